This design comes from an exercise in tuning for small area on the open sky130 flow, not from production work. RTL that was checked went through simulation tests only; none was proved equivalent to the original. Runs are listed by start time; runs that overlapped did not see each other's results, and the first one shown may already differ from the original design. Some runs may be left out. An edit can pass the tests and still lose a function that they never use. The RTL of runs 1 to 6 was laid out without a check of its function. No activity file was given, so power comes from the tool's default toggle rates.

$ cat flow/design.v
package riscv_pkg;
    localparam XLEN = 64;
endpackage
package riscv_privileged_pkg;
    localparam MXLEN            = 64;
    localparam BOOT_ADDRESS     = 63'h100;
    typedef enum logic [1:0]
    {
        XLEN_32     = 2'd1,
        XLEN_64     = 2'd2,
        XLEN_128    = 2'd3
    } mxl_t;
    typedef enum logic [25:0]
    {
        A  = 26'h1,
        B  = 26'h2,
        C  = 26'h4,
        D  = 26'h8,
        E  = 26'h10,
        F  = 26'h20,
        G  = 26'h40,           
        H  = 26'h80,
        I  = 26'h100,          
        J  = 26'h200,          
        K  = 26'h400,          
        L  = 26'h800,          
        M  = 26'h1000,
        N  = 26'h2000,
        O  = 26'h4000,         
        P  = 26'h8000,
        Q  = 26'h10000,
        R  = 26'h20000,        
        S  = 26'h40000,
        T  = 26'h80000,        
        U  = 26'h100000,
        V  = 26'h200000,
        W  = 26'h400000,       
        X  = 26'h800000,
        Y  = 26'h1000000,      
        Z  = 26'h2000000       
    } extensions_t;
    typedef struct packed
    {
        logic           sd;
        logic [24:0]    wpri_4;
        logic           mbe;
        logic           sbe;
        logic [1:0]     sxl;
        logic [1:0]     uxl;
        logic [8:0]     wpri_3;
        logic           tsr;
        logic           tw;
        logic           tvm;
        logic           mxr;
        logic           sum;
        logic           mprv;
        logic [1:0]     xs;
        logic [1:0]     fs;
        logic [1:0]     mpp;
        logic [1:0]     vs;
        logic           spp;
        logic           mpie;
        logic           ube;
        logic           spie;
        logic           wpri_2;
        logic           mie;
        logic           wpri_1;
        logic           sie;
        logic           wpri_0;
    } mstatus_t;
    typedef struct packed
    {
        logic [1:0]     mxl;
        logic [35:0]    zero;
        logic [25:0]    extensions;
    } misa_t;
    typedef logic [63:0]        medeleg_t;
    typedef logic [MXLEN - 1:0] mideleg_t;
    typedef struct packed {
        logic [47:0]    non_standard;
        logic [1:0]     zero_7;
        logic           lcofie;
        logic           zero_6;
        logic           meie;
        logic           zero_5;
        logic           seie;
        logic           zero_4;
        logic           mtie;
        logic           zero_3;
        logic           stie;
        logic           zero_2;
        logic           msie;
        logic           zero_1;
        logic           ssie;
        logic           zero_0;
    } mie_t;
    typedef struct packed
    {
        logic [61:0]    base;
        logic [1:0]     mode;
    } mtvec_t;
    typedef enum logic [1:0]
    {
        DIRECT      = 2'd0,
        VECTORED    = 2'd1
    } mtvec_mode_t;
    typedef struct packed
    {
        logic hpm31;
        logic hpm30;
        logic hpm29;
        logic hpm28;
        logic hpm27;
        logic hpm26;
        logic hpm25;
        logic hpm24;
        logic hpm23;
        logic hpm22;
        logic hpm21;
        logic hpm20;
        logic hpm19;
        logic hpm18;
        logic hpm17;
        logic hpm16;
        logic hpm15;
        logic hpm14;
        logic hpm13;
        logic hpm12;
        logic hpm11;
        logic hpm10;
        logic hpm9;
        logic hpm8;
        logic hpm7;
        logic hpm6;
        logic hpm5;
        logic hpm4;
        logic hpm3;
        logic ir;
        logic tm;
        logic cy;
    } mcounteren_t;
    typedef struct packed {
        logic [25:0]    wpri_1;
        logic           mbe;
        logic           sbe;
        logic [3:0]     wpri_0;
    } mstatush_t;
    typedef logic [MXLEN - 1:0] medelegh_t;  
    typedef logic [MXLEN - 1:0] mscratch_t;
    typedef logic [MXLEN - 1:0] mepc_t;
    typedef struct packed {
        logic           interrupt;
        logic [62:0]    exception_code;
    } mcause_t;
    typedef logic [MXLEN - 1:0] mtval_t;
    typedef struct packed {
        logic [47:0]    non_standard;
        logic [1:0]     zero_7;
        logic           lcofip;
        logic           zero_6;
        logic           meip;
        logic           zero_5;
        logic           seip;
        logic           zero_4;
        logic           mtip;
        logic           zero_3;
        logic           stip;
        logic           zero_2;
        logic           msip;
        logic           zero_1;
        logic           ssip;
        logic           zero_0;
    } mip_t;
    typedef logic [MXLEN - 1:0] mtinst_t;
    typedef logic [MXLEN - 1:0] mtval2_t;
    typedef logic [MXLEN - 1:0] mcycle_t;
    typedef logic [MXLEN - 1:0] minstret_t;
    typedef logic [MXLEN - 1:0] mhpmcounter_t;
    typedef enum logic [MXLEN - 2:0]
    {
        SUPERVISOR_SOFTWARE_INTERRUPT   = 63'd1,
        MACHINE_SOFTWARE_INTERRUPT      = 63'd3,
        SUPERVISOR_TIMER_INTERRUPT      = 63'd5,
        MACHINE_TIMER_INTERRUPT         = 63'd7,
        SUPERVISOR_EXTERNAL_INTERRUPT   = 63'd9,
        MACHINE_EXTERNAL_INTERRUPT      = 63'd11,
        COUNTER_OVERFLOW_INTERRUPT      = 63'd13
    } asynchronous_exception_code_t;
    typedef enum logic [MXLEN - 2:0]
    {   
        INSTRUCTION_ADDRESS_MISALIGNED  = 63'd0,
        INSTRUCTION_ACCESS_FAULT        = 63'd1,
        ILLEGAL_INSTRUCTION             = 63'd2,
        BREAKPOINT                      = 63'd3,
        LOAD_ADDRESS_MISALIGNED         = 63'd4,
        LOAD_ACCESS_FAULT               = 63'd5,
        STORE_AMO_ADDRESS_MISALIGNED    = 63'd6,
        STORE_AMO_ACCESS_FAULT          = 63'd7,
        ENVIRONMENT_CALL_FROM_U_MODE    = 63'd8,
        ENVIRONMENT_CALL_FROM_S_MODE    = 63'd9,
        ENVIRONMENT_CALL_FROM_M_MODE    = 63'd11,
        INSTRUCTION_PAGE_FAULT          = 63'd12,
        LOAD_PAGE_FAULT                 = 63'd13,
        STORE_AMO_PAGE_FAULT            = 63'd15,
        SOFTWARE_CHECK                  = 63'd18,
        HARDWARE_ERROR                  = 63'd19
    } synchronous_exception_code_t;
    typedef logic [MXLEN - 1:0] exception_code_t;
    typedef struct packed
    {
        logic               interrupt;
        exception_code_t    exception_code;
    } csr_exception_cause_t;
    typedef enum logic [1:0]
    {
        USER        = 2'b00,
        SUPERVISOR  = 2'b01,
        RESERVED    = 2'b10,
        MACHINE     = 2'b11
    } privilege_level_t;
    typedef enum logic [1:0]
    {
        OFF     = 2'b00,
        INITIAL = 2'b01,
        CLEAN   = 2'b10,
        DIRTY   = 2'b11
    } extension_status_t;
    typedef enum logic [11:0]
    {
        CSR_MSTATUS         = 12'h300,
        CSR_MISA            = 12'h301,
        CSR_MEDELEG         = 12'h302,
        CSR_MIDELEG         = 12'h303,
        CSR_MIE             = 12'h304,
        CSR_MTVEC           = 12'h305,
        CSR_MCOUNTEREN      = 12'h306,
        CSR_MSCRATCH        = 12'h340,
        CSR_MEPC            = 12'h341,
        CSR_MCAUSE          = 12'h342,
        CSR_MTVAL           = 12'h343,
        CSR_MIP             = 12'h344,
        CSR_MTINST          = 12'h34A,
        CSR_MTVAL2          = 12'h34B,
        CSR_MCYCLE           = 12'hB00,
        CSR_MINSTRET         = 12'hB02,
        CSR_MHPMCOUNTER_3    = 12'hB03,
        CSR_MHPMCOUNTER_4    = 12'hB04,
        CSR_MHPMCOUNTER_5    = 12'hB05,
        CSR_MHPMCOUNTER_6    = 12'hB06,
        CSR_MHPMCOUNTER_7    = 12'hB07,
        CSR_MHPMCOUNTER_8    = 12'hB08,
        CSR_MHPMCOUNTER_9    = 12'hB09,
        CSR_MHPMCOUNTER_10   = 12'hB0A,
        CSR_MHPMCOUNTER_11   = 12'hB0B,
        CSR_MHPMCOUNTER_12   = 12'hB0C,
        CSR_MHPMCOUNTER_13   = 12'hB0D,
        CSR_MHPMCOUNTER_14   = 12'hB0E,
        CSR_MHPMCOUNTER_15   = 12'hB0F,
        CSR_MHPMCOUNTER_16   = 12'hB10,
        CSR_MHPMCOUNTER_17   = 12'hB11,
        CSR_MHPMCOUNTER_18   = 12'hB12,
        CSR_MHPMCOUNTER_19   = 12'hB13,
        CSR_MHPMCOUNTER_20   = 12'hB14,
        CSR_MHPMCOUNTER_21   = 12'hB15,
        CSR_MHPMCOUNTER_22   = 12'hB16,
        CSR_MHPMCOUNTER_23   = 12'hB17,
        CSR_MHPMCOUNTER_24   = 12'hB18,
        CSR_MHPMCOUNTER_25   = 12'hB19,
        CSR_MHPMCOUNTER_26   = 12'hB1A,
        CSR_MHPMCOUNTER_27   = 12'hB1B,
        CSR_MHPMCOUNTER_28   = 12'hB1C,
        CSR_MHPMCOUNTER_29   = 12'hB1D,
        CSR_MHPMCOUNTER_30   = 12'hB1E,
        CSR_MHPMCOUNTER_31   = 12'hB1F
    } csr_allocation_t;
    typedef enum logic [3:0]
    {
        WRITE_AND_READ  = 4'b0001,
        SET_AND_READ    = 4'b0010,
        CLEAR_AND_READ  = 4'b0011,
        READ_ONLY       = 4'b0101,
        WRITE_ONLY      = 4'b1000
    } csr_command_t;
    typedef struct packed
    {
        logic [1:0]         read_write_access;
        privilege_level_t   minimum_privilege_level;
        logic [7:0]         physical_address;
    } csr_address_t;
endpackage
module exception_handler
(
    input logic                             clock_i,
    input logic                             reset_ni,
    input logic [riscv_pkg::XLEN - 1:0]                pc_i,
    input riscv_privileged_pkg::csr_address_t                     csr_address_i,
    input riscv_privileged_pkg::csr_command_t                     csr_command_i,
    input logic [riscv_privileged_pkg::MXLEN - 1:0]               csr_write_data_i,
    input logic                             csr_exception_i,
    input riscv_privileged_pkg::csr_exception_cause_t             csr_exception_cause_i,
    input logic [riscv_pkg::XLEN - 1:0]                csr_exception_pc_i,
    input logic                             timer_interrupt_i,
    input logic                             instruction_retired_i,
    input logic                             mret_i,
    output logic [riscv_privileged_pkg::MXLEN - 1:0]              csr_read_data_o,
    output logic                            csr_read_data_valid_o,
    output logic [riscv_pkg::XLEN - 1:0]               trap_pc_o,
    output logic                            flush_pipeline_o
);
    riscv_privileged_pkg::mstatus_t       mstatus_r,          mstatus_w,          mstatus_reset_w;
    riscv_privileged_pkg::misa_t          misa_r,             misa_w,             misa_reset_w;
    riscv_privileged_pkg::mie_t           mie_r,              mie_w,              mie_reset_w;
    riscv_privileged_pkg::mtvec_t         mtvec_r,            mtvec_w,            mtvec_reset_w;
    riscv_privileged_pkg::mcounteren_t    mcounteren_r,       mcounteren_w,       mcounteren_reset_w;
    riscv_privileged_pkg::mscratch_t      mscratch_r,         mscratch_w,         mscratch_reset_w;
    riscv_privileged_pkg::mepc_t          mepc_r,             mepc_w,             mepc_reset_w;
    riscv_privileged_pkg::mcause_t        mcause_r,           mcause_w,           mcause_reset_w;
    riscv_privileged_pkg::mtval_t         mtval_r,            mtval_w,            mtval_reset_w;
    riscv_privileged_pkg::mip_t           mip_r,              mip_w,              mip_reset_w;
    riscv_privileged_pkg::mtinst_t        mtinst_r,           mtinst_w,           mtinst_reset_w;
    riscv_privileged_pkg::mtval2_t        mtval2_r,           mtval2_w,           mtval2_reset_w;
    riscv_privileged_pkg::privilege_level_t   privilege_level_r, privilege_level_w;
    logic               trap_taken_w;
    logic csr_address_exists_w;
    logic csr_privilege_violation_w;
    logic csr_read_enable_w;
    logic csr_write_enable_w;
    riscv_privileged_pkg::mstatus_t       mstatus_write_data;
    assign mstatus_write_data      = riscv_privileged_pkg::mstatus_t'(csr_write_data_i);
    riscv_privileged_pkg::mie_t           mie_write_data_w;
    assign mie_write_data_w        = riscv_privileged_pkg::mie_t'(csr_write_data_i);
    riscv_privileged_pkg::mtvec_t         mtvec_write_data_w;
    assign mtvec_write_data_w      = riscv_privileged_pkg::mtvec_t'(csr_write_data_i);
    riscv_privileged_pkg::mcounteren_t    mcounteren_write_data;
    assign mcounteren_write_data   = riscv_privileged_pkg::mcounteren_t'(csr_write_data_i[31:0]);
    riscv_privileged_pkg::mscratch_t      mscratch_write_data;
    assign mscratch_write_data     = riscv_privileged_pkg::mscratch_t'(csr_write_data_i);
    riscv_privileged_pkg::mepc_t          mepc_write_data;
    assign mepc_write_data         = riscv_privileged_pkg::mepc_t'(csr_exception_pc_i);
    riscv_privileged_pkg::mcause_t        mcause_write_data;
    assign mcause_write_data       = riscv_privileged_pkg::mcause_t'(csr_exception_cause_i);
    riscv_privileged_pkg::mtval_t         mtval_write_data;
    assign mtval_write_data        = riscv_privileged_pkg::mtval_t'(csr_write_data_i);
    riscv_privileged_pkg::mip_t           mip_write_data;
    assign mip_write_data          = riscv_privileged_pkg::mip_t'(csr_write_data_i);
    riscv_privileged_pkg::mtinst_t        mtinst_write_data;
    assign mtinst_write_data       = riscv_privileged_pkg::mtinst_t'(csr_write_data_i);
    riscv_privileged_pkg::mtval2_t        mtval2_write_data;
    assign mtval2_write_data       = riscv_privileged_pkg::mtval2_t'(csr_write_data_i);
    assign mstatus_reset_w          = '0;
    assign misa_reset_w             = misa_w;
    assign mie_reset_w              = '0;
    assign mtvec_reset_w.base       = {2'b0, riscv_privileged_pkg::BOOT_ADDRESS};
    assign mtvec_reset_w.mode       = riscv_privileged_pkg::DIRECT;
    assign mcounteren_reset_w       = '0;
    assign mscratch_reset_w         = '0;
    assign mepc_reset_w             = '0;
    assign mcause_reset_w           = '0;
    assign mtval_reset_w            = '0;
    assign mip_reset_w              = '0;
    assign mtinst_reset_w           = '0;
    assign mtval2_reset_w           = '0;
    assign privilege_level_w = riscv_privileged_pkg::MACHINE;
    always_comb
        case(csr_address_i)
            riscv_privileged_pkg::CSR_MSTATUS,
            riscv_privileged_pkg::CSR_MISA,
            riscv_privileged_pkg::CSR_MEDELEG,
            riscv_privileged_pkg::CSR_MIDELEG,
            riscv_privileged_pkg::CSR_MIE,
            riscv_privileged_pkg::CSR_MTVEC,
            riscv_privileged_pkg::CSR_MCOUNTEREN,
            riscv_privileged_pkg::CSR_MSCRATCH,
            riscv_privileged_pkg::CSR_MEPC,
            riscv_privileged_pkg::CSR_MCAUSE,
            riscv_privileged_pkg::CSR_MTVAL,
            riscv_privileged_pkg::CSR_MIP,
            riscv_privileged_pkg::CSR_MTINST,
            riscv_privileged_pkg::CSR_MTVAL2:             csr_address_exists_w = 1'b1;
            default:                csr_address_exists_w = 1'b0;
        endcase
    assign csr_privilege_violation_w    = (csr_address_i.minimum_privilege_level < privilege_level_r) ? 1'b1 : 1'b0;
    assign csr_read_enable_w            = (csr_command_i == riscv_privileged_pkg::READ_ONLY || csr_command_i == riscv_privileged_pkg::WRITE_AND_READ)    && csr_address_exists_w && !csr_privilege_violation_w ? 1'b1 : 1'b0;
    assign csr_write_enable_w           = (csr_command_i == riscv_privileged_pkg::WRITE_ONLY || csr_command_i == riscv_privileged_pkg::WRITE_AND_READ)   && csr_address_exists_w && !csr_privilege_violation_w ? 1'b1 : 1'b0;
    assign csr_read_data_valid_o        = csr_address_exists_w && !csr_privilege_violation_w ? 1'b1 : 1'b0;
    always_ff @ (posedge clock_i, negedge reset_ni)
        if (!reset_ni)
            privilege_level_r <= riscv_privileged_pkg::MACHINE;
        else
            privilege_level_r <= privilege_level_w;
    always_comb
        if (csr_read_enable_w)
            case(csr_address_i)
                riscv_privileged_pkg::CSR_MSTATUS:            csr_read_data_o = mstatus_r;
                riscv_privileged_pkg::CSR_MISA:               csr_read_data_o = misa_r;
                riscv_privileged_pkg::CSR_MIE:                csr_read_data_o = mie_r;
                riscv_privileged_pkg::CSR_MTVEC:              csr_read_data_o = mtvec_r;
                riscv_privileged_pkg::CSR_MCOUNTEREN:         csr_read_data_o = mcounteren_r;
                riscv_privileged_pkg::CSR_MSCRATCH:           csr_read_data_o = mscratch_r;
                riscv_privileged_pkg::CSR_MEPC:               csr_read_data_o = mepc_r;
                riscv_privileged_pkg::CSR_MCAUSE:             csr_read_data_o = mcause_r;
                riscv_privileged_pkg::CSR_MTVAL:              csr_read_data_o = mtval_r;
                riscv_privileged_pkg::CSR_MIP:                csr_read_data_o = mip_r;
                riscv_privileged_pkg::CSR_MTINST:             csr_read_data_o = mtinst_r;
                riscv_privileged_pkg::CSR_MTVAL2:             csr_read_data_o = mtval2_r;
                default:            csr_read_data_o = '0;
            endcase
        else
            csr_read_data_o = '0;
    always_ff @ (posedge clock_i, negedge reset_ni)
        if (!reset_ni)
            begin
                mstatus_r       <= mstatus_reset_w;
                misa_r          <= misa_reset_w;
                mie_r           <= mie_reset_w;
                mtvec_r         <= mtvec_reset_w;
                mcounteren_r    <= mcounteren_reset_w;
                mscratch_r      <= mscratch_reset_w;
                mepc_r          <= mepc_reset_w;
                mcause_r        <= mcause_reset_w;
                mtval_r         <= mtval_reset_w;
                mip_r           <= mip_reset_w;
                mtinst_r        <= mtinst_reset_w;
                mtval2_r        <= mtval2_reset_w;
            end
        else
            begin
                mstatus_r       <= mstatus_w;
                misa_r          <= misa_w;
                mie_r           <= mie_w;
                mtvec_r         <= mtvec_w;
                mcounteren_r    <= mcounteren_w;
                mscratch_r      <= mscratch_w;
                mepc_r          <= mepc_w;
                mcause_r        <= mcause_w;
                mtval_r         <= mtval_w;
                mip_r           <= mip_w;
                mtinst_r        <= mtinst_w;
                mtval2_r        <= mtval2_w;
            end
    always_comb
        begin   : mstatus_update
            mstatus_w.sd        = '0;
            mstatus_w.xs        = '0;
            mstatus_w.fs        = '0;
            mstatus_w.vs        = '0;
            mstatus_w.wpri_4    = '0;
            mstatus_w.wpri_3    = '0;
            mstatus_w.wpri_2    = '0;
            mstatus_w.wpri_1    = '0;
            mstatus_w.wpri_0    = '0;
            mstatus_w.mbe       = '0;
            mstatus_w.sbe       = '0;
            mstatus_w.ube       = '0;
            mstatus_w.uxl       = '0;
            mstatus_w.sxl       = '0;
            mstatus_w.tsr       = '0;
            mstatus_w.tw        = '0;
            mstatus_w.tvm       = '0;
            mstatus_w.mxr       = '0;
            mstatus_w.sum       = '0;
            mstatus_w.mprv      = '0;
            mstatus_w.spp       = '0;
            mstatus_w.spie      = '0;
            mstatus_w.sie       = '0;
            if (csr_write_enable_w && !csr_privilege_violation_w && csr_address_i == riscv_privileged_pkg::CSR_MSTATUS)
                mstatus_w.mie = mstatus_write_data.mie;
            else
                mstatus_w.mie = mstatus_r.mie;
            if (trap_taken_w)
                begin
                    mstatus_w.mpp   = privilege_level_r;
                    mstatus_w.mpie  = mstatus_r.mie;
                    mstatus_w.mie   = 1'b0;
                end
            else if (mret_i)
                begin
                    mstatus_w.mpp   = riscv_privileged_pkg::MACHINE;
                    mstatus_w.mpie  = 1'b0;
                    mstatus_w.mie   = mstatus_r.mpie;
                end
            else
                begin
                    mstatus_w.mpp   = mstatus_r.mpp;
                    mstatus_w.mpie  = mstatus_r.mpie;
                end
        end     : mstatus_update
    always_comb
        begin   : misa_update
            misa_w.mxl          = riscv_privileged_pkg::XLEN_64;
            misa_w.zero         = '0;
            misa_w.extensions   = riscv_privileged_pkg::I;
        end     : misa_update
    always_comb
        begin   : mie_update
            mie_w.non_standard  = '0;
            mie_w.lcofie        = '0;
            mie_w.seie          = '0;
            mie_w.stie          = '0;
            mie_w.ssie          = '0;
            mie_w.zero_7        = '0;
            mie_w.zero_6        = '0;
            mie_w.zero_5        = '0;
            mie_w.zero_4        = '0;
            mie_w.zero_3        = '0;
            mie_w.zero_2        = '0;
            mie_w.zero_1        = '0;
            mie_w.zero_0        = '0;
            if (csr_write_enable_w && csr_address_i == riscv_privileged_pkg::CSR_MIE)
                begin
                    mie_w.meie = mie_write_data_w.meie;
                    mie_w.mtie = mie_write_data_w.mtie;
                    mie_w.msie = mie_write_data_w.msie;
                end
            else
                begin
                    mie_w.meie = mie_r.meie;
                    mie_w.mtie = mie_r.mtie;
                    mie_w.msie = mie_r.msie;
                end
        end     : mie_update
    always_comb
        begin   : mtvec_update
            if (csr_write_enable_w && csr_address_i == riscv_privileged_pkg::CSR_MTVEC)
                begin
                    mtvec_w.base = mtvec_write_data_w.base;
                    mtvec_w.mode = mtvec_write_data_w.mode;
                end
            else
                begin
                    mtvec_w.base = mtvec_r.base;
                    mtvec_w.mode = mtvec_r.mode;
                end
        end     : mtvec_update
    always_comb
        begin   : mcounteren_update
            if (csr_write_enable_w && csr_address_i == riscv_privileged_pkg::CSR_MCOUNTEREN)
                mcounteren_w = mcounteren_write_data;
            else
                mcounteren_w = mcounteren_r;
        end     : mcounteren_update
    always_comb
        begin   : mscratch_update
            if (csr_write_enable_w && csr_address_i == riscv_privileged_pkg::CSR_MSCRATCH)
                mscratch_w = mscratch_write_data;
            else
                mscratch_w = mscratch_r;
        end     : mscratch_update
    always_comb
        begin   : mepc_update
            mepc_w = mepc_r;
            if (csr_exception_i && csr_write_enable_w && csr_address_i == riscv_privileged_pkg::CSR_MEPC)
                mepc_w = {mepc_write_data[63:1], 1'b0};
            else
                mepc_w = mepc_r;
            if (trap_taken_w)
                mepc_w = pc_i;
            else
                mepc_w = mepc_r;
        end     : mepc_update
    always_comb
        begin   : mcause_update
            if (timer_interrupt_i)
                begin
                    mcause_w.interrupt      = 1'b1;
                    mcause_w.exception_code = riscv_privileged_pkg::MACHINE_TIMER_INTERRUPT;
                end
            else
                mcause_w = mcause_r;
        end     : mcause_update
    always_comb
        begin   : mtval_update
            if (csr_exception_i && csr_write_enable_w)
                case (csr_exception_cause_i)
                    riscv_privileged_pkg::LOAD_ADDRESS_MISALIGNED,
                    riscv_privileged_pkg::LOAD_ACCESS_FAULT, 
                    riscv_privileged_pkg::STORE_AMO_ADDRESS_MISALIGNED,
                    riscv_privileged_pkg::STORE_AMO_ACCESS_FAULT,
                    riscv_privileged_pkg::LOAD_ACCESS_FAULT,
                    riscv_privileged_pkg::STORE_AMO_PAGE_FAULT,
                    riscv_privileged_pkg::INSTRUCTION_PAGE_FAULT,
                    riscv_privileged_pkg::INSTRUCTION_ADDRESS_MISALIGNED  : mtval_w = csr_write_data_i;
                    riscv_privileged_pkg::ILLEGAL_INSTRUCTION             : mtval_w = '0;
                    riscv_privileged_pkg::BREAKPOINT                      : mtval_w = csr_exception_pc_i;
                    default                         : mtval_w = '0; 
                endcase
            else
                mtval_w = mtval_r;
        end     : mtval_update
    always_comb
        begin   : mip_update
            mip_w.non_standard  = '0;
            mip_w.lcofip        = '0;
            mip_w.seip          = '0;
            mip_w.stip          = '0;
            mip_w.ssip          = '0;
            mip_w.zero_7        = '0;
            mip_w.zero_6        = '0;
            mip_w.zero_5        = '0;
            mip_w.zero_4        = '0;
            mip_w.zero_3        = '0;
            mip_w.zero_2        = '0;
            mip_w.zero_1        = '0;
            mip_w.zero_0        = '0;
            mip_w.meip          = '0;
            mip_w.mtip          = '0;
            mip_w.msip          = '0;
            if (timer_interrupt_i)
                mip_w.mtip = '1;
            if (csr_exception_i && csr_write_enable_w && csr_address_i == riscv_privileged_pkg::CSR_MIP)
                begin
                    mip_w.meip = mip_write_data.meip;
                    mip_w.mtip = mip_write_data.mtip;
                    mip_w.msip = mip_write_data.msip;
                end
            else
                mip_w = mip_r;
        end     : mip_update
    always_comb
        begin   : mtinst_update
            if (csr_exception_i && csr_write_enable_w && csr_address_i == riscv_privileged_pkg::CSR_MTINST)
                mtinst_w = mtinst_write_data;
            else
                mtinst_w = mtinst_r;
        end     : mtinst_update
    always_comb
        begin   : mtval2_update
            if (csr_exception_i && csr_write_enable_w && csr_address_i == riscv_privileged_pkg::CSR_MTVAL2)
                mtval2_w = mtval2_write_data;
            else
                mtval2_w = mtval2_r;
        end     : mtval2_update
    always_comb
        begin   : interrupt_handler
            trap_taken_w        = 1'b0;
            if (mstatus_r.mie)
                if (mip_r.mtip && mie_r.mtie)
                    trap_taken_w = 1'b1;
                else if (mret_i)
                    trap_taken_w = 1'b0;
                else
                    trap_taken_w = 1'b0;
        end     : interrupt_handler
    always_comb
        begin   : pipeline_update
            flush_pipeline_o = 1'b0;
            if (trap_taken_w && instruction_retired_i)
                flush_pipeline_o = 1'b1;
            else
                flush_pipeline_o = 1'b0;
        end     : pipeline_update
    always_comb
        if (trap_taken_w)
            case(mtvec_r.mode)
                riscv_privileged_pkg::DIRECT:     trap_pc_o = riscv_privileged_pkg::BOOT_ADDRESS;
                riscv_privileged_pkg::VECTORED:   trap_pc_o = {1'b0, riscv_privileged_pkg::BOOT_ADDRESS} + (64'd4 * {1'b0, mcause_w.exception_code});
                default:    trap_pc_o = riscv_privileged_pkg::BOOT_ADDRESS;
            endcase
        else
            trap_pc_o = pc_i + 'd4;
endmodule
$ cat flow/run.sh
#!/bin/bash
# synth_recipe.tcl (not shown) runs the flow's synth.tcl, then flattens the netlist and writes it again
# the make line also repeats each setting of config.mk as NAME=value (left out here)
make -C /OpenROAD-flow-scripts/flow DESIGN_CONFIG=/design/flow/config.mk WORK_HOME=/design/flow/orfs CLKGATE_MAP_FILE= SYNTH_SCRIPT=/design/flow/synth_recipe.tcl finish
$ cat flow/config.mk
export PLATFORM = sky130hd
export DESIGN_NAME = exception_handler
export DESIGN_NICKNAME = exception_handler
export VERILOG_FILES = /design/flow/design.v
export SDC_FILE = /design/flow/constraint.sdc
export NUM_CORES = 4
export LEC_CHECK = 0
export CAP_MARGIN = 20
export CORE_MARGIN = 2
export CORE_UTILIZATION = 40
export SLEW_MARGIN = 20
$ cat flow/constraint.sdc
create_clock -name core_clock -period 8.0 [get_ports {clock_i}]
set_input_delay 1.6000 -clock core_clock [delete_from_list [all_inputs] [get_ports {clock_i}]]
set_output_delay 1.6000 -clock core_clock [all_outputs]
set_load 0.01 [all_outputs]
==> results.json, run 1 <==
{
  "synth_largest_type_area_fraction": 0.4992,
  "unrepaired_setup_endpoints_after_global_routing": "no",
  "dominant_combinational_cell_family_by_area_after_synthesis": "compound AO/OA/AOI/OAI gates",
  "die_boundary_width_um": 251.1,
  "synth_edf_count": 0,
  "vdd_ir_drop_max_mv": 0.1799,
  "global_route.usage.total": 0.2955,
  "detailedPlacementHpwl_um": 63830,
  "placementRows": 90,
  "report.final.setup_viol": 0,
  "synth.distinct_cells": 65,
  "place.gp.congestion": 0.9079,
  "critical_path.slowest_cell": "sky130_fd_sc_hd__clkdlybuf4s50_1",
  "cts.hold.buffers_added": 0,
  "worst_r2r_path_depth": 4,
  "final.setup_skew_ps": 12.52,
  "synth.ff_latch_count": 488,
  "wl_um": 94640,
  "syn2layout_area_growth_pct": 28.50,
  "worst-path-max-fanout": 5,
  "routedWlPerCell_um": 27.06,
  "clkSinkCount": 488,
  "grt.overflow.total": 0,
  "async_flop_share": 1.000,
  "drt_first_iter_violations": 1939,
  "crit_required_ps": 6400,
  "yosys.area_share.xor_xnor": 0.04125,
  "final_hold_viol_count": 0,
  "synth_seq_area_share": 0.5002,
  "timing.critical_path.arrival_ps": 5470,
  "critPathMaxStageDelay_ps": 720,
  "die_height_um": 251.1,
  "cp_common_cell": "sky130_fd_sc_hd__clkdlybuf4s50_1",
  "layout_worst_path_cycle_share": 0.8832,
  "antenna_found_initial": 6,
  "prevailing_post_synth_register_cell": "sky130_fd_sc_hd__dfrtp_1",
  "yosys.area.top_type": "sky130_fd_sc_hd__dfrtp_1",
  "yosys_warnings": 1,
  "outcome": "complete, no violations",
  "syn_inst": 2309,
  "layout.nets": 2952,
  "cts_inserted_buffers": 54,
  "final_period_minus_worst_setup_slack_ps": 7066,
  "synth.cell_area_sq_mm": 0.02441,
  "root_buffer": "sky130_fd_sc_hd__clkbuf_16",
  "timing.max_cap.violations": 0,
  "drt_pass1_iterations": 7,
  "final_common_cell": "sky130_fd_sc_hd__dfrtp_1",
  "timing.hold.worst.start": "mcause_r[63]$_DFFE_PN0P_",
  "grt_start_max_net_pins": 178,
  "initial_core_util": 0.4045,
  "fillCellCount": 5370,
  "maxSlewHeadroom": 0.2192,
  "tritoncts": "yes",
  "port-buffer-count": 408,
  "die-area_sq_mm": 0.06303,
  "synthSimpleGateAreaFrac": 0.1449,
  "cts.clk_slew.worst_paths_ps": 60,
  "launch_instance_of_the_worst_register_to_register_path": "mip_r[7]$_DFFE_PN0P_",
  "synth_adder_area_share": 0.001025,
  "whs_path_depth": 1,
  "post_cts.repair.setup_buffers": 0,
  "p_leak_nw": 12.95,
  "power.density_mw_per_mm2": 176.3,
  "critical_path.startpoint_type": "input port",
  "share_of_layout_cells_above_drive_strength_1": 0.1745,
  "dr_total_vias": 21270,
  "ant_nets": 0,
  "drv_slew": 0,
  "worstMarginPinSlew_ps": 1171,
  "clock_path_buffers": 3,
  "global_route_wire_length_before_repair_um": 140600,
  "clock.fmax_ghz": 0.1415,
  "final.hold.worst_slack_ps": 467.0,
  "drt_drc_violations_left": 0,
  "kind_of_critical_path": "input port to output port",
  "core_sq_mm": 0.06036,
  "fin_total_pwr_mw": 5.532,
  "compound_gate_fraction_of_synth_area": 0.1455,
  "worst_hold_path_type": "flop to flop",
  "end_kind": "output port",
  "crit_chain": "clkdlybuf4s50_1 -> nand4_1 -> nor4b_2 -> nand2_1 -> or4_1 -> xor2_1 -> o22ai_1 -> clkdlybuf4s50_1",
  "cts_repair_resize_count": 0,
  "crit_path_start": "pc_i[6]",
  "vias_per_cell": 6.081,
  "most_area_consuming_cells_after_synthesis": "sky130_fd_sc_hd__dfrtp_1, sky130_fd_sc_hd__mux2_2, sky130_fd_sc_hd__a22oi_1",
  "avgSynthCellArea_sq_um": 10.57,
  "muxShareOfSynthArea": 0.1368,
  "pin_count": 409,
  "final.setup.tns_ps": 0,
  "grt_pass1_vias": 21810,
  "worst_skew_pair.late_latency_ps": 620,
  "mostFrequentLayoutCells": "sky130_fd_sc_hd__dfrtp_1, sky130_fd_sc_hd__clkdlybuf4s50_1, sky130_fd_sc_hd__nand2_1, sky130_fd_sc_hd__mux2_2, sky130_fd_sc_hd__a22oi_1",
  "htree_num_levels": 2
}
-- path summary, 6_finish.rpt --
check,end,slack [ps]
worst max-delay path,trap_pc_o[36],930
worst min-delay path,mcause_r[63]$_DFFE_PN0P_,470
worst max register to register,mepc_r[50]$_DFFE_PN0P_,5570
worst min register to register,mcause_r[63]$_DFFE_PN0P_,470
max in group asynchronous,mtval_r[38]$_DFFE_PN0P_,5400
min in group asynchronous,mtval_r[17]$_DFFE_PN0P_,1020
-- state kept, by name, indices dropped and copies added (netlist names) --
register      count
mepc_r           64
mscratch_r       64
mtinst_r         64
mtval2_r         64
mtval_r          64
mtvec_r          64
mcause_r         63
mcounteren_r     32
mie_r             3
mip_r             3
mstatus_r         3
-- routing by layer --
layer  track usage  part of all wire  vias up
li1              -                 -     9260
met1        0.3985              0.42    10790
met2        0.4771              0.47      989
met3       0.04587             0.074      225
met4        0.1211             0.041        2
met5             0           0.00013        -
-- cell usage after synthesis (36+ instances only) --
cell and number:
sky130_fd_sc_hd__nand3_1 67, sky130_fd_sc_hd__a221oi_1 52, sky130_fd_sc_hd__clkbuf_1 121, sky130_fd_sc_hd__nor2_1 92
sky130_fd_sc_hd__dfrtp_1 487, sky130_fd_sc_hd__xor2_1 44, sky130_fd_sc_hd__o22ai_1 58, sky130_fd_sc_hd__xnor2_1 71
sky130_fd_sc_hd__nor3_1 36, sky130_fd_sc_hd__a222oi_1 36, sky130_fd_sc_hd__nor2b_1 57, sky130_fd_sc_hd__o21ai_1 61
sky130_fd_sc_hd__a22oi_1 175, sky130_fd_sc_hd__a21oi_1 39, sky130_fd_sc_hd__nand2_1 315, sky130_fd_sc_hd__mux2_2 289
-- final cells by class --
| type | count | area, sq um | share of cell area |
|---|---|---|---|
| Multi-Input combinational cell | 1639 | 11590 | 0.3695 |
| Clock buffer | 76 | 1565 | 0.04989 |
| Sequential cell | 488 | 12210 | 0.3893 |
| Antenna cell | 4 | 10.01 | 0.0003190 |
| Clock inverter | 20 | 301.5 | 0.009611 |
| Timing Repair Buffer | 467 | 4634 | 0.1477 |
| Tap cell | 782 | 978.4 | 0.03119 |
| Inverter | 21 | 78.83 | 0.002512 |
-- per-stage QoR --
stage                     instances  setup WS (ps)  area [sq um]  utilization
after detailed placement       3396          988.9         29470       0.4882
after global placement         3396           1012         29470       0.4882
after CTS                      3492          960.0         31340       0.5192
final                          3497          934.2         31370       0.5198
after global routing           3497          708.7         31370       0.5198
after floorplan                2309           1949         24410            -
-- logic make-up after synthesis --
kind of cell | after synthesis
mux | 297
fa+ha+maj | 2
compound gates | 503
simple gates | 722
buf+inv | 182
flops | 488
xor+xnor | 115
-- critical path, delay by kind of cell --
family	cells	cell delay [ps]
buf+inv	2	1350
simple gates	4	2020
xor+xnor	1	160
compound gates	1	330
-- report_power, final --
group / switching [mW] / leakage (nW) / internal (mW) / total, mW
Combinational: 0.234 / 5.58 / 0.199 / 0.433
Sequential: 0.00129 / 6.45 / 2.47 / 2.47
Clock: 1.04 / 0.914 / 1.58 / 2.63
==> run 2, diff against run 1 <==
==> flow/design.v (replaced) <==
package riscv_pkg;
    localparam XLEN = 64;
endpackage
package riscv_privileged_pkg;
    localparam MXLEN            = 64;
    localparam BOOT_ADDRESS     = 63'h100;
    typedef enum logic [1:0]
    {
        XLEN_32     = 2'd1,
        XLEN_64     = 2'd2,
        XLEN_128    = 2'd3
    } mxl_t;
    typedef enum logic [25:0]
    {
        A  = 26'h1,
        B  = 26'h2,
        C  = 26'h4,
        D  = 26'h8,
        E  = 26'h10,
        F  = 26'h20,
        G  = 26'h40,           
        H  = 26'h80,
        I  = 26'h100,          
        J  = 26'h200,          
        K  = 26'h400,          
        L  = 26'h800,          
        M  = 26'h1000,
        N  = 26'h2000,
        O  = 26'h4000,         
        P  = 26'h8000,
        Q  = 26'h10000,
        R  = 26'h20000,        
        S  = 26'h40000,
        T  = 26'h80000,        
        U  = 26'h100000,
        V  = 26'h200000,
        W  = 26'h400000,       
        X  = 26'h800000,
        Y  = 26'h1000000,      
        Z  = 26'h2000000       
    } extensions_t;
    typedef struct packed
    {
        logic           sd;
        logic [24:0]    wpri_4;
        logic           mbe;
        logic           sbe;
        logic [1:0]     sxl;
        logic [1:0]     uxl;
        logic [8:0]     wpri_3;
        logic           tsr;
        logic           tw;
        logic           tvm;
        logic           mxr;
        logic           sum;
        logic           mprv;
        logic [1:0]     xs;
        logic [1:0]     fs;
        logic [1:0]     mpp;
        logic [1:0]     vs;
        logic           spp;
        logic           mpie;
        logic           ube;
        logic           spie;
        logic           wpri_2;
        logic           mie;
        logic           wpri_1;
        logic           sie;
        logic           wpri_0;
    } mstatus_t;
    typedef struct packed
    {
        logic [1:0]     mxl;
        logic [35:0]    zero;
        logic [25:0]    extensions;
    } misa_t;
    typedef logic [63:0]        medeleg_t;
    typedef logic [MXLEN - 1:0] mideleg_t;
    typedef struct packed {
        logic [47:0]    non_standard;
        logic [1:0]     zero_7;
        logic           lcofie;
        logic           zero_6;
        logic           meie;
        logic           zero_5;
        logic           seie;
        logic           zero_4;
        logic           mtie;
        logic           zero_3;
        logic           stie;
        logic           zero_2;
        logic           msie;
        logic           zero_1;
        logic           ssie;
        logic           zero_0;
    } mie_t;
    typedef struct packed
    {
        logic [61:0]    base;
        logic [1:0]     mode;
    } mtvec_t;
    typedef enum logic [1:0]
    {
        DIRECT      = 2'd0,
        VECTORED    = 2'd1
    } mtvec_mode_t;
    typedef struct packed
    {
        logic hpm31;
        logic hpm30;
        logic hpm29;
        logic hpm28;
        logic hpm27;
        logic hpm26;
        logic hpm25;
        logic hpm24;
        logic hpm23;
        logic hpm22;
        logic hpm21;
        logic hpm20;
        logic hpm19;
        logic hpm18;
        logic hpm17;
        logic hpm16;
        logic hpm15;
        logic hpm14;
        logic hpm13;
        logic hpm12;
        logic hpm11;
        logic hpm10;
        logic hpm9;
        logic hpm8;
        logic hpm7;
        logic hpm6;
        logic hpm5;
        logic hpm4;
        logic hpm3;
        logic ir;
        logic tm;
        logic cy;
    } mcounteren_t;
    typedef struct packed {
        logic [25:0]    wpri_1;
        logic           mbe;
        logic           sbe;
        logic [3:0]     wpri_0;
    } mstatush_t;
    typedef logic [MXLEN - 1:0] medelegh_t;  
    typedef logic [MXLEN - 1:0] mscratch_t;
    typedef logic [MXLEN - 1:0] mepc_t;
    typedef struct packed {
        logic           interrupt;
        logic [62:0]    exception_code;
    } mcause_t;
    typedef logic [MXLEN - 1:0] mtval_t;
    typedef struct packed {
        logic [47:0]    non_standard;
        logic [1:0]     zero_7;
        logic           lcofip;
        logic           zero_6;
        logic           meip;
        logic           zero_5;
        logic           seip;
        logic           zero_4;
        logic           mtip;
        logic           zero_3;
        logic           stip;
        logic           zero_2;
        logic           msip;
        logic           zero_1;
        logic           ssip;
        logic           zero_0;
    } mip_t;
    typedef logic [MXLEN - 1:0] mtinst_t;
    typedef logic [MXLEN - 1:0] mtval2_t;
    typedef logic [MXLEN - 1:0] mcycle_t;
    typedef logic [MXLEN - 1:0] minstret_t;
    typedef logic [MXLEN - 1:0] mhpmcounter_t;
    typedef enum logic [MXLEN - 2:0]
    {
        SUPERVISOR_SOFTWARE_INTERRUPT   = 63'd1,
        MACHINE_SOFTWARE_INTERRUPT      = 63'd3,
        SUPERVISOR_TIMER_INTERRUPT      = 63'd5,
        MACHINE_TIMER_INTERRUPT         = 63'd7,
        SUPERVISOR_EXTERNAL_INTERRUPT   = 63'd9,
        MACHINE_EXTERNAL_INTERRUPT      = 63'd11,
        COUNTER_OVERFLOW_INTERRUPT      = 63'd13
    } asynchronous_exception_code_t;
    typedef enum logic [MXLEN - 2:0]
    {   
        INSTRUCTION_ADDRESS_MISALIGNED  = 63'd0,
        INSTRUCTION_ACCESS_FAULT        = 63'd1,
        ILLEGAL_INSTRUCTION             = 63'd2,
        BREAKPOINT                      = 63'd3,
        LOAD_ADDRESS_MISALIGNED         = 63'd4,
        LOAD_ACCESS_FAULT               = 63'd5,
        STORE_AMO_ADDRESS_MISALIGNED    = 63'd6,
        STORE_AMO_ACCESS_FAULT          = 63'd7,
        ENVIRONMENT_CALL_FROM_U_MODE    = 63'd8,
        ENVIRONMENT_CALL_FROM_S_MODE    = 63'd9,
        ENVIRONMENT_CALL_FROM_M_MODE    = 63'd11,
        INSTRUCTION_PAGE_FAULT          = 63'd12,
        LOAD_PAGE_FAULT                 = 63'd13,
        STORE_AMO_PAGE_FAULT            = 63'd15,
        SOFTWARE_CHECK                  = 63'd18,
        HARDWARE_ERROR                  = 63'd19
    } synchronous_exception_code_t;
    typedef logic [MXLEN - 1:0] exception_code_t;
    typedef struct packed
    {
        logic               interrupt;
        exception_code_t    exception_code;
    } csr_exception_cause_t;
    typedef enum logic [1:0]
    {
        USER        = 2'b00,
        SUPERVISOR  = 2'b01,
        RESERVED    = 2'b10,
        MACHINE     = 2'b11
    } privilege_level_t;
    typedef enum logic [1:0]
    {
        OFF     = 2'b00,
        INITIAL = 2'b01,
        CLEAN   = 2'b10,
        DIRTY   = 2'b11
    } extension_status_t;
    typedef enum logic [11:0]
    {
        CSR_MSTATUS         = 12'h300,
        CSR_MISA            = 12'h301,
        CSR_MEDELEG         = 12'h302,
        CSR_MIDELEG         = 12'h303,
        CSR_MIE             = 12'h304,
        CSR_MTVEC           = 12'h305,
        CSR_MCOUNTEREN      = 12'h306,
        CSR_MSCRATCH        = 12'h340,
        CSR_MEPC            = 12'h341,
        CSR_MCAUSE          = 12'h342,
        CSR_MTVAL           = 12'h343,
        CSR_MIP             = 12'h344,
        CSR_MTINST          = 12'h34A,
        CSR_MTVAL2          = 12'h34B,
        CSR_MCYCLE           = 12'hB00,
        CSR_MINSTRET         = 12'hB02,
        CSR_MHPMCOUNTER_3    = 12'hB03,
        CSR_MHPMCOUNTER_4    = 12'hB04,
        CSR_MHPMCOUNTER_5    = 12'hB05,
        CSR_MHPMCOUNTER_6    = 12'hB06,
        CSR_MHPMCOUNTER_7    = 12'hB07,
        CSR_MHPMCOUNTER_8    = 12'hB08,
        CSR_MHPMCOUNTER_9    = 12'hB09,
        CSR_MHPMCOUNTER_10   = 12'hB0A,
        CSR_MHPMCOUNTER_11   = 12'hB0B,
        CSR_MHPMCOUNTER_12   = 12'hB0C,
        CSR_MHPMCOUNTER_13   = 12'hB0D,
        CSR_MHPMCOUNTER_14   = 12'hB0E,
        CSR_MHPMCOUNTER_15   = 12'hB0F,
        CSR_MHPMCOUNTER_16   = 12'hB10,
        CSR_MHPMCOUNTER_17   = 12'hB11,
        CSR_MHPMCOUNTER_18   = 12'hB12,
        CSR_MHPMCOUNTER_19   = 12'hB13,
        CSR_MHPMCOUNTER_20   = 12'hB14,
        CSR_MHPMCOUNTER_21   = 12'hB15,
        CSR_MHPMCOUNTER_22   = 12'hB16,
        CSR_MHPMCOUNTER_23   = 12'hB17,
        CSR_MHPMCOUNTER_24   = 12'hB18,
        CSR_MHPMCOUNTER_25   = 12'hB19,
        CSR_MHPMCOUNTER_26   = 12'hB1A,
        CSR_MHPMCOUNTER_27   = 12'hB1B,
        CSR_MHPMCOUNTER_28   = 12'hB1C,
        CSR_MHPMCOUNTER_29   = 12'hB1D,
        CSR_MHPMCOUNTER_30   = 12'hB1E,
        CSR_MHPMCOUNTER_31   = 12'hB1F
    } csr_allocation_t;
    typedef enum logic [3:0]
    {
        WRITE_AND_READ  = 4'b0001,
        SET_AND_READ    = 4'b0010,
        CLEAR_AND_READ  = 4'b0011,
        READ_ONLY       = 4'b0101,
        WRITE_ONLY      = 4'b1000
    } csr_command_t;
    typedef struct packed
    {
        logic [1:0]         read_write_access;
        privilege_level_t   minimum_privilege_level;
        logic [7:0]         physical_address;
    } csr_address_t;
endpackage
module exception_handler
(
    input logic                             clock_i,
    input logic                             reset_ni,
    input logic [riscv_pkg::XLEN - 1:0]                pc_i,
    input riscv_privileged_pkg::csr_address_t                     csr_address_i,
    input riscv_privileged_pkg::csr_command_t                     csr_command_i,
    input logic [riscv_privileged_pkg::MXLEN - 1:0]               csr_write_data_i,
    input logic                             csr_exception_i,
    input riscv_privileged_pkg::csr_exception_cause_t             csr_exception_cause_i,
    input logic [riscv_pkg::XLEN - 1:0]                csr_exception_pc_i,
    input logic                             timer_interrupt_i,
    input logic                             instruction_retired_i,
    input logic                             mret_i,
    output logic [riscv_privileged_pkg::MXLEN - 1:0]              csr_read_data_o,
    output logic                            csr_read_data_valid_o,
    output logic [riscv_pkg::XLEN - 1:0]               trap_pc_o,
    output logic                            flush_pipeline_o
);
    logic [11:0] a;
    assign a = csr_address_i;
    logic hi30, hi34;
    assign hi30 = (a[11:4] == 8'h30);
    assign hi34 = (a[11:4] == 8'h34);
    logic a300, a301, a304, a305, a306, a340, a341, a342, a343, a344, a34a, a34b;
    assign a300 = hi30 & (a[3:0] == 4'h0);
    assign a301 = hi30 & (a[3:0] == 4'h1);
    assign a304 = hi30 & (a[3:0] == 4'h4);
    assign a305 = hi30 & (a[3:0] == 4'h5);
    assign a306 = hi30 & (a[3:0] == 4'h6);
    assign a340 = hi34 & (a[3:0] == 4'h0);
    assign a341 = hi34 & (a[3:0] == 4'h1);
    assign a342 = hi34 & (a[3:0] == 4'h2);
    assign a343 = hi34 & (a[3:0] == 4'h3);
    assign a344 = hi34 & (a[3:0] == 4'h4);
    assign a34a = hi34 & (a[3:0] == 4'hA);
    assign a34b = hi34 & (a[3:0] == 4'hB);
    logic exists;
    assign exists = (hi30 & (a[3:0] <= 4'h6)) | (hi34 & ((a[3:0] <= 4'h4) | (a[3:1] == 3'b101)));
    logic rd_cmd, wr_cmd, rd_en, wr_en, xwr;
    assign rd_cmd = (csr_command_i == 4'b0001) | (csr_command_i == 4'b0101);
    assign wr_cmd = (csr_command_i == 4'b0001) | (csr_command_i == 4'b1000);
    assign rd_en  = rd_cmd & exists;
    assign wr_en  = wr_cmd & exists;
    assign xwr    = csr_exception_i & wr_en;
    logic mie_b, mpie_b, mpp_b;           
    logic [2:0] mie_r;                    
    logic [2:0] mip_r;                    
    logic mcause_b;                       
    logic v_mtvec, v_mcounteren, v_mscratch, v_mepc, v_mtval, v_mtinst, v_mtval2;
    logic [63:0] mtvec_q, mscratch_q, mepc_q, mtval_q, mtinst_q, mtval2_q;
    logic [31:0] mcounteren_q;
    logic trap;
    assign trap = mie_b & mip_r[1] & mie_r[1];
    logic we_mtvec, we_mcounteren, we_mscratch, we_mie, we_mip, we_mtinst, we_mtval2;
    assign we_mtvec      = wr_en & a305;
    assign we_mcounteren = wr_en & a306;
    assign we_mscratch   = wr_en & a340;
    assign we_mie        = wr_en & a304;
    assign we_mip        = xwr & a344;
    assign we_mtinst     = xwr & a34a;
    assign we_mtval2     = xwr & a34b;
    logic [64:0] cause;
    assign cause = csr_exception_cause_i;
    logic cause_small, c_wdata, c_epc;
    assign cause_small = (cause[64:4] == 61'd0);
    assign c_wdata = cause_small & (cause[3:0] == 4'd0 || cause[3:0] == 4'd4 || cause[3:0] == 4'd5 ||
                                    cause[3:0] == 4'd6 || cause[3:0] == 4'd7 || cause[3:0] == 4'd12 ||
                                    cause[3:0] == 4'd15);
    assign c_epc = cause_small & (cause[3:0] == 4'd3);
    logic [63:0] mtval_new;
    assign mtval_new = ({64{c_wdata}} & csr_write_data_i) | ({64{c_epc}} & csr_exception_pc_i);
    always_ff @(posedge clock_i, negedge reset_ni)
        if (!reset_ni) begin
            mie_b <= 1'b0; mpie_b <= 1'b0; mpp_b <= 1'b0;
            mie_r <= 3'b0; mip_r <= 3'b0; mcause_b <= 1'b0;
            v_mtvec <= 1'b0; v_mcounteren <= 1'b0; v_mscratch <= 1'b0; v_mepc <= 1'b0;
            v_mtval <= 1'b0; v_mtinst <= 1'b0; v_mtval2 <= 1'b0;
        end else begin
            if (trap) begin
                mpp_b <= 1'b1; mpie_b <= mie_b; mie_b <= 1'b0;
            end else if (mret_i) begin
                mpp_b <= 1'b1; mpie_b <= 1'b0; mie_b <= mpie_b;
            end else if (wr_en & a300)
                mie_b <= csr_write_data_i[3];
            if (we_mie) mie_r <= {csr_write_data_i[11], csr_write_data_i[7], csr_write_data_i[3]};
            if (we_mip) mip_r <= {csr_write_data_i[11], csr_write_data_i[7], csr_write_data_i[3]};
            if (timer_interrupt_i) mcause_b <= 1'b1;
            if (we_mtvec)      v_mtvec <= 1'b1;
            if (we_mcounteren) v_mcounteren <= 1'b1;
            if (we_mscratch)   v_mscratch <= 1'b1;
            if (trap)          v_mepc <= 1'b1;
            if (xwr)           v_mtval <= 1'b1;
            if (we_mtinst)     v_mtinst <= 1'b1;
            if (we_mtval2)     v_mtval2 <= 1'b1;
        end
    always_ff @(posedge clock_i) begin
        if (we_mtvec)      mtvec_q <= csr_write_data_i;
        if (we_mcounteren) mcounteren_q <= csr_write_data_i[31:0];
        if (we_mscratch)   mscratch_q <= csr_write_data_i;
        if (trap)          mepc_q <= pc_i;
        if (xwr)           mtval_q <= mtval_new;
        if (we_mtinst)     mtinst_q <= csr_write_data_i;
        if (we_mtval2)     mtval2_q <= csr_write_data_i;
    end
    logic s_mstatus, s_misa, s_mie, s_mtvec, s_mtvec0, s_mcounteren, s_mscratch, s_mepc,
          s_mcause, s_mtval, s_mip, s_mtinst, s_mtval2;
    assign s_mstatus    = rd_en & a300;
    assign s_misa       = rd_en & a301;
    assign s_mie        = rd_en & a304;
    assign s_mtvec      = rd_en & a305 & v_mtvec;
    assign s_mtvec0     = rd_en & a305 & ~v_mtvec;
    assign s_mcounteren = rd_en & a306 & v_mcounteren;
    assign s_mscratch   = rd_en & a340 & v_mscratch;
    assign s_mepc       = rd_en & a341 & v_mepc;
    assign s_mcause     = rd_en & a342 & mcause_b;
    assign s_mtval      = rd_en & a343 & v_mtval;
    assign s_mip        = rd_en & a344;
    assign s_mtinst     = rd_en & a34a & v_mtinst;
    assign s_mtval2     = rd_en & a34b & v_mtval2;
    logic [63:0] rd_small;
    always_comb begin
        rd_small = 64'd0;
        rd_small[3]  = (s_mstatus & mie_b) | (s_mie & mie_r[0]) | (s_mip & mip_r[0]);
        rd_small[7]  = (s_mstatus & mpie_b) | (s_mie & mie_r[1]) | (s_mip & mip_r[1]);
        rd_small[11] = (s_mstatus & mpp_b) | (s_mie & mie_r[2]) | (s_mip & mip_r[2]);
        rd_small[12] = s_mstatus & mpp_b;
        rd_small[63] = s_misa | s_mcause;
        rd_small[8]  = s_misa;
        rd_small[2:0] = {3{s_mcause}};
        rd_small[10] = s_mtvec0;
    end
    assign csr_read_data_o = rd_small
                           | ({64{s_mtvec}}      & mtvec_q)
                           | ({64{s_mcounteren}} & {32'd0, mcounteren_q})
                           | ({64{s_mscratch}}   & mscratch_q)
                           | ({64{s_mepc}}       & mepc_q)
                           | ({64{s_mtval}}      & mtval_q)
                           | ({64{s_mtinst}}     & mtinst_q)
                           | ({64{s_mtval2}}     & mtval2_q);
    assign csr_read_data_valid_o = exists;
    assign flush_pipeline_o = trap & instruction_retired_i;
    logic vec, code7;
    assign vec   = v_mtvec & (mtvec_q[1:0] == 2'b01);
    assign code7 = vec & (timer_interrupt_i | mcause_b);
    assign trap_pc_o = trap ? {55'd0, 1'b1, 3'b000, {3{code7}}, 2'b00}
                            : pc_i + 64'd4;
endmodule
==> run 2 against run 1 <==
Sequential power about the same. Via count fell by 34%. First-iteration DRC count is 36% lower. Critical path type unchanged. Global-route usage shrank 3.9 points. Clock skew increased by 14 ps. Synthesized cell count decreased by 44%. Clock-buffer cell count is 15 lower. Flip-flop and latch count fell by 55. Synthesized area down 24%. Cell count shrank 33%. Wire length down 34%.
==> results.json, run 2 <==
{
  "synth.cell_area_sq_mm": 0.01862,
  "critical_path.startpoint_type": "input port",
  "global_route.usage.total": 0.2563,
  "clock.fmax_ghz": 0.1392,
  "final_common_cell": "sky130_fd_sc_hd__edfxtp_1",
  "cts_repair_resize_count": 0,
  "most_area_consuming_cells_after_synthesis": "sky130_fd_sc_hd__edfxtp_1, sky130_fd_sc_hd__a22oi_1, sky130_fd_sc_hd__a22o_1",
  "initial_core_util": 0.4025,
  "share_clk_of_total_power": 0.428,
  "tritoncts": "yes",
  "report.final.setup_viol": 0,
  "placementRows": 79,
  "end_kind": "output port",
  "globalRoute.busiestLayer": "met2",
  "synth.ff_latch_count": 433,
  "worst_hold_path_type": "flop to flop",
  "prevailing_post_synth_register_cell": "sky130_fd_sc_hd__edfxtp_1",
  "outcome": "complete, no violations",
  "syn_inst": 1282,
  "comb_power_share": 0.062,
  "crit_required_ps": 6400,
  "grt_start_max_net_pins": 114,
  "yosys.area.top_type": "sky130_fd_sc_hd__edfxtp_1",
  "internal_power_mw": 3.864,
  "kind_of_critical_path": "input port to output port",
  "layout_worst_path_cycle_share": 0.8977,
  "place.gp.congestion": 0.8846,
  "layout.nets": 1968,
  "detailedPlacementHpwl_um": 40560,
  "worstMarginPinSlew_ps": 1122,
  "dr_total_vias": 13980,
  "yosys_warnings": 1,
  "unrepaired_setup_endpoints_after_global_routing": "no",
  "cts_inserted_buffers": 46,
  "use_met1": 0.3317,
  "power.density_mw_per_mm2": 195.2,
  "drt_pass1_iterations": 6,
  "ant_nets": 0,
  "drt_drc_violations_left": 0,
  "core_sq_mm": 0.04626,
  "hold_end": "v_mscratch$_DFFE_PN0P_",
  "seq_power_share": 0.510,
  "post_cts.repair.setup_buffers": 0,
  "synth_edf_count": 416,
  "sw_frac_of_total": 0.2047,
  "final.setup.tns_ps": 0,
  "vias_per_cell": 5.993,
  "syn2layout_area_growth_pct": 33.68,
  "final_period_minus_worst_setup_slack_ps": 7182,
  "timing.critical_path.arrival_ps": 5580,
  "die_height_um": 219.8,
  "port-buffer-count": 408,
  "ff2ff_setup_slack_ps": 6010,
  "commonest_cells_in_the_netlist": "sky130_fd_sc_hd__edfxtp_1, sky130_fd_sc_hd__a22oi_1, sky130_fd_sc_hd__a22o_1, sky130_fd_sc_hd__nor2_1, sky130_fd_sc_hd__nand3_1",
  "worst_r2r_path_depth": 4,
  "clkSinkCount": 433,
  "timing.max_cap.violations": 0,
  "die-area_sq_mm": 0.04830,
  "maxSlewHeadroom": 0.2518,
  "wl_um": 62800,
  "root_buffer": "sky130_fd_sc_hd__clkbuf_16",
  "final.setup_skew_ps": 27.02,
  "grt.overflow.total": 0,
  "net-switching-power_mw": 0.9945,
  "synth_largest_type_area_fraction": 0.6708,
  "share_of_layout_cells_above_drive_strength_1": 0.08125,
  "grtUsageMet3": 0.03920,
  "avgSynthCellArea_sq_um": 14.53,
  "synth.distinct_cells": 67,
  "cts.clk_slew.worst_paths_ps": 60,
  "worst_skew_pair.late_latency_ps": 580,
  "launch_instance_of_the_worst_register_to_register_path": "mie_b$_DFFE_PN0P_",
  "timing.hold.worst.start": "v_mscratch$_DFFE_PN0P_",
  "yosysMostFrequentCell": "sky130_fd_sc_hd__edfxtp_1",
  "p_leak_nw": 7.730,
  "synth_seq_area_share": 0.6937,
  "antenna_found_initial": 4,
  "clock_path_buffers": 3,
  "worst-path-max-fanout": 26,
  "drt_first_iter_violations": 1243,
  "mostFrequentLayoutCells": "sky130_fd_sc_hd__edfxtp_1, sky130_fd_sc_hd__clkdlybuf4s50_1, sky130_fd_sc_hd__a22oi_1, sky130_fd_sc_hd__a22o_1, sky130_fd_sc_hd__clkbuf_16",
  "fin_total_pwr_mw": 4.859,
  "async_flop_share": 0.03926,
  "routedWlPerCell_um": 26.93,
  "groute.layer.met2.usage": 0.4409,
  "cts.hold.buffers_added": 0,
  "die_boundary_width_um": 219.8,
  "worst_r2r_endpoint": "mepc_q[20]$_DFFE_PP_",
  "pin_count": 409,
  "drv_slew": 0,
  "global_route_wire_length_before_repair_um": 90560,
  "htree_num_levels": 2,
  "grt_pass1_vias": 14160,
  "final_hold_viol_count": 0,
  "whs_path_depth": 1,
  "vdd_ir_drop_max_mv": 0.1631
}
-- run 2: changes by cell type in the layout (fill, tap and decap cells not counted), moves of 37 or more --
cell,delta
sky130_fd_sc_hd__nor2b_1,-52
sky130_fd_sc_hd__o21ai_1,-54
sky130_fd_sc_hd__o22ai_1,-57
sky130_fd_sc_hd__nand2_1,-277
sky130_fd_sc_hd__a22o_1,+74
sky130_fd_sc_hd__xnor2_1,-54
sky130_fd_sc_hd__nor2_1,-47
sky130_fd_sc_hd__edfxtp_1,+416
sky130_fd_sc_hd__mux2_2,-283
sky130_fd_sc_hd__o211ai_1,+37
sky130_fd_sc_hd__dfrtp_1,-470
sky130_fd_sc_hd__a221oi_1,-52
-- run 2: cell families after synthesis --
family,after synthesis,synth area share
muxes,6,0.003628
and+or+nand+nor,311,0.09857
AOI/OAI and AO/OA,397,0.1625
buffers and inverters,102,0.02593
xor gates and xnor gates,32,0.01505
adders and majority gates,1,0.0006718
DFF,433,0.6937
-- run 2: metal layers --
layer	vias up	share of wire
met2	640	0.50
met4	2	0.028
met1	7113	0.40
met5	-	0.00021
met3	103	0.075
li1	6118	-
-- run 2: area by class of cell --
type	count	area (sq um)
Fill cell	3890	21370
Sequential cell	433	12920
Multi-Input combinational cell	747	5293
Timing Repair Buffer	447	4402
Clock buffer	61	1271
Tap cell	607	759.5
Clock inverter	22	193.9
Inverter	13	51.30
Antenna cell	2	5.005
-- run 2: per-stage QoR --
step	utilization	std cells	instance area, sq um	hold WS, ps	worst slack [ps]
global placement	0.5063	2247	23420	440.5	857.2
global route	0.5381	2332	24890	478.5	768.8
floorplan	-	1282	18630	424.4	229.9
CTS	0.5380	2330	24890	459.9	808.3
detailed placement	0.5063	2247	23420	444.9	829.6
finish	0.5381	2332	24890	459.0	818.2
-- run 2: power groups by stage --
stage	Sequential (mW)	Combinational (mW)	Clock, mW
floorplan	2.53	0.0591	0
global placement	2.53	0.295	0
detailed placement	2.53	0.298	0
CTS	2.48	0.300	2.12
global route	2.48	0.318	2.20
finish	2.48	0.299	2.08
-- run 2: worst max path at each step --
stage                                       to        startpoint  cells past startpoint  slack [ps]
after floorplan           mtvec_q[0]$_DFFE_PP_  csr_address_i[2]                      6         230
final                      csr_read_data_o[38]  csr_address_i[1]                      7         820
after detailed placement   csr_read_data_o[27]  csr_address_i[1]                      7         830
after CTS                  csr_read_data_o[27]  csr_address_i[1]                      7         810
after global routing       csr_read_data_o[38]  csr_address_i[1]                      7         770
after global placement     csr_read_data_o[27]  csr_address_i[1]                      7         860
-- run 2: critical path, cell delays in order --
cell and delay (ps):
sky130_fd_sc_hd__clkdlybuf4s50_1 700, sky130_fd_sc_hd__or2_1 410, sky130_fd_sc_hd__a311o_1 560, sky130_fd_sc_hd__or3_2 890, sky130_fd_sc_hd__buf_4 420, sky130_fd_sc_hd__o211ai_1 370, sky130_fd_sc_hd__clkdlybuf4s50_1 610
==> run 3, diff against run 2 <==
==> flow/flow/run.sh (new file) <==
#!/bin/bash
# Standard layout (standard.sh: standard synthesis and ORFS flow), with
# plain buf_1 cells as port buffers and small clock-tree buffers without dummy loads.
set -euo pipefail
export BUFFER_PORTS_ARGS="-buffer_cell sky130_fd_sc_hd__buf_1"
export CTS_ARGS="-sink_clustering_enable -repair_clock_nets -buf_list sky130_fd_sc_hd__clkbuf_4 -dont_use_dummy_load"
bash standard.sh > standard_flow.log 2>&1
==> flow/standard.sh (new file) <==
#!/bin/bash
# synth_recipe.tcl (not shown) runs the flow's synth.tcl, then flattens the netlist and writes it again
# the make line also repeats each setting of config.mk as NAME=value (left out here)
make -C /OpenROAD-flow-scripts/flow DESIGN_CONFIG=/design/flow/config.mk WORK_HOME=/design/flow/orfs CLKGATE_MAP_FILE= SYNTH_SCRIPT=/design/flow/synth_recipe.tcl "${@:-finish}"
removed: flow/run.sh
==> run 3 against run 2 <==
Still clean on timing, DRC and antenna. Critical path type unchanged. Synthesized area unchanged. Critical path depth increased by 2. Non-clock buffer count decreased by 11. Utilization decreased by 7.1 points. Register-to-register slack got worse by 80 ps. Wire length decreased by 2.9%. Synthesized cell count unchanged. Maximum frequency increased by 10%. Clock power decreased by 34%. Clock skew increased by 45 ps.
==> results.json, run 3 <==
{
  "outcome": "complete, no violations",
  "layout.nets": 2021,
  "synth.ff_latch_count": 433,
  "layout_worst_path_cycle_share": 0.8132,
  "cts.hold.buffers_added": 0,
  "post_dp_cell_area_sq_mm": 0.02077,
  "syn2layout_area_growth_pct": 16.03,
  "root_buffer": "sky130_fd_sc_hd__clkbuf_4",
  "commonest_cells_in_the_netlist": "sky130_fd_sc_hd__edfxtp_1, sky130_fd_sc_hd__a22oi_1, sky130_fd_sc_hd__a22o_1, sky130_fd_sc_hd__nor2_1, sky130_fd_sc_hd__nand3_1",
  "syn_inst": 1282,
  "dr_total_vias": 14020,
  "yosysMostFrequentCell": "sky130_fd_sc_hd__edfxtp_1",
  "drt_pass1_iterations": 8,
  "die-area_sq_mm": 0.04830,
  "worst_hold_path_type": "flop to flop",
  "final.setup.tns_ps": 0,
  "end_kind": "output port",
  "vdd_ir_drop_max_mv": 0.07878,
  "htree_num_levels": 3,
  "grt_start_max_net_pins": 65,
  "global_route_wire_length_before_repair_um": 87340,
  "die_height_um": 219.8,
  "layout.cell_area.non_filler_sq_mm": 0.02161,
  "worst-path-max-fanout": 36,
  "async_flop_share": 0.03926,
  "timing.critical_path.arrival_ps": 4910,
  "port-buffer-count": 408,
  "critical_path.startpoint_type": "input port",
  "cts.clk_slew.worst_paths_ps": 60,
  "synth_seq_area_share": 0.6937,
  "initial_core_util": 0.4025,
  "p_leak_nw": 6.393,
  "ant_nets": 0,
  "most_area_consuming_cells_after_synthesis": "sky130_fd_sc_hd__edfxtp_1, sky130_fd_sc_hd__a22oi_1, sky130_fd_sc_hd__a22o_1",
  "final_common_cell": "sky130_fd_sc_hd__edfxtp_1",
  "vias_per_cell": 5.971,
  "clock_path_buffers": 3,
  "die_boundary_width_um": 219.8,
  "grt.overflow.total": 0,
  "final.setup_skew_ps": 72.44,
  "synth_largest_type_area_fraction": 0.6708,
  "clkSinkCount": 433,
  "drt_drc_violations_left": 0,
  "kind_of_critical_path": "input port to output port",
  "final_hold_viol_count": 0,
  "timing.max_cap.violations": 0,
  "pin_count": 409,
  "routedWlPerCell_um": 25.97,
  "post_cts.repair.setup_buffers": 0,
  "worstMarginPinSlew_ps": 1102,
  "antenna_found_initial": 5,
  "share_of_layout_cells_above_drive_strength_1": 0.1024,
  "cts_inserted_buffers": 110,
  "core_sq_mm": 0.04626,
  "power.density_mw_per_mm2": 187.1,
  "avgSynthCellArea_sq_um": 14.53,
  "wl_um": 60990,
  "drt_first_iter_violations": 1099,
  "cts_repair_resize_count": 0,
  "yosys.area.top_type": "sky130_fd_sc_hd__edfxtp_1",
  "synth.cell_area_sq_mm": 0.01862,
  "global_route.usage.total": 0.2495,
  "drv_slew": 0,
  "placementRows": 79,
  "maxSlewHeadroom": 0.2650,
  "worst_skew_pair.late_latency_ps": 790,
  "report.final.setup_viol": 0,
  "clock.fmax_ghz": 0.1537,
  "crit_required_ps": 6400,
  "unrepaired_setup_endpoints_after_global_routing": "no",
  "grt_pass1_vias": 13950,
  "place.gp.congestion": 0.8543,
  "prevailing_post_synth_register_cell": "sky130_fd_sc_hd__edfxtp_1",
  "tritoncts": "yes",
  "mostFrequentLayoutCells": "sky130_fd_sc_hd__edfxtp_1, sky130_fd_sc_hd__buf_1, sky130_fd_sc_hd__a22oi_1, sky130_fd_sc_hd__clkbuf_4, sky130_fd_sc_hd__a22o_1",
  "detailedPlacementHpwl_um": 39860,
  "final_period_minus_worst_setup_slack_ps": 6505,
  "yosys_warnings": 1,
  "synth_edf_count": 416,
  "synth.distinct_cells": 67
}
-- run 3: worst paths after layout --
check                                       end                start  cells past startpoint  slack (ps)
max                         csr_read_data_o[53]     csr_address_i[6]                      9        1490
min                         v_mtval$_DFFE_PN0P_  v_mtval$_DFFE_PN0P_                      1         460
max reg2reg                mepc_q[41]$_DFFE_PP_    mie_b$_DFFE_PN0P_                      4        5930
min reg2reg                 v_mtval$_DFFE_PN0P_  v_mtval$_DFFE_PN0P_                      1         460
max in group asynchronous    v_mepc$_DFFE_PN0P_             reset_ni                      1        6870
min in group asynchronous    mpie_b$_DFFE_PN0P_             reset_ni                      1         760
-- run 3: power breakdown --
group          internal, mW  switching, mW  total, mW
Clock                 0.618          0.757       1.37
Combinational        0.0598          0.129      0.189
Sequential             2.48       0.000415       2.48
-- run 3: kinds of logic (layout without fill, tap and decap cells) --
logic type	count (synthesis)	count (layout)	synth area share
fa+ha+maj	1	1	0.0006718
xor+xnor	32	32	0.01505
compound gates	397	397	0.1625
mux	6	6	0.003628
flops	433	433	0.6937
simple gates	311	311	0.09857
other cells	0	2	0
buf+inv	102	559	0.02593
-- run 3: metrics by stage --
| stage | util | instances | setup WS [ps] | power, mW | hold WS, ps |
|---|---|---|---|---|---|
| after floorplan | - | 1282 | 229.9 | 2.586 | 424.4 |
| after global placement | 0.4491 | 2236 | 1544 | 2.709 | 443.3 |
| after CTS | 0.4669 | 2346 | 1511 | 4.093 | 463.5 |
| final | 0.4671 | 2348 | 1495 | 4.043 | 462.7 |
| after detailed placement | 0.4491 | 2236 | 1514 | 2.713 | 445.7 |
| after global routing | 0.4671 | 2348 | 1287 | 4.207 | 472.8 |
-- run 3: routing by layer --
layer | track usage | up-vias | routed length, um
met5 | 0 | - | 13
met4 | 0.09374 | 2 | 1554
met3 | 0.05190 | 94 | 4381
met2 | 0.4285 | 651 | 30800
met1 | 0.3099 | 7067 | 24240
li1 | - | 6207 | -
-- run 3: layout make-up --
class	count	area, sq um
diodes	2	5.005
clock buffers	110	825.8
fillers	4263	24650
inverters	13	51.30
multi-input cells	747	5293
flip-flops and latches	433	12920
well taps	607	759.5
repair buffers	436	1755
-- run 3: critical path, stage by stage --
cell and delay, ps:
sky130_fd_sc_hd__buf_1 510, sky130_fd_sc_hd__or3b_2 570, sky130_fd_sc_hd__nor4_4 150, sky130_fd_sc_hd__buf_4 280, sky130_fd_sc_hd__and2_2 930, sky130_fd_sc_hd__buf_4 400, sky130_fd_sc_hd__a22oi_1 100, sky130_fd_sc_hd__o211ai_1 150
sky130_fd_sc_hd__buf_1 180
==> run 4, diff against run 3 <==
==> flow/run.sh (new file) <==
#!/bin/bash
# synth_recipe.tcl (not shown) runs the flow's synth.tcl, then flattens the netlist and writes it again
# the make line also repeats each setting of config.mk as NAME=value (left out here)
make -C /OpenROAD-flow-scripts/flow DESIGN_CONFIG=/design/flow/config.mk WORK_HOME=/design/flow/orfs CLKGATE_MAP_FILE= SYNTH_SCRIPT=/design/flow/synth_recipe.tcl finish
--- a/flow/config.mk
+++ b/flow/config.mk
@@ -9,3 +9,4 @@
 export CORE_MARGIN = 2
 export CORE_UTILIZATION = 40
+export CTS_BUF_LIST = sky130_fd_sc_hd__clkbuf_4
 export SLEW_MARGIN = 20
removed: flow/flow/run.sh
removed: flow/standard.sh
==> run 4 against run 3 <==
Maximum frequency fell by 9.3%. Utilization up 7.0 points. Flip-flop and latch count did not move. Wire length grew 3.8%. Combinational power rose by 58%. Sequential share of layout area is 7.8 points lower. Die area unchanged. First-iteration DRC count is 25% higher.
==> results.json, run 4 <==
{
  "outcome": "complete, no violations",
  "die_boundary_width_um": 219.8,
  "antenna_found_initial": 6,
  "commonest_cells_in_the_netlist": "sky130_fd_sc_hd__edfxtp_1, sky130_fd_sc_hd__a22oi_1, sky130_fd_sc_hd__a22o_1, sky130_fd_sc_hd__nor2_1, sky130_fd_sc_hd__nand3_1",
  "worst-path-max-fanout": 26,
  "vias_per_cell": 5.834,
  "worst_hold_path_type": "flop to flop",
  "cts.clk_slew.worst_paths_ps": 70,
  "drv_slew": 0,
  "avgSynthCellArea_sq_um": 14.53,
  "grt.overflow.total": 0,
  "syn2layout_area_growth_pct": 33.41,
  "cts_repair_resize_count": 0,
  "synth_seq_area_share": 0.6937,
  "global_route.usage.total": 0.2595,
  "final.hold.worst_slack_ps": 464.7,
  "post_dp_cell_area_sq_mm": 0.02342,
  "synth.cell_area_sq_mm": 0.01862,
  "post_cts.repair.setup_buffers": 0,
  "async_flop_share": 0.03926,
  "drt_first_iter_violations": 1375,
  "initial_core_util": 0.4025,
  "clock.fmax_ghz": 0.1395,
  "p_leak_nw": 7.854,
  "die-area_sq_mm": 0.04830,
  "grt_pass1_vias": 14650,
  "muxShareOfSynthArea": 0.003628,
  "yosys_warnings": 1,
  "wl_um": 63290,
  "timing.critical_path.arrival_ps": 5570,
  "crit_required_ps": 6400,
  "drt_drc_violations_left": 0,
  "final_period_minus_worst_setup_slack_ps": 7169,
  "cts.hold.buffers_added": 0,
  "synthSimpleGateAreaFrac": 0.09857,
  "share_of_layout_cells_above_drive_strength_1": 0.1386,
  "place.gp.congestion": 0.8846,
  "worst_skew_pair.late_latency_ps": 860,
  "layout_worst_path_cycle_share": 0.8961,
  "layout.cell_area.non_filler_sq_mm": 0.02484,
  "area.sequential_sq_mm": 0.01292,
  "crit_path_start": "csr_address_i[1]",
  "fin_total_pwr_mw": 4.647,
  "tritoncts": "yes",
  "drt_pass1_iterations": 8,
  "clkSinkCount": 433,
  "die_height_um": 219.8,
  "timing.max_cap.violations": 0,
  "yosys.area.top_type": "sky130_fd_sc_hd__edfxtp_1",
  "detailedPlacementHpwl_um": 40560,
  "worstMarginPinSlew_ps": 1123,
  "dp.cells": 2247,
  "yosysMostFrequentCell": "sky130_fd_sc_hd__edfxtp_1",
  "htree_num_levels": 3,
  "launch_instance_of_the_worst_register_to_register_path": "mie_b$_DFFE_PN0P_",
  "end_kind": "output port",
  "unrepaired_setup_endpoints_after_global_routing": "no",
  "final_cell_count_no_fill": 2447,
  "final_common_cell": "sky130_fd_sc_hd__edfxtp_1",
  "final.setup.tns_ps": 0,
  "syn_inst": 1282,
  "vdd_ir_drop_max_mv": 0.08426,
  "port-buffer-count": 408,
  "clock_path_buffers": 3,
  "synth.distinct_cells": 67,
  "most_area_consuming_cells_after_synthesis": "sky130_fd_sc_hd__edfxtp_1, sky130_fd_sc_hd__a22oi_1, sky130_fd_sc_hd__a22o_1",
  "multiInputGateArea_sq_mm": 0.005293,
  "final.setup_skew_ps": 56.17,
  "prevailing_post_synth_register_cell": "sky130_fd_sc_hd__edfxtp_1",
  "kind_of_critical_path": "input port to output port",
  "dominant_combinational_cell_family_by_area_after_synthesis": "compound AO/OA/AOI/OAI gates",
  "fillCellCount": 3963,
  "layout.nets": 2033,
  "synth.ff_latch_count": 433,
  "placementRows": 79,
  "routedWlPerCell_um": 25.86,
  "mostFrequentLayoutCells": "sky130_fd_sc_hd__edfxtp_1, sky130_fd_sc_hd__clkdlybuf4s50_1, sky130_fd_sc_hd__clkbuf_4, sky130_fd_sc_hd__a22oi_1, sky130_fd_sc_hd__a22o_1",
  "compound_gate_fraction_of_synth_area": 0.1625,
  "synth_largest_type_area_fraction": 0.6708,
  "synth_edf_count": 416,
  "ant_nets": 0,
  "dr_total_vias": 14280,
  "yosys.area_share.xor_xnor": 0.01505,
  "power.density_mw_per_mm2": 187.0,
  "grt_start_max_net_pins": 114,
  "maxSlewHeadroom": 0.2514,
  "synth_adder_area_share": 0.0006719,
  "report.final.setup_viol": 0,
  "final_hold_viol_count": 0,
  "global_route_wire_length_before_repair_um": 91310,
  "critical_path.startpoint_type": "input port",
  "pin_count": 409,
  "cts_inserted_buffers": 111,
  "root_buffer": "sky130_fd_sc_hd__clkbuf_4",
  "core_sq_mm": 0.04626,
  "timing.hold.worst.start": "v_mcounteren$_DFFE_PN0P_"
}
==> run 4: cell counts after synthesis <==
Identical to the previous run, type by type.
==> run 4: worst max-delay path, stage by stage <==
cell and delay (ps):
sky130_fd_sc_hd__clkdlybuf4s50_1 690, sky130_fd_sc_hd__or2_1 410, sky130_fd_sc_hd__a311o_1 550, sky130_fd_sc_hd__or3_2 890, sky130_fd_sc_hd__buf_4 420, sky130_fd_sc_hd__o211ai_1 360, sky130_fd_sc_hd__clkdlybuf4s50_1 620
==> run 4: routing by layer <==
metal | track usage | routed length (um)
met2 | 0.4340 | 31230
met5 | 0 | 13
met4 | 0.1029 | 2008
met3 | 0.05535 | 4732
met1 | 0.3293 | 25300
==> run 4: logic make-up (layout without fill, tap and decap cells) <==
family,after synthesis,after routing
buf+inv,102,653
simple gates,311,311
xor+xnor,32,32
compound gates,397,397
mux,6,6
other cells,0,7
flops,433,433
fa+ha+maj,1,1
==> run 4: cell type report <==
| cell class | count | area share |
|---|---|---|
| multi-input combinational | 747 | 0.2130 |
| sequential | 433 | 0.5200 |
| tap | 607 | 0.03057 |
| clock inverter | 25 | 0.005691 |
| timing repair buffer | 447 | 0.1772 |
| inverter | 13 | 0.002065 |
| clock buffer | 168 | 0.05077 |
| antenna | 7 | 0.0007051 |
==> run 4: per-stage QoR <==
step,setup WS (ps),utilization
final,831.2,0.5370
after global routing,770.5,0.5370
after CTS,801.3,0.5366
after detailed placement,829.6,0.5063
after global placement,857.2,0.5063
after floorplan,229.9,-
==> run 4: worst paths after layout <==
| kind | to | slack, ps | cells after the start |
|---|---|---|---|
| max reg2reg | mepc_q[26]$_DFFE_PP_ | 6020 | 4 |
| max | csr_read_data_o[22] | 830 | 7 |
| min | v_mcounteren$_DFFE_PN0P_ | 460 | 1 |
| max in group asynchronous | mip_r[0]$_DFFE_PN0P_ | 6200 | 1 |
| min in group asynchronous | v_mcounteren$_DFFE_PN0P_ | 1240 | 1 |
| min reg2reg | v_mcounteren$_DFFE_PN0P_ | 460 | 1 |
==> run 4: report_power, final <==
part	switching, mW	internal (mW)	total (mW)
Sequential	0.000414	2.48	2.48
Combinational	0.127	0.172	0.299
Clock	0.887	0.983	1.87
Total	1.01	3.63	4.65
==> run 5, diff against run 4 <==
==> flow/flow/run.sh (new file) <==
#!/bin/bash
# The standard layout (standard.sh: the standard synthesis and ORFS flow) with two changes:
# the port buffers are plain buf_1 cells, and the clock tree uses clkbuf_8 cells in larger
# clusters, without dummy loads. All output goes to standard_flow.log here (ORFS keeps each
# step's own log under orfs/logs/).
set -euo pipefail
export BUFFER_PORTS_ARGS="-buffer_cell sky130_fd_sc_hd__buf_1"
export CTS_ARGS="-sink_clustering_enable -repair_clock_nets -buf_list sky130_fd_sc_hd__clkbuf_8 -dont_use_dummy_load -sink_clustering_size 20 -sink_clustering_max_diameter 80"
bash standard.sh > standard_flow.log 2>&1
==> flow/standard.sh (new file) <==
#!/bin/bash
# synth_recipe.tcl (not shown) runs the flow's synth.tcl, then flattens the netlist and writes it again
# the make line also repeats each setting of config.mk as NAME=value (left out here)
make -C /OpenROAD-flow-scripts/flow DESIGN_CONFIG=/design/flow/config.mk WORK_HOME=/design/flow/orfs CLKGATE_MAP_FILE= SYNTH_SCRIPT=/design/flow/synth_recipe.tcl "${@:-finish}"
--- a/flow/config.mk
+++ b/flow/config.mk
@@ -9,4 +9,3 @@
 export CORE_MARGIN = 2
 export CORE_UTILIZATION = 40
-export CTS_BUF_LIST = sky130_fd_sc_hd__clkbuf_4
 export SLEW_MARGIN = 20
removed: flow/run.sh
==> run 5 against run 4 <==
Sequential power is essentially flat. First-iteration DRC count shrank 13%. Critical endpoint is now csr_read_data_o[49]. Flip-flop and latch count is the same. Maximum frequency grew 10%. Clock skew shrank 14 ps. Global-route usage shrank 1.7 points. Wire length shrank 4.7%.
==> results.json, run 5 <==
{
  "outcome": "complete, no violations",
  "cts_repair_resize_count": 0,
  "report.final.setup_viol": 0,
  "die_boundary_width_um": 219.8,
  "clock_path_buffers": 3,
  "synth_edf_count": 416,
  "crit_required_ps": 6400,
  "dr_wl_met3_um": 4127,
  "p_leak_nw": 6.081,
  "syn_inst": 1282,
  "cts.hold.buffers_added": 0,
  "maxSlewHeadroom": 0.2770,
  "placementRows": 79,
  "detailedPlacementHpwl_um": 39860,
  "final_period_minus_worst_setup_slack_ps": 6506,
  "synth.ff_latch_count": 433,
  "global_route_wire_length_before_repair_um": 85980,
  "routedWlPerCell_um": 26.62,
  "htree_num_levels": 1,
  "tritoncts": "yes",
  "final_cell_count_no_fill": 2265,
  "drt-met1-wl_um": 24220,
  "place.gp.congestion": 0.8543,
  "ant_nets": 0,
  "unrepaired_setup_endpoints_after_global_routing": "no",
  "layout_worst_path_cycle_share": 0.8133,
  "layout.cell_area.non_filler_sq_mm": 0.02115,
  "avgSynthCellArea_sq_um": 14.53,
  "commonest_cells_in_the_netlist": "sky130_fd_sc_hd__edfxtp_1, sky130_fd_sc_hd__a22oi_1, sky130_fd_sc_hd__a22o_1, sky130_fd_sc_hd__nor2_1, sky130_fd_sc_hd__nand3_1",
  "wl_um": 60300,
  "critical_path.startpoint_type": "input port",
  "timing.critical_path.arrival_ps": 4910,
  "yosys.area.top_type": "sky130_fd_sc_hd__edfxtp_1",
  "post_dp_cell_area_sq_mm": 0.02077,
  "critPathMaxStageDelay_ps": 920,
  "async_flop_share": 0.03926,
  "mostFrequentLayoutCells": "sky130_fd_sc_hd__edfxtp_1, sky130_fd_sc_hd__buf_1, sky130_fd_sc_hd__a22oi_1, sky130_fd_sc_hd__a22o_1, sky130_fd_sc_hd__nand3_1",
  "yosys_warnings": 1,
  "end_kind": "output port",
  "die-area_sq_mm": 0.04830,
  "vdd_ir_drop_max_mv": 0.09997,
  "finalCoreUtilization": 0.4573,
  "drt_drc_violations_left": 0,
  "root_buffer": "sky130_fd_sc_hd__clkbuf_8",
  "most_area_consuming_cells_after_synthesis": "sky130_fd_sc_hd__edfxtp_1, sky130_fd_sc_hd__a22oi_1, sky130_fd_sc_hd__a22o_1",
  "highest-signal-layer": "met5",
  "met2RoutedLength_um": 30650,
  "dr_total_vias": 13600,
  "post_cts.repair.setup_buffers": 0,
  "timing.final.ws_setup_ps": 1494,
  "share_of_layout_cells_above_drive_strength_1": 0.05737,
  "critical_path.slowest_cell": "sky130_fd_sc_hd__and2_2",
  "fin_total_pwr_mw": 3.625,
  "synth.distinct_cells": 67,
  "power.density_mw_per_mm2": 171.4,
  "final.hold.worst_slack_ps": 476.6,
  "initial_core_util": 0.4025,
  "die_height_um": 219.8,
  "antenna_found_initial": 3,
  "timing.max_cap.violations": 0,
  "synth_seq_area_share": 0.6937,
  "layout.nets": 1938,
  "drv_slew": 0,
  "grt_pass1_vias": 13150,
  "syn2layout_area_growth_pct": 13.59,
  "crit_chain": "buf_1 -> or3b_2 -> nor4_4 -> buf_4 -> and2_2 -> buf_4 -> a22oi_1 -> o211ai_1 -> buf_1",
  "vias_per_cell": 6.004,
  "pin_count": 409,
  "kind_of_critical_path": "input port to output port",
  "final.setup_skew_ps": 42.01,
  "worst_hold_path_type": "flop to flop",
  "grt.overflow.total": 0,
  "dp.cells": 2236,
  "detailedPlace.worstSlack_ps": 1514,
  "synth_largest_type_area_fraction": 0.6708,
  "cts.clk_slew.worst_paths_ps": 120,
  "cts_inserted_buffers": 27,
  "worst-path-max-fanout": 36,
  "port-buffer-count": 408,
  "drt_pass1_iterations": 8,
  "global_route.usage.total": 0.2429,
  "grt_start_max_net_pins": 65,
  "drt_first_iter_violations": 1190,
  "worstMarginPinSlew_ps": 1084,
  "prevailing_post_synth_register_cell": "sky130_fd_sc_hd__edfxtp_1",
  "core_sq_mm": 0.04626,
  "yosysMostFrequentCell": "sky130_fd_sc_hd__edfxtp_1",
  "final_hold_viol_count": 0,
  "final_common_cell": "sky130_fd_sc_hd__edfxtp_1",
  "final.setup.tns_ps": 0,
  "worst_skew_pair.late_latency_ps": 630,
  "clock.fmax_ghz": 0.1537,
  "synth.cell_area_sq_mm": 0.01862,
  "clkSinkCount": 433
}
## run 5: final cells by class
class | count | area, sq um
Antenna cell | 2 | 5.005
Clock buffer | 27 | 371.6
Fill cell | 4239 | 25110
Inverter | 13 | 51.30
Multi-Input combinational cell | 747 | 5293
Sequential cell | 433 | 12920
Tap cell | 607 | 759.5
Timing Repair Buffer | 436 | 1755
## run 5: layer usage
layer  up-vias  global-route usage
met3        76             0.03492
met5         -                   0
met4         2             0.06107
li1       6007                   -
met1      6922              0.3151
met2       593              0.4278
## run 5: critical path: cells and delay by family
family                 cells  cell delay, ps
AO/OA/AOI/OAI              2             240
buffers and inverters      4            1390
AND/OR/NAND/NOR            3            1630
## run 5: cell families after synthesis
group,after synthesis,synth area share
and+or+nand+nor,311,0.09857
DFF,433,0.6937
xor gates and xnor gates,32,0.01505
adders and majority gates,1,0.0006718
muxes,6,0.003628
buffers and inverters,102,0.02593
AOI/OAI and AO/OA,397,0.1625
## run 5: worst paths after layout
kind,startpoint,endpoint,slack (ps),depth (start not counted)
worst max-delay path,csr_address_i[6],csr_read_data_o[49],1490,9
worst min-delay path,v_mcounteren$_DFFE_PN0P_,v_mcounteren$_DFFE_PN0P_,480,1
worst max register to register,mie_b$_DFFE_PN0P_,mepc_q[24]$_DFFE_PP_,5930,4
worst min register to register,v_mcounteren$_DFFE_PN0P_,v_mcounteren$_DFFE_PN0P_,480,1
max in group asynchronous,reset_ni,v_mepc$_DFFE_PN0P_,6740,1
min in group asynchronous,reset_ni,mie_b$_DFFE_PN0P_,900,1
## run 5: report_power, final
group / internal, mW / leakage [nW] / total (mW) / switching (mW)
Sequential: 2.47 / 3.83 / 2.47 / 0.000412
Clock: 0.303 / 0.194 / 0.962 / 0.659
Combinational: 0.0598 / 2.06 / 0.188 / 0.129
Total: 2.84 / 6.08 / 3.63 / 0.788
==> run 6, diff against run 5 <==
--- a/flow/design.v
+++ b/flow/design.v
@@ -339,6 +339,8 @@
     logic mcause_b;                       
     logic v_mtvec, v_mcounteren, v_mscratch, v_mepc, v_mtval, v_mtinst, v_mtval2;
-    logic [63:0] mtvec_q, mscratch_q, mepc_q, mtval_q, mtinst_q, mtval2_q;
-    logic [31:0] mcounteren_q;
+    logic [63:0] mtvec_n, mscratch_n, mepc_n, mtval_n, mtinst_n, mtval2_n;
+    logic [31:0] mcounteren_n;
+    logic [63:0] mtvec_d, mscratch_d, mepc_d, mtval_d, mtinst_d, mtval2_d;
+    logic [31:0] mcounteren_d;
     logic trap;
     assign trap = mie_b & mip_r[1] & mie_r[1];
@@ -359,6 +361,19 @@
                                     cause[3:0] == 4'd15);
     assign c_epc = cause_small & (cause[3:0] == 4'd3);
-    logic [63:0] mtval_new;
-    assign mtval_new = ({64{c_wdata}} & csr_write_data_i) | ({64{c_epc}} & csr_exception_pc_i);
+    logic en_w, en_e;
+    assign en_w = xwr & c_wdata;
+    assign en_e = xwr & c_epc;
+    for (genvar i = 0; i < 64; i++) begin : g_next
+        eh_hold_n u_mtvec    (.we(we_mtvec), .we_h(we_mtvec),    .d(csr_write_data_i[i]), .qn(mtvec_n[i]),    .dn(mtvec_d[i]));
+        eh_hold_n u_mscratch (.we(we_mscratch), .we_h(we_mscratch), .d(csr_write_data_i[i]), .qn(mscratch_n[i]), .dn(mscratch_d[i]));
+        eh_hold_n u_mepc     (.we(trap), .we_h(trap),        .d(pc_i[i]),             .qn(mepc_n[i]),     .dn(mepc_d[i]));
+        eh_hold_n u_mtinst   (.we(we_mtinst), .we_h(we_mtinst),   .d(csr_write_data_i[i]), .qn(mtinst_n[i]),   .dn(mtinst_d[i]));
+        eh_hold_n u_mtval2   (.we(we_mtval2), .we_h(we_mtval2),   .d(csr_write_data_i[i]), .qn(mtval2_n[i]),   .dn(mtval2_d[i]));
+        eh_mtval_n u_mtval   (.ew(en_w), .wd(csr_write_data_i[i]), .ee(en_e), .ed(csr_exception_pc_i[i]),
+                              .we(xwr), .qn(mtval_n[i]), .dn(mtval_d[i]));
+    end
+    for (genvar i = 0; i < 32; i++) begin : g_next_cnt
+        eh_hold_n u_mcounteren (.we(we_mcounteren), .we_h(we_mcounteren), .d(csr_write_data_i[i]), .qn(mcounteren_n[i]), .dn(mcounteren_d[i]));
+    end
     always_ff @(posedge clock_i, negedge reset_ni)
         if (!reset_ni) begin
@@ -386,27 +401,27 @@
         end
     always_ff @(posedge clock_i) begin
-        if (we_mtvec)      mtvec_q <= csr_write_data_i;
-        if (we_mcounteren) mcounteren_q <= csr_write_data_i[31:0];
-        if (we_mscratch)   mscratch_q <= csr_write_data_i;
-        if (trap)          mepc_q <= pc_i;
-        if (xwr)           mtval_q <= mtval_new;
-        if (we_mtinst)     mtinst_q <= csr_write_data_i;
-        if (we_mtval2)     mtval2_q <= csr_write_data_i;
+        mtvec_n      <= mtvec_d;
+        mcounteren_n <= mcounteren_d;
+        mscratch_n   <= mscratch_d;
+        mepc_n       <= mepc_d;
+        mtval_n      <= mtval_d;
+        mtinst_n     <= mtinst_d;
+        mtval2_n     <= mtval2_d;
     end
-    logic s_mstatus, s_misa, s_mie, s_mtvec, s_mtvec0, s_mcounteren, s_mscratch, s_mepc,
-          s_mcause, s_mtval, s_mip, s_mtinst, s_mtval2;
+    logic s_mstatus, s_misa, s_mie, s_mtvec0, s_mcause, s_mip;
     assign s_mstatus    = rd_en & a300;
     assign s_misa       = rd_en & a301;
     assign s_mie        = rd_en & a304;
-    assign s_mtvec      = rd_en & a305 & v_mtvec;
     assign s_mtvec0     = rd_en & a305 & ~v_mtvec;
-    assign s_mcounteren = rd_en & a306 & v_mcounteren;
-    assign s_mscratch   = rd_en & a340 & v_mscratch;
-    assign s_mepc       = rd_en & a341 & v_mepc;
     assign s_mcause     = rd_en & a342 & mcause_b;
-    assign s_mtval      = rd_en & a343 & v_mtval;
     assign s_mip        = rd_en & a344;
-    assign s_mtinst     = rd_en & a34a & v_mtinst;
-    assign s_mtval2     = rd_en & a34b & v_mtval2;
+    logic sn_mtvec, sn_mcounteren, sn_mscratch, sn_mepc, sn_mtval, sn_mtinst, sn_mtval2;
+    assign sn_mtvec      = ~(rd_en & a305 & v_mtvec);
+    assign sn_mcounteren = ~(rd_en & a306 & v_mcounteren);
+    assign sn_mscratch   = ~(rd_en & a340 & v_mscratch);
+    assign sn_mepc       = ~(rd_en & a341 & v_mepc);
+    assign sn_mtval      = ~(rd_en & a343 & v_mtval);
+    assign sn_mtinst     = ~(rd_en & a34a & v_mtinst);
+    assign sn_mtval2     = ~(rd_en & a34b & v_mtval2);
     logic [63:0] rd_small;
     always_comb begin
@@ -421,18 +436,77 @@
         rd_small[10] = s_mtvec0;
     end
-    assign csr_read_data_o = rd_small
-                           | ({64{s_mtvec}}      & mtvec_q)
-                           | ({64{s_mcounteren}} & {32'd0, mcounteren_q})
-                           | ({64{s_mscratch}}   & mscratch_q)
-                           | ({64{s_mepc}}       & mepc_q)
-                           | ({64{s_mtval}}      & mtval_q)
-                           | ({64{s_mtinst}}     & mtinst_q)
-                           | ({64{s_mtval2}}     & mtval2_q);
+    logic [63:0] rd_wide;
+    for (genvar i = 0; i < 32; i++) begin : g_rd_lo
+        eh_rd7n u_rd (
+            .sn({sn_mtvec, sn_mscratch, sn_mepc, sn_mtval, sn_mtinst, sn_mtval2, sn_mcounteren}),
+            .qn({mtvec_n[i], mscratch_n[i], mepc_n[i], mtval_n[i], mtinst_n[i], mtval2_n[i], mcounteren_n[i]}),
+            .y(rd_wide[i]));
+    end
+    for (genvar i = 32; i < 64; i++) begin : g_rd_hi
+        eh_rd6n u_rd (
+            .sn({sn_mtvec, sn_mscratch, sn_mepc, sn_mtval, sn_mtinst, sn_mtval2}),
+            .qn({mtvec_n[i], mscratch_n[i], mepc_n[i], mtval_n[i], mtinst_n[i], mtval2_n[i]}),
+            .y(rd_wide[i]));
+    end
+    assign csr_read_data_o = rd_small | rd_wide;
     assign csr_read_data_valid_o = exists;
     assign flush_pipeline_o = trap & instruction_retired_i;
     logic vec, code7;
-    assign vec   = v_mtvec & (mtvec_q[1:0] == 2'b01);
+    assign vec   = v_mtvec & (mtvec_n[1:0] == 2'b10);    
     assign code7 = vec & (timer_interrupt_i | mcause_b);
-    assign trap_pc_o = trap ? {55'd0, 1'b1, 3'b000, {3{code7}}, 2'b00}
-                            : pc_i + 64'd4;
+    logic tn;
+    assign tn = ~trap;
+    logic [63:0] inc_g;
+    logic [15:0] blk_c;    
+    logic [14:0] blk_p;    
+    assign blk_c[0] = 1'b1;
+    for (genvar k = 0; k < 15; k++) begin : g_inc
+        eh_inc4 u_inc (.p(pc_i[4*k+2 +: 4]), .c(blk_c[k]), .tn(tn), .o(inc_g[4*k+2 +: 4]), .g(blk_p[k]));
+        assign blk_c[k+1] = blk_c[k] & blk_p[k];
+    end
+    assign inc_g[62] = tn & (pc_i[62] ^ blk_c[15]);
+    assign inc_g[63] = tn & (pc_i[63] ^ (blk_c[15] & pc_i[62]));
+    assign inc_g[1:0] = {2{tn}} & pc_i[1:0];
+    assign trap_pc_o = inc_g | {55'd0, trap, 3'b000, {3{trap & code7}}, 2'b00};
+endmodule
+module eh_hold_n (input logic we, input logic we_h, input logic d, input logic qn, output logic dn);
+    assign dn = ~((we & d) | (~we_h & ~qn));
+endmodule
+module eh_mtval_n (input logic ew, input logic wd, input logic ee, input logic ed,
+                   input logic we, input logic qn, output logic dn);
+    logic h;
+    eh_nor2 u_h (.a(we), .b(qn), .y(h));
+    eh_aoi221 u_d (.a1(ew), .a2(wd), .b1(ee), .b2(ed), .c(h), .y(dn));
+endmodule
+module eh_nor2 (input logic a, b, output logic y);
+    assign y = ~(a | b);
+endmodule
+module eh_aoi221 (input logic a1, a2, b1, b2, c, output logic y);
+    assign y = ~((a1 & a2) | (b1 & b2) | c);
+endmodule
+module eh_rd7n (input logic [6:0] sn, input logic [6:0] qn, output logic y);
+    logic n0, n1, n2;
+    eh_oai22 u0 (.a1(sn[0]), .a2(qn[0]), .b1(sn[1]), .b2(qn[1]), .y(n0));
+    eh_oai22 u1 (.a1(sn[2]), .a2(qn[2]), .b1(sn[3]), .b2(qn[3]), .y(n1));
+    eh_oai22 u2 (.a1(sn[4]), .a2(qn[4]), .b1(sn[5]), .b2(qn[5]), .y(n2));
+    assign y = n0 | n1 | n2 | ~(sn[6] | qn[6]);
+endmodule
+module eh_rd6n (input logic [5:0] sn, input logic [5:0] qn, output logic y);
+    logic n0, n1, n2;
+    eh_oai22 u0 (.a1(sn[0]), .a2(qn[0]), .b1(sn[1]), .b2(qn[1]), .y(n0));
+    eh_oai22 u1 (.a1(sn[2]), .a2(qn[2]), .b1(sn[3]), .b2(qn[3]), .y(n1));
+    eh_oai22 u2 (.a1(sn[4]), .a2(qn[4]), .b1(sn[5]), .b2(qn[5]), .y(n2));
+    assign y = n0 | n1 | n2;
+endmodule
+module eh_oai22 (input logic a1, a2, b1, b2, output logic y);
+    assign y = ~((a1 | a2) & (b1 | b2));
+endmodule
+module eh_inc4 (input logic [3:0] p, input logic c, input logic tn, output logic [3:0] o, output logic g);
+    logic [3:0] cc;
+    assign cc[0] = c;
+    assign cc[1] = c & p[0];
+    assign cc[2] = c & p[0] & p[1];
+    assign cc[3] = c & p[0] & p[1] & p[2];
+    assign o = {4{tn}} & (p ^ cc);
+    assign g = &p;
 endmodule
==> flow/flow/run.sh (replaced) <==
#!/bin/bash
# The standard layout (standard.sh: the standard synthesis and ORFS flow) with three
# changes: combinational cells are set to their smallest size before floorplan
# (flow/downsize.tcl; repair sizes up what timing needs), the port buffers are plain buf_1
# cells, and the clock tree uses clkbuf_8 cells in larger clusters, without dummy loads.
# All output goes to standard_flow.log here (ORFS keeps each step's own log under orfs/logs/).
set -euo pipefail
export PRE_FLOORPLAN_TCL="$PWD/flow/downsize.tcl"
export BUFFER_PORTS_ARGS="-buffer_cell sky130_fd_sc_hd__buf_1"
export CTS_ARGS="-sink_clustering_enable -repair_clock_nets -buf_list sky130_fd_sc_hd__clkbuf_8 -dont_use_dummy_load -sink_clustering_size 20 -sink_clustering_max_diameter 80"
bash standard.sh > standard_flow.log 2>&1
==> flow/flow/downsize.tcl (new file) <==
# Sourced by ORFS at the start of floorplan (PRE_FLOORPLAN_TCL), after the synthesized
# netlist is loaded: every combinational cell that synthesis gave a stronger drive than it
# needs is put back to the smallest cell of its family (same function). Timing repair later
# in the flow sizes up whatever the timing or slew needs. Flip-flops, buffers and inverters
# are left alone.
set db [ord::get_db]
set block [ord::get_db_block]
array set best {}
foreach m [concat {*}[lmap l [$db getLibs] {$l getMasters}]] {
  set n [$m getName]
  if {![regexp {^(sky130_fd_sc_hd__[a-z0-9]+)_([0-9]+)$} $n -> fam drv]} { continue }
  set a [expr {[$m getWidth] * [$m getHeight]}]
  if {[info exists ::env(DONT_USE_CELLS)] && [lsearch -exact $::env(DONT_USE_CELLS) $n] >= 0} { continue }
  if {![info exists best($fam)] || $a < [lindex $best($fam) 1] || ($a == [lindex $best($fam) 1] && $drv > [lindex $best($fam) 2])} {
    set best($fam) [list $n $a $drv]
  }
}
set count 0
foreach inst [$block getInsts] {
  set m [$inst getMaster]
  set n [$m getName]
  if {![regexp {^(sky130_fd_sc_hd__[a-z0-9]+)_([0-9]+)$} $n -> fam drv]} { continue }
  if {[regexp {buf|inv|df|dl|sdf|edf|conb|tap|fill|decap} $fam]} { continue }
  if {![info exists best($fam)]} { continue }
  set a [expr {[$m getWidth] * [$m getHeight]}]
  if {[lindex $best($fam) 1] < $a} {
    replace_cell [$inst getName] [lindex $best($fam) 0]
    incr count
  }
}
puts "downsize.tcl: $count cells set to the smallest size of their family"
--- a/flow/config.mk
+++ b/flow/config.mk
@@ -10,2 +10,4 @@
 export CORE_UTILIZATION = 40
 export SLEW_MARGIN = 20
+export SYNTH_HIERARCHICAL = 1
+export SYNTH_MINIMUM_KEEP_SIZE = 0
==> run 6 against run 5 <==
Register-to-register slack got worse by 200 ps. Utilization increased by 0.51 points. First-iteration DRC count decreased by 38%. Still clean. Maximum frequency increased by 2.4%. Combinational power decreased by 9%. Wire length decreased by 8.9%.
==> results.json, run 6 <==
{
  "global_route_wire_length_before_repair_um": 84260,
  "crit_path_start": "pc_i[5]",
  "pin_count": 409,
  "die-area_sq_mm": 0.04435,
  "cts.hold.buffers_added": 0,
  "p_leak_nw": 7.507,
  "worst_hold_path_type": "flop to flop",
  "critical_path.startpoint_type": "input port",
  "crit_required_ps": 6400,
  "layout.nets": 2285,
  "fillCellCount": 4079,
  "root_buffer": "sky130_fd_sc_hd__clkbuf_8",
  "routedWlPerCell_um": 22.00,
  "post_cts.repair.setup_buffers": 0,
  "share_clk_of_total_power": 0.287,
  "antenna_found_initial": 6,
  "launch_instance_of_the_worst_register_to_register_path": "mie_r[1]$_DFFE_PN0P_",
  "vdd_ir_drop_max_mv": 0.09147,
  "place.gp.congestion": 0.8741,
  "internal_power_mw": 2.521,
  "worst_r2r_endpoint": "mepc_n[11]$_DFF_P_",
  "worstMarginPinSlew_ps": 1065,
  "clock.fmax_ghz": 0.1574,
  "final_cell_count_no_fill": 2498,
  "syn_inst": 1565,
  "clkSinkCount": 433,
  "grt.overflow.total": 0,
  "clock_path_buffers": 3,
  "hold_end": "v_mscratch$_DFFE_PN0P_",
  "timing.hold.worst.start": "v_mscratch$_DFFE_PN0P_",
  "worst_skew_pair.late_latency_ps": 630,
  "seq_power_share": 0.660,
  "kind_of_critical_path": "input port to output port",
  "ff2ff_setup_slack_ps": 5730,
  "final_hold_viol_count": 0,
  "drt_drc_violations_left": 0,
  "worst_r2r_path_depth": 4,
  "maxSlewHeadroom": 0.2898,
  "detailedPlacementHpwl_um": 35600,
  "drv_slew": 0,
  "port-buffer-count": 408,
  "cts_repair_resize_count": 0,
  "grt_pass1_vias": 14530,
  "mostFrequentLayoutCells": "sky130_fd_sc_hd__dfxtp_1, sky130_fd_sc_hd__buf_1, sky130_fd_sc_hd__a2bb2oi_1, sky130_fd_sc_hd__o22ai_1, sky130_fd_sc_hd__nor2_1",
  "outcome": "complete, no violations",
  "share_of_layout_cells_above_drive_strength_1": 0.04494,
  "placementRows": 75,
  "dp.cells": 2471,
  "net-switching-power_mw": 0.7619,
  "vias_per_cell": 5.888,
  "drt_first_iter_violations": 743,
  "cts.clk_slew.worst_paths_ps": 130,
  "tritoncts": "yes",
  "yosys_warnings": 7,
  "timing.critical_path.arrival_ps": 4750,
  "global_route.usage.total": 0.2412,
  "core_sq_mm": 0.04204,
  "final_period_minus_worst_setup_slack_ps": 6352,
  "initial_core_util": 0.4061,
  "whs_path_depth": 1,
  "final_common_cell": "sky130_fd_sc_hd__dfxtp_1",
  "cts_inserted_buffers": 26,
  "ant_nets": 0,
  "worst-path-max-fanout": 4,
  "comb_power_share": 0.052,
  "timing.max_cap.violations": 0,
  "dr_total_vias": 14710,
  "power.density_mw_per_mm2": 168.9,
  "final.setup_skew_ps": 43.09,
  "die_boundary_width_um": 210.6,
  "report.final.setup_viol": 0,
  "final.setup.tns_ps": 0,
  "htree_num_levels": 1,
  "grt_start_max_net_pins": 92,
  "layout_worst_path_cycle_share": 0.7941,
  "end_kind": "output port",
  "drt_pass1_iterations": 6,
  "die_height_um": 210.6,
  "sw_frac_of_total": 0.2321,
  "wl_um": 54960,
  "unrepaired_setup_endpoints_after_global_routing": "no"
}
-- run 6: layer usage --
metal,share of wire,GRT usage,vias to the layer above
met5,0.0012,0,-
met4,0.021,0.05270,10
met3,0.061,0.04127,80
met2,0.47,0.4078,514
met1,0.45,0.3233,7017
li1,-,-,7088
-- run 6: metrics by stage --
stage	instance area (sq um)	hold slack (ps)	setup slack, ps	util	total power, mW
2_1_floorplan	17090	427.4	1390	-	2.269
3_3_place_gp	19080	458.3	1658	0.4538	2.382
3_5_place_dp	19080	462.5	1601	0.4538	2.386
4_1_cts	19440	491.2	1593	0.4624	3.320
5_1_grt	19440	503.0	1489	0.4624	3.412
6_report	19440	490.0	1648	0.4624	3.282
-- run 6: cell type report --
class	instances	area, sq um	area share
diodes	1	2.502	0.0001287
clock buffers	26	357.8	0.01841
inverters	8	32.53	0.001673
multi-input cells	1062	7930	0.4079
flip-flops and latches	433	8753	0.4503
well taps	539	674.4	0.03469
repair buffers	429	1689	0.08689
-- run 6: power groups by stage --
stage	registers, mW	clock network (mW)	logic, mW
detailed placement	2.22	0	0.170
global route	2.17	1.05	0.189
global placement	2.22	0	0.166
finish	2.17	0.943	0.171
floorplan	2.21	0	0.0540
CTS	2.17	0.981	0.171
-- run 6: worst max-delay path by stage --
stage,endpoint,cells past startpoint
detailed placement,trap_pc_o[61],14
global route,trap_pc_o[61],14
global placement,trap_pc_o[61],14
floorplan,v_mtvec$_DFFE_PN0P_,5
finish,trap_pc_o[61],14
CTS,trap_pc_o[61],14
-- run 6: critical path: stages --
cell,delay (ps)
sky130_fd_sc_hd__buf_1,160
sky130_fd_sc_hd__and4_1,410
sky130_fd_sc_hd__nand3_1,200
sky130_fd_sc_hd__nor2_1,400
sky130_fd_sc_hd__nand2_1,310
sky130_fd_sc_hd__inv_1,210
sky130_fd_sc_hd__and3_1,230
sky130_fd_sc_hd__and2_1,260
sky130_fd_sc_hd__ha_1,190
sky130_fd_sc_hd__ha_1,140
sky130_fd_sc_hd__ha_1,190
sky130_fd_sc_hd__xor2_1,140
sky130_fd_sc_hd__and2_1,130
sky130_fd_sc_hd__buf_1,160
==> run 7, diff against run 6 <==
--- a/flow/design.v
+++ b/flow/design.v
@@ -462,5 +462,5 @@
     assign blk_c[0] = 1'b1;
     for (genvar k = 0; k < 15; k++) begin : g_inc
-        eh_inc4 u_inc (.p(pc_i[4*k+2 +: 4]), .c(blk_c[k]), .tn(tn), .o(inc_g[4*k+2 +: 4]), .g(blk_p[k]));
+        eh_inc4 u_inc (.p(pc_i[4*k+2 +: 4]), .c(blk_c[k]), .t(trap), .o(inc_g[4*k+2 +: 4]), .g(blk_p[k]));
         assign blk_c[k+1] = blk_c[k] & blk_p[k];
     end
@@ -502,11 +502,32 @@
     assign y = ~((a1 | a2) & (b1 | b2));
 endmodule
-module eh_inc4 (input logic [3:0] p, input logic c, input logic tn, output logic [3:0] o, output logic g);
-    logic [3:0] cc;
-    assign cc[0] = c;
-    assign cc[1] = c & p[0];
-    assign cc[2] = c & p[0] & p[1];
-    assign cc[3] = c & p[0] & p[1] & p[2];
-    assign o = {4{tn}} & (p ^ cc);
+module eh_inc4 (input logic [3:0] p, input logic c, input logic t, output logic [3:0] o, output logic g);
+    logic n1, n2, n3, x0, x1, x2, x3;
+    eh_nand2 u_n1 (.a(c), .b(p[0]), .y(n1));                         
+    eh_nand3 u_n2 (.a(c), .b(p[0]), .c(p[1]), .y(n2));               
+    eh_nand4 u_n3 (.a(c), .b(p[0]), .c(p[1]), .d(p[2]), .y(n3));     
+    eh_xnor2 u_x0 (.a(p[0]), .b(c),  .y(x0));                        
+    eh_xor2  u_x1 (.a(p[1]), .b(n1), .y(x1));                        
+    eh_xor2  u_x2 (.a(p[2]), .b(n2), .y(x2));
+    eh_xor2  u_x3 (.a(p[3]), .b(n3), .y(x3));
+    eh_nor2  u_o0 (.a(t), .b(x0), .y(o[0]));
+    eh_nor2  u_o1 (.a(t), .b(x1), .y(o[1]));
+    eh_nor2  u_o2 (.a(t), .b(x2), .y(o[2]));
+    eh_nor2  u_o3 (.a(t), .b(x3), .y(o[3]));
     assign g = &p;
 endmodule
+module eh_nand2 (input logic a, b, output logic y);
+    assign y = ~(a & b);
+endmodule
+module eh_nand3 (input logic a, b, c, output logic y);
+    assign y = ~(a & b & c);
+endmodule
+module eh_nand4 (input logic a, b, c, d, output logic y);
+    assign y = ~(a & b & c & d);
+endmodule
+module eh_xor2 (input logic a, b, output logic y);
+    assign y = a ^ b;
+endmodule
+module eh_xnor2 (input logic a, b, output logic y);
+    assign y = ~(a ^ b);
+endmodule
==> flow/flow/run.sh (replaced) <==
#!/bin/bash
# The standard layout (standard.sh: the standard synthesis and ORFS flow) with three
# changes: combinational cells are set to their smallest size before floorplan
# (flow/downsize.tcl; repair sizes up what timing needs), the port buffers are plain buf_1
# cells, and the clock tree uses clkbuf_8 cells in larger within 50 um, without dummy loads.
# All output goes to standard_flow.log here (ORFS keeps each step's own log under orfs/logs/).
set -euo pipefail
export PRE_FLOORPLAN_TCL="$PWD/flow/downsize.tcl"
export BUFFER_PORTS_ARGS="-buffer_cell sky130_fd_sc_hd__buf_1"
export CTS_ARGS="-sink_clustering_enable -repair_clock_nets -buf_list sky130_fd_sc_hd__clkbuf_8 -dont_use_dummy_load -sink_clustering_size 12 -sink_clustering_max_diameter 50"
bash standard.sh > standard_flow.log 2>&1
==> run 7 against run 6 <==
Clock-buffer cell count grew 20. Clock skew shrank 21 ps. Sequential share of layout area shrank 0.50 points. Via count grew 1.7%. Clock power grew 29%. Utilization grew 0.72 points.
==> results.json, run 7 <==
{
  "kind_of_critical_path": "input port to output port",
  "syn_inst": 1601,
  "grt.overflow.total": 0,
  "worst_hold_path_type": "flop to flop",
  "unrepaired_setup_endpoints_after_global_routing": "no",
  "layout.nets": 2300,
  "area.sequential_sq_mm": 0.008753,
  "htree_num_levels": 2,
  "maxSlewHeadroom": 0.3100,
  "cts_inserted_buffers": 46,
  "initial_core_util": 0.4045,
  "fillCellCount": 3988,
  "grt_pass1_vias": 14580,
  "fin_total_pwr_mw": 3.566,
  "mostFrequentLayoutCells": "sky130_fd_sc_hd__dfxtp_1, sky130_fd_sc_hd__buf_1, sky130_fd_sc_hd__a2bb2oi_1, sky130_fd_sc_hd__o22ai_1, sky130_fd_sc_hd__nor2_1",
  "detailedPlacementHpwl_um": 35380,
  "final.setup_skew_ps": 22.18,
  "crit_required_ps": 6400,
  "final_cell_count_no_fill": 2557,
  "global_route_wire_length_before_repair_um": 84230,
  "worstMarginPinSlew_ps": 1035,
  "grtUsageMet3": 0.03905,
  "tritoncts": "yes",
  "port-buffer-count": 408,
  "die_height_um": 209.7,
  "cts_repair_resize_count": 0,
  "clkSinkCount": 433,
  "final_common_cell": "sky130_fd_sc_hd__dfxtp_1",
  "worst_r2r_endpoint": "mepc_n[40]$_DFF_P_",
  "final_hold_viol_count": 0,
  "critical_path.slowest_cell": "sky130_fd_sc_hd__nor3_1",
  "place.gp.congestion": 0.8712,
  "whs_path_depth": 1,
  "grt_start_max_net_pins": 159,
  "ant_nets": 0,
  "timing.hold.worst.start": "mtinst_n[0]$_DFF_P_",
  "worst_skew_pair.late_latency_ps": 610,
  "crit_chain": "buf_1 -> nor3_1 -> nand3_1 -> nor3_1 -> nand3_4 -> buf_4 -> o22ai_1 -> nor3_1 -> o21ai_1 -> buf_1",
  "drt_first_iter_violations": 891,
  "drt_drc_violations_left": 0,
  "worst-path-max-fanout": 46,
  "p_leak_nw": 7.229,
  "hold_end": "mtinst_n[0]$_DFF_P_",
  "report.final.setup_viol": 0,
  "end_kind": "output port",
  "clock_path_buffers": 3,
  "dp.cells": 2511,
  "dr_total_vias": 14950,
  "die-area_sq_mm": 0.04398,
  "launch_instance_of_the_worst_register_to_register_path": "mie_r[1]$_DFFE_PN0P_",
  "layout_worst_path_cycle_share": 0.8227,
  "timing.max_cap.violations": 0,
  "use_met1": 0.3376,
  "placementRows": 75,
  "root_buffer": "sky130_fd_sc_hd__clkbuf_8",
  "critical_path.startpoint_type": "input port",
  "vdd_ir_drop_max_mv": 0.07907,
  "pin_count": 409,
  "cts.clk_slew.worst_paths_ps": 50,
  "final_period_minus_worst_setup_slack_ps": 6582,
  "clock.fmax_ghz": 0.1519,
  "yosys_warnings": 7,
  "globalRoute.busiestLayer": "met2",
  "post_cts.repair.setup_buffers": 0,
  "die_boundary_width_um": 209.7,
  "cp_common_cell": "sky130_fd_sc_hd__nor3_1",
  "ff2ff_setup_slack_ps": 5730,
  "antenna_found_initial": 2,
  "final.setup.tns_ps": 0,
  "worst_r2r_path_depth": 4,
  "crit_path_start": "csr_address_i[5]",
  "global_route.usage.total": 0.2423,
  "vias_per_cell": 5.848,
  "timing.critical_path.arrival_ps": 4980,
  "multiInputGateArea_sq_mm": 0.007802,
  "share_of_layout_cells_above_drive_strength_1": 0.04906,
  "routedWlPerCell_um": 21.55,
  "core_sq_mm": 0.04185,
  "drv_slew": 0,
  "critPathMaxStageDelay_ps": 740,
  "outcome": "complete, no violations",
  "wl_um": 55110,
  "drt_pass1_iterations": 5,
  "cts.hold.buffers_added": 0,
  "groute.layer.met2.usage": 0.3904,
  "power.density_mw_per_mm2": 181.4,
  "ant_cells": 0
}
==> run 7: through the flow <==
step,setup WS (ps),util,cell area [sq um],hold slack (ps)
after global routing,1160,0.4697,19660,495.5
after floorplan,766.2,-,16960,434.3
after global placement,1557,0.4541,19000,465.5
after CTS,1430,0.4697,19660,487.2
after detailed placement,1447,0.4545,19020,465.7
final,1418,0.4697,19660,487.5
==> run 7: where the power goes <==
group	internal, mW	total [mW]	leakage [nW]	switching, mW
Sequential	2.16	2.17	3.57	0.00366
Combinational	0.0616	0.177	3.33	0.115
Clock	0.511	1.22	0.331	0.713
Total	2.73	3.57	7.23	0.832
==> run 7: critical path: cells and delay by family <==
| family | cells | cell delay, ps |
|---|---|---|
| AO/OA/AOI/OAI | 2 | 310 |
| buffers and inverters | 3 | 760 |
| AND/OR/NAND/NOR | 5 | 2290 |
==> run 7: routing by layer <==
| metal | share of wire | vias to the layer above |
|---|---|---|
| met2 | 0.46 | 492 |
| li1 | - | 7243 |
| met4 | 0.017 | 4 |
| met3 | 0.059 | 78 |
| met5 | 0.00049 | - |
| met1 | 0.47 | 7137 |
==> run 7: worst max-delay path by stage <==
| stage | endpoint | slack, ps | cells after the start |
|---|---|---|---|
| detailed placement | csr_read_data_o[16] | 1450 | 10 |
| CTS | csr_read_data_o[16] | 1430 | 10 |
| finish | csr_read_data_o[24] | 1420 | 10 |
| global route | csr_read_data_o[6] | 1160 | 10 |
| global placement | csr_read_data_o[16] | 1560 | 10 |
| floorplan | mtval2_n[0]$_DFF_P_ | 770 | 7 |
==> run 7: final cells by class <==
| type | instances | share of cell area |
|---|---|---|
| Clock buffer | 46 | 0.03221 |
| Inverter | 9 | 0.001973 |
| Multi-Input combinational cell | 1099 | 0.3969 |
| Sequential cell | 433 | 0.4453 |
| Tap cell | 539 | 0.03431 |
| Timing Repair Buffer | 431 | 0.08924 |
==> run 8, diff against run 7 <==
--- a/flow/config.mk
+++ b/flow/config.mk
@@ -8,5 +8,5 @@
 export CAP_MARGIN = 20
 export CORE_MARGIN = 2
-export CORE_UTILIZATION = 40
+export CORE_UTILIZATION = 60
 export SLEW_MARGIN = 20
 export SYNTH_HIERARCHICAL = 1
==> run 8 against run 7 <==
Still clean on timing, DRC and antenna. Clock power hardly changed. Register-to-register slack worse by 130 ps. Cell count down 5.9%. Maximum frequency rose by 0.10%.
==> results.json, run 8 <==
{
  "kind_of_critical_path": "input port to output port",
  "detailedPlace.worstSlack_ps": 1555,
  "timing.final.ws_setup_ps": 1425,
  "grt_pass1_vias": 14010,
  "crit_chain": "buf_1 -> nor3_1 -> nand3_1 -> nor3_1 -> nand3_4 -> buf_4 -> o22ai_1 -> nor3_1 -> o21ai_1 -> or2_2 -> buf_1",
  "layout_worst_path_cycle_share": 0.8219,
  "share_of_layout_cells_above_drive_strength_1": 0.05138,
  "drt_first_iter_violations": 1130,
  "htree_num_levels": 2,
  "grt_start_max_net_pins": 107,
  "placementRows": 61,
  "end_kind": "output port",
  "ant_nets": 0,
  "final_period_minus_worst_setup_slack_ps": 6575,
  "post_dp_cell_area_sq_mm": 0.01882,
  "worst-path-max-fanout": 35,
  "routedWlPerCell_um": 21.29,
  "syn_inst": 1601,
  "pin_count": 409,
  "wl_um": 51250,
  "port-buffer-count": 408,
  "maxSlewHeadroom": 0.3504,
  "power.density_mw_per_mm2": 182.2,
  "drv_slew": 0,
  "clock.fmax_ghz": 0.1521,
  "place.gp.congestion": 0.9331,
  "worst_hold_path_type": "flop to flop",
  "vdd_ir_drop_max_mv": 0.1606,
  "final.setup.tns_ps": 0,
  "die_height_um": 172.0,
  "outcome": "complete, no violations",
  "grt.overflow.total": 0,
  "final_hold_viol_count": 0,
  "layout.nets": 2306,
  "vias_per_cell": 6.407,
  "critical_path.startpoint_type": "input port",
  "worst_skew_pair.late_latency_ps": 570,
  "worstMarginPinSlew_ps": 974.4,
  "cp_common_cell": "sky130_fd_sc_hd__nor3_1",
  "clock_path_buffers": 3,
  "cts.clk_slew.worst_paths_ps": 60,
  "critPathMaxStageDelay_ps": 760,
  "antenna_found_initial": 4,
  "timing.critical_path.arrival_ps": 4980,
  "critical_path.slowest_cell": "sky130_fd_sc_hd__nor3_1",
  "dr_total_vias": 15420,
  "global_route.usage.total": 0.3341,
  "p_leak_nw": 7.259,
  "post_cts.repair.setup_buffers": 0,
  "cts.hold.buffers_added": 0,
  "mostFrequentLayoutCells": "sky130_fd_sc_hd__dfxtp_1, sky130_fd_sc_hd__buf_1, sky130_fd_sc_hd__a2bb2oi_1, sky130_fd_sc_hd__o22ai_1, sky130_fd_sc_hd__nor2_1",
  "crit_required_ps": 6400,
  "tritoncts": "yes",
  "dp.cells": 2355,
  "timing.max_cap.violations": 0,
  "cts_inserted_buffers": 46,
  "cts_repair_resize_count": 0,
  "detailedPlacementHpwl_um": 33030,
  "drt_drc_violations_left": 0,
  "final_common_cell": "sky130_fd_sc_hd__dfxtp_1",
  "die-area_sq_mm": 0.02957,
  "unrepaired_setup_endpoints_after_global_routing": "no",
  "final.setup_skew_ps": 44.71,
  "yosys_warnings": 7,
  "final_cell_count_no_fill": 2407,
  "report.final.setup_viol": 0,
  "core_sq_mm": 0.02778,
  "initial_core_util": 0.6093,
  "fin_total_pwr_mw": 3.549,
  "root_buffer": "sky130_fd_sc_hd__clkbuf_8",
  "global_route_wire_length_before_repair_um": 77630,
  "die_boundary_width_um": 172.0,
  "clkSinkCount": 433,
  "layout.cell_area.non_filler_sq_mm": 0.01948,
  "drt_pass1_iterations": 7
}
## run 8: critical path: cells and delay by family
kind                   cells  cell delay (ps)
AND/OR/NAND/NOR            6             2320
AO/OA/AOI/OAI              2              300
buffers and inverters      3              700
## run 8: layout make-up
type / count / area (sq um)
inverter: 9 / 38.79
clock buffer: 46 / 633.1
antenna: 5 / 12.51
timing repair buffer: 437 / 1774
tap: 378 / 473.0
multi-input combinational: 1099 / 7796
sequential: 433 / 8753
fill: 2224 / 8300
## run 8: power breakdown
part / switching (mW) / internal, mW
sequential: 0.00380 / 2.16
combinational: 0.113 / 0.0616
clock: 0.697 / 0.512
## run 8: path summary, 6_finish.rpt
check                                    startpoint                  endpoint  slack [ps]  depth (start not counted)
max                                csr_address_i[5]        csr_read_data_o[0]        1420                         11
min                        v_mcounteren$_DFFE_PN0P_  v_mcounteren$_DFFE_PN0P_         470                          1
max reg2reg                    mie_r[1]$_DFFE_PN0P_        mepc_n[33]$_DFF_P_        5600                          4
min reg2reg                v_mcounteren$_DFFE_PN0P_  v_mcounteren$_DFFE_PN0P_         470                          1
max in group asynchronous                  reset_ni      mie_r[0]$_DFFE_PN0P_        6220                          1
min in group asynchronous                  reset_ni      mip_r[1]$_DFFE_PN0P_        1170                          1
## run 8: layer usage
layer / vias to the layer above / part of all wire / track usage
met5: - / 0 / 0
li1: 7298 / - / -
met4: 0 / 0.031 / 0.1418
met1: 7280 / 0.44 / 0.4616
met2: 742 / 0.45 / 0.5207
met3: 101 / 0.082 / 0.05539
## run 8: per-stage QoR
| step | hold slack [ps] | utilization |
|---|---|---|
| final | 474.0 | 0.7012 |
| after global routing | 494.1 | 0.7011 |
| after CTS | 478.9 | 0.7001 |
| after detailed placement | 462.2 | 0.6773 |
| after global placement | 457.7 | 0.6773 |
| after floorplan | 434.3 | - |
==> run 9, diff against run 8 <==
--- a/flow/flow/run.sh
+++ b/flow/flow/run.sh
@@ -8,4 +8,4 @@
 export PRE_FLOORPLAN_TCL="$PWD/flow/downsize.tcl"
 export BUFFER_PORTS_ARGS="-buffer_cell sky130_fd_sc_hd__buf_1"
-export CTS_ARGS="-sink_clustering_enable -repair_clock_nets -buf_list sky130_fd_sc_hd__clkbuf_8 -dont_use_dummy_load -sink_clustering_size 12 -sink_clustering_max_diameter 50"
+export CTS_ARGS="-sink_clustering_enable -repair_clock_nets -buf_list sky130_fd_sc_hd__clkbuf_8 -dont_use_dummy_load -sink_clustering_size 20 -sink_clustering_max_diameter 70"
 bash standard.sh > standard_flow.log 2>&1
--- a/flow/config.mk
+++ b/flow/config.mk
@@ -8,5 +8,5 @@
 export CAP_MARGIN = 20
 export CORE_MARGIN = 2
-export CORE_UTILIZATION = 60
+export CORE_UTILIZATION = 40
 export SLEW_MARGIN = 20
 export SYNTH_HIERARCHICAL = 1
==> run 9 against run 8 <==
Still clean on timing, DRC and antenna. Critical path depth fell by 1. Combinational power about the same. Utilization fell by 24 points. Setup slack got worse by 7.5 ps. Wire length up 6.5%. Global-route usage shrank 9.6 points. Register-to-register slack improved by 130 ps. Clock skew barely moved.
==> results.json, run 9 <==
{
  "syn_inst": 1601,
  "unrepaired_setup_endpoints_after_global_routing": "no",
  "maxSlewHeadroom": 0.3131,
  "seq_power_share": 0.656,
  "final_period_minus_worst_setup_slack_ps": 6583,
  "die-area_sq_mm": 0.04398,
  "sw_frac_of_total": 0.2346,
  "placementRows": 75,
  "cts_inserted_buffers": 27,
  "port-buffer-count": 408,
  "routedWlPerCell_um": 21.51,
  "comb_power_share": 0.054,
  "worstMarginPinSlew_ps": 1030,
  "drt_first_iter_violations": 941,
  "mostFrequentLayoutCells": "sky130_fd_sc_hd__dfxtp_1, sky130_fd_sc_hd__buf_1, sky130_fd_sc_hd__a2bb2oi_1, sky130_fd_sc_hd__o22ai_1, sky130_fd_sc_hd__nor2_1",
  "htree_num_levels": 1,
  "wl_um": 54590,
  "initial_core_util": 0.4045,
  "cts.hold.buffers_added": 0,
  "grt.overflow.total": 0,
  "final_common_cell": "sky130_fd_sc_hd__dfxtp_1",
  "dr_total_vias": 14920,
  "worst_hold_path_type": "flop to flop",
  "place.gp.congestion": 0.8712,
  "root_buffer": "sky130_fd_sc_hd__clkbuf_8",
  "drt_pass1_iterations": 5,
  "end_kind": "output port",
  "core_sq_mm": 0.04185,
  "power.density_mw_per_mm2": 170.3,
  "drt_drc_violations_left": 0,
  "p_leak_nw": 7.092,
  "kind_of_critical_path": "input port to output port",
  "timing.critical_path.arrival_ps": 4980,
  "final.setup_skew_ps": 44.71,
  "fillCellCount": 4004,
  "die_height_um": 209.7,
  "cts_repair_resize_count": 0,
  "outcome": "complete, no violations",
  "detailedPlacementHpwl_um": 35380,
  "post_cts.repair.setup_buffers": 0,
  "vdd_ir_drop_max_mv": 0.09028,
  "report.final.setup_viol": 0,
  "pin_count": 409,
  "grt_start_max_net_pins": 159,
  "antenna_found_initial": 1,
  "final_cell_count_no_fill": 2538,
  "clock.fmax_ghz": 0.1519,
  "ant_nets": 0,
  "net-switching-power_mw": 0.7747,
  "timing.max_cap.violations": 0,
  "final.setup.tns_ps": 0,
  "share_of_layout_cells_above_drive_strength_1": 0.04002,
  "cts.clk_slew.worst_paths_ps": 80,
  "layout.cell_area.non_filler_sq_mm": 0.01939,
  "share_clk_of_total_power": 0.290,
  "yosys_warnings": 7,
  "layout.nets": 2281,
  "worst-path-max-fanout": 46,
  "clkSinkCount": 433,
  "timing.final.ws_setup_ps": 1417,
  "grt_pass1_vias": 14370,
  "critical_path.startpoint_type": "input port",
  "worst_skew_pair.late_latency_ps": 630,
  "vias_per_cell": 5.879,
  "die_boundary_width_um": 209.7,
  "drv_slew": 0,
  "layout_worst_path_cycle_share": 0.8228,
  "global_route_wire_length_before_repair_um": 83460,
  "ant_cells": 0,
  "clock_path_buffers": 3,
  "crit_required_ps": 6400,
  "detailedPlace.worstSlack_ps": 1447,
  "tritoncts": "yes",
  "post_dp_cell_area_sq_mm": 0.01902,
  "dp.cells": 2511,
  "fin_total_pwr_mw": 3.302,
  "internal_power_mw": 2.528,
  "global_route.usage.total": 0.2384,
  "final_hold_viol_count": 0
}
## run 9: per-layer routing
metal / global-route usage / part of all wire
met1: 0.3375 / 0.47
met2: 0.3885 / 0.46
met3: 0.03172 / 0.056
met4: 0.05234 / 0.016
met5: 0 / 0.00024
## run 9: critical path, stage by stage
cell and delay (ps):
sky130_fd_sc_hd__buf_1 70, sky130_fd_sc_hd__nor3_1 570, sky130_fd_sc_hd__nand3_1 190, sky130_fd_sc_hd__nor3_1 740, sky130_fd_sc_hd__nand3_4 730, sky130_fd_sc_hd__buf_4 500, sky130_fd_sc_hd__o22ai_1 180, sky130_fd_sc_hd__nor3_1 60
sky130_fd_sc_hd__o21ai_1 130, sky130_fd_sc_hd__buf_1 190
## run 9: area by class of cell
| class | instances | area [sq um] | share of cell area |
|---|---|---|---|
| Clock buffer | 27 | 371.6 | 0.01916 |
| Inverter | 9 | 38.79 | 0.002000 |
| Sequential cell | 433 | 8753 | 0.4513 |
| Tap cell | 539 | 674.4 | 0.03477 |
| Timing Repair Buffer | 431 | 1754 | 0.09045 |
| Multi-Input combinational cell | 1099 | 7802 | 0.4023 |
## run 9: path summary, 6_finish.rpt
path	from	to	slack, ps	cells after the start
max in group asynchronous	reset_ni	mip_r[2]$_DFFE_PN0P_	6260	1
hold / removal	mtinst_n[0]$_DFF_P_	mtinst_n[0]$_DFF_P_	490	1
hold reg to reg	mtinst_n[0]$_DFF_P_	mtinst_n[0]$_DFF_P_	490	1
min in group asynchronous	reset_ni	v_mcounteren$_DFFE_PN0P_	1130	1
setup reg to reg	mie_b$_DFFE_PN0P_	mepc_n[40]$_DFF_P_	5730	4
setup / recovery	csr_address_i[5]	csr_read_data_o[24]	1420	10
## run 9: power by group through the flow
stage,clock network (mW),registers [mW],logic (mW)
after floorplan,0,2.21,0.0538
after global placement,0,2.21,0.173
after detailed placement,0,2.21,0.176
after CTS,0.989,2.17,0.177
after global routing,1.07,2.17,0.194
final,0.959,2.17,0.177
## run 9: through the flow
stage	util	hold slack, ps
final	0.4634	492.2
after floorplan	-	434.3
after detailed placement	0.4545	465.7
after CTS	0.4634	491.1
after global placement	0.4541	465.5
after global routing	0.4634	501.0
==> run 10, diff against run 9 <==
--- a/flow/flow/run.sh
+++ b/flow/flow/run.sh
@@ -8,4 +8,4 @@
 export PRE_FLOORPLAN_TCL="$PWD/flow/downsize.tcl"
 export BUFFER_PORTS_ARGS="-buffer_cell sky130_fd_sc_hd__buf_1"
-export CTS_ARGS="-sink_clustering_enable -repair_clock_nets -buf_list sky130_fd_sc_hd__clkbuf_8 -dont_use_dummy_load -sink_clustering_size 20 -sink_clustering_max_diameter 70"
+export CTS_ARGS="-sink_clustering_enable -repair_clock_nets -buf_list sky130_fd_sc_hd__clkbuf_8 -dont_use_dummy_load -sink_clustering_size 15 -sink_clustering_max_diameter 60"
 bash standard.sh > standard_flow.log 2>&1
--- a/flow/config.mk
+++ b/flow/config.mk
@@ -6,8 +6,8 @@
 export NUM_CORES = 4
 export LEC_CHECK = 0
-export CAP_MARGIN = 20
+export CAP_MARGIN = 0
 export CORE_MARGIN = 2
 export CORE_UTILIZATION = 40
-export SLEW_MARGIN = 20
+export SLEW_MARGIN = 0
 export SYNTH_HIERARCHICAL = 1
 export SYNTH_MINIMUM_KEEP_SIZE = 0
==> run 10 against run 9 <==
Still clean. Combinational power is essentially flat. Critical path depth is the same. Via count grew 0.84%. Non-clock buffer count shrank 1. Maximum frequency shrank 0.53%. Synthesized cell count is the same. Die area is the same. Sequential share of layout area shrank 0.27 points. Cell count grew 0.35%. Critical endpoint unchanged. Global-route usage grew 0.21 points.
==> results.json, run 10 <==
{
  "outcome": "complete, no violations",
  "cts_inserted_buffers": 37,
  "critPathMaxStageDelay_ps": 740,
  "worstMarginPinSlew_ps": 1178,
  "die-area_sq_mm": 0.04398,
  "share_of_layout_cells_above_drive_strength_1": 0.04432,
  "fillCellCount": 4028,
  "routedWlPerCell_um": 21.45,
  "final_hold_viol_count": 0,
  "critical_path.startpoint_type": "input port",
  "sw_frac_of_total": 0.2332,
  "finalCoreUtilization": 0.4662,
  "tritoncts": "yes",
  "global_route.usage.total": 0.2406,
  "die_boundary_width_um": 209.7,
  "report.final.setup_viol": 0,
  "grt.overflow.total": 0,
  "vdd_ir_drop_max_mv": 0.08630,
  "critical_path.slowest_cell": "sky130_fd_sc_hd__nor3_1",
  "drv_slew": 0,
  "drt-met1-wl_um": 25100,
  "ant_nets": 0,
  "drt_first_iter_violations": 971,
  "place.gp.congestion": 0.8712,
  "final_period_minus_worst_setup_slack_ps": 6617,
  "grt_pass1_vias": 14500,
  "detailedPlacementHpwl_um": 35180,
  "root_buffer": "sky130_fd_sc_hd__clkbuf_8",
  "worst-path-max-fanout": 46,
  "highest-signal-layer": "met5",
  "unrepaired_setup_endpoints_after_global_routing": "no",
  "dr_total_vias": 15050,
  "layout.nets": 2290,
  "detailedPlace.worstSlack_ps": 1451,
  "kind_of_critical_path": "input port to output port",
  "initial_core_util": 0.4045,
  "met2RoutedLength_um": 24840,
  "worst_skew_pair.late_latency_ps": 580,
  "drt_pass1_iterations": 7,
  "net-switching-power_mw": 0.8025,
  "internal_power_mw": 2.639,
  "crit_family": "simple AND/OR/NAND/NOR gates",
  "comb_power_share": 0.051,
  "share_clk_of_total_power": 0.320,
  "worst_hold_path_type": "flop to flop",
  "power.density_mw_per_mm2": 176.4,
  "placementRows": 75,
  "antenna_found_initial": 1,
  "end_kind": "output port",
  "clock.fmax_ghz": 0.1511,
  "die_height_um": 209.7,
  "maxSlewHeadroom": 0.2128,
  "launch_instance_of_the_worst_register_to_register_path": "mie_r[1]$_DFFE_PN0P_",
  "critical_path_buf_inv_count": 3,
  "htree_num_levels": 2,
  "timing.critical_path.arrival_ps": 5020,
  "drt_drc_violations_left": 0,
  "post_cts.repair.setup_buffers": 0,
  "port-buffer-count": 408,
  "timing.max_cap.violations": 0,
  "clkSinkCount": 433,
  "pin_count": 409,
  "vias_per_cell": 5.908,
  "cts_repair_resize_count": 0,
  "core_sq_mm": 0.04185,
  "cts.clk_slew.worst_paths_ps": 80,
  "seq_power_share": 0.629,
  "dr_wl_met3_um": 3593,
  "layout_worst_path_cycle_share": 0.8272,
  "syn_inst": 1601,
  "global_route_wire_length_before_repair_um": 83950,
  "cts.hold.buffers_added": 0,
  "timing.final.ws_setup_ps": 1383,
  "grt_start_max_net_pins": 159,
  "final.setup_skew_ps": 31.58,
  "crit_chain": "buf_1 -> nor2b_1 -> nand3_1 -> nor3_1 -> nand3_4 -> buf_4 -> o22ai_1 -> nor3_1 -> o21ai_1 -> buf_1",
  "ant_cells": 0,
  "mostFrequentLayoutCells": "sky130_fd_sc_hd__dfxtp_1, sky130_fd_sc_hd__buf_1, sky130_fd_sc_hd__a2bb2oi_1, sky130_fd_sc_hd__o22ai_1, sky130_fd_sc_hd__nor2_1",
  "crit_path_start": "csr_address_i[6]",
  "p_leak_nw": 7.156,
  "wl_um": 54630,
  "timing.hold.worst.start": "v_mtinst$_DFFE_PN0P_",
  "yosys_warnings": 7,
  "crit_required_ps": 6400,
  "final.setup.tns_ps": 0,
  "final_common_cell": "sky130_fd_sc_hd__dfxtp_1",
  "clock_path_buffers": 3,
  "ff2ff_setup_slack_ps": 5710
}
## run 10: path summary, 6_finish.rpt
| kind | cells after the start | to |
|---|---|---|
| max | 10 | csr_read_data_o[24] |
| min reg2reg | 1 | v_mtinst$_DFFE_PN0P_ |
| min | 1 | v_mtinst$_DFFE_PN0P_ |
| max reg2reg | 4 | mepc_n[33]$_DFF_P_ |
| max in group asynchronous | 1 | mpp_b$_DFFE_PN0P_ |
| min in group asynchronous | 1 | v_mcounteren$_DFFE_PN0P_ |
## run 10: power groups by stage
| stage | Sequential (mW) | Combinational [mW] | Clock [mW] |
|---|---|---|---|
| floorplan | 2.21 | 0.0538 | 0 |
| global placement | 2.21 | 0.173 | 0 |
| detailed placement | 2.22 | 0.175 | 0 |
| CTS | 2.16 | 0.176 | 1.14 |
| global route | 2.17 | 0.194 | 1.22 |
| finish | 2.16 | 0.176 | 1.10 |
## run 10: final cells by class
type / instances / area [sq um] / share of cell area
flip-flops and latches: 433 / 8753 / 0.4486
clock buffers: 37 / 509.2 / 0.02610
repair buffers: 430 / 1734 / 0.08887
multi-input cells: 1099 / 7802 / 0.3999
well taps: 539 / 674.4 / 0.03456
inverters: 9 / 38.79 / 0.001988
## run 10: worst register-to-register path: stages (launching register included)
cell and delay, ps:
sky130_fd_sc_hd__dfrtp_1 380, sky130_fd_sc_hd__nand3_1 470, sky130_fd_sc_hd__inv_6 460, sky130_fd_sc_hd__buf_12 520, sky130_fd_sc_hd__a2bb2oi_1 310
## run 10: stage by stage
stage          total power, mW  cell area, sq um  hold slack, ps  std cells
2_1_floorplan            2.268             16960           434.3       1604
3_3_place_gp             2.388             19000           465.5       2510
3_5_place_dp             2.390             19000           465.7       2510
4_1_cts                  3.480             19510           488.1       2547
5_1_grt                  3.577             19510           498.3       2547
6_report                 3.442             19510           487.7       2547
## run 10: per-layer routing
layer	up-vias	track usage
li1	7212	-
met1	7189	0.3389
met2	571	0.3847
met3	73	0.04070
met4	2	0.05845
met5	-	0
==> run 11, diff against run 10 <==
--- a/flow/config.mk
+++ b/flow/config.mk
@@ -6,8 +6,9 @@
 export NUM_CORES = 4
 export LEC_CHECK = 0
-export CAP_MARGIN = 0
+export CAP_MARGIN = 20
 export CORE_MARGIN = 2
 export CORE_UTILIZATION = 40
-export SLEW_MARGIN = 0
+export PLACE_DENSITY = 0.85
+export SLEW_MARGIN = 20
 export SYNTH_HIERARCHICAL = 1
 export SYNTH_MINIMUM_KEEP_SIZE = 0
==> run 11 against run 10 <==
Still clean. Flip-flop and latch count did not move. Register-to-register slack worse by 50 ps. Hold slack got worse by 1.3 ps. Non-clock buffer count up 1. Wire length increased by 3.2%. Setup slack got worse by 39 ps. Global-route usage is 0.71 points higher. Critical path depth stayed put. Die area did not move. Via count up 2.7%. Critical path type unchanged. Critical endpoint is now csr_read_data_o[20]. Highest routed layer unchanged.
==> results.json, run 11 <==
{
  "final.setup_skew_ps": 31.30,
  "mostFrequentLayoutCells": "sky130_fd_sc_hd__dfxtp_1, sky130_fd_sc_hd__buf_1, sky130_fd_sc_hd__a2bb2oi_1, sky130_fd_sc_hd__o22ai_1, sky130_fd_sc_hd__nor2_1",
  "yosys_warnings": 7,
  "layout_worst_path_cycle_share": 0.8320,
  "use_met1": 0.3197,
  "port-buffer-count": 408,
  "drv_slew": 0,
  "antenna_found_initial": 8,
  "worst_hold_path_type": "flop to flop",
  "end_kind": "output port",
  "fin_total_pwr_mw": 3.469,
  "launch_instance_of_the_worst_register_to_register_path": "mie_b$_DFFE_PN0P_",
  "crit_path_start": "csr_address_i[5]",
  "layout.nets": 2292,
  "ff2ff_setup_slack_ps": 5660,
  "tritoncts": "yes",
  "cts.hold.buffers_added": 0,
  "critical_path.startpoint_type": "input port",
  "syn_inst": 1601,
  "unrepaired_setup_endpoints_after_global_routing": "no",
  "final_hold_viol_count": 0,
  "final_period_minus_worst_setup_slack_ps": 6656,
  "die_boundary_width_um": 209.7,
  "report.final.setup_viol": 0,
  "hold_end": "mtval2_n[18]$_DFF_P_",
  "cts_repair_resize_count": 0,
  "globalRoute.busiestLayer": "met2",
  "cts_inserted_buffers": 38,
  "groute.layer.met2.usage": 0.4084,
  "timing.hold.worst.start": "mtval2_n[18]$_DFF_P_",
  "share_of_layout_cells_above_drive_strength_1": 0.04527,
  "die-area_sq_mm": 0.04398,
  "grt.overflow.total": 0,
  "clock_path_buffers": 3,
  "outcome": "complete, no violations",
  "crit_required_ps": 6400,
  "grt_start_max_net_pins": 107,
  "timing.max_cap.violations": 0,
  "final.hold.worst_slack_ps": 486.4,
  "clock.fmax_ghz": 0.1502,
  "global_route.usage.total": 0.2477,
  "dr_total_vias": 15450,
  "ant_nets": 0,
  "worst_r2r_path_depth": 4,
  "cts.clk_slew.worst_paths_ps": 50,
  "detailedPlacementHpwl_um": 36350,
  "worstMarginPinSlew_ps": 1063,
  "power.density_mw_per_mm2": 177.7,
  "whs_path_depth": 1,
  "core_sq_mm": 0.04185,
  "clkSinkCount": 433,
  "final.setup.tns_ps": 0,
  "final_cell_count_no_fill": 2557,
  "final_common_cell": "sky130_fd_sc_hd__dfxtp_1",
  "worst-path-max-fanout": 37,
  "initial_core_util": 0.4045,
  "root_buffer": "sky130_fd_sc_hd__clkbuf_8",
  "wl_um": 56360,
  "global_route_wire_length_before_repair_um": 85460,
  "post_cts.repair.setup_buffers": 0,
  "die_height_um": 209.7,
  "htree_num_levels": 2,
  "kind_of_critical_path": "input port to output port",
  "vias_per_cell": 6.042,
  "timing.critical_path.arrival_ps": 5060,
  "placementRows": 75,
  "p_leak_nw": 7.165,
  "drt_drc_violations_left": 0,
  "maxSlewHeadroom": 0.2917,
  "vdd_ir_drop_max_mv": 0.1137,
  "grt_pass1_vias": 14870,
  "pin_count": 409,
  "grtUsageMet3": 0.04968,
  "worst_skew_pair.late_latency_ps": 610,
  "routedWlPerCell_um": 22.04,
  "worst_r2r_endpoint": "mepc_n[9]$_DFF_P_",
  "place.gp.congestion": 0.8776,
  "drt_pass1_iterations": 5,
  "drt_first_iter_violations": 1259,
  "dp.cells": 2511
}
-- run 11: worst max-delay path, stage by stage --
cell,delay (ps)
sky130_fd_sc_hd__buf_1,70
sky130_fd_sc_hd__nor3_1,630
sky130_fd_sc_hd__nand3_1,200
sky130_fd_sc_hd__nor3_1,750
sky130_fd_sc_hd__nand3_4,640
sky130_fd_sc_hd__buf_4,490
sky130_fd_sc_hd__o22ai_1,220
sky130_fd_sc_hd__nor3_1,70
sky130_fd_sc_hd__o21ai_1,140
sky130_fd_sc_hd__buf_1,190
-- run 11: report_power, final --
part	switching, mW	internal, mW
Clock	0.697	0.427
Sequential	0.00401	2.16
Combinational	0.119	0.0617
Total	0.820	2.65
-- run 11: cell type report --
class                      count  area, sq um
antenna                        8        20.02
clock buffer                  38        523.0
fill                        3819        22320
inverter                       9        38.79
multi-input combinational   1099         7802
sequential                   433         8753
tap                          539        674.4
timing repair buffer         431         1717
-- run 11: worst max-delay path by stage --
stage	cells past startpoint	slack (ps)	to
after floorplan	7	770	mtval2_n[0]$_DFF_P_
after global placement	10	1540	csr_read_data_o[20]
after detailed placement	10	1480	csr_read_data_o[20]
after CTS	10	1460	csr_read_data_o[20]
after global routing	10	1210	csr_read_data_o[20]
final	10	1340	csr_read_data_o[20]
-- run 11: per-stage QoR --
stage | setup WS, ps | utilization | cell area [sq um]
3_5_place_dp | 1479 | 0.4536 | 18990
5_1_grt | 1208 | 0.4665 | 19520
3_3_place_gp | 1535 | 0.4536 | 18990
6_report | 1344 | 0.4666 | 19530
2_1_floorplan | 766.2 | - | 16960
4_1_cts | 1459 | 0.4661 | 19510
-- run 11: layer usage --
metal | part of all wire | routed length [um]
met1 | 0.42 | 23840
met5 | 0.00023 | 13
met2 | 0.47 | 26310
met4 | 0.032 | 1816
met3 | 0.078 | 4369
==> run 12, diff against run 11 <==
--- a/flow/config.mk
+++ b/flow/config.mk
@@ -9,5 +9,4 @@
 export CORE_MARGIN = 2
 export CORE_UTILIZATION = 40
-export PLACE_DENSITY = 0.85
 export SLEW_MARGIN = 20
 export SYNTH_HIERARCHICAL = 1
==> run 12 against run 11 <==
Die area unchanged. Sequential share of layout area about the same. Cell count down 0.31%. Maximum frequency up 1.1%. Clock power about the same. Sequential power about the same. Non-clock buffer count unchanged. Flip-flop and latch count unchanged.
==> results.json, run 12 <==
{
  "port-buffer-count": 408,
  "global_route.usage.total": 0.2398,
  "dp.cells": 2511,
  "drt_pass1_iterations": 5,
  "tritoncts": "yes",
  "drt_drc_violations_left": 0,
  "final_common_cell": "sky130_fd_sc_hd__dfxtp_1",
  "cp_common_cell": "sky130_fd_sc_hd__nor3_1",
  "p_leak_nw": 7.171,
  "critical_path.slowest_cell": "sky130_fd_sc_hd__nor3_1",
  "layout_worst_path_cycle_share": 0.8230,
  "cts_repair_resize_count": 0,
  "ant_nets": 0,
  "initial_core_util": 0.4045,
  "final.hold.worst_slack_ps": 489.7,
  "launch_instance_of_the_worst_register_to_register_path": "mie_r[1]$_DFFE_PN0P_",
  "worst_skew_pair.late_latency_ps": 580,
  "critPathMaxStageDelay_ps": 740,
  "report.final.setup_viol": 0,
  "share_of_layout_cells_above_drive_strength_1": 0.04527,
  "die_height_um": 209.7,
  "place.gp.congestion": 0.8712,
  "timing.max_cap.violations": 0,
  "yosys_warnings": 7,
  "die-area_sq_mm": 0.04398,
  "dr_wl_met3_um": 3604,
  "sw_frac_of_total": 0.2335,
  "root_buffer": "sky130_fd_sc_hd__clkbuf_8",
  "end_kind": "output port",
  "drt-met1-wl_um": 25180,
  "internal_power_mw": 2.650,
  "worst_hold_path_type": "flop to flop",
  "mostFrequentLayoutCells": "sky130_fd_sc_hd__dfxtp_1, sky130_fd_sc_hd__buf_1, sky130_fd_sc_hd__a2bb2oi_1, sky130_fd_sc_hd__o22ai_1, sky130_fd_sc_hd__nor2_1",
  "highest-signal-layer": "met5",
  "ant_cells": 0,
  "detailedPlacementHpwl_um": 35380,
  "kind_of_critical_path": "input port to output port",
  "post_dp_cell_area_sq_mm": 0.01902,
  "drt_first_iter_violations": 988,
  "crit_required_ps": 6400,
  "critical_path.startpoint_type": "input port",
  "final.setup.tns_ps": 0,
  "vias_per_cell": 5.899,
  "crit_path_start": "csr_address_i[5]",
  "maxSlewHeadroom": 0.3090,
  "cts.clk_slew.worst_paths_ps": 60,
  "cts_inserted_buffers": 38,
  "final.setup_skew_ps": 41.72,
  "outcome": "complete, no violations",
  "clock_path_buffers": 3,
  "core_sq_mm": 0.04185,
  "timing.final.ws_setup_ps": 1416,
  "crit_chain": "buf_1 -> nor3_1 -> nand3_1 -> nor3_1 -> nand3_4 -> buf_4 -> o22ai_1 -> nor3_1 -> o21ai_1 -> buf_1",
  "syn_inst": 1601,
  "grt.overflow.total": 0,
  "routedWlPerCell_um": 21.52,
  "net-switching-power_mw": 0.8074,
  "seq_power_share": 0.626,
  "final_cell_count_no_fill": 2549,
  "final_hold_viol_count": 0,
  "clock.fmax_ghz": 0.1519,
  "drv_slew": 0,
  "crit_family": "simple AND/OR/NAND/NOR gates",
  "worst-path-max-fanout": 46,
  "detailedPlace.worstSlack_ps": 1447,
  "share_clk_of_total_power": 0.323,
  "cts.hold.buffers_added": 0,
  "pin_count": 409,
  "dr_total_vias": 15040,
  "timing.hold.worst.start": "mtvec_n[55]$_DFF_P_",
  "global_route_wire_length_before_repair_um": 83590,
  "grt_pass1_vias": 14450,
  "post_cts.repair.setup_buffers": 0,
  "unrepaired_setup_endpoints_after_global_routing": "no",
  "layout.nets": 2292,
  "critical_path_buf_inv_count": 3,
  "antenna_found_initial": 1,
  "worstMarginPinSlew_ps": 1037,
  "vdd_ir_drop_max_mv": 0.1108,
  "timing.critical_path.arrival_ps": 4980,
  "clkSinkCount": 433,
  "power.density_mw_per_mm2": 176.9,
  "met2RoutedLength_um": 25090,
  "placementRows": 75,
  "grt_start_max_net_pins": 159,
  "wl_um": 54860,
  "final_period_minus_worst_setup_slack_ps": 6584,
  "layout.cell_area.non_filler_sq_mm": 0.01955,
  "htree_num_levels": 2,
  "die_boundary_width_um": 209.7,
  "comb_power_share": 0.051
}
run 12: path summary, 6_finish.rpt:
path	to	slack (ps)	depth (start not counted)
setup / recovery	csr_read_data_o[16]	1420	10
hold / removal	mtvec_n[55]$_DFF_P_	490	1
setup reg to reg	mepc_n[40]$_DFF_P_	5720	4
hold reg to reg	mtvec_n[55]$_DFF_P_	490	1
max in group asynchronous	mpp_b$_DFFE_PN0P_	6220	1
min in group asynchronous	mcause_b$_DFFE_PN0P_	1170	1
run 12: metal layers:
| metal | vias up | global-route usage |
|---|---|---|
| met5 | - | 0 |
| met4 | 2 | 0.05356 |
| met3 | 74 | 0.03965 |
| met2 | 556 | 0.3898 |
| met1 | 7181 | 0.3351 |
| li1 | 7224 | - |
run 12: through the flow:
step	total power [mW]	util
finish	3.457	0.4670
detailed placement	2.391	0.4545
floorplan	2.268	-
global placement	2.388	0.4541
CTS	3.490	0.4670
global route	3.579	0.4670
run 12: power by group through the flow:
stage / logic (mW) / registers [mW] / clock network [mW]
5_1_grt: 0.194 / 2.17 / 1.22
3_3_place_gp: 0.173 / 2.21 / 0
6_report: 0.177 / 2.17 / 1.12
2_1_floorplan: 0.0538 / 2.21 / 0
4_1_cts: 0.177 / 2.17 / 1.15
3_5_place_dp: 0.176 / 2.21 / 0
run 12: cell type report:
| class | instances | area [sq um] |
|---|---|---|
| multi-input cells | 1099 | 7802 |
| flip-flops and latches | 433 | 8753 |
| clock buffers | 38 | 523.0 |
| repair buffers | 431 | 1754 |
| fillers | 4000 | 22310 |
| well taps | 539 | 674.4 |
| inverters | 9 | 38.79 |
run 12: worst reg2reg max path: stages, from the launching register on:
cell	delay [ps]
sky130_fd_sc_hd__dfrtp_1	390
sky130_fd_sc_hd__nand3_1	460
sky130_fd_sc_hd__inv_6	450
sky130_fd_sc_hd__buf_12	540
sky130_fd_sc_hd__a2bb2oi_1	310
==> run 13, diff against run 12 <==
--- a/flow/design.v
+++ b/flow/design.v
@@ -461,5 +461,7 @@
     logic [14:0] blk_p;    
     assign blk_c[0] = 1'b1;
-    for (genvar k = 0; k < 15; k++) begin : g_inc
+    eh_inc4_first u_inc0 (.p(pc_i[5:2]), .t(trap), .o(inc_g[5:2]), .g(blk_p[0]));
+    assign blk_c[1] = blk_p[0];
+    for (genvar k = 1; k < 15; k++) begin : g_inc
         eh_inc4 u_inc (.p(pc_i[4*k+2 +: 4]), .c(blk_c[k]), .t(trap), .o(inc_g[4*k+2 +: 4]), .g(blk_p[k]));
         assign blk_c[k+1] = blk_c[k] & blk_p[k];
@@ -514,4 +516,17 @@
     eh_nor2  u_o1 (.a(t), .b(x1), .y(o[1]));
     eh_nor2  u_o2 (.a(t), .b(x2), .y(o[2]));
+    eh_nor2  u_o3 (.a(t), .b(x3), .y(o[3]));
+    assign g = &p;
+endmodule
+module eh_inc4_first (input logic [3:0] p, input logic t, output logic [3:0] o, output logic g);
+    logic n2, n3, x1, x2, x3;
+    eh_nand2 u_n2 (.a(p[0]), .b(p[1]), .y(n2));                      
+    eh_nand3 u_n3 (.a(p[0]), .b(p[1]), .c(p[2]), .y(n3));            
+    eh_xnor2 u_x1 (.a(p[1]), .b(p[0]), .y(x1));                      
+    eh_xor2  u_x2 (.a(p[2]), .b(n2), .y(x2));
+    eh_xor2  u_x3 (.a(p[3]), .b(n3), .y(x3));
+    eh_nor2  u_o0 (.a(t), .b(p[0]), .y(o[0]));
+    eh_nor2  u_o1 (.a(t), .b(x1), .y(o[1]));
+    eh_nor2  u_o2 (.a(t), .b(x2), .y(o[2]));
     eh_nor2  u_o3 (.a(t), .b(x3), .y(o[3]));
     assign g = &p;
--- a/flow/flow/run.sh
+++ b/flow/flow/run.sh
@@ -3,5 +3,5 @@
 # changes: combinational cells are set to their smallest size before floorplan
 # (flow/downsize.tcl; repair sizes up what timing needs), the port buffers are plain buf_1
-# cells, and the clock tree uses clkbuf_8 cells in larger within 50 um, without dummy loads.
+# cells, and the clock tree uses clkbuf_8 cells in clusters of at most 15 sinks within 60 um, without dummy loads.
 # All output goes to standard_flow.log here (ORFS keeps each step's own log under orfs/logs/).
 set -euo pipefail
==> run 13 against run 12 <==
Clock skew increased by 7.0 ps. Cell area about the same. Sequential power about the same. Via count decreased by 0.54%. Critical path type unchanged. Largest cell class unchanged.
==> results.json, run 13 <==
{
  "outcome": "complete, no violations",
  "yosys_warnings": 7,
  "fin_total_pwr_mw": 3.465,
  "final_period_minus_worst_setup_slack_ps": 6655,
  "clock_path_buffers": 3,
  "net-switching-power_mw": 0.8154,
  "grt_pass1_vias": 14620,
  "antenna_found_initial": 3,
  "seq_power_share": 0.625,
  "cts.hold.buffers_added": 0,
  "worstMarginPinSlew_ps": 1108,
  "final_common_cell": "sky130_fd_sc_hd__dfxtp_1",
  "routedWlPerCell_um": 21.73,
  "cts_repair_resize_count": 0,
  "initial_core_util": 0.4041,
  "worst_skew_pair.late_latency_ps": 570,
  "worst_hold_path_type": "flop to flop",
  "report.final.setup_viol": 0,
  "maxSlewHeadroom": 0.2614,
  "end_kind": "output port",
  "final.setup_skew_ps": 48.69,
  "tritoncts": "yes",
  "kind_of_critical_path": "input port to output port",
  "timing.max_cap.violations": 0,
  "critical_path.startpoint_type": "input port",
  "crit_required_ps": 6400,
  "die-area_sq_mm": 0.04394,
  "cts.clk_slew.worst_paths_ps": 60,
  "drv_slew": 0,
  "sw_frac_of_total": 0.2353,
  "vdd_ir_drop_max_mv": 0.1050,
  "share_of_layout_cells_above_drive_strength_1": 0.04826,
  "drt_first_iter_violations": 993,
  "port-buffer-count": 408,
  "crit_path_start": "csr_address_i[5]",
  "ant_nets": 0,
  "layout_worst_path_cycle_share": 0.8318,
  "share_clk_of_total_power": 0.325,
  "launch_instance_of_the_worst_register_to_register_path": "mie_r[1]$_DFFE_PN0P_",
  "wl_um": 55420,
  "dr_total_vias": 14960,
  "timing.hold.worst.start": "mcounteren_n[8]$_DFF_P_",
  "syn_inst": 1598,
  "comb_power_share": 0.050,
  "core_sq_mm": 0.04185,
  "global_route_wire_length_before_repair_um": 85320,
  "die_boundary_width_um": 209.6,
  "htree_num_levels": 2,
  "final_hold_viol_count": 0,
  "post_cts.repair.setup_buffers": 0,
  "mostFrequentLayoutCells": "sky130_fd_sc_hd__dfxtp_1, sky130_fd_sc_hd__buf_1, sky130_fd_sc_hd__a2bb2oi_1, sky130_fd_sc_hd__o22ai_1, sky130_fd_sc_hd__nor2_1",
  "cts_inserted_buffers": 38,
  "drt_drc_violations_left": 0,
  "dp.cells": 2511,
  "fillCellCount": 4064,
  "die_height_um": 209.6,
  "final_cell_count_no_fill": 2550,
  "detailedPlacementHpwl_um": 35070,
  "global_route.usage.total": 0.2452,
  "pin_count": 409,
  "internal_power_mw": 2.650,
  "clkSinkCount": 433,
  "vias_per_cell": 5.865,
  "drt_pass1_iterations": 5,
  "grt.overflow.total": 0,
  "root_buffer": "sky130_fd_sc_hd__clkbuf_8",
  "clock.fmax_ghz": 0.1503,
  "worst-path-max-fanout": 15,
  "final.setup.tns_ps": 0,
  "grt_start_max_net_pins": 85,
  "place.gp.congestion": 0.8229,
  "timing.critical_path.arrival_ps": 5050,
  "unrepaired_setup_endpoints_after_global_routing": "no",
  "p_leak_nw": 7.197,
  "layout.nets": 2292,
  "placementRows": 75,
  "power.density_mw_per_mm2": 177.3
}
[run 13: cell type report]
type | instances | area, sq um | area share
diodes | 1 | 2.502 | 0.0001281
well taps | 539 | 674.4 | 0.03451
repair buffers | 437 | 1774 | 0.09079
flip-flops and latches | 433 | 8753 | 0.4479
inverters | 8 | 35.03 | 0.001793
clock buffers | 38 | 523.0 | 0.02676
multi-input cells | 1094 | 7779 | 0.3981
[run 13: power by group through the flow]
stage / Clock, mW / Sequential, mW / Combinational (mW)
finish: 1.13 / 2.16 / 0.173
global route: 1.23 / 2.17 / 0.192
CTS: 1.16 / 2.16 / 0.173
detailed placement: 0 / 2.21 / 0.172
global placement: 0 / 2.21 / 0.170
floorplan: 0 / 2.21 / 0.0531
[run 13: path summary, 6_finish.rpt]
check / to / slack (ps) / depth (start not counted)
min in group asynchronous: mie_r[1]$_DFFE_PN0P_ / 1150 / 1
max in group asynchronous: mie_b$_DFFE_PN0P_ / 6230 / 1
worst max-delay path: csr_read_data_o[20] / 1350 / 11
worst min-delay path: mcounteren_n[8]$_DFF_P_ / 490 / 1
worst min register to register: mcounteren_n[8]$_DFF_P_ / 490 / 1
worst max register to register: mepc_n[31]$_DFF_P_ / 5390 / 4
[run 13: metrics by stage]
stage / hold WS [ps] / instance area (sq um) / setup slack (ps) / utilization
after global placement: 467.8 / 19020 / 1542 / 0.4544
after detailed placement: 471.8 / 19020 / 1435 / 0.4544
after global routing: 497.9 / 19540 / 1189 / 0.4669
after CTS: 489.9 / 19540 / 1426 / 0.4668
after floorplan: 434.3 / 16930 / 766.2 / -
final: 488.3 / 19540 / 1345 / 0.4669
[run 13: critical path: stages]
cell and delay [ps]:
sky130_fd_sc_hd__buf_1 70, sky130_fd_sc_hd__nor3_1 640, sky130_fd_sc_hd__nand2_1 310, sky130_fd_sc_hd__nor3_1 310
sky130_fd_sc_hd__buf_4 220, sky130_fd_sc_hd__nand4_1 760, sky130_fd_sc_hd__buf_4 500, sky130_fd_sc_hd__o22ai_1 170
sky130_fd_sc_hd__nor3_1 70, sky130_fd_sc_hd__o21ai_1 210, sky130_fd_sc_hd__buf_1 190
[run 13: per-layer routing]
layer  global-route usage  wire (um)  vias up
li1                     -          -     7228
met1               0.3405      25760     7159
met2               0.3999      25150      495
met3              0.04384       3539       70
met4              0.05282        945        4
met5                    0         27        -
==> run 14, diff against run 13 <==
--- a/flow/config.mk
+++ b/flow/config.mk
@@ -9,4 +9,5 @@
 export CORE_MARGIN = 2
 export CORE_UTILIZATION = 40
+export PLACE_DENSITY = 0.85
 export SLEW_MARGIN = 20
 export SYNTH_HIERARCHICAL = 1
==> run 14 against run 13 <==
Still clean. Die area unchanged. First-iteration DRC count increased by 28%. Hold slack got worse by 4.5 ps. Register-to-register slack improved by 400 ps. Critical endpoint is now csr_read_data_o[63].
==> results.json, run 14 <==
{
  "whs_path_depth": 1,
  "yosys_warnings": 7,
  "worst-path-max-fanout": 44,
  "grt.overflow.total": 0,
  "hold_end": "mtvec_n[39]$_DFF_P_",
  "final_common_cell": "sky130_fd_sc_hd__dfxtp_1",
  "worst_hold_path_type": "flop to flop",
  "wl_um": 53160,
  "drt_pass1_iterations": 5,
  "timing.hold.worst.start": "mtvec_n[39]$_DFF_P_",
  "clock.fmax_ghz": 0.1486,
  "clkSinkCount": 433,
  "report.final.setup_viol": 0,
  "outcome": "complete, no violations",
  "cts.hold.buffers_added": 0,
  "die_height_um": 209.6,
  "worst_r2r_path_depth": 4,
  "unrepaired_setup_endpoints_after_global_routing": "no",
  "core_sq_mm": 0.04185,
  "ant_nets": 0,
  "final_hold_viol_count": 0,
  "clock_path_buffers": 3,
  "grt_start_max_net_pins": 153,
  "final.setup_skew_ps": 47.82,
  "routedWlPerCell_um": 20.89,
  "kind_of_critical_path": "input port to output port",
  "global_route.usage.total": 0.2327,
  "syn_inst": 1598,
  "vdd_ir_drop_max_mv": 0.1152,
  "worst_r2r_endpoint": "mepc_n[34]$_DFF_P_",
  "drt_first_iter_violations": 1275,
  "power.density_mw_per_mm2": 176.9,
  "timing.critical_path.arrival_ps": 5130,
  "vias_per_cell": 6.086,
  "pin_count": 409,
  "worstMarginPinSlew_ps": 1158,
  "timing.max_cap.violations": 0,
  "placementRows": 75,
  "drv_slew": 0,
  "dr_total_vias": 15490,
  "antenna_found_initial": 0,
  "htree_num_levels": 2,
  "critical_path.slowest_cell": "sky130_fd_sc_hd__nor3_1",
  "critical_path.startpoint_type": "input port",
  "detailedPlacementHpwl_um": 34610,
  "fin_total_pwr_mw": 3.450,
  "mostFrequentLayoutCells": "sky130_fd_sc_hd__dfxtp_1, sky130_fd_sc_hd__buf_1, sky130_fd_sc_hd__a2bb2oi_1, sky130_fd_sc_hd__o22ai_1, sky130_fd_sc_hd__nor2_1",
  "crit_chain": "buf_1 -> nor2b_1 -> nand3_1 -> nor3_1 -> nand3_4 -> buf_4 -> o22ai_1 -> or3_1 -> a211o_1 -> buf_1",
  "drt_drc_violations_left": 0,
  "global_route_wire_length_before_repair_um": 82030,
  "grt_pass1_vias": 15110,
  "crit_required_ps": 6400,
  "end_kind": "output port",
  "initial_core_util": 0.4041,
  "launch_instance_of_the_worst_register_to_register_path": "mie_b$_DFFE_PN0P_",
  "final_period_minus_worst_setup_slack_ps": 6729,
  "ff2ff_setup_slack_ps": 5790,
  "finalCoreUtilization": 0.4658,
  "cts_repair_resize_count": 0,
  "place.gp.congestion": 0.8931,
  "die_boundary_width_um": 209.6,
  "maxSlewHeadroom": 0.2218,
  "share_of_layout_cells_above_drive_strength_1": 0.04541,
  "worst_skew_pair.late_latency_ps": 610,
  "layout_worst_path_cycle_share": 0.8411,
  "cp_common_cell": "sky130_fd_sc_hd__buf_1",
  "final.setup.tns_ps": 0,
  "die-area_sq_mm": 0.04394,
  "layout.nets": 2286,
  "post_cts.repair.setup_buffers": 0,
  "p_leak_nw": 7.174,
  "critPathMaxStageDelay_ps": 770,
  "cts_inserted_buffers": 38,
  "root_buffer": "sky130_fd_sc_hd__clkbuf_8",
  "tritoncts": "yes",
  "port-buffer-count": 408,
  "cts.clk_slew.worst_paths_ps": 30
}
-- run 14: routing by layer --
layer	vias up	global-route usage	part of all wire
met3	118	0.03950	0.088
met5	-	0	0
met4	0	0.09146	0.032
li1	7189	-	-
met2	782	0.3882	0.47
met1	7400	0.3009	0.41
-- run 14: worst max-delay path: cells and delay by family --
| kind | cells | cell delay, ps |
|---|---|---|
| AND/OR/NAND/NOR | 5 | 2070 |
| buffers and inverters | 3 | 1040 |
| AO/OA/AOI/OAI | 2 | 320 |
-- run 14: per-stage QoR --
| stage | hold WS [ps] | setup slack [ps] | area (sq um) | instances |
|---|---|---|---|---|
| 2_1_floorplan | 434.3 | 766.2 | 16930 | 1598 |
| 3_3_place_gp | 459.2 | 1534 | 18960 | 2505 |
| 3_5_place_dp | 479.5 | 1408 | 18970 | 2505 |
| 4_1_cts | 487.6 | 1385 | 19490 | 2543 |
| 5_1_grt | 501.7 | 1157 | 19490 | 2543 |
| 6_report | 483.9 | 1271 | 19490 | 2545 |
-- run 14: cell type report --
| class | count | area [sq um] |
|---|---|---|
| Inverter | 8 | 35.03 |
| Multi-Input combinational cell | 1094 | 7787 |
| Timing Repair Buffer | 431 | 1717 |
| Antenna cell | 2 | 5.005 |
| Tap cell | 539 | 674.4 |
| Clock buffer | 38 | 523.0 |
| Fill cell | 3829 | 22360 |
| Sequential cell | 433 | 8753 |
-- run 14: worst max path at each step --
stage	startpoint	to	slack (ps)	depth (start not counted)
2_1_floorplan	csr_address_i[6]	mtval2_n[0]$_DFF_P_	770	7
3_3_place_gp	csr_address_i[6]	csr_read_data_o[63]	1530	10
3_5_place_dp	csr_address_i[5]	csr_read_data_o[63]	1410	10
4_1_cts	csr_address_i[5]	csr_read_data_o[63]	1390	10
5_1_grt	csr_address_i[6]	csr_read_data_o[63]	1160	10
6_report	csr_address_i[6]	csr_read_data_o[63]	1270	10
-- run 14: power breakdown --
part	switching [mW]	internal [mW]
clock network	0.686	0.426
registers	0.00385	2.16
logic	0.111	0.0612
total	0.801	2.65
==> run 15, diff against run 14 <==
==> flow/flow/run.sh (replaced) <==
#!/bin/bash
# The standard layout (standard.sh: the standard synthesis and ORFS flow) with three
# changes: combinational cells are set to their smallest size before floorplan
# (flow/downsize.tcl; repair sizes up what timing needs), the port buffers are plain buf_1
# cells, and the clock tree uses clkbuf_4 cells in clusters of at most 8 sinks within 40 um, without dummy loads.
# All output goes to standard_flow.log here (ORFS keeps each step's own log under orfs/logs/).
set -euo pipefail
export PRE_FLOORPLAN_TCL="$PWD/flow/downsize.tcl"
export BUFFER_PORTS_ARGS="-buffer_cell sky130_fd_sc_hd__buf_1"
export CTS_ARGS="-sink_clustering_enable -repair_clock_nets -buf_list sky130_fd_sc_hd__clkbuf_4 -dont_use_dummy_load -sink_clustering_size 8 -sink_clustering_max_diameter 40"
bash standard.sh > standard_flow.log 2>&1
==> run 15 against run 14 <==
Still clean. Wire length increased by 0.69%. First-iteration DRC count down 7.3%. Flip-flop and latch count unchanged. Via count increased by 2.0%. Clock power barely moved. Combinational power hardly changed. Clock-buffer cell count grew 33. Sequential power barely moved. Register-to-register slack lost 40 ps. Synthesized cell count unchanged. Sequential share of layout area about the same. Critical path type unchanged. Critical endpoint unchanged. Largest power group unchanged.
==> results.json, run 15 <==
{
  "outcome": "complete, no violations",
  "cts.hold.buffers_added": 0,
  "cts_inserted_buffers": 71,
  "root_buffer": "sky130_fd_sc_hd__clkbuf_4",
  "worst_r2r_path_depth": 4,
  "drt_drc_violations_left": 0,
  "final_hold_viol_count": 0,
  "placementRows": 75,
  "clock_path_buffers": 3,
  "worst_skew_pair.late_latency_ps": 740,
  "core_sq_mm": 0.04185,
  "timing.max_cap.violations": 0,
  "place.gp.congestion": 0.8931,
  "drt_pass1_iterations": 5,
  "timing.final.ws_setup_ps": 1254,
  "syn_inst": 1598,
  "htree_num_levels": 3,
  "final_period_minus_worst_setup_slack_ps": 6746,
  "p_leak_nw": 7.227,
  "die_boundary_width_um": 209.6,
  "unrepaired_setup_endpoints_after_global_routing": "no",
  "crit_required_ps": 6400,
  "vias_per_cell": 6.127,
  "vdd_ir_drop_max_mv": 0.1138,
  "layout.nets": 2319,
  "fillCellCount": 3859,
  "critical_path.startpoint_type": "input port",
  "cp_common_cell": "sky130_fd_sc_hd__buf_1",
  "crit_chain": "buf_1 -> nor2b_1 -> nand3_1 -> nor3_1 -> nand3_4 -> buf_4 -> o22ai_1 -> or3_1 -> a211o_1 -> buf_1",
  "worst_r2r_endpoint": "mepc_n[27]$_DFF_P_",
  "routedWlPerCell_um": 20.75,
  "grt.overflow.total": 0,
  "dr_total_vias": 15800,
  "pin_count": 409,
  "grt_pass1_vias": 15410,
  "die_height_um": 209.6,
  "wl_um": 53530,
  "antenna_found_initial": 2,
  "clock.fmax_ghz": 0.1482,
  "ff2ff_setup_slack_ps": 5750,
  "whs_path_depth": 1,
  "worst-path-max-fanout": 44,
  "global_route_wire_length_before_repair_um": 82630,
  "maxSlewHeadroom": 0.2836,
  "final.setup_skew_ps": 56.70,
  "mostFrequentLayoutCells": "sky130_fd_sc_hd__dfxtp_1, sky130_fd_sc_hd__buf_1, sky130_fd_sc_hd__a2bb2oi_1, sky130_fd_sc_hd__o22ai_1, sky130_fd_sc_hd__nor2_1",
  "initial_core_util": 0.4041,
  "final_common_cell": "sky130_fd_sc_hd__dfxtp_1",
  "crit_family": "simple AND/OR/NAND/NOR gates",
  "hold_end": "mtvec_n[39]$_DFF_P_",
  "ant_nets": 0,
  "critical_path_buf_inv_count": 3,
  "tritoncts": "yes",
  "grt_start_max_net_pins": 153,
  "post_cts.repair.setup_buffers": 0,
  "die-area_sq_mm": 0.04394,
  "report.final.setup_viol": 0,
  "worst_hold_path_type": "flop to flop",
  "drt_first_iter_violations": 1182,
  "yosys_warnings": 7,
  "timing.critical_path.arrival_ps": 5150,
  "cts_repair_resize_count": 0,
  "final.setup.tns_ps": 0,
  "critPathMaxStageDelay_ps": 770,
  "detailedPlace.worstSlack_ps": 1408,
  "end_kind": "output port",
  "port-buffer-count": 408,
  "share_of_layout_cells_above_drive_strength_1": 0.06087,
  "launch_instance_of_the_worst_register_to_register_path": "mie_b$_DFFE_PN0P_",
  "global_route.usage.total": 0.2350,
  "power.density_mw_per_mm2": 177.7,
  "drv_slew": 0,
  "cts.clk_slew.worst_paths_ps": 40,
  "critical_path.slowest_cell": "sky130_fd_sc_hd__nor3_1",
  "detailedPlacementHpwl_um": 34610,
  "clkSinkCount": 433,
  "layout_worst_path_cycle_share": 0.8433,
  "worstMarginPinSlew_ps": 1066,
  "kind_of_critical_path": "input port to output port",
  "timing.hold.worst.start": "mtvec_n[39]$_DFF_P_"
}
==> run 15: worst max-delay path by stage <==
stage | startpoint | depth (start not counted) | end | slack [ps]
2_1_floorplan | csr_address_i[6] | 7 | mtval2_n[0]$_DFF_P_ | 770
3_3_place_gp | csr_address_i[6] | 10 | csr_read_data_o[63] | 1530
3_5_place_dp | csr_address_i[5] | 10 | csr_read_data_o[63] | 1410
4_1_cts | csr_address_i[5] | 10 | csr_read_data_o[63] | 1390
5_1_grt | csr_address_i[6] | 10 | csr_read_data_o[63] | 1160
6_report | csr_address_i[6] | 10 | csr_read_data_o[63] | 1250
==> run 15: layout make-up <==
type / instances / area, sq um / area share
clock buffer: 71 / 533.0 / 0.02732
antenna: 3 / 7.507 / 0.0003848
timing repair buffer: 431 / 1717 / 0.08800
sequential: 433 / 8753 / 0.4487
multi-input combinational: 1094 / 7787 / 0.3992
inverter: 8 / 35.03 / 0.001796
tap: 539 / 674.4 / 0.03457
==> run 15: report_power, final <==
group	internal (mW)	switching, mW	total, mW
Clock	0.408	0.721	1.13
Combinational	0.0612	0.111	0.172
Sequential	2.16	0.00388	2.17
==> run 15: metal layers <==
metal | track usage | share of wire | wire (um) | vias to the layer above
li1 | - | - | - | 7309
met1 | 0.2999 | 0.42 | 22310 | 7488
met2 | 0.3881 | 0.46 | 24700 | 865
met3 | 0.05192 | 0.089 | 4779 | 140
met4 | 0.09195 | 0.032 | 1736 | 0
met5 | 0 | 0 | 0 | -
==> run 15: metrics by stage <==
step	utilization	hold WS (ps)	instances	total power, mW	area, sq um
global placement	0.4530	459.2	2505	2.378	18960
floorplan	-	434.3	1598	2.267	16930
detailed placement	0.4532	479.5	2505	2.385	18970
global route	0.4661	500.3	2579	3.604	19510
CTS	0.4659	488.4	2576	3.498	19500
finish	0.4661	484.9	2579	3.466	19510
==> run 15: worst register-to-register path, cell delays in order (launching register included) <==
cell and delay [ps]:
sky130_fd_sc_hd__dfrtp_1 390, sky130_fd_sc_hd__nand3_1 460, sky130_fd_sc_hd__inv_6 450, sky130_fd_sc_hd__buf_12 550, sky130_fd_sc_hd__a2bb2oi_1 200

## separate check: timing with driven ports
Ports are ideal in the flow. The routed layouts listed here were re-timed in OpenROAD.
Step 1 assumes that a clkbuf_16 drives the clock port and a buf_2 every other input.
Step 2 moves the port delays by t, midway between the first and last clock arrival at a register: inputs arrive t later, outputs are due t later. That takes back most of the time a late clock gives input paths.
a / b / c = no drivers / after step 1 / after step 2; a / b = the first two.
run	shift t [ns]	slack for setup (ns)	hold WS [ns]	latest minus earliest clock arrival (ns)	worst slew at a driven data input, ns
run 1	0.669	0.934 / 0.904 / 0.904	0.467 / 0.467 / 0.467	0.022 / 0.023	0.11
run 2	0.621	0.818 / 0.787 / 0.787	0.459 / 0.459 / 0.459	0.028 / 0.029	0.08
run 3	0.827	1.495 / 1.466 / 1.466	0.463 / 0.463 / 0.463	0.121 / 0.120	0.09
run 4	0.883	0.831 / 0.800 / 0.800	0.465 / 0.465 / 0.465	0.075 / 0.076	0.09
run 5	0.668	1.494 / 1.466 / 1.466	0.477 / 0.477 / 0.477	0.047 / 0.047	0.09
run 6	0.648	1.648 / 1.627 / 1.627	0.490 / 0.490 / 0.490	0.070 / 0.070	0.11
run 7	0.640	1.418 / 1.396 / 1.396	0.488 / 0.488 / 0.488	0.040 / 0.040	0.08
run 8	0.599	1.425 / 1.404 / 1.404	0.474 / 0.474 / 0.474	0.051 / 0.051	0.13
run 9	0.660	1.417 / 1.395 / 1.395	0.492 / 0.492 / 0.492	0.047 / 0.046	0.08
run 10	0.610	1.383 / 1.356 / 1.356	0.488 / 0.488 / 0.488	0.036 / 0.036	0.08
run 11	0.633	1.344 / 1.321 / 1.321	0.486 / 0.486 / 0.486	0.060 / 0.060	0.22
run 12	0.601	1.416 / 1.394 / 1.394	0.490 / 0.490 / 0.490	0.052 / 0.052	0.08
run 13	0.607	1.345 / 1.323 / 1.323	0.488 / 0.488 / 0.488	0.061 / 0.061	0.10
run 14	0.625	1.271 / 1.244 / 1.244	0.484 / 0.484 / 0.484	0.066 / 0.066	0.10
run 15	0.764	1.254 / 1.227 / 1.227	0.485 / 0.485 / 0.485	0.104 / 0.105	0.08
After both steps setup and hold are still met in every run listed.
